This is an optimization exercise on Yosys and OpenROAD, whose aim is small area, not a production implementation.
RTL that was checked went through simulation tests only; none was proved equivalent to the original.
The runs stand in the order in which they began. Some may have run side by side, so a run need not build on the results above it, and the first need not be the original design.
The series may have gaps, and a smaller design here may also do less where the tests do not look.
For runs 2, 11 to 13, 17 and 18, only the layout was checked, not whether the RTL still works.
The flow treats the clock pin as an ideal source, which a real chip does not have.
No activity file was given, so power comes from the tool's default toggle rates.

## run.sh

```bash
#!/bin/bash
# synth_recipe.tcl (not shown) runs the flow's synth.tcl, then flattens the netlist and writes it again
# the make line also repeats each setting of config.mk as NAME=value (left out here)
make -C /OpenROAD-flow-scripts/flow DESIGN_CONFIG=/design/flow/config.mk WORK_HOME=/design/flow/orfs CLKGATE_MAP_FILE= SYNTH_SCRIPT=/design/flow/synth_recipe.tcl finish
```

## config.mk

```make
export PLATFORM = sky130hd
export DESIGN_NAME = Pong
export DESIGN_NICKNAME = Pong
export VERILOG_FILES = /design/flow/design.v
export SDC_FILE = /design/flow/constraint.sdc
export NUM_CORES = 4
export LEC_CHECK = 0
export CAP_MARGIN = 20
export CORE_MARGIN = 2
export CORE_UTILIZATION = 40
export PLACE_DENSITY = 0.6
export SLEW_MARGIN = 20
```

## constraint.sdc

```tcl
create_clock -name core_clock -period 6.0 [get_ports {clock}]
set_input_delay 1.2000 -clock core_clock [delete_from_list [all_inputs] [get_ports {clock}]]
set_output_delay 1.2000 -clock core_clock [all_outputs]
set_load 0.01 [all_outputs]
```

## design.v

```verilog
module clock_divider #(
    parameter DIVISOR = 10000
    ) (
    input clock,
    input reset,
    output reg out_tick
    );
    integer counter;
    always @(posedge clock) begin
        if (reset) begin
            counter <= 0;
            out_tick <= 0;
        end else begin
            counter <= (counter >= DIVISOR-1) ? 0 : counter + 1;
            out_tick <= (counter >= DIVISOR-1) ? 1 : 0;
        end
    end
endmodule
module button_debouncer (
    input button,         
    input clock,            
    input reset,
    input enable,
    output reg debounced_button
    );
    parameter IDLE = 2'b00, PRESS_CHECK = 2'b01, PRESSED = 2'b10, RELEASE_CHECK = 2'b11;
    parameter DEBOUNCE_TIME = 10; 
    reg [1:0] state;
    reg [3:0] debounce_counter;
    always @(posedge clock) begin
        if (reset) begin
            debounced_button <= 0;
            debounce_counter <= 0;
            state <= IDLE;
        end else if (enable) begin
            case (state)
                IDLE: begin
                    debounced_button <= 0;
                    debounce_counter <= 0;
                    state <= (button) ? PRESS_CHECK : IDLE;
                end
                PRESS_CHECK: begin
                    if (!button) begin
                        state <= IDLE;
                    end else if (debounce_counter == DEBOUNCE_TIME) begin
                        state <= PRESSED;
                    end else begin
                        debounce_counter <= debounce_counter + 1;
                    end
                end
                PRESSED: begin
                    debounced_button <= 1;
                    debounce_counter <= 0;
                    state <= (!button) ? RELEASE_CHECK : PRESSED;
                end
                RELEASE_CHECK: begin
                    if (button) begin
                        state <= PRESSED;
                    end else if (debounce_counter == DEBOUNCE_TIME) begin
                        state <= IDLE;
                    end else begin 
                        debounce_counter <= debounce_counter + 1;
                    end
                end
            endcase
        end
    end
endmodule
module VGA_Sync_Pulse_Generator #(
    parameter   
    TOTAL_COLS = 800, 
    TOTAL_ROWS = 525,
    ACTIVE_COLS = 640,
    ACTIVE_ROWS = 480
    ) (
    input clock,  
    input reset,
    output out_Hsync,
    output out_Vsync,
    output reg [9:0] column_count,
    output reg [9:0] row_count
    );
    always @(posedge clock) begin
        if (reset) begin
            column_count <= 0;
            row_count <= 0;
        end else if (column_count == TOTAL_COLS-1) begin
            column_count <= 0;
            row_count <= (row_count == TOTAL_ROWS-1) ? 0 : row_count + 1;
        end else begin
            column_count <= column_count + 1;
        end
    end
    assign out_Hsync = (column_count < ACTIVE_COLS-1) ? 1 : 0;
    assign out_Vsync = (row_count < ACTIVE_ROWS-1) ? 1 : 0;
endmodule 
module VGA_Sync_to_Count #(
    parameter
    TOTAL_COLS = 800,
    TOTAL_ROWS = 525
    ) (
    input clock,
    input reset,
    input in_Hsync,
    input in_Vsync,
    output reg out_Hsync,
    output reg out_Vsync,
    output reg [9:0] column_count,
    output reg [9:0] row_count
    );
    wire start;
    assign start = (~in_Vsync & in_Vsync); 
    always @(posedge clock) begin
        if (reset) begin
            out_Hsync <= 0;
            out_Vsync <= 0;
        end else begin
            out_Hsync <= in_Hsync;
            out_Vsync <= in_Vsync;
        end
    end
    always @(posedge clock) begin
        if (reset || start) begin
            row_count <= 0;
            column_count <= 0;
        end else begin
            if (column_count == TOTAL_COLS-1) begin
                row_count <= (row_count == TOTAL_ROWS-1) ? 0 : row_count + 1;
                column_count <= 0;
            end else begin
                column_count <= column_count + 1;
            end
        end
    end
endmodule
module VGA_Sync_Porch #(
    parameter   
    TOTAL_COLS = 800, 
    TOTAL_ROWS = 525,
    ACTIVE_COLS = 640,
    ACTIVE_ROWS = 480,
    H_FRONT_PORCH = 16,
    H_BACK_PORCH = 48,
    V_FRONT_PORCH = 10,
    V_BACK_PORCH = 33
    ) (
    input clock,
    input reset,
    input in_Hsync,
    input in_Vsync,
    input [3:0] in_Red,
    input [3:0] in_Green,
    input [3:0] in_Blue,
    output reg out_Hsync,
    output reg out_Vsync,
    output reg [3:0] out_Red,
    output reg [3:0] out_Green,
    output reg [3:0] out_Blue
    );
    wire temp_Hsync, temp_Vsync;
    wire [9:0] column_count, row_count;
    reg [3:0] temp_Red, temp_Green, temp_Blue;
    VGA_Sync_to_Count #(
        .TOTAL_COLS(TOTAL_COLS),
        .TOTAL_ROWS(TOTAL_ROWS)
        ) Sync_to_Count_wrap (
        .clock(clock),
        .reset(reset),
        .in_Hsync(in_Hsync),
        .in_Vsync(in_Vsync),
        .out_Hsync(temp_Hsync),
        .out_Vsync(temp_Vsync),
        .column_count(column_count),
        .row_count(row_count)
        );
    always @(posedge clock) begin
        if (reset) begin
            out_Hsync <= 0;
            out_Vsync <= 0;
        end else begin
            out_Hsync <=  ((column_count < H_FRONT_PORCH + ACTIVE_COLS-1) 
            || (column_count > TOTAL_COLS - H_BACK_PORCH-1)) ? 1 : temp_Hsync;
            out_Vsync <= ((row_count < V_FRONT_PORCH + ACTIVE_ROWS-1)
            || (row_count > TOTAL_ROWS - V_BACK_PORCH-1)) ? 1 : temp_Vsync;
        end
    end
    always @(posedge clock) begin
        if (reset) begin
            temp_Red <= 0;
            temp_Green <= 0;
            temp_Blue <= 0;
            out_Red <= 0;
            out_Green <= 0;
            out_Blue <= 0;
        end else begin
            temp_Red <= in_Red;
            temp_Green <= in_Green;
            temp_Blue <= in_Blue;
            out_Red <= temp_Red;
            out_Green <= temp_Green;
            out_Blue <= temp_Blue;
        end
    end
endmodule
module Pong_Paddle_Control #(
    parameter
    PADDLE_HEIGHT = 6,
    GAME_HEIGHT = 30
    ) (
    input clock,
    input reset,
    input [5:0] column_count,
    input [5:0] row_count,
    input up, down,
    output reg [5:0] paddle_y
    );
    parameter PADDLE_SPEED = 125000;
    integer paddle_count;
    wire paddle_enable;
    assign paddle_enable = up ^ down;
    always @(posedge clock) begin
        if (reset) begin
            paddle_count <= 0;
            paddle_y <= 0;
        end else begin
            if (paddle_enable) begin
                paddle_count <= (paddle_count == PADDLE_SPEED) ? 0 : paddle_count + 1;
            end
            if (up && (paddle_count == PADDLE_SPEED) && paddle_y != 0) begin
                paddle_y <= paddle_y - 1;
            end else if (down && (paddle_count == PADDLE_SPEED) && paddle_y != GAME_HEIGHT-PADDLE_HEIGHT-1) begin
                paddle_y <= paddle_y + 1;
            end
        end
    end
endmodule
module Pong_Ball_Control #(
    parameter
    GAME_WIDTH = 40,
    GAME_HEIGHT = 30
    ) (
    input clock,
    input reset,
    input reset_n,
    input [5:0] column_count,
    input [5:0] row_count,
    output reg [5:0] ball_x,
    output reg [5:0] ball_y
    );
    parameter BALL_SPEED = 125000;
    reg [5:0] previous_ball_x, previous_ball_y;
    integer ball_count;
    always @(posedge clock) begin
        if (reset) begin
            ball_x <= GAME_WIDTH/2;
            ball_y <= GAME_HEIGHT/2;
            previous_ball_x <= GAME_WIDTH/2 + 1;
            previous_ball_y <= GAME_HEIGHT/2 + 1;
            ball_count <= 0;
        end else if (~reset_n) begin
            ball_x <= GAME_WIDTH/2;
            ball_y <= GAME_HEIGHT/2;
            previous_ball_x <= GAME_WIDTH/2 + 1;
            previous_ball_y <= GAME_HEIGHT/2 + 1;
        end else begin
            if (ball_count < BALL_SPEED) begin
                ball_count <= ball_count + 1;
            end else begin
                ball_count <= 0;
                previous_ball_x <= ball_x;
                previous_ball_y <= ball_y;
                ball_x <= ((previous_ball_x < ball_x && ball_x == GAME_WIDTH-1) 
                || (previous_ball_x > ball_x && ball_x != 0)) ? ball_x - 1 : ball_x + 1;
                ball_y <= ((previous_ball_y < ball_y && ball_y == GAME_HEIGHT-1) 
                || (previous_ball_y > ball_y && ball_y != 0)) ? ball_y - 1 : ball_y + 1;
            end
        end
    end
endmodule
module Draw #(
    parameter
    P1_PADDLE_X = 0,
    P2_PADDLE_X = 39,
    PADDLE_HEIGHT = 6
    ) (
    input clock,
    input reset,
    input [5:0] p1_paddle_y,
    input [5:0] p2_paddle_y,
    input [5:0] ball_x,
    input [5:0] ball_y,
    input [5:0] column_count,
    input [5:0] row_count,
    output [3:0] out_Red,
    output [3:0] out_Green,
    output [3:0] out_Blue
    );
    reg draw_ball, draw_paddle_p1, draw_paddle_p2;
    wire draw; 
    assign draw = draw_ball | draw_paddle_p1 | draw_paddle_p2;
    always @(posedge clock) begin
        if (reset) begin
            draw_paddle_p1 <= 0;
            draw_paddle_p2 <= 0;
            draw_ball <= 0;
        end else begin
            draw_paddle_p1 <= ((column_count == P1_PADDLE_X) && (row_count >= p1_paddle_y)
            && (row_count <= p1_paddle_y + PADDLE_HEIGHT)) ? 1 : 0;
            draw_paddle_p2 <= ((column_count == P2_PADDLE_X) && (row_count >= p2_paddle_y)
            && (row_count <= p2_paddle_y + PADDLE_HEIGHT)) ? 1 : 0;
            draw_ball <= (column_count == ball_x && row_count == ball_y) ? 1 : 0;
        end
    end
    assign out_Red = draw ? 4'b1111 : 4'b0000;
    assign out_Green = draw ? 4'b1111 : 4'b0000;
    assign out_Blue = draw ? 4'b1111 : 4'b0000;
endmodule
module Pong_FSM #(
    parameter
    TOTAL_COLS = 800,
    TOTAL_ROWS = 525,
    ACTIVE_COLS = 640,
    ACTIVE_ROWS = 480
    ) (
    input clock,
    input reset,
    input in_Hsync,
    input in_Vsync,
    input start,
    input p1_up,
    input p1_down,
    input p2_up,
    input p2_down,
    output reg out_Hsync,
    output reg out_Vsync,
    output reg [3:0] p1_score,
    output reg [3:0] p2_score,
    output [3:0] out_Red,
    output [3:0] out_Green,
    output [3:0] out_Blue
    );
    parameter GAME_WIDTH = 40, GAME_HEIGHT = 30;
    parameter SCORE_LIMIT = 9;
    parameter PADDLE_HEIGHT = 6;
    parameter P1_PADDLE_COLUMN = 0, P2_PADDLE_COLUMN = GAME_WIDTH-1;
    parameter IDLE = 3'd0, RUNNING = 3'd1, P1_SCORE = 3'd2, P2_SCORE = 3'd3, RESTART = 3'd4;
    reg [3:0] state;
    wire temp_Hsync, temp_Vsync, p1_draw_paddle, p2_draw_paddle, draw, reset_n;
    wire [9:0] column_count, row_count;
    wire [5:0] p1_paddle_y, p2_paddle_y, ball_x, ball_y;
    wire [5:0] small_column_count, small_row_count;
    assign small_column_count = column_count[9:4];
    assign small_row_count = row_count[9:4];
    assign reset_n = (state == RUNNING) ? 1 : 0;
    VGA_Sync_to_Count #(
        .TOTAL_COLS(TOTAL_COLS),
        .TOTAL_ROWS(TOTAL_ROWS)
        ) VGA_Sync_to_Count_wrap (
        .clock(clock),
        .reset(reset),
        .in_Hsync(in_Hsync),
        .in_Vsync(in_Vsync),
        .out_Hsync(temp_Hsync),
        .out_Vsync(temp_Vsync),
        .column_count(column_count),
        .row_count(row_count)
        );
    always @(posedge clock) begin
        if (reset) begin
            out_Hsync <= 0;
            out_Vsync <= 0;
        end else begin
            out_Hsync <= temp_Hsync;
            out_Vsync <= temp_Vsync;
        end
    end
    Pong_Paddle_Control #(
        .PADDLE_HEIGHT(PADDLE_HEIGHT),
        .GAME_HEIGHT(GAME_HEIGHT)
        ) p1_paddle (
        .clock(clock),
        .reset(reset),
        .column_count(small_column_count),
        .row_count(small_row_count),
        .up(p1_up),
        .down(p1_down),
        .paddle_y(p1_paddle_y)
        );
    Pong_Paddle_Control #(
        .PADDLE_HEIGHT(PADDLE_HEIGHT),
        .GAME_HEIGHT(GAME_HEIGHT)
        ) p2_paddle (
        .clock(clock),
        .reset(reset),
        .column_count(small_column_count),
        .row_count(small_row_count),
        .up(p2_up),
        .down(p2_down),
        .paddle_y(p2_paddle_y)
        );
    Pong_Ball_Control #(
        .GAME_HEIGHT(GAME_HEIGHT),
        .GAME_WIDTH(GAME_WIDTH)
        ) ball_wrap (
        .clock(clock),
        .reset(reset),
        .reset_n(reset_n),
        .column_count(small_column_count),
        .row_count(small_row_count),
        .ball_x(ball_x),
        .ball_y(ball_y)
        );
    Draw #(
        .P1_PADDLE_X(P1_PADDLE_COLUMN),
        .P2_PADDLE_X(P2_PADDLE_COLUMN),
        .PADDLE_HEIGHT(PADDLE_HEIGHT)
        ) draw_wrap (
        .clock(clock),
        .reset(reset),
        .p1_paddle_y(p1_paddle_y),
        .p2_paddle_y(p2_paddle_y),
        .ball_x(ball_x),
        .ball_y(ball_y),
        .column_count(small_column_count),
        .row_count(small_row_count),
        .out_Red(out_Red),
        .out_Green(out_Green),
        .out_Blue(out_Blue)
        );
    always @(posedge clock) begin
        if (reset) begin
            state <= IDLE;
            p1_score <= 0;
            p2_score <= 0;
        end else begin
            case (state)
            IDLE: state <= (start) ? RUNNING : IDLE;
            RUNNING: begin
                if ((ball_x == GAME_WIDTH-1) && ((ball_y < p2_paddle_y)
                    || (ball_y > (p2_paddle_y + PADDLE_HEIGHT)))) begin
                    state <= P1_SCORE;
                end else if ((ball_x == 0) && ((ball_y < p1_paddle_y) 
                    || (ball_y > (p1_paddle_y + PADDLE_HEIGHT)))) begin
                    state <= P2_SCORE;
                end
            end
            P1_SCORE: begin
                if (p1_score == SCORE_LIMIT-1) begin
                    p1_score <= 0;
                    p2_score <= 0;
                end else begin
                    p1_score <= p1_score + 1;
                end
                state <= RESTART;
            end
            P2_SCORE: begin
                if (p2_score == SCORE_LIMIT-1) begin
                    p1_score <= 0;
                    p2_score <= 0;
                end else begin
                    p2_score <= p2_score + 1;
                end
                state <= RESTART;
            end
            RESTART: state <= IDLE;
            default: state <= IDLE;
            endcase
        end
    end
endmodule
module Pong (
    input clock,
    input reset,
    input p1_up,
    input p1_down,
    input p2_up,
    input p2_down,
    input start,
    output out_Hsync,
    output out_Vsync,
    output [3:0] out_Red,
    output [3:0] out_Green,
    output [3:0] out_Blue,
    output [3:0] p1_score,
    output [3:0] p2_score
    );
    parameter TOTAL_COLS = 800, TOTAL_ROWS = 525;
    parameter ACTIVE_COLS = 640, ACTIVE_ROWS = 480;
    wire debounce_tick;
    wire temp1_Hsync, temp1_Vsync, temp2_Hsync, temp2_Vsync;
    wire [3:0] temp_Red, temp_Green, temp_Blue;
    wire p1_up_debounced, p1_down_debounced;
    wire p2_up_debounced, p2_down_debounced;
    clock_divider #(
        .DIVISOR(1250) 
        ) clock_debounce (
        .clock(clock),
        .reset(reset),
        .out_tick(debounce_tick)
        );
    button_debouncer debounce_p1_up(
        .clock(clock),
        .reset(reset),
        .enable(debounce_tick),
        .button(p1_up),
        .debounced_button(p1_up_debounced)
        );
    button_debouncer debounce_p1_down(
        .clock(clock),
        .reset(reset),
        .enable(debounce_tick),
        .button(p1_down),
        .debounced_button(p1_down_debounced)
        );
    button_debouncer debounce_p2_up(
        .clock(clock),
        .reset(reset),
        .enable(debounce_tick),
        .button(p2_up),
        .debounced_button(p2_up_debounced)
        );
    button_debouncer debounce_p2_down(
        .clock(clock),
        .reset(reset),
        .enable(debounce_tick),
        .button(p2_down),
        .debounced_button(p2_down_debounced)
        );
    VGA_Sync_Pulse_Generator #(
        .TOTAL_COLS(TOTAL_COLS),
        .TOTAL_ROWS(TOTAL_ROWS),
        .ACTIVE_COLS(ACTIVE_COLS),
        .ACTIVE_ROWS(ACTIVE_ROWS)
        ) sync_pulse_gen (
        .clock(clock),
        .reset(reset),
        .out_Hsync(temp1_Hsync),
        .out_Vsync(temp1_Vsync),
        .column_count(),
        .row_count()
        );
    Pong_FSM #(
        .TOTAL_COLS(TOTAL_COLS),
        .TOTAL_ROWS(TOTAL_ROWS),
        .ACTIVE_COLS(ACTIVE_COLS),
        .ACTIVE_ROWS(ACTIVE_ROWS)
        ) pong_fsm_wrap (
        .clock(clock),
        .reset(reset),
        .in_Hsync(temp1_Hsync),
        .in_Vsync(temp1_Vsync),
        .start(start),
        .p1_up(p1_up_debounced),
        .p1_down(p1_down_debounced),
        .p2_up(p2_up_debounced),
        .p2_down(p2_down_debounced),
        .out_Hsync(temp2_Hsync),
        .out_Vsync(temp2_Vsync),
        .p1_score(p1_score),
        .p2_score(p2_score),
        .out_Red(temp_Red),
        .out_Green(temp_Green),
        .out_Blue(temp_Blue)
        );
    VGA_Sync_Porch #(
        .TOTAL_COLS(TOTAL_COLS),
        .TOTAL_ROWS(TOTAL_ROWS),
        .ACTIVE_COLS(ACTIVE_COLS),
        .ACTIVE_ROWS(ACTIVE_ROWS)
        ) sync_porch (
        .clock(clock),
        .reset(reset),
        .in_Hsync(temp2_Hsync),
        .in_Vsync(temp2_Vsync),
        .in_Red(temp_Red),
        .in_Green(temp_Green),
        .in_Blue(temp_Blue),
        .out_Hsync(out_Hsync),
        .out_Vsync(out_Vsync),
        .out_Red(out_Red),
        .out_Green(out_Green),
        .out_Blue(out_Blue)
        );
endmodule
```

==> impl_metrics.py, run 1 <==
metrics = {
    "clock_tree": {
        "htree_levels": 2,
        "clk_latency_ns": 0.53,
        "ctsHoldBuffers": 0,
        "cts_max_path_buffers": 3,
        "cts_tree": "yes",
        "post_cts_buffers": 0,
        "clock-sinks": 277,
        "cts_resized": 0,
        "clk_pin_slew_ns": 0.06,
        "root_buffer": "clkbuf_16",
        "cts_made_buffers": 34,
    },
    "run": {
        "cap_violations": 0,
    },
    "timing": {
        "worst_slew_pin_slew_ns": 0.989,
        "relSlewSlack_pct": 34.1,
        "skew_ns": 0.0191,
        "finalSetupViolCount": 0,
        "final.min_clock_period_ns": 3.72,
        "rsz0062_at_grt": "false",
        "hold_viol": 0,
        "final_max_slew_viol_count": 0,
        "holdWs_ns": 0.445,
        "timing.fmax_mhz": 269,
        "fin_crit_sh_pct": 62.0,
        "fin_setup_tns_ns": 0,
    },
    "setup_path": {
        "cp-end-kind": "flip-flop",
        "path_class": "flip-flop to flip-flop",
        "cpMaxStageDelayCell": "mux2i_1",
        "path_cells": "inv_1 > ha_1 > a21o_1 > a21o_1 > a221oi_1 > mux2i_1 > ha_1 > a21oi_1 > o21ai_0 > a21o_1 > a21oi_1 > xor2_1 > or3_1 > a21oi_1",
        "r2r-start": "pong_fsm_wrap.ball_wrap.ball_x[3]$_SDFFE_PP0N_",
        "startpoint_type": "flip-flop",
        "reg2reg_slack_ns": 2.28,
        "required_ns": 6.45,
        "worstPathMaxFanout": 6,
        "r2r_end": "pong_fsm_wrap.ball_wrap.ball_x[5]$_SDFFE_PP0N_",
        "crit_arrival_ns": 4.17,
        "cpPeakStageDelay_ns": 0.58,
        "reg2reg_depth": 14,
    },
    "route": {
        "dr.first_iter.drc_count": 459,
        "drtAntennaViolNets": 0,
        "drc": 0,
        "vias_per_cell": 5.11,
        "maxUsedRoutingLayer": "met4",
        "wl_met3_um": 747,
        "wl_met1_um": 14200,
        "wire_per_inst_um": 12.7,
        "dr_wl_met2_um": 12500,
        "vias": 11300,
        "drt_pre_antenna_iters": 5,
        "wl_um": 28000,
    },
    "min_path": {
        "worstHoldPathType": "flip-flop to flip-flop",
        "holdPathStages": 1,
    },
    "floorplan": {
        "die_h_um": 194,
        "io_pins": 29,
        "start_util_pct": 40.5,
        "core_um2": 35500,
        "dieArea_um2": 37500,
        "die_w_um": 194,
        "row_count": 69,
    },
    "grt": {
        "gr-total-overflow": 0,
        "track_usage_pct": 15.0,
        "antenna_found_initial": 0,
        "grt_max_degree": 71,
        "grt_first_pass_wirelength_um": 49700,
        "grt_pass1_vias": 10900,
    },
    "synthesis": {
        "synth_edf_count": 0,
        "ys_seq_area_share_pct": 38.6,
        "syn_inst": 1705,
        "synth_top_flop_cell": "dfxtp_1",
        "synth_seq_cells": 277,
        "async_flop_share_pct": 0,
        "syn-num-nets": 1818,
        "yosys_warnings": 9,
        "postSynthAreaPerCell_um2": 8.43,
        "syn-cell-area_um2": 14400,
        "synth_cell_types": 68,
    },
    "placed_design": {
        "globalplace.congestion": 0.801,
        "post-dp-hpwl_um": 19000,
        "portBuffers": 28,
    },
    "pwr": {
        "vdd_drop_max_mv": 0.222,
        "power_leakage_uw": 0.00619,
        "power_density_nw_per_um2": 244,
    },
    "final_layout": {
        "diodes": 0,
        "area_growth_pct": 12.3,
        "drive_gt1_share_pct": 4.88,
        "fin_nets": 1830,
    },
    "outcome": {
        "outcome": "no timing/DRC/antenna violations",
    },
}
[cell families (layout without fill, tap and decap cells)]
| group | count (synthesis) | count (layout) | synth area share [%] |
|---|---|---|---|
| buffers and inverters | 124 | 161 | 3.55 |
| XOR/XNOR | 200 | 200 | 12.2 |
| flip-flops | 277 | 277 | 38.6 |
| AO/OA/AOI/OAI | 230 | 230 | 9.91 |
| multiplexers | 14 | 14 | 0.983 |
| AND/OR/NAND/NOR | 754 | 754 | 25.4 |
| adder cells (fa/ha/maj) | 106 | 106 | 9.43 |
[final cells by class]
| class | instances | area (um^2) |
|---|---|---|
| tap | 461 | 577 |
| sequential | 277 | 5550 |
| timing repair buffer | 33 | 315 |
| multi-input combinational | 1304 | 8330 |
| fill | 3534 | 19300 |
| clock inverter | 12 | 86.3 |
| inverter | 67 | 251 |
| clock buffer | 49 | 1040 |
[Yosys cell counts (33+ instances only)]
master / count / area share (%)
a21oi_1: 83 / 2.9
nand4_1: 65 / 2.8
and3_1: 35 / 1.5
ha_1: 102 / 8.9
xor2_1: 132 / 8.0
xnor2_1: 68 / 4.1
nor2_1: 283 / 7.4
dfxtp_1: 277 / 39
nand3_1: 76 / 2.6
clkbuf_1: 38 / 0.99
o21ai_0: 56 / 1.9
nand2_1: 135 / 3.5
inv_1: 66 / 1.7
nor3_1: 33 / 1.1
[report_power, final]
group	total (uW)	switching [uW]	leakage (uW)	internal, uW
combinational	77.4	50.8	0.00338	26.7
sequential	1860	11.0	0.00224	1850
clock	2000	793	0.000567	1210
total	3940	854	0.00619	3090
[layer usage]
layer,up-vias,global-route usage (%)
li1,5907,-
met1,5232,20.1
met2,87,24.7
met3,42,2.53
met4,0,4.58
met5,-,0
[cells in the final DEF (no fill, tap or decap), types with 27 or more instances in the layout]
cell	n
a21oi_1	83
ha_1	102
inv_1	66
nor2_1	283
and3_1	35
xnor2_1	68
nand4_1	65
clkbuf_16	35
nand2_1	135
nor3_1	33
dfxtp_1	277
o21ai_0	56
clkdlybuf4s50_1	27
xor2_1	132
nand3_1	76
[critical path, delay by kind of cell (launching register included)]
family                     cells  cell delay, ns
and+or+nand+nor                1            0.33
xor gates and xnor gates       1            0.10
adders and majority gates      2            0.67
DFF                            1            0.43
muxes                          1            0.58
AOI/OAI and AO/OA              8            1.45
buffers and inverters          1            0.11
[through the flow]
step | instance area (um^2) | util [%] | total power (uW) | setup WS, ns | std cells
2_1_floorplan | 14400 | - | 1960 | 2.65 | 1705
3_3_place_gp | 15000 | 42.3 | 1980 | 2.35 | 2142
3_5_place_dp | 15000 | 42.3 | 1980 | 2.28 | 2142
4_1_cts | 16100 | 45.5 | 4020 | 2.28 | 2203
5_1_grt | 16100 | 45.5 | 4110 | 2.05 | 2203
6_report | 16100 | 45.5 | 3940 | 2.28 | 2203
[worst max-delay path by stage]
stage                                                   start  cells after the start                                        endpoint  slack, ns
3_3_place_gp   pong_fsm_wrap.ball_wrap.ball_x[3]$_SDFFE_PP0N_                     14  pong_fsm_wrap.ball_wrap.ball_x[5]$_SDFFE_PP0N_       2.35
2_1_floorplan  pong_fsm_wrap.ball_wrap.ball_x[3]$_SDFFE_PP0N_                     14  pong_fsm_wrap.ball_wrap.ball_x[5]$_SDFFE_PP0N_       2.65
3_5_place_dp   pong_fsm_wrap.ball_wrap.ball_x[3]$_SDFFE_PP0N_                     14  pong_fsm_wrap.ball_wrap.ball_x[5]$_SDFFE_PP0N_       2.28
5_1_grt        pong_fsm_wrap.ball_wrap.ball_x[3]$_SDFFE_PP0N_                     14  pong_fsm_wrap.ball_wrap.ball_x[5]$_SDFFE_PP0N_       2.05
4_1_cts        pong_fsm_wrap.ball_wrap.ball_x[3]$_SDFFE_PP0N_                     14  pong_fsm_wrap.ball_wrap.ball_x[5]$_SDFFE_PP0N_       2.28
6_report       pong_fsm_wrap.ball_wrap.ball_x[3]$_SDFFE_PP0N_                     14  pong_fsm_wrap.ball_wrap.ball_x[5]$_SDFFE_PP0N_       2.28
[state kept, by name (all words and copies together), names as in the netlist, 6 cells and up, named ones only]
signal                                             flops
clock_debounce.counter                                32
pong_fsm_wrap.VGA_Sync_to_Count_wrap.column_count     10
pong_fsm_wrap.VGA_Sync_to_Count_wrap.row_count        10
pong_fsm_wrap.ball_wrap.ball_count                    32
pong_fsm_wrap.ball_wrap.ball_x                         6
pong_fsm_wrap.ball_wrap.ball_y                         6
pong_fsm_wrap.ball_wrap.previous_ball_x                6
pong_fsm_wrap.ball_wrap.previous_ball_y                6
pong_fsm_wrap.p1_paddle.paddle_count                  32
pong_fsm_wrap.p1_paddle.paddle_y                       6
pong_fsm_wrap.p2_paddle.paddle_count                  32
pong_fsm_wrap.p2_paddle.paddle_y                       6
sync_porch.Sync_to_Count_wrap.column_count            10
sync_porch.Sync_to_Count_wrap.row_count               10
sync_pulse_gen.column_count                           10
sync_pulse_gen.row_count                              10
==> run 2, diff against run 1 <==
==> design.v (replaced) <==
module Pong (
    input clock,
    input reset,
    input p1_up,
    input p1_down,
    input p2_up,
    input p2_down,
    input start,
    output reg out_Hsync,
    output reg out_Vsync,
    output [3:0] out_Red,
    output [3:0] out_Green,
    output [3:0] out_Blue,
    output reg [3:0] p1_score,
    output reg [3:0] p2_score
    );
    reg [9:0] col, row;
    wire col_end = (col[9:8] == 2'b11) && (col[4:0] == 5'h1f);    
    wire row_end = row[9] && row[3] && row[2];                     
    always @(posedge clock) begin
        if (reset) begin
            col <= 0;
            row <= 0;
        end else if (col_end) begin
            col <= 0;
            row <= row_end ? 10'd0 : row + 1'b1;
        end else begin
            col <= col + 1'b1;
        end
    end
    always @(posedge clock) begin
        if (reset) begin
            out_Hsync <= 0;
            out_Vsync <= 0;
        end else begin
            out_Hsync <= !((col >= 655) && (col <= 751));
            out_Vsync <= !((row >= 489) && (row <= 491));
        end
    end
    reg [10:0] tcnt;
    reg tick;
    wire tcnt_end = tcnt[10] && tcnt[7] && tcnt[6] && tcnt[5] && tcnt[0];  
    always @(posedge clock) begin
        if (reset) begin
            tcnt <= 0;
            tick <= 0;
        end else begin
            tcnt <= tcnt_end ? 11'd0 : tcnt + 1'b1;
            tick <= tcnt_end;
        end
    end
    wire [3:0] btn = {p2_down, p2_up, p1_down, p1_up};
    reg  [3:0] deb;
    reg  [1:0] dst [0:3];
    reg  [3:0] dcnt [0:3];
    integer i;
    always @(posedge clock) begin
        for (i = 0; i < 4; i = i + 1) begin
            if (reset) begin
                deb[i] <= 0;
                dst[i] <= 2'b00;
            end else if (tick) begin
                case (dst[i])
                2'b00: begin
                    deb[i] <= 0;
                    dcnt[i] <= 0;
                    dst[i] <= btn[i] ? 2'b01 : 2'b00;
                end
                2'b01: begin
                    if (!btn[i]) dst[i] <= 2'b00;
                    else if (dcnt[i][3] && dcnt[i][1]) dst[i] <= 2'b10;
                    else dcnt[i] <= dcnt[i] + 1'b1;
                end
                2'b10: begin
                    deb[i] <= 1;
                    dcnt[i] <= 0;
                    dst[i] <= btn[i] ? 2'b10 : 2'b11;
                end
                2'b11: begin
                    if (btn[i]) dst[i] <= 2'b10;
                    else if (dcnt[i][3] && dcnt[i][1]) dst[i] <= 2'b00;
                    else dcnt[i] <= dcnt[i] + 1'b1;
                end
                endcase
            end
        end
    end
    reg [16:0] pc1, pc2;
    reg [4:0] py1, py2;
    wire pl1 = pc1[16] & pc1[15] & pc1[14] & pc1[13] & pc1[11] & pc1[6] & pc1[3];
    wire pl2 = pc2[16] & pc2[15] & pc2[14] & pc2[13] & pc2[11] & pc2[6] & pc2[3];
    always @(posedge clock) begin
        if (reset) begin
            pc1 <= 0;
            py1 <= 0;
        end else begin
            if (deb[0] ^ deb[1]) pc1 <= pl1 ? 17'd0 : pc1 + 1'b1;
            if (deb[0] && pl1 && py1 != 0) py1 <= py1 - 1'b1;
            else if (deb[1] && pl1 && py1 != 23) py1 <= py1 + 1'b1;
        end
    end
    always @(posedge clock) begin
        if (reset) begin
            pc2 <= 0;
            py2 <= 0;
        end else begin
            if (deb[2] ^ deb[3]) pc2 <= pl2 ? 17'd0 : pc2 + 1'b1;
            if (deb[2] && pl2 && py2 != 0) py2 <= py2 - 1'b1;
            else if (deb[3] && pl2 && py2 != 23) py2 <= py2 + 1'b1;
        end
    end
    localparam IDLE = 2'd0, RUNNING = 2'd1, SCORE = 2'd2, RESTART = 2'd3;
    reg [1:0] state;
    wire running = (state == RUNNING);
    reg [16:0] bc;
    reg [5:0] bx;
    reg [4:0] by;
    reg bxl, byu;    
    wire bl = bc[16] & bc[15] & bc[14] & bc[13] & bc[11] & bc[6] & bc[3];
    wire decx = bxl ? (bx != 0) : (bx == 39);
    wire decy = byu ? (by != 0) : (by == 29);
    always @(posedge clock) begin
        if (reset) begin
            bc <= 0;
        end else if (running) begin
            bc <= bl ? 17'd0 : bc + 1'b1;
        end
    end
    always @(posedge clock) begin
        if (reset || !running) begin
            bx <= 20;
            by <= 15;
            bxl <= 1;
            byu <= 1;
        end else if (bl) begin
            bx <= decx ? bx - 1'b1 : bx + 1'b1;
            by <= decy ? by - 1'b1 : by + 1'b1;
            bxl <= decx;
            byu <= decy;
        end
    end
    wire [4:0] pys = bx[5] ? py2 : py1;
    wire [5:0] pys_end = pys + 6;
    wire miss = (by < pys) || (by > pys_end);
    wire at_edge = (bx == 39) || (bx == 0);
    always @(posedge clock) begin
        if (reset) begin
            state <= IDLE;
            p1_score <= 0;
            p2_score <= 0;
        end else begin
            case (state)
            IDLE: state <= start ? RUNNING : IDLE;
            RUNNING: if (at_edge && miss) state <= SCORE;
            SCORE: begin
                if (bx[5]) begin
                    if (p1_score[3]) begin
                        p1_score <= 0;
                        p2_score <= 0;
                    end else begin
                        p1_score <= p1_score + 1'b1;
                    end
                end else begin
                    if (p2_score[3]) begin
                        p1_score <= 0;
                        p2_score <= 0;
                    end else begin
                        p2_score <= p2_score + 1'b1;
                    end
                end
                state <= RESTART;
            end
            RESTART: state <= IDLE;
            endcase
        end
    end
    wire [5:0] cc = col[9:4];
    wire [5:0] rc = row[9:4];
    wire [4:0] pyd = cc[5] ? py2 : py1;    
    wire [5:0] pyd_end = pyd + 6;
    wire on_paddle_col = (cc == 0) || (cc == 39);
    wire draw_now = (on_paddle_col && (rc >= pyd) && (rc <= pyd_end))
                  || (cc == bx && rc == {1'b0, by});
    reg d1, d2, d3;
    always @(posedge clock) begin
        if (reset) begin
            d1 <= 0;
            d2 <= 0;
            d3 <= 0;
        end else begin
            d1 <= draw_now;
            d2 <= d1;
            d3 <= d2;
        end
    end
    assign out_Red = {4{d3}};
    assign out_Green = {4{d3}};
    assign out_Blue = {4{d3}};
endmodule
==> run 2 against run 1 <==
  * Still clean
  * Power shrank 41%
  * Synthesized cell count shrank 47%
  * Sequential power shrank 44%
  * Clock power shrank 44%
  * Die area shrank 44%
  * Combinational power grew 120%
  * Hold slack lost 0.0038 ns
  * Setup slack gained 0.55 ns
  * Flip-flop and latch count shrank 128
  * Critical path type unchanged
  * Largest cell class unchanged
==> impl_metrics.py, run 2 <==
metrics = {
    "timing": {
        "final.min_clock_period_ns": 3.17,
        "timing.fmax_mhz": 315,
        "worst_slack_ns": 2.83,
        "fin_crit_sh_pct": 52.9,
        "rsz0062_at_grt": "false",
        "skew_ns": 0.00776,
        "relSlewSlack_pct": 30.7,
        "final_max_slew_viol_count": 0,
        "worst_slew_pin_slew_ns": 1.04,
        "finalSetupViolCount": 0,
        "hold_viol": 0,
        "fin_setup_tns_ns": 0,
    },
    "route": {
        "vias": 6063,
        "drt_pre_antenna_iters": 5,
        "drtAntennaViolNets": 0,
        "wire_per_inst_um": 12.8,
        "vias_per_cell": 5.11,
        "wl_um": 15200,
        "dr.first_iter.drc_count": 262,
        "drc": 0,
    },
    "floorplan": {
        "row_count": 51,
        "die_w_um": 145,
        "io_pins": 29,
        "core_um2": 19500,
        "die_h_um": 145,
        "start_util_pct": 40.8,
        "dieArea_um2": 21100,
    },
    "setup_path": {
        "cp-startpoint": "bx[5]$_SDFFE_PP0P_",
        "r2r_end": "bx[5]$_SDFFE_PP0P_",
        "startpoint_type": "flip-flop",
        "crit_path_end": "bx[5]$_SDFFE_PP0P_",
        "reg2reg_depth": 7,
        "path_class": "flip-flop to flip-flop",
        "crit_arrival_ns": 3.52,
        "r2r-start": "bx[5]$_SDFFE_PP0P_",
        "reg2reg_slack_ns": 2.83,
        "worstPathMaxFanout": 26,
        "cp-end-kind": "flip-flop",
        "required_ns": 6.35,
    },
    "grt": {
        "grt_max_degree": 47,
        "grt_first_pass_wirelength_um": 26600,
        "antenna_found_initial": 0,
        "gr-total-overflow": 0,
        "grt_pass1_vias": 5573,
        "track_usage_pct": 14.9,
    },
    "synthesis": {
        "syn_inst": 897,
        "yosysTopAreaCell": "dfxtp_1",
        "synth_cell_types": 48,
        "syn-cell-area_um2": 7970,
        "synth_top_flop_cell": "dfxtp_1",
        "yosys_warnings": 3,
        "postSynthAreaPerCell_um2": 8.89,
        "ys_seq_area_share_pct": 39.4,
        "synth.area.top_cells": "dfxtp_1, ha_1, xnor2_1, edfxtp_1, nor2_1",
        "synth_edf_count": 16,
        "synthTopCellsByCount": "dfxtp_1, nor2_1, nand2_1, xnor2_1, ha_1",
        "syn-num-nets": 961,
        "async_flop_share_pct": 0,
        "netlist.area_leader.share_pct": 33.4,
        "synth_most_common_cell": "dfxtp_1",
        "synth_seq_cells": 149,
    },
    "clock_tree": {
        "cts_tree": "yes",
        "ctsHoldBuffers": 0,
        "cts_made_buffers": 17,
        "clk_pin_slew_ns": 0.06,
        "root_buffer": "clkbuf_16",
        "clk_latency_ns": 0.43,
        "post_cts_buffers": 0,
        "cts_max_path_buffers": 2,
        "clock-sinks": 149,
        "htree_levels": 4,
        "cts_resized": 0,
    },
    "pwr": {
        "p_comb_share_pct": 7.2,
        "power_leakage_uw": 0.00337,
        "p_sw_share_pct": 23.8,
        "power_density_nw_per_um2": 257,
        "seq_power_share_pct": 44.8,
        "p_switching_uw": 552,
        "clkPwrFrac_pct": 48.0,
        "finalPower_uw": 2320,
        "vdd_drop_max_mv": 0.155,
        "internal-power_uw": 1770,
    },
    "placed_design": {
        "post-dp-hpwl_um": 10300,
        "pre_cts_ws_ns": 2.48,
        "dp.cells": 1155,
        "portBuffers": 28,
        "globalplace.congestion": 0.772,
    },
    "run": {
        "cap_violations": 0,
    },
    "final_layout": {
        "diodes": 0,
        "seqCellArea_um2": 3140,
        "layout_commonest_cell": "dfxtp_1",
        "fin_nets": 973,
        "multi_input_comb_area_um2": 4550,
        "area_growth_pct": 13.2,
        "num-fill-cells": 1954,
        "drive_gt1_share_pct": 4.01,
        "reg_top3": "bc (17), pc1 (17), pc2 (17)",
        "final_cell_mix": "dfxtp_1, nor2_1, nand2_1, xnor2_1, ha_1",
        "fin_cells": 1187,
        "final_util_pct": 46.2,
    },
    "outcome": {
        "outcome": "no timing/DRC/antenna violations",
    },
    "min_path": {
        "worstHoldPathType": "flip-flop to flip-flop",
    },
}
==> run 2: cell count changes in the layout (fill, tap and decap cells not counted), sizes merged, moves of 38 or more <==
cell	delta
xor2	-90
dfxtp	-144
a21oi	-41
inv	-38
nand2	-70
nand4	-40
nor2	-156
ha	-49
==> run 2: kinds of logic (layout without fill, tap and decap cells) <==
group | count (synthesis) | in the layout | share of synthesized area [%]
compound gates | 125 | 125 | 9.82
xor+xnor | 103 | 103 | 11.3
fa+ha+maj | 57 | 57 | 9.32
flops | 149 | 149 | 39.4
mux | 35 | 35 | 4.57
buf+inv | 65 | 90 | 3.62
simple gates | 363 | 363 | 21.9
==> run 2: area by class of cell <==
class | count | area share (%)
Clock buffer | 21 | 5.10
Clock inverter | 11 | 1.68
Inverter | 29 | 1.21
Multi-Input combinational cell | 683 | 50.4
Sequential cell | 149 | 34.8
Tap cell | 265 | 3.67
Timing Repair Buffer | 29 | 3.13
==> run 2: power groups by stage <==
stage | registers, uW | clock network (uW) | logic [uW]
6_report | 1040 | 1110 | 168
5_1_grt | 1040 | 1180 | 191
4_1_cts | 1040 | 1140 | 168
3_5_place_dp | 1060 | 0 | 167
3_3_place_gp | 1060 | 0 | 167
2_1_floorplan | 1060 | 0 | 125
==> run 2: worst min path at each step <==
stage                        from            end  slack (ns)  cells after the start
global route        d1$_SDFF_PP0_  d2$_SDFF_PP0_        0.45                      1
CTS                 d1$_SDFF_PP0_  d2$_SDFF_PP0_        0.44                      1
global placement    d1$_SDFF_PP0_  d2$_SDFF_PP0_        0.42                      1
finish              d1$_SDFF_PP0_  d2$_SDFF_PP0_        0.44                      1
floorplan           d1$_SDFF_PP0_  d2$_SDFF_PP0_        0.41                      1
detailed placement  d1$_SDFF_PP0_  d2$_SDFF_PP0_        0.43                      1
==> run 2: critical path, stage by stage, from the launching register on <==
cell	delay [ns]
dfxtp_1	1.00
a41oi_1	0.25
a211oi_2	0.60
ha_1	0.30
nand3_1	0.09
o211ai_1	0.23
mux4_2	0.53
o2111ai_1	0.09
==> run 2: layer usage <==
| layer | global-route usage (%) | vias up | routed length, um |
|---|---|---|---|
| met5 | 0 | - | 0 |
| met4 | 5.59 | 0 | 200 |
| met3 | 3.30 | 15 | 469 |
| met2 | 23.2 | 81 | 6750 |
| met1 | 20.3 | 2798 | 7750 |
| li1 | - | 3169 | - |
==> run 2: stage by stage <==
| stage | area (um^2) | hold WS (ns) |
|---|---|---|
| after floorplan | 7970 | 0.414 |
| after global placement | 8410 | 0.420 |
| after detailed placement | 8410 | 0.425 |
| after CTS | 9020 | 0.439 |
| after global routing | 9030 | 0.453 |
| final | 9030 | 0.441 |
==> run 3, diff against run 2 <==
==> design.v (replaced) <==
module Pong (
    input clock,
    input reset,
    input p1_up,
    input p1_down,
    input p2_up,
    input p2_down,
    input start,
    output reg out_Hsync,
    output reg out_Vsync,
    output [3:0] out_Red,
    output [3:0] out_Green,
    output [3:0] out_Blue,
    output reg [3:0] p1_score,
    output reg [3:0] p2_score
    );
    reg [9:0] col, row;
    wire col_end = col[9] & col[8] & col[4] & col[3] & col[2] & col[1] & col[0];  
    wire row_end = row[9] & row[3] & row[2];                                      
    wire [10:0] ccar;
    wire [10:0] rcar;
    assign ccar[0] = 1'b1;
    assign rcar[0] = col_end;
    genvar g;
    generate
        for (g = 0; g < 10; g = g + 1) begin : rast
            assign ccar[g+1] = ccar[g] & col[g];
            assign rcar[g+1] = rcar[g] & row[g];
        end
    endgenerate
    always @(posedge clock) begin
        if (reset || col_end) col <= 0;
        else col <= col ^ ccar[9:0];
        if (reset || (col_end && row_end)) row <= 0;
        else row <= row ^ rcar[9:0];
    end
    wire h_low = (col[9:7] == 3'b101) && (col[6:4] != 3'b111)
               && ((col[6:4] != 3'b000) || (col[3:0] == 4'b1111));
    wire v_low = (row[9:2] == 8'b0111_1010) && (row[1:0] != 2'b00);
    always @(posedge clock) begin
        if (reset) begin
            out_Hsync <= 0;
            out_Vsync <= 0;
        end else begin
            out_Hsync <= !h_low;
            out_Vsync <= !v_low;
        end
    end
    reg [10:0] tw;
    wire tick = (tw == 11'b00000111100);
    always @(posedge clock) begin
        if (reset) tw <= 11'b01111111111;
        else if (tick) tw <= 0;
        else tw <= {~tw[9:0], tw[10] ~^ tw[8]};
    end
    wire [3:0] btn = {p2_down, p2_up, p1_down, p1_up};
    reg  [3:0] L, C;
    reg  [3:0] dc [0:3];
    wire [3:0] x = btn ^ L;
    wire [3:0] t11;
    generate
        for (g = 0; g < 4; g = g + 1) begin : deb
            assign t11[g] = (dc[g] == 4'b0011);
            always @(posedge clock) begin
                if (reset) begin
                    L[g] <= 0;
                    C[g] <= 0;
                end else if (tick) begin
                    L[g] <= L[g] ^ (C[g] & t11[g]);
                    C[g] <= x[g] ^ (C[g] & t11[g]);
                end
                if (tick) begin
                    if (C[g] & x[g] & !t11[g]) dc[g] <= {~dc[g][2:0], dc[g][3] ~^ dc[g][2]};
                    else dc[g] <= 0;
                end
            end
        end
    endgenerate
    localparam [16:0] LIM = 17'b10000101100000111;
    reg [16:0] pc1, pc2;
    reg [4:0] py1, py2;
    wire pl1 = (pc1 == LIM);
    wire pl2 = (pc2 == LIM);
    wire pe1 = L[0] ^ L[1];
    wire pe2 = L[2] ^ L[3];
    always @(posedge clock) begin
        if (reset || (pe1 && pl1)) pc1 <= 0;
        else if (pe1) pc1 <= {~pc1[15:0], pc1[16] ~^ pc1[13]};
        if (reset || (pe2 && pl2)) pc2 <= 0;
        else if (pe2) pc2 <= {~pc2[15:0], pc2[16] ~^ pc2[13]};
    end
    wire m1 = pl1 & (L[0] ? (py1 != 0) : (L[1] & (py1 != 23)));
    wire m2 = pl2 & (L[2] ? (py2 != 0) : (L[3] & (py2 != 23)));
    wire [5:0] t1, t2;
    assign t1[0] = m1;
    assign t2[0] = m2;
    generate
        for (g = 0; g < 5; g = g + 1) begin : pad
            assign t1[g+1] = t1[g] & (py1[g] ^ L[0]);
            assign t2[g+1] = t2[g] & (py2[g] ^ L[2]);
        end
    endgenerate
    always @(posedge clock) begin
        if (reset) begin
            py1 <= 0;
            py2 <= 0;
        end else begin
            py1 <= py1 ^ t1[4:0];
            py2 <= py2 ^ t2[4:0];
        end
    end
    reg s0, s1;
    wire running = s0 & !s1;
    wire scoring = s0 & s1;
    reg [16:0] bc;
    reg [5:0] bx;
    reg [4:0] by;
    reg bxl, byu;    
    wire bl = (bc == LIM);
    always @(posedge clock) begin
        if (reset || (running && bl)) bc <= 0;
        else if (running) bc <= {~bc[15:0], bc[16] ~^ bc[13]};
    end
    wire decx = bxl ? (bx != 0) : (bx == 39);
    wire decy = byu ? (by != 0) : (by == 29);
    wire [6:0] tx;
    wire [5:0] ty;
    assign tx[0] = 1'b1;
    assign ty[0] = 1'b1;
    generate
        for (g = 0; g < 6; g = g + 1) begin : bxg
            assign tx[g+1] = tx[g] & (bx[g] ^ decx);
        end
        for (g = 0; g < 5; g = g + 1) begin : byg
            assign ty[g+1] = ty[g] & (by[g] ^ decy);
        end
    endgenerate
    always @(posedge clock) begin
        if (reset || !running) begin
            bx <= 20;
            by <= 15;
            bxl <= 1;
            byu <= 1;
        end else if (bl) begin
            bx <= bx ^ tx[5:0];
            by <= by ^ ty[4:0];
            bxl <= decx;
            byu <= decy;
        end
    end
    wire [4:0] pys = bx[5] ? py2 : py1;
    wire [6:0] sd = {2'b00, by} - {2'b00, pys};
    wire hit = (sd[6:3] == 0) && (sd[2:0] != 3'b111);
    wire at_edge = (bx == 39) || (bx == 0);
    wire [4:0] s1c, s2c;
    assign s1c[0] = 1'b1;
    assign s2c[0] = 1'b1;
    generate
        for (g = 0; g < 4; g = g + 1) begin : scg
            assign s1c[g+1] = s1c[g] & p1_score[g];
            assign s2c[g+1] = s2c[g] & p2_score[g];
        end
    endgenerate
    always @(posedge clock) begin
        if (reset) begin
            s0 <= 0;
            s1 <= 0;
            p1_score <= 0;
            p2_score <= 0;
        end else begin
            s0 <= !s1 & (s0 | start);
            s1 <= s0 & (s1 | (at_edge & !hit));
            if (scoring) begin
                if (bx[5] ? p1_score[3] : p2_score[3]) begin
                    p1_score <= 0;
                    p2_score <= 0;
                end else if (bx[5]) begin
                    p1_score <= p1_score ^ s1c[3:0];
                end else begin
                    p2_score <= p2_score ^ s2c[3:0];
                end
            end
        end
    end
    wire [5:0] cc = col[9:4];
    wire [5:0] rc = row[9:4];
    wire [4:0] pyd = cc[5] ? py2 : py1;    
    wire [6:0] dd = {1'b0, rc} - {2'b00, pyd};
    wire on_paddle_col = (cc == 0) || (cc == 39);
    wire draw_now = (on_paddle_col && (dd[6:3] == 0) && (dd[2:0] != 3'b111))
                  || (cc == bx && rc == {1'b0, by});
    reg d1, d2, d3;
    always @(posedge clock) begin
        if (reset) begin
            d1 <= 0;
            d2 <= 0;
            d3 <= 0;
        end else begin
            d1 <= draw_now;
            d2 <= d1;
            d3 <= d2;
        end
    end
    assign out_Red = {4{d3}};
    assign out_Green = {4{d3}};
    assign out_Blue = {4{d3}};
endmodule
==> run 3 against run 2 <==
  * Count of clock-buffer cells in the layout increased by 1
  * Hold slack got worse by 0.054 ns
  * Maximum frequency increased by 14%
  * First-iteration DRC count increased by 27%
  * Die area decreased by 13%
  * Highest routed layer unchanged
==> impl_metrics.py, run 3 <==
metrics = {
    "outcome": {
        "outcome": "no timing/DRC/antenna violations",
    },
    "grt": {
        "grt_pass1_vias": 4670,
        "antenna_found_initial": 0,
        "gr-total-overflow": 0,
        "grt_first_pass_wirelength_um": 22400,
        "track_usage_pct": 15.3,
        "grt_max_degree": 60,
    },
    "floorplan": {
        "row_count": 48,
        "start_util_pct": 40.4,
        "io_pins": 29,
        "die_w_um": 135,
        "die_h_um": 135,
        "dieArea_um2": 18300,
        "core_um2": 17100,
    },
    "final_layout": {
        "final_cell_mix": "nor2_1, dfxtp_1, a21oi_1, ha_1, a211oi_1",
        "diodes": 0,
        "reg_top3": "bc (17), pc1 (17), pc2 (17)",
        "layout_commonest_cell": "nor2_1",
        "fin_nets": 797,
        "drive_gt1_share_pct": 8.36,
        "fin_cells": 991,
        "area_growth_pct": 14.7,
    },
    "timing": {
        "fin_setup_tns_ns": 0,
        "final_max_slew_viol_count": 0,
        "hold_viol": 0,
        "skew_ns": 0.00696,
        "timing.fmax_mhz": 361,
        "worst_slew_pin_slew_ns": 0.936,
        "finalSetupViolCount": 0,
        "worst_slack_ns": 3.23,
        "final.min_clock_period_ns": 2.77,
        "fin_crit_sh_pct": 46.2,
        "rsz0062_at_grt": "false",
        "relSlewSlack_pct": 37.6,
    },
    "clock_tree": {
        "cts_resized": 0,
        "cts_tree": "yes",
        "clk_pin_slew_ns": 0.06,
        "cts_max_path_buffers": 2,
        "ctsHoldBuffers": 0,
        "clk_latency_ns": 0.42,
        "htree_levels": 4,
        "root_buffer": "clkbuf_16",
        "clock-sinks": 144,
        "post_cts_buffers": 0,
        "cts_made_buffers": 17,
    },
    "route": {
        "drt_pre_antenna_iters": 5,
        "dr.first_iter.drc_count": 334,
        "vias": 5106,
        "wl_um": 13400,
        "drtAntennaViolNets": 0,
        "drc": 0,
        "wire_per_inst_um": 13.5,
        "vias_per_cell": 5.15,
    },
    "synthesis": {
        "async_flop_share_pct": 0,
        "synth_cell_types": 66,
        "synth_top_flop_cell": "dfxtp_1",
        "yosysTopAreaCell": "dfxtp_1",
        "ys_seq_area_share_pct": 44.1,
        "syn-num-nets": 799,
        "synth_seq_cells": 144,
        "syn_inst": 755,
        "postSynthAreaPerCell_um2": 9.14,
        "syn-cell-area_um2": 6900,
        "synth_most_common_cell": "nor2_1",
        "synth_edf_count": 16,
        "synth.area.top_cells": "dfxtp_1, nor2_1, edfxtp_1, ha_1, a211oi_1",
        "yosys_warnings": 2,
        "netlist.area_leader.share_pct": 37.1,
        "synthTopCellsByCount": "nor2_1, dfxtp_1, a21oi_1, ha_1, a211oi_1",
    },
    "setup_path": {
        "startpoint_type": "flip-flop",
        "required_ns": 6.31,
        "reg2reg_depth": 13,
        "r2r_end": "row[9]$_SDFF_PP0_",
        "crit_arrival_ns": 3.08,
        "r2r-start": "col[9]$_SDFF_PP0_",
        "path_class": "flip-flop to flip-flop",
        "cp-end-kind": "flip-flop",
        "worstPathMaxFanout": 10,
        "crit_path_end": "row[9]$_SDFF_PP0_",
        "reg2reg_slack_ns": 3.23,
        "cp-startpoint": "col[9]$_SDFF_PP0_",
    },
    "pwr": {
        "p_switching_uw": 442,
        "seq_power_share_pct": 44.2,
        "power_leakage_uw": 0.00302,
        "internal-power_uw": 1830,
        "clkPwrFrac_pct": 53.0,
        "p_sw_share_pct": 19.4,
        "p_comb_share_pct": 2.9,
        "vdd_drop_max_mv": 0.194,
        "power_density_nw_per_um2": 287,
    },
    "placed_design": {
        "dp.cells": 959,
        "post-dp-hpwl_um": 9150,
        "pre_cts_ws_ns": 3.24,
        "globalplace.congestion": 0.777,
        "portBuffers": 28,
    },
    "min_path": {
        "worstHoldPathType": "flip-flop to flip-flop",
    },
    "run": {
        "cap_violations": 0,
    },
}
-- run 3: logic make-up after synthesis --
group                    synth area share (%)
AND/OR/NAND/NOR                          21.9
flip-flops                               44.1
AO/OA/AOI/OAI                            13.9
buffers and inverters                    5.06
adder cells (fa/ha/maj)                  6.93
XOR/XNOR                                 4.32
multiplexers                             3.75
-- run 3: area by class of cell --
type	count	area, um^2
fillers	1608	9150
multi-input cells	537	3520
flip-flops and latches	144	3040
clock buffers	22	474
repair buffers	32	305
well taps	225	282
clock inverters	10	206
inverters	21	78.8
-- run 3: critical path, stage by stage, from the launching register on --
cell and delay (ns):
dfxtp_1 0.47, nand4_1 0.18, nor2_1 0.09, ha_1 0.19
ha_1 0.18, ha_1 0.18, ha_1 0.18, ha_1 0.18
ha_1 0.18, ha_1 0.18, ha_1 0.18, ha_1 0.18
xor2_1 0.14, and2_1 0.16
-- run 3: worst min path at each step --
stage	from	end	slack, ns	cells after the start
after floorplan	tw[4]$_SDFF_PP1_	tw[5]$_SDFF_PP1_	0.37	1
after global placement	tw[2]$_SDFF_PP1_	tw[3]$_SDFF_PP1_	0.37	1
after detailed placement	tw[4]$_SDFF_PP1_	tw[5]$_SDFF_PP1_	0.38	1
after CTS	tw[4]$_SDFF_PP1_	tw[5]$_SDFF_PP1_	0.39	1
after global routing	tw[4]$_SDFF_PP1_	tw[5]$_SDFF_PP1_	0.41	1
final	tw[4]$_SDFF_PP1_	tw[5]$_SDFF_PP1_	0.39	1
-- run 3: metal layers --
metal	track usage (%)	part of all wire [%]	vias to the layer above	wire length, um
met1	20.3	49	2353	6510
met4	5.56	1.3	0	172
met3	3.89	3.7	18	497
li1	-	-	2652	-
met2	24.2	46	83	6230
met5	0	0	-	0
-- run 3: per-stage QoR --
| step | total power (uW) | util [%] | instance area [um^2] | hold WS, ns |
|---|---|---|---|---|
| 2_1_floorplan | 1070 | - | 6900 | 0.365 |
| 3_3_place_gp | 1090 | 42.4 | 7230 | 0.373 |
| 3_5_place_dp | 1090 | 42.4 | 7230 | 0.378 |
| 4_1_cts | 2300 | 46.4 | 7910 | 0.392 |
| 5_1_grt | 2350 | 46.4 | 7910 | 0.414 |
| 6_report | 2270 | 46.4 | 7910 | 0.387 |
-- run 3: power by group through the flow --
stage / registers [uW] / logic, uW / clock network, uW
after floorplan: 1020 / 52.0 / 0
after global placement: 1020 / 64.6 / 0
after detailed placement: 1020 / 66.4 / 0
after CTS: 1000 / 66.6 / 1230
after global routing: 1010 / 73.5 / 1270
final: 1000 / 65.6 / 1200
==> run 4, diff against run 3 <==
--- a/config.mk
+++ b/config.mk
@@ -10,2 +10,5 @@
 export CORE_UTILIZATION = 40
+export CTS_BUF_LIST = sky130_fd_sc_hd__clkbuf_2 sky130_fd_sc_hd__clkbuf_4 sky130_fd_sc_hd__clkbuf_8
+export CTS_CLUSTER_DIAMETER = 100
+export CTS_CLUSTER_SIZE = 30
 export PLACE_DENSITY = 0.6
==> run 4 against run 3 <==
  * Highest routed layer unchanged
  * Via count is essentially flat
  * Combinational power about the same
  * Design area is 2.3% lower
  * Power shrank 12%
  * Clock power shrank 22%
  * Clock skew is 0.0044 ns higher
  * Synthesized area is the same
  * Setup slack gained 0.0075 ns
  * Sequential power is essentially flat
  * Non-clock buffer count unchanged
  * Routed wire length shrank 0.39%
  * Critical path depth is the same
  * Critical endpoint unchanged
==> impl_metrics.py, run 4 <==
metrics = {
    "outcome": {
        "outcome": "no timing/DRC/antenna violations",
    },
    "route": {
        "drtAntennaViolNets": 0,
        "dr.first_iter.drc_count": 310,
        "drt_pre_antenna_iters": 5,
        "wl_um": 13400,
        "wire_per_inst_um": 13.5,
        "vias_per_cell": 5.15,
        "vias": 5105,
        "drc": 0,
    },
    "pwr": {
        "finalPower_uw": 2010,
        "p_comb_share_pct": 3.3,
        "seq_power_share_pct": 49.9,
        "power_density_nw_per_um2": 260,
        "clkPwrFrac_pct": 46.8,
        "p_switching_uw": 412,
        "p_sw_share_pct": 20.5,
        "vdd_drop_max_mv": 0.126,
        "power_leakage_uw": 0.00294,
        "internal-power_uw": 1600,
    },
    "synthesis": {
        "synth_edf_count": 16,
        "netlist.area_leader.share_pct": 37.1,
        "yosys_warnings": 2,
        "synth_cell_types": 66,
        "syn-cell-area_um2": 6900,
        "synth_most_common_cell": "nor2_1",
        "synth_top_flop_cell": "dfxtp_1",
        "async_flop_share_pct": 0,
        "syn-num-nets": 799,
        "synth.area.top_cells": "dfxtp_1, nor2_1, edfxtp_1, ha_1, a211oi_1",
        "syn_inst": 755,
        "yosysTopAreaCell": "dfxtp_1",
        "synthTopCellsByCount": "nor2_1, dfxtp_1, a21oi_1, ha_1, a211oi_1",
        "ys_seq_area_share_pct": 44.1,
        "postSynthAreaPerCell_um2": 9.14,
        "synth_seq_cells": 144,
    },
    "final_layout": {
        "drive_gt1_share_pct": 8.62,
        "num-fill-cells": 1640,
        "layout_commonest_cell": "nor2_1",
        "fin_nets": 797,
        "diodes": 0,
        "final_cell_mix": "nor2_1, dfxtp_1, a21oi_1, ha_1, a211oi_1",
        "reg_top3": "bc (17), pc1 (17), pc2 (17)",
        "area_growth_pct": 12.0,
    },
    "grt": {
        "grt_pass1_vias": 4730,
        "antenna_found_initial": 0,
        "track_usage_pct": 15.3,
        "grt_first_pass_wirelength_um": 22300,
        "grt_max_degree": 60,
        "gr-total-overflow": 0,
    },
    "floorplan": {
        "io_pins": 29,
        "core_um2": 17100,
        "start_util_pct": 40.4,
        "dieArea_um2": 18300,
        "die_h_um": 135,
        "row_count": 48,
        "die_w_um": 135,
    },
    "timing": {
        "final_max_slew_viol_count": 0,
        "skew_ns": 0.0114,
        "finalSetupViolCount": 0,
        "hold_viol": 0,
        "fin_crit_sh_pct": 46.1,
        "worst_slack_ns": 3.23,
        "timing.fmax_mhz": 362,
        "rsz0062_at_grt": "false",
        "worst_slew_pin_slew_ns": 0.936,
        "relSlewSlack_pct": 37.5,
        "final.min_clock_period_ns": 2.77,
        "fin_setup_tns_ns": 0,
    },
    "min_path": {
        "worstHoldPathType": "flip-flop to flip-flop",
    },
    "clock_tree": {
        "clock-sinks": 144,
        "cts_max_path_buffers": 2,
        "clk_pin_slew_ns": 0.07,
        "root_buffer": "clkbuf_8",
        "clk_latency_ns": 0.45,
        "post_cts_buffers": 0,
        "cts_resized": 0,
        "cts_tree": "yes",
        "cts_made_buffers": 17,
        "htree_levels": 4,
        "ctsHoldBuffers": 0,
    },
    "setup_path": {
        "cp_common_cell": "ha_1",
        "critPathTopFamily": "adder cells",
        "worstPathMaxFanout": 10,
        "path_class": "flip-flop to flip-flop",
        "cp-end-kind": "flip-flop",
        "path_cells": "nand4_1 > nor2_1 > ha_1 > ha_1 > ha_1 > ha_1 > ha_1 > ha_1 > ha_1 > ha_1 > ha_1 > xor2_1 > and2_1",
        "required_ns": 6.34,
        "crit_arrival_ns": 3.11,
        "cpPeakStageDelay_ns": 0.47,
        "cpMaxStageDelayCell": "dfxtp_1",
        "reg2reg_slack_ns": 3.23,
        "startpoint_type": "flip-flop",
        "path_buf_inv": 0,
    },
    "placed_design": {
        "globalplace.congestion": 0.777,
        "portBuffers": 28,
        "pre_cts_ws_ns": 3.24,
        "post-dp-hpwl_um": 9150,
    },
    "run": {
        "cap_violations": 0,
    },
}
[run 4: cell counts after synthesis]
No cell type changed its count.
[run 4: final timing paths]
path | end | cells past startpoint | from
max | row[9]$_SDFF_PP0_ | 13 | col[9]$_SDFF_PP0_
min | tw[5]$_SDFF_PP1_ | 1 | tw[4]$_SDFF_PP1_
max reg2reg | row[9]$_SDFF_PP0_ | 13 | col[9]$_SDFF_PP0_
min reg2reg | tw[5]$_SDFF_PP1_ | 1 | tw[4]$_SDFF_PP1_
[run 4: layer usage]
layer | share of wire (%) | track usage, % | vias to the layer above
met5 | 0 | 0 | -
met4 | 1.7 | 5.67 | 0
met3 | 4.0 | 4.41 | 23
met2 | 46 | 24.0 | 82
met1 | 49 | 20.2 | 2347
li1 | - | - | 2653
[run 4: kinds of logic after synthesis]
family | synth area share (%)
AND/OR/NAND/NOR | 21.9
AO/OA/AOI/OAI | 13.9
flip-flops | 44.1
XOR/XNOR | 4.32
adder cells (fa/ha/maj) | 6.93
multiplexers | 3.75
buffers and inverters | 5.06
[run 4: power by group through the flow]
stage                     clock network [uW]  logic [uW]  registers (uW)
after detailed placement                   0        66.4            1020
after global routing                    1000        73.4            1010
after CTS                                964        66.4            1000
final                                    941        65.6            1000
after global placement                     0        64.6            1020
after floorplan                            0        52.0            1020
[run 4: layout make-up]
type	count	area (um^2)	share of cell area [%]
well taps	225	282	3.64
repair buffers	32	305	3.95
flip-flops and latches	144	3040	39.4
clock inverters	10	206	2.67
clock buffers	22	290	3.76
multi-input cells	537	3520	45.6
inverters	21	78.8	1.02
[run 4: through the flow]
step / utilization (%) / cell area (um^2) / std cells / hold slack [ns]
6_report: 45.3 / 7730 / 991 / 0.392
5_1_grt: 45.3 / 7730 / 991 / 0.420
4_1_cts: 45.3 / 7730 / 991 / 0.396
3_5_place_dp: 42.4 / 7230 / 959 / 0.378
3_3_place_gp: 42.4 / 7230 / 959 / 0.373
2_1_floorplan: - / 6900 / 755 / 0.365
[run 4: worst reg2reg max path, stage by stage, from the launching register on]
cell	delay [ns]
dfxtp_1	0.47
nand4_1	0.18
nor2_1	0.09
ha_1	0.19
ha_1	0.18
ha_1	0.18
ha_1	0.18
ha_1	0.18
ha_1	0.18
ha_1	0.18
ha_1	0.18
ha_1	0.19
xor2_1	0.14
and2_1	0.16
==> run 5, diff against run 4 <==
==> flow/run.sh (new file) <==
#!/bin/bash
export CTS_ARGS="-sink_clustering_enable -repair_clock_nets -dont_use_dummy_load -buf_list {sky130_fd_sc_hd__clkbuf_8} -sink_clustering_size 40 -sink_clustering_max_diameter 150"
export BUFFER_PORTS_ARGS="-buffer_cell sky130_fd_sc_hd__buf_1"
bash standard.sh > standard.log 2>&1
==> standard.sh (new file) <==
#!/bin/bash
# synth_recipe.tcl (not shown) runs the flow's synth.tcl, then flattens the netlist and writes it again
# the make line also repeats each setting of config.mk as NAME=value (left out here)
make -C /OpenROAD-flow-scripts/flow DESIGN_CONFIG=/design/flow/config.mk WORK_HOME=/design/flow/orfs CLKGATE_MAP_FILE= SYNTH_SCRIPT=/design/flow/synth_recipe.tcl "${@:-finish}"
removed: run.sh
==> run 5 against run 4 <==
  * Still clean
  * Flip-flop and latch count is the same
  * Synthesized area stayed put
  * Combinational power decreased by 9.8%
  * Sequential share of layout area grew 2.3 points
  * Utilization shrank 2.5 points
  * Critical path depth did not move
  * Die area stayed put
  * Final cell count shrank 1.5%
  * Power down 20%
  * Highest routed layer unchanged
==> impl_metrics.py, run 5 <==
metrics = {
    "synthesis": {
        "synth_top_flop_cell": "dfxtp_1",
        "syn-cell-area_um2": 6900,
        "netlist.area_leader.share_pct": 37.1,
        "postSynthAreaPerCell_um2": 9.14,
        "synth_cell_types": 66,
        "yosysTopAreaCell": "dfxtp_1",
        "synth_seq_cells": 144,
        "async_flop_share_pct": 0,
        "yosys_warnings": 2,
        "ys_seq_area_share_pct": 44.1,
        "synth_most_common_cell": "nor2_1",
        "syn-num-nets": 799,
        "syn_inst": 755,
        "synth.area.top_cells": "dfxtp_1, nor2_1, edfxtp_1, ha_1, a211oi_1",
        "synth_edf_count": 16,
        "synthTopCellsByCount": "nor2_1, dfxtp_1, a21oi_1, ha_1, a211oi_1",
    },
    "clock_tree": {
        "post_cts_buffers": 0,
        "htree_levels": 4,
        "cts_tree": "yes",
        "clk_pin_slew_ns": 0.07,
        "cts_resized": 0,
        "clk_latency_ns": 0.44,
        "clock-sinks": 144,
        "cts_made_buffers": 17,
        "ctsHoldBuffers": 0,
        "root_buffer": "clkbuf_8",
        "cts_max_path_buffers": 2,
    },
    "floorplan": {
        "dieArea_um2": 18300,
        "die_h_um": 135,
        "start_util_pct": 40.4,
        "row_count": 48,
        "core_um2": 17100,
        "die_w_um": 135,
        "io_pins": 29,
    },
    "setup_path": {
        "startpoint_type": "flip-flop",
        "worstPathMaxFanout": 10,
        "path_class": "flip-flop to flip-flop",
        "reg2reg_slack_ns": 3.23,
        "cp-end-kind": "flip-flop",
        "crit_arrival_ns": 3.10,
        "required_ns": 6.33,
    },
    "pwr": {
        "power_leakage_uw": 0.00274,
        "finalPower_uw": 1610,
        "vdd_drop_max_mv": 0.120,
        "power_density_nw_per_um2": 221,
    },
    "grt": {
        "antenna_found_initial": 0,
        "gr-total-overflow": 0,
        "track_usage_pct": 15.5,
        "grt_pass1_vias": 4812,
        "grt_first_pass_wirelength_um": 22800,
        "grt_max_degree": 60,
    },
    "timing": {
        "relSlewSlack_pct": 39.4,
        "finalSetupViolCount": 0,
        "timing.fmax_mhz": 362,
        "fin_setup_tns_ns": 0,
        "final_max_slew_viol_count": 0,
        "hold_viol": 0,
        "rsz0062_at_grt": "false",
        "worst_slew_pin_slew_ns": 0.900,
        "skew_ns": 0.0177,
        "fin_crit_sh_pct": 46.1,
        "final.min_clock_period_ns": 2.77,
    },
    "route": {
        "vias": 5127,
        "drc": 0,
        "dr.first_iter.drc_count": 250,
        "wire_per_inst_um": 13.6,
        "wl_um": 13300,
        "drt_pre_antenna_iters": 4,
        "drtAntennaViolNets": 0,
        "vias_per_cell": 5.25,
    },
    "run": {
        "cap_violations": 0,
    },
    "final_layout": {
        "num-fill-cells": 1652,
        "final_cell_mix": "nor2_1, dfxtp_1, a21oi_1, ha_1, a211oi_1",
        "reg_top3": "bc (17), pc1 (17), pc2 (17)",
        "fin_nets": 797,
        "seqCellArea_um2": 3040,
        "area_growth_pct": 5.75,
        "layout_commonest_cell": "nor2_1",
        "drive_gt1_share_pct": 6.79,
        "diodes": 0,
        "design_area_um2": 7300,
        "multi_input_comb_area_um2": 3520,
    },
    "min_path": {
        "worstHoldPathType": "flip-flop to flip-flop",
    },
    "placed_design": {
        "post-dp-hpwl_um": 9470,
        "globalplace.congestion": 0.862,
        "dpl-instance-area_um2": 7060,
        "portBuffers": 28,
    },
    "outcome": {
        "outcome": "no timing/DRC/antenna violations",
    },
}
-- run 5: layout make-up --
| cell class | count | share of cell area, % |
|---|---|---|
| clock buffer | 17 | 3.21 |
| inverter | 21 | 1.08 |
| multi-input combinational | 537 | 48.3 |
| sequential | 144 | 41.7 |
| tap | 225 | 3.86 |
| timing repair buffer | 32 | 1.87 |
-- run 5: layer usage --
| metal | vias to the layer above | wire length, um | track usage, % |
|---|---|---|---|
| met1 | 2410 | 6480 | 20.0 |
| met5 | - | 0 | 0 |
| met3 | 7 | 479 | 4.45 |
| li1 | 2626 | - | - |
| met4 | 0 | 95 | 5.50 |
| met2 | 84 | 6260 | 25.0 |
-- run 5: worst max-delay path, stage by stage (launching register included) --
cell     delay (ns)
dfxtp_1        0.47
nand4_1        0.17
nor2_1         0.09
ha_1           0.19
ha_1           0.19
ha_1           0.18
ha_1           0.18
ha_1           0.18
ha_1           0.18
ha_1           0.18
ha_1           0.17
ha_1           0.18
xor2_1         0.14
and2_1         0.16
-- run 5: worst paths after layout --
check,start,end,cells past startpoint
hold / removal,tw[5]$_SDFF_PP1_,tw[6]$_SDFF_PP1_,1
setup reg to reg,col[9]$_SDFF_PP0_,row[9]$_SDFF_PP0_,13
hold reg to reg,tw[5]$_SDFF_PP1_,tw[6]$_SDFF_PP1_,1
setup / recovery,col[9]$_SDFF_PP0_,row[9]$_SDFF_PP0_,13
-- run 5: cell families after synthesis --
logic type                 Yosys count  synth area share [%]
buffers and inverters               74                  5.06
adders and majority gates           37                  6.93
xor gates and xnor gates            34                  4.32
muxes                               25                  3.75
DFF                                144                  44.1
AOI/OAI and AO/OA                  141                  13.9
and+or+nand+nor                    300                  21.9
-- run 5: where the power goes --
group	switching [uW]	leakage (uW)	total, uW	internal [uW]
Sequential	14.0	0.00118	1000	990
Combinational	36.2	0.00145	59.2	23.0
Clock	301	0.000122	550	249
Total	351	0.00274	1610	1260
-- run 5: stage by stage --
stage               hold WS, ns  util, %  instances  setup slack [ns]
floorplan                 0.365        -        755              3.42
global placement          0.369     41.4        959              3.31
detailed placement        0.376     41.4        959              3.25
CTS                       0.390     42.8        976              3.23
global route              0.400     42.8        976              2.99
finish                    0.390     42.8        976              3.23
==> run 6, diff against run 5 <==
==> flow/run.sh (replaced) <==
#!/bin/bash
export CTS_ARGS="-sink_clustering_enable -repair_clock_nets -dont_use_dummy_load -buf_list {sky130_fd_sc_hd__clkbuf_2 sky130_fd_sc_hd__clkbuf_4 sky130_fd_sc_hd__clkbuf_8} -sink_clustering_size 30 -sink_clustering_max_diameter 100"
export BUFFER_PORTS_ARGS="-buffer_cell sky130_fd_sc_hd__buf_1"
export RECOVER_POWER=100
bash standard.sh > standard.log 2>&1
==> run 6 against run 5 <==
  * Now fails the layout checks on capacitance limit, slew limit
  * Synthesized area is the same
  * Flip-flop and latch count is the same
  * Utilization shrank 0.088 points
  * Highest routed layer unchanged
  * Design area shrank 0.21%
  * First-iteration DRC count shrank 0.80%
==> impl_metrics.py, run 6 <==
metrics = {
    "pwr": {
        "vdd_drop_max_mv": 0.122,
        "power_leakage_uw": 0.00272,
        "power_density_nw_per_um2": 222,
    },
    "setup_path": {
        "startpoint_type": "input port",
        "cp-end-kind": "flip-flop",
        "required_ns": 6.33,
        "crit_arrival_ns": 4.22,
        "worstPathMaxFanout": 59,
        "path_class": "input port to flip-flop",
    },
    "floorplan": {
        "core_um2": 17100,
        "die_h_um": 135,
        "dieArea_um2": 18300,
        "row_count": 48,
        "start_util_pct": 40.4,
        "io_pins": 29,
        "die_w_um": 135,
    },
    "clock_tree": {
        "post_cts_buffers": 0,
        "ctsHoldBuffers": 0,
        "clock-sinks": 144,
        "cts_resized": 0,
        "htree_levels": 4,
        "root_buffer": "clkbuf_8",
        "cts_tree": "yes",
        "cts_made_buffers": 17,
        "clk_latency_ns": 0.44,
        "clk_pin_slew_ns": 0.06,
        "cts_max_path_buffers": 2,
    },
    "placed_design": {
        "post-dp-hpwl_um": 9470,
        "globalplace.congestion": 0.862,
        "dp.cells": 959,
        "portBuffers": 28,
    },
    "synthesis": {
        "synth_most_common_cell": "nor2_1",
        "synth_compound_area_share_pct": 13.9,
        "synth_mux_area_share_pct": 3.75,
        "synth-xor-area-share_pct": 4.32,
        "synth_top_flop_cell": "dfxtp_1",
        "synth_cell_types": 66,
        "synthTopCellsByCount": "nor2_1, dfxtp_1, a21oi_1, ha_1, a211oi_1",
        "synth_top_family_by_area": "simple AND/OR/NAND/NOR gates",
        "netlist.area_leader.share_pct": 37.1,
        "synthSimpleGateAreaFrac_pct": 21.9,
        "synth_edf_count": 16,
        "syn-cell-area_um2": 6900,
        "ys_seq_area_share_pct": 44.1,
        "postSynthAreaPerCell_um2": 9.14,
        "syn-num-nets": 799,
        "yosys_warnings": 2,
        "synth_fa_ha_area_share_pct": 6.93,
        "synth.area.top_cells": "dfxtp_1, nor2_1, edfxtp_1, ha_1, a211oi_1",
        "synth_seq_cells": 144,
        "syn_inst": 755,
        "async_flop_share_pct": 0,
        "yosysTopAreaCell": "dfxtp_1",
    },
    "timing": {
        "hold_viol": 0,
        "timing.fmax_mhz": 257,
        "relSlewSlack_pct": -73.0,
        "skew_ns": 0.0173,
        "final.min_clock_period_ns": 3.89,
        "holdWs_ns": 0.389,
        "rsz0062_at_grt": "false",
        "worst_slew_pin_slew_ns": 2.60,
        "final_max_slew_viol_count": 60,
        "fin_crit_sh_pct": 64.8,
        "finalSetupViolCount": 0,
        "fin_setup_tns_ns": 0,
    },
    "final_layout": {
        "reg_top3": "bc (17), pc1 (17), pc2 (17)",
        "drive_gt1_share_pct": 6.13,
        "final_cell_mix": "nor2_1, dfxtp_1, a21oi_1, ha_1, a211oi_1",
        "fin_nets": 797,
        "area_growth_pct": 5.53,
        "layout_commonest_cell": "nor2_1",
        "diodes": 0,
        "fin_cells": 976,
        "final_util_pct": 42.7,
    },
    "outcome": {
        "outcome": "failed layout checks",
        "check.faults": "capacitance limit, slew limit",
    },
    "route": {
        "wl_um": 13300,
        "vias": 5107,
        "dr.first_iter.drc_count": 248,
        "drtAntennaViolNets": 0,
        "drc": 0,
        "drt_pre_antenna_iters": 4,
        "wire_per_inst_um": 13.6,
        "vias_per_cell": 5.23,
    },
    "grt": {
        "grt_first_pass_wirelength_um": 22800,
        "grt_pass1_vias": 4812,
        "gr-total-overflow": 0,
        "track_usage_pct": 15.5,
        "grt_max_degree": 60,
        "antenna_found_initial": 0,
    },
    "run": {
        "cap_violations": 1,
    },
    "min_path": {
        "worstHoldPathType": "flip-flop to flip-flop",
    },
}
[run 6: cell counts after synthesis]
No cell type changed its count.
[run 6: critical path: stages]
cell and delay (ns):
clkbuf_2 0.07, clkbuf_1 1.82, nor2_1 0.61, nand2_1 0.22, a21oi_1 0.06, a31o_2 0.21
[run 6: stage by stage]
| step | worst slack, ns | area, um^2 | power (uW) |
|---|---|---|---|
| floorplan | 3.42 | 6900 | 1070 |
| global placement | 3.31 | 7060 | 1080 |
| detailed placement | 3.25 | 7060 | 1090 |
| CTS | 3.23 | 7300 | 1640 |
| global route | 1.80 | 7280 | 1690 |
| finish | 2.11 | 7280 | 1620 |
[run 6: cell type report]
class                      instances  area (um^2)
timing repair buffer              32          133
multi-input combinational        537         3510
inverter                          21         78.8
fill                            1654         9780
tap                              225          282
clock buffer                      17          234
sequential                       144         3040
[run 6: per-layer routing]
| metal | vias to the layer above | part of all wire [%] | GRT usage (%) | wire [um] |
|---|---|---|---|---|
| met1 | 2385 | 49 | 20.0 | 6470 |
| met4 | 0 | 1.3 | 5.50 | 177 |
| met2 | 83 | 46 | 25.0 | 6180 |
| met3 | 14 | 3.6 | 4.45 | 479 |
| met5 | - | 0 | 0 | 0 |
| li1 | 2625 | - | - | - |
[run 6: final timing paths]
path / startpoint / to / slack (ns) / cells after the start
worst max-delay path: reset / bx[5]$_SDFFE_PP0P_ / 2.11 / 6
worst min-delay path: tw[5]$_SDFF_PP1_ / tw[6]$_SDFF_PP1_ / 0.39 / 1
worst max register to register: col[9]$_SDFF_PP0_ / row[9]$_SDFF_PP0_ / 3.24 / 13
worst min register to register: tw[5]$_SDFF_PP1_ / tw[6]$_SDFF_PP1_ / 0.39 / 1
[run 6: where the power goes]
part / leakage (uW) / switching, uW / internal, uW / total [uW]
clock: 0.000122 / 304 / 249 / 553
combinational: 0.00142 / 36.1 / 22.6 / 58.6
sequential: 0.00118 / 13.9 / 990 / 1000
total: 0.00272 / 354 / 1260 / 1620
[run 6: logic make-up after synthesis]
| logic type | after synthesis |
|---|---|
| buffers and inverters | 74 |
| AOI/OAI and AO/OA | 141 |
| and+or+nand+nor | 300 |
| DFF | 144 |
| xor gates and xnor gates | 34 |
| adders and majority gates | 37 |
| muxes | 25 |
==> run 7, diff against run 6 <==
--- a/flow/run.sh
+++ b/flow/run.sh
@@ -3,3 +3,2 @@
 export BUFFER_PORTS_ARGS="-buffer_cell sky130_fd_sc_hd__buf_1"
-export RECOVER_POWER=100
 bash standard.sh > standard.log 2>&1
==> run 7 against run 6 <==
  * Non-clock buffer count unchanged
  * Sequential share of layout area down 0.086 points
  * Largest power group unchanged
  * Via count up 0.39%
  * Synthesized area unchanged
  * Now clean on timing, DRC and antenna
  * Clock power about the same
  * Design area up 0.21%
  * Highest routed layer unchanged
  * Maximum frequency up 41%
  * Final cell count unchanged
  * Clock skew about the same
  * Global-route usage unchanged
  * First-iteration DRC count up 0.81%
==> impl_metrics.py, run 7 <==
metrics = {
    "floorplan": {
        "start_util_pct": 40.4,
        "die_h_um": 135,
        "core_um2": 17100,
        "row_count": 48,
        "dieArea_um2": 18300,
        "die_w_um": 135,
        "io_pins": 29,
    },
    "timing": {
        "worst_slew_pin_slew_ns": 0.900,
        "finalSetupViolCount": 0,
        "hold_viol": 0,
        "skew_ns": 0.0177,
        "rsz0062_at_grt": "false",
        "relSlewSlack_pct": 39.4,
        "timing.fmax_mhz": 362,
        "final_max_slew_viol_count": 0,
        "final.min_clock_period_ns": 2.77,
        "fin_crit_sh_pct": 46.1,
        "fin_setup_tns_ns": 0,
        "holdWs_ns": 0.390,
    },
    "synthesis": {
        "synth_seq_cells": 144,
        "synthSimpleGateAreaFrac_pct": 21.9,
        "async_flop_share_pct": 0,
        "synthTopCellsByCount": "nor2_1, dfxtp_1, a21oi_1, ha_1, a211oi_1",
        "synth-xor-area-share_pct": 4.32,
        "synth_fa_ha_area_share_pct": 6.93,
        "syn-cell-area_um2": 6900,
        "netlist.area_leader.share_pct": 37.1,
        "synth_top_family_by_area": "simple AND/OR/NAND/NOR gates",
        "synth_cell_types": 66,
        "synth.area.top_cells": "dfxtp_1, nor2_1, edfxtp_1, ha_1, a211oi_1",
        "synth_compound_area_share_pct": 13.9,
        "syn-num-nets": 799,
        "yosys_warnings": 2,
        "synth_most_common_cell": "nor2_1",
        "postSynthAreaPerCell_um2": 9.14,
        "synth_mux_area_share_pct": 3.75,
        "syn_inst": 755,
        "synth_edf_count": 16,
        "synth_top_flop_cell": "dfxtp_1",
        "ys_seq_area_share_pct": 44.1,
        "yosysTopAreaCell": "dfxtp_1",
    },
    "final_layout": {
        "reg_top3": "bc (17), pc1 (17), pc2 (17)",
        "diodes": 0,
        "area_growth_pct": 5.75,
        "design_area_um2": 7300,
        "layout_commonest_cell": "nor2_1",
        "final_cell_mix": "nor2_1, dfxtp_1, a21oi_1, ha_1, a211oi_1",
        "fin_nets": 797,
        "drive_gt1_share_pct": 6.79,
    },
    "pwr": {
        "p_switching_uw": 351,
        "seq_power_share_pct": 62.2,
        "clkPwrFrac_pct": 34.1,
        "vdd_drop_max_mv": 0.120,
        "internal-power_uw": 1260,
        "power_density_nw_per_um2": 221,
        "p_comb_share_pct": 3.7,
        "p_sw_share_pct": 21.8,
        "power_leakage_uw": 0.00274,
    },
    "clock_tree": {
        "clock-sinks": 144,
        "root_buffer": "clkbuf_8",
        "post_cts_buffers": 0,
        "htree_levels": 4,
        "cts_made_buffers": 17,
        "clk_pin_slew_ns": 0.07,
        "cts_resized": 0,
        "cts_tree": "yes",
        "clk_latency_ns": 0.44,
        "cts_max_path_buffers": 2,
        "ctsHoldBuffers": 0,
    },
    "grt": {
        "gr-total-overflow": 0,
        "grt_pass1_vias": 4812,
        "grt_first_pass_wirelength_um": 22800,
        "grt_max_degree": 60,
        "antenna_found_initial": 0,
        "track_usage_pct": 15.5,
    },
    "min_path": {
        "worstHoldPathType": "flip-flop to flip-flop",
    },
    "route": {
        "dr.first_iter.drc_count": 250,
        "drtAntennaViolNets": 0,
        "vias": 5127,
        "wire_per_inst_um": 13.6,
        "wl_um": 13300,
        "vias_per_cell": 5.25,
        "drt_pre_antenna_iters": 4,
        "drc": 0,
    },
    "placed_design": {
        "dpl-instance-area_um2": 7060,
        "portBuffers": 28,
        "globalplace.congestion": 0.862,
        "post-dp-hpwl_um": 9470,
    },
    "setup_path": {
        "cpMaxStageDelayCell": "dfxtp_1",
        "path_buf_inv": 0,
        "startpoint_type": "flip-flop",
        "cpPeakStageDelay_ns": 0.47,
        "path_class": "flip-flop to flip-flop",
        "required_ns": 6.33,
        "crit_arrival_ns": 3.10,
        "cp_common_cell": "ha_1",
        "worstPathMaxFanout": 10,
        "critPathTopFamily": "adder cells",
        "path_cells": "nand4_1 > nor2_1 > ha_1 > ha_1 > ha_1 > ha_1 > ha_1 > ha_1 > ha_1 > ha_1 > ha_1 > xor2_1 > and2_1",
        "cp-end-kind": "flip-flop",
    },
    "run": {
        "cap_violations": 0,
    },
    "outcome": {
        "outcome": "no timing/DRC/antenna violations",
    },
}
==> run 7: metrics by stage <==
step / power [uW] / util (%) / worst slack (ns) / std cells
2_1_floorplan: 1070 / - / 3.42 / 755
3_3_place_gp: 1080 / 41.4 / 3.31 / 959
3_5_place_dp: 1090 / 41.4 / 3.25 / 959
4_1_cts: 1640 / 42.8 / 3.23 / 976
5_1_grt: 1690 / 42.8 / 2.99 / 976
6_report: 1610 / 42.8 / 3.23 / 976
==> run 7: cell type report <==
type	count	area, um^2
Fill cell	1652	9760
Multi-Input combinational cell	537	3520
Sequential cell	144	3040
Tap cell	225	282
Clock buffer	17	234
Timing Repair Buffer	32	136
Inverter	21	78.8
==> run 7: worst reg2reg max path: cells and delay by family, from the launching register on <==
family,cells,cell delay [ns]
adder cells (fa/ha/maj),9,1.63
XOR/XNOR,1,0.14
AND/OR/NAND/NOR,3,0.43
flip-flops,1,0.47
==> run 7: final timing paths <==
path	end	cells after the start	slack [ns]	from
max reg2reg	row[9]$_SDFF_PP0_	13	3.23	col[9]$_SDFF_PP0_
max	row[9]$_SDFF_PP0_	13	3.23	col[9]$_SDFF_PP0_
min reg2reg	tw[6]$_SDFF_PP1_	1	0.39	tw[5]$_SDFF_PP1_
min	tw[6]$_SDFF_PP1_	1	0.39	tw[5]$_SDFF_PP1_
==> run 7: layer usage <==
layer / track usage, % / vias up / wire length (um)
met5: 0 / - / 0
met4: 5.50 / 0 / 95
met3: 4.45 / 7 / 479
met2: 25.0 / 84 / 6260
met1: 20.0 / 2410 / 6480
li1: - / 2626 / -
==> run 7: power groups by stage <==
stage	registers (uW)	logic [uW]	clock network (uW)
after CTS	1000	60.2	575
after global routing	1010	67.9	615
after global placement	1020	57.6	0
after floorplan	1020	52.0	0
after detailed placement	1030	60.0	0
final	1000	59.2	550
==> run 7: cell families after synthesis <==
kind of cell	count (synthesis)
mux	25
compound gates	141
fa+ha+maj	37
xor+xnor	34
flops	144
simple gates	300
buf+inv	74
==> run 8, diff against run 7 <==
==> flow/run.sh (replaced) <==
#!/bin/bash
export CTS_ARGS="-sink_clustering_enable -repair_clock_nets -dont_use_dummy_load -buf_list {sky130_fd_sc_hd__clkbuf_8} -sink_clustering_size 40 -sink_clustering_max_diameter 150"
export BUFFER_PORTS_ARGS="-buffer_cell sky130_fd_sc_hd__buf_1"
bash standard.sh > standard.log 2>&1
==> config.mk (replaced) <==
export PLATFORM = sky130hd
export DESIGN_NAME = Pong
export DESIGN_NICKNAME = Pong
export VERILOG_FILES = /design/flow/design.v
export SDC_FILE = /design/flow/constraint.sdc
export NUM_CORES = 4
export LEC_CHECK = 0
export CAP_MARGIN = 20
export CORE_MARGIN = 2
export CORE_UTILIZATION = 65
export PLACE_DENSITY = 0.75
export SLEW_MARGIN = 20
==> run 8 against run 7 <==
  * Synthesized cell count is the same
  * Register-to-register slack gained 0.04 ns
  * Critical endpoint unchanged
  * Critical path type unchanged
  * Synthesized area is the same
  * Non-clock buffer count is the same
  * Setup slack gained 0.043 ns
  * Sequential power is essentially flat
  * Still clean on timing, DRC and antenna
  * Count of clock-buffer cells in the layout is the same
  * Clock skew grew 0.0053 ns
==> impl_metrics.py, run 8 <==
metrics = {
    "synthesis": {
        "syn-num-nets": 799,
        "yosys_warnings": 2,
        "synthSimpleGateAreaFrac_pct": 21.9,
        "synth.area.top_cells": "dfxtp_1, nor2_1, edfxtp_1, ha_1, a211oi_1",
        "yosysTopAreaCell": "dfxtp_1",
        "synth_most_common_cell": "nor2_1",
        "synth_fa_ha_area_share_pct": 6.93,
        "synth-xor-area-share_pct": 4.32,
        "synth_top_family_by_area": "simple AND/OR/NAND/NOR gates",
        "synth_cell_types": 66,
        "synthTopCellsByCount": "nor2_1, dfxtp_1, a21oi_1, ha_1, a211oi_1",
        "synth_top_flop_cell": "dfxtp_1",
        "syn_inst": 755,
        "netlist.area_leader.share_pct": 37.1,
        "syn-cell-area_um2": 6900,
        "async_flop_share_pct": 0,
        "synth_compound_area_share_pct": 13.9,
        "ys_seq_area_share_pct": 44.1,
        "synth_mux_area_share_pct": 3.75,
        "postSynthAreaPerCell_um2": 9.14,
        "synth_edf_count": 16,
        "synth_seq_cells": 144,
    },
    "setup_path": {
        "crit_arrival_ns": 3.04,
        "required_ns": 6.31,
        "r2r_end": "row[9]$_SDFF_PP0_",
        "startpoint_type": "flip-flop",
        "reg2reg_depth": 13,
        "reg2reg_slack_ns": 3.28,
        "r2r-start": "col[9]$_SDFF_PP0_",
        "worstPathMaxFanout": 10,
        "path_class": "flip-flop to flip-flop",
        "cp-end-kind": "flip-flop",
    },
    "clock_tree": {
        "clock-sinks": 144,
        "cts_tree": "yes",
        "ctsHoldBuffers": 0,
        "root_buffer": "clkbuf_8",
        "clk_pin_slew_ns": 0.07,
        "cts_resized": 0,
        "cts_made_buffers": 17,
        "clk_latency_ns": 0.43,
        "post_cts_buffers": 0,
        "htree_levels": 4,
        "cts_max_path_buffers": 2,
    },
    "final_layout": {
        "num-fill-cells": 830,
        "diodes": 0,
        "final_cell_mix": "nor2_1, dfxtp_1, a21oi_1, ha_1, a211oi_1",
        "fin_nets": 797,
        "layout_commonest_cell": "nor2_1",
        "drive_gt1_share_pct": 6.79,
        "design_area_um2": 7180,
        "reg_top3": "bc (17), pc1 (17), pc2 (17)",
        "multi_input_comb_area_um2": 3520,
        "area_growth_pct": 4.13,
        "seqCellArea_um2": 3040,
    },
    "floorplan": {
        "die_h_um": 107,
        "io_pins": 29,
        "die_w_um": 107,
        "row_count": 37,
        "dieArea_um2": 11500,
        "core_um2": 10300,
        "start_util_pct": 66.8,
    },
    "route": {
        "drtAntennaViolNets": 0,
        "drc": 0,
        "vias_per_cell": 5.84,
        "vias": 5181,
        "drt_pre_antenna_iters": 5,
        "wire_per_inst_um": 14.0,
        "dr.first_iter.drc_count": 260,
        "wl_um": 12400,
    },
    "timing": {
        "final.min_clock_period_ns": 2.72,
        "skew_ns": 0.0230,
        "rsz0062_at_grt": "false",
        "finalSetupViolCount": 0,
        "timing.fmax_mhz": 367,
        "fin_crit_sh_pct": 45.4,
        "relSlewSlack_pct": 36.1,
        "fin_setup_tns_ns": 0,
        "final_max_slew_viol_count": 0,
        "hold_viol": 0,
        "worst_slew_pin_slew_ns": 0.949,
    },
    "run": {
        "cap_violations": 0,
    },
    "placed_design": {
        "dpl-instance-area_um2": 6950,
        "globalplace.congestion": 0.785,
        "portBuffers": 28,
        "post-dp-hpwl_um": 8830,
    },
    "grt": {
        "track_usage_pct": 22.8,
        "gr-total-overflow": 0,
        "antenna_found_initial": 0,
        "grt_pass1_vias": 4731,
        "grt_max_degree": 60,
        "grt_first_pass_wirelength_um": 21200,
    },
    "min_path": {
        "min_to": "tw[5]$_SDFF_PP1_",
        "min-delay-start": "tw[4]$_SDFF_PP1_",
        "holdPathStages": 1,
        "worstHoldPathType": "flip-flop to flip-flop",
    },
    "pwr": {
        "finalPower_uw": 1600,
        "power_leakage_uw": 0.00274,
        "vdd_drop_max_mv": 0.161,
        "power_density_nw_per_um2": 223,
    },
    "outcome": {
        "outcome": "no timing/DRC/antenna violations",
    },
}
[run 8: final cells by class]
| class | count | share of cell area (%) |
|---|---|---|
| clock buffers | 17 | 3.26 |
| repair buffers | 32 | 1.90 |
| well taps | 136 | 2.37 |
| inverters | 21 | 1.10 |
| flip-flops and latches | 144 | 42.4 |
| multi-input cells | 537 | 49.0 |
[run 8: metal layers]
| layer | GRT usage, % | part of all wire, % |
|---|---|---|
| met3 | 4.01 | 3.0 |
| met1 | 29.4 | 48 |
| met2 | 37.6 | 47 |
| met5 | 0 | 0 |
| met4 | 9.93 | 1.7 |
[run 8: cell families after synthesis]
family          Yosys count
compound gates          141
fa+ha+maj                37
flops                   144
simple gates            300
buf+inv                  74
xor+xnor                 34
mux                      25
[run 8: worst max path at each step]
stage	startpoint	endpoint	slack (ns)
floorplan	col[9]$_SDFF_PP0_	row[9]$_SDFF_PP0_	3.42
global placement	col[9]$_SDFF_PP0_	row[9]$_SDFF_PP0_	3.33
detailed placement	col[9]$_SDFF_PP0_	row[9]$_SDFF_PP0_	3.25
CTS	col[9]$_SDFF_PP0_	row[9]$_SDFF_PP0_	3.26
global route	col[9]$_SDFF_PP0_	row[9]$_SDFF_PP0_	3.11
finish	col[9]$_SDFF_PP0_	row[9]$_SDFF_PP0_	3.28
[run 8: power by group]
group          switching [uW]  total, uW  internal (uW)  leakage, uW
combinational            36.2       59.1           23.0      0.00145
sequential               14.2       1000            990      0.00118
clock                     290        539            249     0.000122
[run 8: metrics by stage]
stage / cells / hold slack (ns) / worst slack (ns) / utilization, %
floorplan: 755 / 0.365 / 3.42 / -
global placement: 870 / 0.370 / 3.33 / 67.3
detailed placement: 870 / 0.381 / 3.25 / 67.3
CTS: 887 / 0.382 / 3.26 / 69.6
global route: 887 / 0.404 / 3.11 / 69.6
finish: 887 / 0.384 / 3.28 / 69.6
[run 8: critical path, cell delays in order, from the launching register on]
cell     delay (ns)
dfxtp_1        0.45
nand4_1        0.16
nor2_1         0.09
ha_1           0.19
ha_1           0.18
ha_1           0.18
ha_1           0.18
ha_1           0.18
ha_1           0.18
ha_1           0.18
ha_1           0.18
ha_1           0.18
xor2_1         0.13
and2_1         0.16
==> run 9, diff against run 8 <==
--- a/config.mk
+++ b/config.mk
@@ -9,4 +9,4 @@
 export CORE_MARGIN = 2
-export CORE_UTILIZATION = 65
-export PLACE_DENSITY = 0.75
+export CORE_UTILIZATION = 80
+export PLACE_DENSITY = 0.88
 export SLEW_MARGIN = 20
==> run 9 against run 8 <==
  * Still clean on timing, DRC and antenna
  * Critical endpoint unchanged
  * First-iteration DRC count up 30%
  * Utilization up 17 points
  * Critical path depth unchanged
  * Final cell count down 3.5%
  * Register-to-register slack worse by 0.11 ns
  * Critical path type unchanged
  * Design area down 0.54%
  * Clock power up 1%
  * Power up 0.69%
  * Hold slack better by 0.031 ns
==> impl_metrics.py, run 9 <==
metrics = {
    "placed_design": {
        "post-dp-hpwl_um": 9510,
        "globalplace.congestion": 0.828,
        "dp.cells": 839,
        "pre_cts_ws_ns": 3.25,
        "portBuffers": 28,
    },
    "setup_path": {
        "startpoint_type": "flip-flop",
        "critPathTopFamily": "adder cells",
        "cpMaxStageDelayCell": "dfxtp_1",
        "cpPeakStageDelay_ns": 0.63,
        "path_class": "flip-flop to flip-flop",
        "path_cells": "nand4_1 > nor2_1 > ha_1 > ha_1 > ha_1 > ha_1 > ha_1 > ha_1 > ha_1 > ha_1 > ha_1 > xor2_1 > and2_1",
        "cp-end-kind": "flip-flop",
        "crit_arrival_ns": 3.22,
        "required_ns": 6.39,
        "cp_common_cell": "ha_1",
        "worstPathMaxFanout": 10,
        "path_buf_inv": 0,
    },
    "clock_tree": {
        "clk_latency_ns": 0.45,
        "cts_max_path_buffers": 2,
        "post_cts_buffers": 0,
        "ctsHoldBuffers": 0,
        "clock-sinks": 144,
        "cts_tree": "yes",
        "htree_levels": 4,
        "cts_resized": 0,
        "root_buffer": "clkbuf_8",
        "clk_pin_slew_ns": 0.08,
        "cts_made_buffers": 17,
    },
    "final_layout": {
        "area_growth_pct": 3.57,
        "num-fill-cells": 464,
        "reg_top3": "bc (17), pc1 (17), pc2 (17)",
        "drive_gt1_share_pct": 6.79,
        "fin_cells": 856,
        "layout_commonest_cell": "nor2_1",
        "diodes": 0,
        "final_cell_mix": "nor2_1, dfxtp_1, a21oi_1, ha_1, a211oi_1",
        "fin_nets": 797,
    },
    "timing": {
        "worst_slew_pin_slew_ns": 0.905,
        "holdWs_ns": 0.414,
        "skew_ns": 0.0301,
        "fin_crit_sh_pct": 47.2,
        "rsz0062_at_grt": "false",
        "timing.fmax_mhz": 353,
        "worst_slack_ns": 3.17,
        "finalSetupViolCount": 0,
        "final_max_slew_viol_count": 0,
        "relSlewSlack_pct": 39.1,
        "hold_viol": 0,
        "fin_setup_tns_ns": 0,
        "final.min_clock_period_ns": 2.83,
    },
    "pwr": {
        "finalPower_uw": 1610,
        "vdd_drop_max_mv": 0.185,
        "power_leakage_uw": 0.00274,
        "power_density_nw_per_um2": 226,
    },
    "synthesis": {
        "netlist.area_leader.share_pct": 37.1,
        "synthSimpleGateAreaFrac_pct": 21.9,
        "synth-xor-area-share_pct": 4.32,
        "yosysTopAreaCell": "dfxtp_1",
        "yosys_warnings": 2,
        "synth_edf_count": 16,
        "synth_seq_cells": 144,
        "synth_most_common_cell": "nor2_1",
        "synth_cell_types": 66,
        "ys_seq_area_share_pct": 44.1,
        "synth.area.top_cells": "dfxtp_1, nor2_1, edfxtp_1, ha_1, a211oi_1",
        "synthTopCellsByCount": "nor2_1, dfxtp_1, a21oi_1, ha_1, a211oi_1",
        "synth_compound_area_share_pct": 13.9,
        "syn_inst": 755,
        "synth_fa_ha_area_share_pct": 6.93,
        "async_flop_share_pct": 0,
        "syn-num-nets": 799,
        "postSynthAreaPerCell_um2": 9.14,
        "synth_mux_area_share_pct": 3.75,
        "syn-cell-area_um2": 6900,
        "synth_top_flop_cell": "dfxtp_1",
        "synth_top_family_by_area": "simple AND/OR/NAND/NOR gates",
    },
    "route": {
        "vias_per_cell": 6.26,
        "drc": 0,
        "wire_per_inst_um": 16.2,
        "drtAntennaViolNets": 0,
        "dr.first_iter.drc_count": 337,
        "wl_um": 13900,
        "vias": 5359,
        "drt_pre_antenna_iters": 5,
    },
    "floorplan": {
        "core_um2": 8300,
        "row_count": 33,
        "die_h_um": 96.9,
        "dieArea_um2": 9380,
        "io_pins": 29,
        "start_util_pct": 83.1,
        "die_w_um": 96.9,
    },
    "grt": {
        "gr-total-overflow": 0,
        "busiest_layer": "met2",
        "use_met3_pct": 7.37,
        "track_usage_pct": 30.6,
        "grt_first_pass_wirelength_um": 23700,
        "met2_usage_pct": 51.5,
        "grt.met1_usage_pct": 38.2,
        "grt_pass1_vias": 5154,
        "antenna_found_initial": 0,
        "grt_max_degree": 48,
    },
    "run": {
        "cap_violations": 0,
    },
    "min_path": {
        "worstHoldPathType": "flip-flop to flip-flop",
    },
    "outcome": {
        "outcome": "no timing/DRC/antenna violations",
    },
}
## run 9: kinds of logic after synthesis
logic type | count (synthesis)
simple gates | 300
flops | 144
buf+inv | 74
mux | 25
fa+ha+maj | 37
xor+xnor | 34
compound gates | 141
## run 9: cell type report
cell class | instances | area [um^2] | area share (%)
Tap cell | 105 | 131 | 1.84
Inverter | 21 | 78.8 | 1.10
Sequential cell | 144 | 3040 | 42.6
Multi-Input combinational cell | 537 | 3520 | 49.3
Clock buffer | 17 | 234 | 3.27
Timing Repair Buffer | 32 | 136 | 1.91
## run 9: metrics by stage
step                util (%)  area, um^2
floorplan                  -        6900
global placement        83.3        6910
detailed placement      83.3        6910
CTS                     86.1        7150
global route            86.1        7150
finish                  86.1        7150
## run 9: routing by layer
| layer | vias to the layer above | part of all wire [%] | wire length [um] |
|---|---|---|---|
| met5 | - | 0 | 0 |
| met4 | 0 | 2.3 | 316 |
| met3 | 39 | 4.9 | 678 |
| met2 | 173 | 49 | 6810 |
| met1 | 2521 | 44 | 6100 |
| li1 | 2626 | - | - |
## run 9: power breakdown
group	switching [uW]	internal, uW	total [uW]
sequential	15.3	990	1000
combinational	37.6	23.0	60.5
clock	299	249	547
## run 9: path summary, 6_finish.rpt
path | startpoint | endpoint | slack (ns) | cells past startpoint
worst max-delay path | col[9]$_SDFF_PP0_ | row[9]$_SDFF_PP0_ | 3.17 | 13
worst min-delay path | tw[5]$_SDFF_PP1_ | tw[6]$_SDFF_PP1_ | 0.41 | 1
worst max register to register | col[9]$_SDFF_PP0_ | row[9]$_SDFF_PP0_ | 3.17 | 13
worst min register to register | tw[5]$_SDFF_PP1_ | tw[6]$_SDFF_PP1_ | 0.41 | 1
==> run 10, diff against run 9 <==
--- a/design.v
+++ b/design.v
@@ -8,4 +8,4 @@
     input start,
-    output reg out_Hsync,
-    output reg out_Vsync,
+    output out_Hsync,
+    output out_Vsync,
     output [3:0] out_Red,
@@ -13,6 +13,28 @@
     output [3:0] out_Blue,
-    output reg [3:0] p1_score,
-    output reg [3:0] p2_score
+    output [3:0] p1_score,
+    output [3:0] p2_score
     );
-    reg [9:0] col, row;
+    wire [9:0] col, row;
+    wire tick, d3, running;
+    wire [3:0] L;
+    wire [4:0] py1, py2, by;
+    wire [5:0] bx;
+    raster u_r(.clock(clock), .reset(reset), .col(col), .row(row), .out_Hsync(out_Hsync), .out_Vsync(out_Vsync));
+    ticker u_t(.clock(clock), .reset(reset), .tick(tick));
+    debounce u_d0(.clock(clock), .reset(reset), .tick(tick), .b(p1_up), .L(L[0]));
+    debounce u_d1(.clock(clock), .reset(reset), .tick(tick), .b(p1_down), .L(L[1]));
+    debounce u_d2(.clock(clock), .reset(reset), .tick(tick), .b(p2_up), .L(L[2]));
+    debounce u_d3(.clock(clock), .reset(reset), .tick(tick), .b(p2_down), .L(L[3]));
+    paddle u_p1(.clock(clock), .reset(reset), .up(L[0]), .down(L[1]), .py(py1));
+    paddle u_p2(.clock(clock), .reset(reset), .up(L[2]), .down(L[3]), .py(py2));
+    ball u_b(.clock(clock), .reset(reset), .running(running), .bx(bx), .by(by));
+    game u_g(.clock(clock), .reset(reset), .start(start), .bx(bx), .by(by), .py1(py1), .py2(py2),
+             .running(running), .p1_score(p1_score), .p2_score(p2_score));
+    draw u_dr(.clock(clock), .reset(reset), .col(col), .row(row), .bx(bx), .by(by), .py1(py1), .py2(py2), .d3(d3));
+    assign out_Red = {4{d3}};
+    assign out_Green = {4{d3}};
+    assign out_Blue = {4{d3}};
+endmodule
+module raster(input clock, input reset, output reg [9:0] col, output reg [9:0] row,
+              output reg out_Hsync, output reg out_Vsync);
     wire col_end = col[9] & col[8] & col[4] & col[3] & col[2] & col[1] & col[0];  
@@ -48,4 +70,6 @@
     end
+endmodule
+module ticker(input clock, input reset, output tick);
     reg [10:0] tw;
-    wire tick = (tw == 11'b00000111100);
+    assign tick = (tw == 11'b00000111100);
     always @(posedge clock) begin
@@ -55,65 +79,49 @@
     end
-    wire [3:0] btn = {p2_down, p2_up, p1_down, p1_up};
-    reg  [3:0] L, C;
-    reg  [3:0] dc [0:3];
-    wire [3:0] x = btn ^ L;
-    wire [3:0] t11;
-    generate
-        for (g = 0; g < 4; g = g + 1) begin : deb
-            assign t11[g] = (dc[g] == 4'b0011);
-            always @(posedge clock) begin
-                if (reset) begin
-                    L[g] <= 0;
-                    C[g] <= 0;
-                end else if (tick) begin
-                    L[g] <= L[g] ^ (C[g] & t11[g]);
-                    C[g] <= x[g] ^ (C[g] & t11[g]);
-                end
-                if (tick) begin
-                    if (C[g] & x[g] & !t11[g]) dc[g] <= {~dc[g][2:0], dc[g][3] ~^ dc[g][2]};
-                    else dc[g] <= 0;
-                end
-            end
-        end
-    endgenerate
+endmodule
+module debounce(input clock, input reset, input tick, input b, output reg L);
+    reg C;
+    reg [3:0] dc;
+    wire x = b ^ L;
+    wire t11 = (dc == 4'b0011);
+    always @(posedge clock) begin
+        if (reset) begin
+            L <= 0;
+            C <= 0;
+        end else if (tick) begin
+            L <= L ^ (C & t11);
+            C <= x ^ (C & t11);
+        end
+        if (tick) begin
+            if (C & x & !t11) dc <= {~dc[2:0], dc[3] ~^ dc[2]};
+            else dc <= 0;
+        end
+    end
+endmodule
+module paddle(input clock, input reset, input up, input down, output reg [4:0] py);
     localparam [16:0] LIM = 17'b10000101100000111;
-    reg [16:0] pc1, pc2;
-    reg [4:0] py1, py2;
-    wire pl1 = (pc1 == LIM);
-    wire pl2 = (pc2 == LIM);
-    wire pe1 = L[0] ^ L[1];
-    wire pe2 = L[2] ^ L[3];
-    always @(posedge clock) begin
-        if (reset || (pe1 && pl1)) pc1 <= 0;
-        else if (pe1) pc1 <= {~pc1[15:0], pc1[16] ~^ pc1[13]};
-        if (reset || (pe2 && pl2)) pc2 <= 0;
-        else if (pe2) pc2 <= {~pc2[15:0], pc2[16] ~^ pc2[13]};
-    end
-    wire m1 = pl1 & (L[0] ? (py1 != 0) : (L[1] & (py1 != 23)));
-    wire m2 = pl2 & (L[2] ? (py2 != 0) : (L[3] & (py2 != 23)));
-    wire [5:0] t1, t2;
-    assign t1[0] = m1;
-    assign t2[0] = m2;
+    reg [16:0] pc;
+    wire pl = (pc == LIM);
+    wire pe = up ^ down;
+    always @(posedge clock) begin
+        if (reset || (pe && pl)) pc <= 0;
+        else if (pe) pc <= {~pc[15:0], pc[16] ~^ pc[13]};
+    end
+    wire m = pl & (up ? (py != 0) : (down & (py != 23)));
+    wire [5:0] t;
+    assign t[0] = m;
+    genvar g;
     generate
         for (g = 0; g < 5; g = g + 1) begin : pad
-            assign t1[g+1] = t1[g] & (py1[g] ^ L[0]);
-            assign t2[g+1] = t2[g] & (py2[g] ^ L[2]);
-        end
-    endgenerate
-    always @(posedge clock) begin
-        if (reset) begin
-            py1 <= 0;
-            py2 <= 0;
-        end else begin
-            py1 <= py1 ^ t1[4:0];
-            py2 <= py2 ^ t2[4:0];
-        end
-    end
-    reg s0, s1;
-    wire running = s0 & !s1;
-    wire scoring = s0 & s1;
+            assign t[g+1] = t[g] & (py[g] ^ up);
+        end
+    endgenerate
+    always @(posedge clock) begin
+        if (reset) py <= 0;
+        else py <= py ^ t[4:0];
+    end
+endmodule
+module ball(input clock, input reset, input running, output reg [5:0] bx, output reg [4:0] by);
+    localparam [16:0] LIM = 17'b10000101100000111;
     reg [16:0] bc;
-    reg [5:0] bx;
-    reg [4:0] by;
-    reg bxl, byu;    
+    reg bxl, byu;
     wire bl = (bc == LIM);
@@ -129,2 +137,3 @@
     assign ty[0] = 1'b1;
+    genvar g;
     generate
@@ -150,5 +159,13 @@
     end
+endmodule
+module game(input clock, input reset, input start, input [5:0] bx, input [4:0] by,
+            input [4:0] py1, input [4:0] py2, output running,
+            output reg [3:0] p1_score, output reg [3:0] p2_score);
+    reg s0, s1;
+    assign running = s0 & !s1;
+    wire scoring = s0 & s1;
     wire [4:0] pys = bx[5] ? py2 : py1;
-    wire [6:0] sd = {2'b00, by} - {2'b00, pys};
-    wire hit = (sd[6:3] == 0) && (sd[2:0] != 3'b111);
+    wire [4:0] sd;
+    sub5 u_s(.a(by), .b(pys), .d(sd));
+    wire hit = (sd[4:3] == 2'b00) && (sd[2:0] != 3'b111);
     wire at_edge = (bx == 39) || (bx == 0);
@@ -157,2 +174,3 @@
     assign s2c[0] = 1'b1;
+    genvar g;
     generate
@@ -184,10 +202,14 @@
     end
+endmodule
+module draw(input clock, input reset, input [9:0] col, input [9:0] row, input [5:0] bx, input [4:0] by,
+            input [4:0] py1, input [4:0] py2, output reg d3);
     wire [5:0] cc = col[9:4];
     wire [5:0] rc = row[9:4];
-    wire [4:0] pyd = cc[5] ? py2 : py1;    
-    wire [6:0] dd = {1'b0, rc} - {2'b00, pyd};
+    wire [4:0] pyd = cc[5] ? py2 : py1;
+    wire [4:0] dd;
+    sub5 u_s(.a(rc[4:0]), .b(pyd), .d(dd));
     wire on_paddle_col = (cc == 0) || (cc == 39);
-    wire draw_now = (on_paddle_col && (dd[6:3] == 0) && (dd[2:0] != 3'b111))
+    wire draw_now = (on_paddle_col && !rc[5] && (dd[4:3] == 2'b00) && (dd[2:0] != 3'b111))
                   || (cc == bx && rc == {1'b0, by});
-    reg d1, d2, d3;
+    reg d1, d2;
     always @(posedge clock) begin
@@ -203,5 +225,13 @@
     end
-    assign out_Red = {4{d3}};
-    assign out_Green = {4{d3}};
-    assign out_Blue = {4{d3}};
-endmodule
+endmodule
+module sub5(input [4:0] a, input [4:0] b, output [4:0] d);
+    wire [5:0] c;
+    assign c[0] = 1'b1;
+    genvar g;
+    generate
+        for (g = 0; g < 5; g = g + 1) begin : fa
+            assign d[g] = a[g] ^ ~b[g] ^ c[g];
+            assign c[g+1] = (a[g] & ~b[g]) | (a[g] & c[g]) | (~b[g] & c[g]);
+        end
+    endgenerate
+endmodule
==> flow/run.sh (replaced) <==
#!/bin/bash
# Layout flow: the standard ORFS flow (standard.sh) with three changes:
#  - synthesis is the standard flow's script with an area-oriented ABC script (area.abc);
#    everything before ABC, and so every register, is the standard one;
#  - the clock tree is built by pre_cts.tcl / mtree.tcl instead of TritonCTS;
#  - ports are buffered with sky130_fd_sc_hd__buf_1.
# Each tool's output goes to the ORFS logs under orfs/logs and to flow_make.log.
set -euo pipefail
HERE=$(pwd)
F=$HERE/flow
sed "s#^source \$::env(SCRIPTS_DIR)/synth_preamble.tcl#&\nset abc_args [lreplace \$abc_args 1 1 $F/area.abc]#" \
    "$FLOW_HOME/scripts/synth.tcl" > "$HERE/synth_body.tcl"
grep -q "area.abc" "$HERE/synth_body.tcl"
sed "s#\$::env(SCRIPTS_DIR)/synth.tcl#$HERE/synth_body.tcl#" synth_recipe.tcl > "$HERE/my_synth.tcl"
grep -q "synth_body.tcl" "$HERE/my_synth.tcl"
sed "s#SYNTH_SCRIPT=[^ ]*#SYNTH_SCRIPT=$HERE/my_synth.tcl#" standard.sh > "$HERE/my_standard.sh"
grep -q "my_synth.tcl" "$HERE/my_standard.sh"
export PRE_CTS_TCL=$F/pre_cts.tcl
export BUFFER_PORTS_ARGS="-buffer_cell sky130_fd_sc_hd__buf_1"
bash "$HERE/my_standard.sh" > "$HERE/flow_make.log" 2>&1
==> flow/area.abc (new file) <==
strash
balance -l
resub -K 6 -l
rewrite -l
resub -K 6 -N 2 -l
refactor -l
resub -K 8 -l
balance -l
resub -K 8 -N 2 -l
rewrite -l
resub -K 10 -l
rewrite -z -l
resub -K 10 -N 2 -l
balance -l
resub -K 12 -l
refactor -z -l
resub -K 12 -N 2 -l
rewrite -z -l
balance -l
dch -f
amap
topo
==> flow/mtree.tcl (new file) <==
# Manual clock tree for a small design: the flip-flops are split into
# 2^L groups by recursive median bisection of their placed locations, each
# group is driven by one clock buffer at its centre, and the clock port
# drives those buffers (through one root buffer when there are more than 4).

proc mt_split { sinks levels } {
  if { $levels == 0 } { return [list $sinks] }
  set xs [lsort -integer [lmap s $sinks { lindex $s 1 }]]
  set ys [lsort -integer [lmap s $sinks { lindex $s 2 }]]
  set w [expr { [lindex $xs end] - [lindex $xs 0] }]
  set h [expr { [lindex $ys end] - [lindex $ys 0] }]
  set idx [expr { $w >= $h ? 1 : 2 }]
  set sorted [lsort -integer -index $idx $sinks]
  set half [expr { [llength $sorted] / 2 }]
  return [concat [mt_split [lrange $sorted 0 [expr { $half - 1 }]] [expr { $levels - 1 }]] \
                 [mt_split [lrange $sorted $half end] [expr { $levels - 1 }]]]
}

proc mt_buffer { block master name innet outnet x y } {
  set b [odb::dbInst_create $block $master $name]
  [$b findITerm A] connect $innet
  [$b findITerm X] connect $outnet
  $b setLocation [expr { $x - [$master getWidth] / 2 }] [expr { $y - [$master getHeight] / 2 }]
  $b setPlacementStatus PLACED
  return $b
}

proc manual_clock_tree { levels leaf_master root_master } {
  set db [ord::get_db]
  set block [ord::get_db_block]
  set clknet [$block findNet clock]
  set lm [$db findMaster $leaf_master]
  set sinks {}
  foreach it [$clknet getITerms] {
    set bb [[$it getInst] getBBox]
    lappend sinks [list $it [expr { ([$bb xMin] + [$bb xMax]) / 2 }] [expr { ([$bb yMin] + [$bb yMax]) / 2 }]]
  }
  set groups [mt_split $sinks $levels]
  set K [llength $groups]
  set srcnet $clknet
  if { $K > 4 } {
    set srcnet [odb::dbNet_create $block "clknet_root"]
    $srcnet setSigType CLOCK
  }
  set k 0
  set ax 0; set ay 0
  foreach g $groups {
    set net [odb::dbNet_create $block "clknet_leaf_$k"]
    $net setSigType CLOCK
    set sx 0; set sy 0
    foreach s $g { incr sx [lindex $s 1]; incr sy [lindex $s 2] }
    set cx [expr { $sx / [llength $g] }]
    set cy [expr { $sy / [llength $g] }]
    incr ax $cx; incr ay $cy
    foreach s $g {
      set it [lindex $s 0]
      $it disconnect
      $it connect $net
    }
    mt_buffer $block $lm "clkbuf_leaf_$k" $srcnet $net $cx $cy
    puts "clock leaf $k: [llength $g] sinks at ($cx, $cy)"
    incr k
  }
  if { $K > 4 } {
    mt_buffer $block [$db findMaster $root_master] "clkbuf_root" $clknet $srcnet \
      [expr { $ax / $K }] [expr { $ay / $K }]
  }
}
==> flow/pre_cts.tcl (new file) <==
# Hook run by ORFS's cts.tcl before clock_tree_synthesis: build the clock
# tree by hand (see mtree.tcl) and leave TritonCTS nothing to do.
source [file join [file dirname [info script]] mtree.tcl]
manual_clock_tree 3 sky130_fd_sc_hd__clkbuf_8 sky130_fd_sc_hd__clkbuf_8
set skip {clock clknet_root}
for {set k 0} {$k < 8} {incr k} { lappend skip "clknet_leaf_$k" }
set_cts_config -skip_nets $skip
set_propagated_clock [all_clocks]
--- a/config.mk
+++ b/config.mk
@@ -9,4 +9,4 @@
 export CORE_MARGIN = 2
-export CORE_UTILIZATION = 80
-export PLACE_DENSITY = 0.88
+export CORE_UTILIZATION = 65
+export PLACE_DENSITY = 0.75
 export SLEW_MARGIN = 20
==> run 10 against run 9 <==
  * Design area fell by 10%
  * Register-to-register slack worse by 0.49 ns
  * First-iteration DRC count decreased by 23%
  * Sequential share of layout area rose by 4.7 points
  * Power decreased by 9.5%
  * Final cell count shrank 6.8%
  * Utilization shrank 16 points
  * Still clean on timing, DRC and antenna
  * Highest routed layer unchanged
  * Synthesized area down 12%
  * Critical path depth decreased by 1
  * Synthesized cell count is 13% lower
  * Sequential power about the same
  * Combinational power shrank about 10%
==> impl_metrics.py, run 10 <==
metrics = {
    "pwr": {
        "power_leakage_uw": 0.00227,
        "vdd_drop_max_mv": 0.198,
        "power_density_nw_per_um2": 227,
    },
    "final_layout": {
        "reg_top3": "u_b.bc (17), u_p1.pc (17), u_p2.pc (17)",
        "seqCellArea_um2": 3040,
        "diodes": 0,
        "area_growth_pct": 5.63,
        "layout_commonest_cell": "dfxtp_1",
        "drive_gt1_share_pct": 2.62,
        "final_util_pct": 70.2,
        "final_cell_mix": "dfxtp_1, nor2_1, clkinv_1, o22ai_1, a221oi_1",
        "multi_input_comb_area_um2": 2620,
        "fin_nets": 729,
        "num-fill-cells": 746,
    },
    "route": {
        "drt_pre_antenna_iters": 5,
        "vias_per_cell": 5.99,
        "drc": 0,
        "wire_per_inst_um": 13.9,
        "dr.first_iter.drc_count": 260,
        "vias": 4784,
        "wl_um": 11100,
        "drtAntennaViolNets": 0,
    },
    "setup_path": {
        "cp-end-kind": "flip-flop",
        "cp_common_cell": "fa_1",
        "path_class": "flip-flop to flip-flop",
        "reg2reg_depth": 12,
        "cpPeakStageDelay_ns": 0.53,
        "required_ns": 6.34,
        "cpMaxStageDelayCell": "dfxtp_1",
        "crit_arrival_ns": 3.66,
        "worstPathMaxFanout": 10,
        "path_cells": "clkinv_1 > o22ai_1 > ha_1 > clkinv_1 > fa_1 > fa_1 > fa_1 > nor4_1 > o221ai_1 > nor2_1 > a41oi_1 > nor2_1",
        "startpoint_type": "flip-flop",
    },
    "synthesis": {
        "synth_seq_cells": 144,
        "yosys_warnings": 7,
        "syn_inst": 654,
        "postSynthAreaPerCell_um2": 9.31,
        "syn-num-nets": 694,
        "async_flop_share_pct": 0,
        "syn-cell-area_um2": 6090,
        "netlist.area_leader.share_pct": 42.1,
        "ys_seq_area_share_pct": 50.0,
        "synth_top_flop_cell": "dfxtp_1",
        "synthTopCellsByCount": "dfxtp_1, nor2_1, clkinv_1, a221oi_1, o22ai_1",
        "synth_edf_count": 16,
        "synth_most_common_cell": "dfxtp_1",
        "synth_cell_types": 35,
        "yosysTopAreaCell": "dfxtp_1",
        "synth.area.top_cells": "dfxtp_1, edfxtp_1, nor2_1, ha_1, clkinv_1",
    },
    "grt": {
        "antenna_found_initial": 0,
        "grt_first_pass_wirelength_um": 19200,
        "gr-total-overflow": 0,
        "track_usage_pct": 22.0,
        "grt_pass1_vias": 4308,
        "grt_max_degree": 33,
    },
    "clock_tree": {
        "post_cts_buffers": 0,
        "ctsHoldBuffers": 0,
        "clk_pin_slew_ns": 0.11,
        "cts_resized": 0,
        "clk_latency_ns": 0.40,
    },
    "floorplan": {
        "die_h_um": 101,
        "row_count": 35,
        "die_w_um": 101,
        "start_util_pct": 66.5,
        "io_pins": 29,
        "core_um2": 9150,
        "dieArea_um2": 10200,
    },
    "timing": {
        "final_max_slew_viol_count": 0,
        "rsz0062_at_grt": "false",
        "timing.fmax_mhz": 301,
        "worst_slew_pin_slew_ns": 0.679,
        "relSlewSlack_pct": 54.2,
        "final.min_clock_period_ns": 3.32,
        "finalSetupViolCount": 0,
        "hold_viol": 0,
        "fin_crit_sh_pct": 55.3,
        "worst_slack_ns": 2.68,
        "fin_setup_tns_ns": 0,
        "skew_ns": 0.0174,
    },
    "outcome": {
        "outcome": "no timing/DRC/antenna violations",
    },
    "placed_design": {
        "portBuffers": 28,
        "post-dp-hpwl_um": 8090,
        "pre_cts_ws_ns": 2.75,
        "globalplace.congestion": 0.920,
    },
    "min_path": {
        "worstHoldPathType": "flip-flop to flip-flop",
        "holdPathStages": 1,
    },
    "run": {
        "cap_violations": 0,
    },
}
-- run 10: changes by cell type after synthesis, moves of 25 or more --
cell      delta
a21oi_1     -27
a221oi_1    +33
clkbuf_1    -25
clkinv_1    +89
nor2_1      -39
o22ai_1     +32
-- run 10: layout make-up --
| class | count | area share [%] |
|---|---|---|
| repair buffers | 36 | 2.57 |
| flip-flops and latches | 144 | 47.3 |
| multi-input cells | 409 | 40.8 |
| well taps | 111 | 2.16 |
| plain buffers | 9 | 1.93 |
| inverters | 89 | 5.20 |
-- run 10: critical path, delay by kind of cell, from the launching register on --
family	cells	cell delay (ns)
AND/OR/NAND/NOR	3	0.50
adder cells (fa/ha/maj)	4	1.40
buffers and inverters	2	0.38
AO/OA/AOI/OAI	3	0.46
flip-flops	1	0.53
-- run 10: routing by layer --
| metal | wire length [um] | GRT usage (%) |
|---|---|---|
| met1 | 5350 | 31.4 |
| met2 | 5040 | 37.3 |
| met3 | 462 | 1.80 |
| met4 | 208 | 3.69 |
| met5 | 0 | 0 |
-- run 10: path summary, 6_finish.rpt --
check | startpoint | endpoint | slack, ns
max | u_r.col[9]$_SDFF_PP0_ | u_dr.d1$_SDFF_PP0_ | 2.68
min | u_t.tw[4]$_SDFF_PP1_ | u_t.tw[5]$_SDFF_PP1_ | 0.40
max reg2reg | u_r.col[9]$_SDFF_PP0_ | u_dr.d1$_SDFF_PP0_ | 2.68
min reg2reg | u_t.tw[4]$_SDFF_PP1_ | u_t.tw[5]$_SDFF_PP1_ | 0.40
-- run 10: per-stage QoR --
| step | cell area [um^2] | power, uW | std cells | hold slack (ns) |
|---|---|---|---|---|
| detailed placement | 6300 | 1080 | 789 | 0.372 |
| global placement | 6300 | 1080 | 789 | 0.364 |
| finish | 6430 | 1460 | 798 | 0.395 |
| floorplan | 6090 | 1060 | 654 | 0.358 |
| global route | 6430 | 1510 | 798 | 0.417 |
| CTS | 6430 | 1470 | 798 | 0.396 |
-- run 10: logic make-up after synthesis --
| family | count (synthesis) | share of synthesized area [%] |
|---|---|---|
| adders and majority gates | 33 | 7.52 |
| DFF | 144 | 50.0 |
| AOI/OAI and AO/OA | 176 | 20.4 |
| buffers and inverters | 101 | 6.97 |
| xor gates and xnor gates | 1 | 0.144 |
| and+or+nand+nor | 199 | 15.0 |
-- run 10: power by group --
part	internal, uW	switching [uW]	total, uW
combinational	19.1	35.3	54.4
sequential	989	11.6	1000
clock	136	268	404
total	1140	315	1460
==> run 11, diff against run 10 <==
--- a/design.v
+++ b/design.v
@@ -81,6 +81,6 @@
 module debounce(input clock, input reset, input tick, input b, output reg L);
-    reg C;
-    reg [3:0] dc;
+    reg [3:0] q;
     wire x = b ^ L;
-    wire t11 = (dc == 4'b0011);
+    wire last = (q == 4'b1001);
+    wire [3:0] nq = {~q[2:0], q[3] ~^ q[2]};
     always @(posedge clock) begin
@@ -88,10 +88,6 @@
             L <= 0;
-            C <= 0;
+            q <= 0;
         end else if (tick) begin
-            L <= L ^ (C & t11);
-            C <= x ^ (C & t11);
-        end
-        if (tick) begin
-            if (C & x & !t11) dc <= {~dc[2:0], dc[3] ~^ dc[2]};
-            else dc <= 0;
+            L <= L ^ last;
+            q <= x ? (last ? 4'b0000 : nq) : {4{last}};
         end
@@ -100,3 +96,3 @@
 module paddle(input clock, input reset, input up, input down, output reg [4:0] py);
-    localparam [16:0] LIM = 17'b10000101100000111;
+    localparam [16:0] LIM = 17'b10001110100001000;
     reg [16:0] pc;
@@ -106,3 +102,3 @@
         if (reset || (pe && pl)) pc <= 0;
-        else if (pe) pc <= {~pc[15:0], pc[16] ~^ pc[13]};
+        else if (pe) pc <= {pc[15:0], pc[16] ~^ pc[13]};
     end
@@ -123,3 +119,3 @@
 module ball(input clock, input reset, input running, output reg [5:0] bx, output reg [4:0] by);
-    localparam [16:0] LIM = 17'b10000101100000111;
+    localparam [16:0] LIM = 17'b10001110100001000;
     reg [16:0] bc;
@@ -129,3 +125,3 @@
         if (reset || (running && bl)) bc <= 0;
-        else if (running) bc <= {~bc[15:0], bc[16] ~^ bc[13]};
+        else if (running) bc <= {bc[15:0], bc[16] ~^ bc[13]};
     end
--- a/flow/area.abc
+++ b/flow/area.abc
@@ -1,2 +1,20 @@
 strash
+balance -l
+resub -K 6 -l
+rewrite -l
+resub -K 6 -N 2 -l
+refactor -l
+resub -K 8 -l
+balance -l
+resub -K 8 -N 2 -l
+rewrite -l
+resub -K 10 -l
+rewrite -z -l
+resub -K 10 -N 2 -l
+balance -l
+resub -K 12 -l
+refactor -z -l
+resub -K 12 -N 2 -l
+rewrite -z -l
+balance -l
 balance -l
--- a/flow/pre_cts.tcl
+++ b/flow/pre_cts.tcl
@@ -3,3 +3,3 @@
 source [file join [file dirname [info script]] mtree.tcl]
-manual_clock_tree 3 sky130_fd_sc_hd__clkbuf_8 sky130_fd_sc_hd__clkbuf_8
+manual_clock_tree 3 sky130_fd_sc_hd__clkbuf_8 sky130_fd_sc_hd__clkbuf_4
 set skip {clock clknet_root}
--- a/config.mk
+++ b/config.mk
@@ -7,3 +7,3 @@
 export LEC_CHECK = 0
-export CAP_MARGIN = 20
+export CAP_MARGIN = 0
 export CORE_MARGIN = 2
@@ -11,2 +11,2 @@
 export PLACE_DENSITY = 0.75
-export SLEW_MARGIN = 20
+export SLEW_MARGIN = 0
==> run 11 against run 10 <==
  * Register-to-register slack got worse by 0.08 ns
  * Final cell count down 4.9%
  * Via count is 0.42% higher
  * Critical path depth unchanged
  * Routed wire length rose by 5.6%
  * Hold slack worse by 0.0034 ns
  * Power is 3.4% lower
  * Sequential power fell by 4%
  * Synthesized area fell by 1.4%
  * Setup slack worse by 0.075 ns
  * Clock skew fell by 0.0027 ns
==> impl_metrics.py, run 11 <==
metrics = {
    "outcome": {
        "outcome": "no timing/DRC/antenna violations",
    },
    "final_layout": {
        "reg_top3": "u_b.bc (17), u_p1.pc (17), u_p2.pc (17)",
        "layout_commonest_cell": "dfxtp_1",
        "final_cell_mix": "dfxtp_1, nor2_1, clkinv_1, o221a_1, o21ai_0",
        "drive_gt1_share_pct": 2.31,
        "fin_nets": 690,
        "diodes": 0,
        "area_growth_pct": 5.26,
        "final_util_pct": 69.3,
    },
    "synthesis": {
        "synth_cell_types": 38,
        "yosys_warnings": 7,
        "syn_inst": 618,
        "synth_seq_cells": 140,
        "yosysTopAreaCell": "dfxtp_1",
        "synth_top_flop_cell": "dfxtp_1",
        "ys_seq_area_share_pct": 46.7,
        "synthTopCellsByCount": "dfxtp_1, nor2_1, clkinv_1, o221a_1, o21ai_0",
        "synth.area.top_cells": "dfxtp_1, o221a_1, ha_1, nor2_1, clkinv_1",
        "syn-cell-area_um2": 6000,
        "synth_edf_count": 0,
        "syn-num-nets": 658,
        "netlist.area_leader.share_pct": 46.7,
        "postSynthAreaPerCell_um2": 9.71,
        "synth_most_common_cell": "dfxtp_1",
        "async_flop_share_pct": 0,
    },
    "grt": {
        "use_met3_pct": 1.67,
        "grt_max_degree": 46,
        "met2_usage_pct": 38.6,
        "track_usage_pct": 23.0,
        "busiest_layer": "met2",
        "antenna_found_initial": 0,
        "gr-total-overflow": 0,
        "grt_first_pass_wirelength_um": 20000,
        "grt_pass1_vias": 4426,
        "grt.met1_usage_pct": 33.5,
    },
    "timing": {
        "fin_setup_tns_ns": 0,
        "skew_ns": 0.0147,
        "final_max_slew_viol_count": 0,
        "worst_slew_pin_slew_ns": 1.17,
        "final.min_clock_period_ns": 3.39,
        "finalSetupViolCount": 0,
        "timing.fmax_mhz": 295,
        "fin_crit_sh_pct": 56.5,
        "hold_viol": 0,
        "rsz0062_at_grt": "false",
        "relSlewSlack_pct": 21.7,
    },
    "pwr": {
        "vdd_drop_max_mv": 0.208,
        "finalPower_uw": 1410,
        "power_leakage_uw": 0.00227,
        "power_density_nw_per_um2": 223,
    },
    "route": {
        "drt_pre_antenna_iters": 5,
        "drtAntennaViolNets": 0,
        "wl_um": 11700,
        "vias": 4804,
        "vias_per_cell": 6.33,
        "drc": 0,
        "wire_per_inst_um": 15.4,
        "dr.first_iter.drc_count": 165,
    },
    "floorplan": {
        "start_util_pct": 65.9,
        "die_w_um": 100,
        "core_um2": 9110,
        "die_h_um": 100,
        "row_count": 35,
        "dieArea_um2": 10000,
        "io_pins": 29,
    },
    "placed_design": {
        "post-dp-hpwl_um": 8140,
        "portBuffers": 28,
        "globalplace.congestion": 0.815,
    },
    "clock_tree": {
        "post_cts_buffers": 0,
        "clk_latency_ns": 0.50,
        "ctsHoldBuffers": 0,
        "cts_resized": 0,
        "clk_pin_slew_ns": 0.11,
    },
    "setup_path": {
        "required_ns": 6.45,
        "worstPathMaxFanout": 13,
        "cp-end-kind": "flip-flop",
        "path_class": "flip-flop to flip-flop",
        "startpoint_type": "flip-flop",
        "crit_arrival_ns": 3.84,
    },
    "run": {
        "cap_violations": 0,
    },
    "min_path": {
        "worstHoldPathType": "flip-flop to flip-flop",
    },
}
run 11: cell count changes after synthesis, sizes merged, moves of 12 or more:
| cell | change |
|---|---|
| a221oi | -27 |
| clkinv | -19 |
| dfxtp | +12 |
| edfxtp | -16 |
| nor2 | -24 |
| o221a | +62 |
run 11: final cells by class:
class	instances	area (um^2)
buffer	9	118
tap	111	139
fill	758	2790
multi-input combinational	396	2850
inverter	70	263
timing repair buffer	33	143
sequential	140	2800
run 11: path summary, 6_finish.rpt:
| path | startpoint | endpoint | slack [ns] | cells past startpoint |
|---|---|---|---|---|
| setup reg to reg | u_r.col[9]$_SDFF_PP0_ | u_dr.d1$_SDFF_PP0_ | 2.61 | 12 |
| hold / removal | u_t.tw[5]$_SDFF_PP1_ | u_t.tw[6]$_SDFF_PP1_ | 0.39 | 1 |
| hold reg to reg | u_t.tw[5]$_SDFF_PP1_ | u_t.tw[6]$_SDFF_PP1_ | 0.39 | 1 |
| setup / recovery | u_r.col[9]$_SDFF_PP0_ | u_dr.d1$_SDFF_PP0_ | 2.61 | 12 |
run 11: per-stage QoR:
step | setup WS (ns) | hold WS [ns] | area, um^2 | cells
after floorplan | 2.57 | 0.353 | 6000 | 618
after global placement | 2.72 | 0.368 | 6200 | 750
after detailed placement | 2.65 | 0.371 | 6200 | 750
after CTS | 2.62 | 0.394 | 6310 | 759
after global routing | 2.19 | 0.410 | 6310 | 759
final | 2.61 | 0.392 | 6310 | 759
run 11: cell families (layout without fill, tap and decap cells):
logic type | after synthesis | in the layout | synth area share [%]
buffers and inverters | 82 | 112 | 5.88
adder cells (fa/ha/maj) | 33 | 33 | 7.63
AO/OA/AOI/OAI | 194 | 194 | 25.9
XOR/XNOR | 1 | 1 | 0.146
flip-flops | 140 | 140 | 46.7
AND/OR/NAND/NOR | 168 | 168 | 13.8
run 11: layer usage:
metal  wire length (um)  share of wire [%]
met2               5390                 46
met4                191                1.6
met5                  0                  0
met1               5660                 48
met3                439                3.8
run 11: critical path: stages, from the launching register on:
cell       delay (ns)
dfxtp_1          0.61
clkinv_1         0.30
o22ai_1          0.21
ha_1             0.18
clkinv_1         0.07
fa_1             0.38
fa_1             0.39
fa_1             0.39
o21ai_0          0.25
o2111ai_1        0.16
a211oi_1         0.27
a31oi_1          0.07
nor2_1           0.08
run 11: where the power goes:
| part | switching (uW) | internal [uW] |
|---|---|---|
| clock | 268 | 127 |
| combinational | 34.4 | 20.7 |
| sequential | 12.2 | 947 |
==> run 12, diff against run 11 <==
--- a/config.mk
+++ b/config.mk
@@ -10,2 +10,3 @@
 export CORE_UTILIZATION = 65
+export GPL_TIMING_DRIVEN = 0
 export PLACE_DENSITY = 0.75
==> run 12 against run 11 <==
  * Design area rose by 1.2%
  * Die area did not move
  * Register-to-register slack got worse by 0.06 ns
  * Critical endpoint is now u_g.p1_score[3]$_SDFFE_PP0P_
  * Largest power group unchanged
  * Highest routed layer unchanged
==> impl_metrics.py, run 12 <==
metrics = {
    "timing": {
        "final.min_clock_period_ns": 3.78,
        "worst_slack_ns": 2.22,
        "finalSetupViolCount": 0,
        "holdWs_ns": 0.392,
        "relSlewSlack_pct": 17.1,
        "skew_ns": 0.0117,
        "rsz0062_at_grt": "false",
        "fin_crit_sh_pct": 63.0,
        "fin_setup_tns_ns": 0,
        "timing.fmax_mhz": 265,
        "final_max_slew_viol_count": 0,
        "worst_slew_pin_slew_ns": 1.24,
        "hold_viol": 0,
    },
    "setup_path": {
        "reg2reg_slack_ns": 2.55,
        "crit_arrival_ns": 4.14,
        "critPathTopFamily": "buffers and inverters",
        "reg2reg_depth": 6,
        "cp-end-kind": "flip-flop",
        "worstPathMaxFanout": 45,
        "cpPeakStageDelay_ns": 1.31,
        "cp-startpoint": "reset",
        "r2r-start": "u_g.s0$_SDFF_PP0_",
        "path_cells": "buf_1 > clkinv_1 > o21ai_0 > nor2_1",
        "required_ns": 6.36,
        "path_class": "input port to flip-flop",
        "startpoint_type": "input port",
        "path_buf_inv": 2,
        "r2r_end": "u_b.bx[3]$_SDFFE_PP0P_",
        "cpMaxStageDelayCell": "clkinv_1",
    },
    "clock_tree": {
        "clk_pin_slew_ns": 0.10,
        "ctsHoldBuffers": 0,
        "post_cts_buffers": 0,
        "cts_resized": 0,
        "clk_latency_ns": 0.49,
    },
    "pwr": {
        "power_density_nw_per_um2": 221,
        "vdd_drop_max_mv": 0.194,
        "power_leakage_uw": 0.00232,
    },
    "synthesis": {
        "synth_top_flop_cell": "dfxtp_1",
        "synth_compound_area_share_pct": 25.9,
        "syn-cell-area_um2": 6000,
        "netlist.area_leader.share_pct": 46.7,
        "synth_cell_types": 38,
        "synth_fa_ha_area_share_pct": 7.63,
        "postSynthAreaPerCell_um2": 9.71,
        "synth_seq_cells": 140,
        "synthSimpleGateAreaFrac_pct": 13.8,
        "yosysTopAreaCell": "dfxtp_1",
        "yosys_warnings": 7,
        "ys_seq_area_share_pct": 46.7,
        "synth_edf_count": 0,
        "synth_top_family_by_area": "compound AO/OA/AOI/OAI gates",
        "synth.area.top_cells": "dfxtp_1, o221a_1, ha_1, nor2_1, clkinv_1",
        "synthTopCellsByCount": "dfxtp_1, nor2_1, clkinv_1, o221a_1, o21ai_0",
        "async_flop_share_pct": 0,
        "synth-xor-area-share_pct": 0.146,
        "syn-num-nets": 658,
        "synth_most_common_cell": "dfxtp_1",
        "syn_inst": 618,
        "synth_mux_area_share_pct": 0,
    },
    "grt": {
        "track_usage_pct": 22.4,
        "grt_pass1_vias": 4251,
        "grt_first_pass_wirelength_um": 19400,
        "grt_max_degree": 46,
        "gr-total-overflow": 0,
        "antenna_found_initial": 0,
    },
    "min_path": {
        "min-delay-start": "u_t.tw[2]$_SDFF_PP1_",
        "worstHoldPathType": "flip-flop to flip-flop",
        "min_to": "u_t.tw[3]$_SDFF_PP1_",
        "holdPathStages": 1,
    },
    "placed_design": {
        "globalplace.congestion": 0.797,
        "post-dp-hpwl_um": 7910,
        "portBuffers": 28,
        "dp.cells": 758,
        "dpl-instance-area_um2": 6260,
        "pre_cts_ws_ns": 1.67,
    },
    "route": {
        "drt_pre_antenna_iters": 4,
        "vias_per_cell": 6.15,
        "vias": 4723,
        "wl_um": 11300,
        "dr.first_iter.drc_count": 188,
        "drc": 0,
        "drtAntennaViolNets": 0,
        "wire_per_inst_um": 14.8,
    },
    "run": {
        "cap_violations": 0,
    },
    "floorplan": {
        "row_count": 35,
        "dieArea_um2": 10000,
        "die_w_um": 100,
        "start_util_pct": 65.9,
        "die_h_um": 100,
        "io_pins": 29,
        "core_um2": 9110,
    },
    "final_layout": {
        "fin_nets": 699,
        "diodes": 0,
        "multi_input_comb_area_um2": 2860,
        "area_growth_pct": 6.49,
        "num-fill-cells": 720,
        "layout_commonest_cell": "dfxtp_1",
        "final_cell_mix": "dfxtp_1, nor2_1, clkinv_1, o221a_1, o21ai_0",
        "reg_top3": "u_b.bc (17), u_p1.pc (17), u_p2.pc (17)",
        "fin_cells": 768,
        "design_area_um2": 6390,
        "drive_gt1_share_pct": 3.81,
        "seqCellArea_um2": 2800,
    },
    "outcome": {
        "outcome": "no timing/DRC/antenna violations",
    },
}
## run 12: cell counts after synthesis
No cell type changed its count.
## run 12: cells by family after synthesis
group,count (synthesis)
compound gates,194
simple gates,168
flops,140
buf+inv,82
fa+ha+maj,33
xor+xnor,1
## run 12: final cells by class
type,count,share of cell area (%)
Buffer,21,3.25
Inverter,70,4.11
Multi-Input combinational cell,396,44.7
Sequential cell,140,43.9
Tap cell,111,2.17
Timing Repair Buffer,30,1.88
## run 12: per-layer routing
| layer | GRT usage (%) | part of all wire, % | up-vias |
|---|---|---|---|
| li1 | - | - | 2418 |
| met1 | 33.5 | 50 | 2224 |
| met2 | 36.7 | 45 | 67 |
| met3 | 1.60 | 2.8 | 14 |
| met4 | 2.85 | 1.5 | 0 |
| met5 | 0 | 0 | - |
## run 12: worst reg2reg max path, cell delays in order (launching register included)
cell and delay (ns):
dfxtp_1 0.36, clkinv_1 0.09, nor2_1 0.85, clkinv_1 0.76, nor2_1 0.69, clkinv_1 0.33
a221oi_1 0.28
## run 12: report_power, final
group	total [uW]	switching [uW]	internal, uW
logic	57.8	34.5	23.3
registers	960	12.6	947
clock network	395	268	127
## run 12: per-stage QoR
stage / utilization, % / total power (uW)
6_report: 70.1 / 1410
5_1_grt: 70.1 / 1470
4_1_cts: 70.0 / 1420
3_5_place_dp: 68.7 / 1040
3_3_place_gp: 68.5 / 1040
2_1_floorplan: - / 1020
## run 12: how the worst max path moves through the flow
| stage | cells past startpoint | endpoint |
|---|---|---|
| final | 4 | u_g.p1_score[3]$_SDFFE_PP0P_ |
| after global routing | 4 | u_g.p1_score[3]$_SDFFE_PP0P_ |
| after CTS | 5 | u_p2.pc[2]$_SDFFE_PP0N_ |
| after detailed placement | 4 | u_g.p1_score[2]$_SDFFE_PP0P_ |
| after global placement | 7 | u_d0.L$_SDFFE_PP0P_ |
| after floorplan | 7 | u_d0.L$_SDFFE_PP0P_ |
==> run 13, diff against run 12 <==
==> flow/area.abc (replaced) <==
strash
&get -n
&deepsyn -J 100 -T 240
&put
balance -l
resub -K 6 -l
rewrite -l
resub -K 6 -N 2 -l
refactor -l
resub -K 8 -l
balance -l
resub -K 8 -N 2 -l
rewrite -l
resub -K 10 -l
rewrite -z -l
resub -K 10 -N 2 -l
balance -l
resub -K 12 -l
refactor -z -l
resub -K 12 -N 2 -l
rewrite -z -l
balance -l
dch -f
amap -m -F 4 -A 8 -C 1000
topo
--- a/config.mk
+++ b/config.mk
@@ -10,3 +10,2 @@
 export CORE_UTILIZATION = 65
-export GPL_TIMING_DRIVEN = 0
 export PLACE_DENSITY = 0.75
==> run 13 against run 12 <==
  * Sequential power decreased by 1%
  * Synthesized cell count increased by 7.8%
  * First-iteration DRC count increased by 23%
  * Critical path depth increased by 8
  * Highest routed layer unchanged
  * Synthesized area decreased by 1.6%
  * Combinational power decreased by 23%
  * Setup slack improved by 0.28 ns
  * Hold slack got worse by 0.0012 ns
  * Global-route usage increased by 0.37 points
  * Via count increased by 1.1%
  * Maximum frequency increased by 8.1%
  * Sequential share of layout area increased by 1.4 points
  * Still clean
  * Critical endpoint is now u_dr.d1$_SDFF_PP0_
==> impl_metrics.py, run 13 <==
metrics = {
    "grt": {
        "antenna_found_initial": 0,
        "track_usage_pct": 22.7,
        "grt_pass1_vias": 4380,
        "gr-total-overflow": 0,
        "grt_max_degree": 34,
        "grt_first_pass_wirelength_um": 19400,
    },
    "synthesis": {
        "synth_seq_cells": 140,
        "ys_seq_area_share_pct": 47.5,
        "synth_most_common_cell": "dfxtp_1",
        "netlist.area_leader.share_pct": 47.5,
        "syn_inst": 666,
        "yosys_warnings": 7,
        "syn-cell-area_um2": 5900,
        "synth_edf_count": 0,
        "synth_cell_types": 39,
        "yosysTopAreaCell": "dfxtp_1",
        "synth.area.top_cells": "dfxtp_1, o22ai_1, clkinv_1, ha_1, o221ai_1",
        "async_flop_share_pct": 0,
        "synth_top_flop_cell": "dfxtp_1",
        "postSynthAreaPerCell_um2": 8.86,
        "syn-num-nets": 706,
        "synthTopCellsByCount": "dfxtp_1, clkinv_1, o22ai_1, nor2_1, ha_1",
    },
    "setup_path": {
        "r2r_end": "u_dr.d1$_SDFF_PP0_",
        "reg2reg_depth": 12,
        "r2r-start": "u_r.col[9]$_SDFF_PP0_",
        "cpPeakStageDelay_ns": 0.57,
        "reg2reg_slack_ns": 2.50,
        "path_class": "flip-flop to flip-flop",
        "cp-end-kind": "flip-flop",
        "crit_arrival_ns": 3.90,
        "startpoint_type": "flip-flop",
        "cpMaxStageDelayCell": "dfxtp_1",
        "required_ns": 6.41,
        "path_cells": "clkinv_1 > o22ai_1 > ha_1 > clkinv_1 > fa_1 > fa_1 > fa_1 > a21oi_1 > nor2_1 > a2111oi_0 > a41oi_1 > nor3_1",
        "worstPathMaxFanout": 11,
        "critPathTopFamily": "adder cells",
        "cp_common_cell": "fa_1",
        "path_buf_inv": 2,
    },
    "timing": {
        "skew_ns": 0.0126,
        "hold_viol": 0,
        "final_max_slew_viol_count": 0,
        "worst_slew_pin_slew_ns": 0.847,
        "finalSetupViolCount": 0,
        "worst_slack_ns": 2.50,
        "timing.fmax_mhz": 286,
        "rsz0062_at_grt": "false",
        "fin_crit_sh_pct": 58.3,
        "relSlewSlack_pct": 43.2,
        "fin_setup_tns_ns": 0,
        "final.min_clock_period_ns": 3.50,
    },
    "final_layout": {
        "num-fill-cells": 703,
        "reg_top3": "u_b.bc (17), u_p1.pc (17), u_p2.pc (17)",
        "final_cell_mix": "dfxtp_1, clkinv_1, o22ai_1, nor2_1, buf_1",
        "area_growth_pct": 4.87,
        "seqCellArea_um2": 2800,
        "drive_gt1_share_pct": 1.73,
        "fin_nets": 735,
        "layout_commonest_cell": "dfxtp_1",
        "multi_input_comb_area_um2": 2520,
        "diodes": 0,
    },
    "floorplan": {
        "core_um2": 8760,
        "die_h_um": 99.3,
        "row_count": 34,
        "io_pins": 29,
        "die_w_um": 99.3,
        "start_util_pct": 67.4,
        "dieArea_um2": 9860,
    },
    "pwr": {
        "power_density_nw_per_um2": 224,
        "finalPower_uw": 1390,
        "power_leakage_uw": 0.00221,
        "vdd_drop_max_mv": 0.216,
    },
    "clock_tree": {
        "cts_resized": 0,
        "post_cts_buffers": 0,
        "ctsHoldBuffers": 0,
        "clk_pin_slew_ns": 0.10,
        "clk_latency_ns": 0.49,
    },
    "min_path": {
        "worstHoldPathType": "flip-flop to flip-flop",
        "min_to": "u_t.tw[6]$_SDFF_PP1_",
        "holdPathStages": 1,
        "min-delay-start": "u_t.tw[5]$_SDFF_PP1_",
    },
    "outcome": {
        "outcome": "no timing/DRC/antenna violations",
    },
    "placed_design": {
        "portBuffers": 28,
        "globalplace.congestion": 0.865,
        "pre_cts_ws_ns": 2.42,
        "post-dp-hpwl_um": 8200,
    },
    "route": {
        "wl_um": 11200,
        "drt_pre_antenna_iters": 5,
        "drc": 0,
        "dr.first_iter.drc_count": 231,
        "vias_per_cell": 5.96,
        "wire_per_inst_um": 14.0,
        "vias": 4777,
        "drtAntennaViolNets": 0,
    },
    "run": {
        "cap_violations": 0,
    },
}
-- run 13: final cells by class --
type / count / area share, %
Buffer: 9 / 1.90
Timing Repair Buffer: 30 / 1.94
Multi-Input combinational cell: 382 / 40.7
Inverter: 132 / 8.00
Sequential cell: 140 / 45.3
Tap cell: 108 / 2.18
-- run 13: metrics by stage --
| step | cell area [um^2] | hold WS [ns] | instances | utilization, % |
|---|---|---|---|---|
| final | 6190 | 0.391 | 801 | 70.6 |
| after global routing | 6190 | 0.414 | 801 | 70.6 |
| after CTS | 6190 | 0.394 | 801 | 70.6 |
| after detailed placement | 6070 | 0.371 | 792 | 69.3 |
| after global placement | 6070 | 0.367 | 792 | 69.3 |
| after floorplan | 5900 | 0.358 | 666 | - |
-- run 13: report_power, final --
part	total, uW	internal [uW]	switching (uW)	leakage, uW
Combinational	44.4	12.5	31.9	0.00102
Sequential	948	940	7.48	0.00113
Clock	394	127	267	0.0000621
Total	1390	1080	306	0.00221
-- run 13: logic make-up (layout without fill, tap and decap cells) --
kind of cell,count (synthesis),after routing,synth area share (%)
buffers and inverters,144,171,9.92
multiplexers,2,2,0.339
adder cells (fa/ha/maj),33,33,7.76
flip-flops,140,140,47.5
AO/OA/AOI/OAI,183,183,20.7
AND/OR/NAND/NOR,164,164,13.8
-- run 13: worst max-delay path by stage --
stage	startpoint	to	slack (ns)	cells past startpoint
2_1_floorplan	u_r.col[9]$_SDFF_PP0_	u_dr.d1$_SDFF_PP0_	2.97	12
3_3_place_gp	reset	u_d2.q[3]$_SDFFE_PP0P_	2.58	7
3_5_place_dp	reset	u_d0.q[2]$_SDFFE_PP0P_	2.42	7
4_1_cts	u_r.col[9]$_SDFF_PP0_	u_dr.d1$_SDFF_PP0_	2.54	12
5_1_grt	u_r.col[9]$_SDFF_PP0_	u_dr.d1$_SDFF_PP0_	2.25	12
6_report	u_r.col[9]$_SDFF_PP0_	u_dr.d1$_SDFF_PP0_	2.50	12
-- run 13: layer usage --
metal	GRT usage, %	vias up	wire length, um
met5	0	-	0
met4	4.00	0	192
met3	1.48	17	435
met2	39.2	106	5150
met1	32.1	2191	5450
li1	-	2463	-
==> run 14, diff against run 13 <==
--- a/design.v
+++ b/design.v
@@ -104,3 +104,4 @@
     end
-    wire m = pl & (up ? (py != 0) : (down & (py != 23)));
+    wire mu = up & (py != 0);
+    wire m = pl & (mu | (down & (py != 23)));
     wire [5:0] t;
@@ -110,3 +111,3 @@
         for (g = 0; g < 5; g = g + 1) begin : pad
-            assign t[g+1] = t[g] & (py[g] ^ up);
+            assign t[g+1] = t[g] & (py[g] ^ mu);
         end
==> run 14 against run 13 <==
  * Still clean
  * Sequential power about the same
  * Combinational power is 5.0% lower
  * Clock power fell by 1%
  * Final cell count up 0.50%
  * Utilization rose by 0.071 points
  * Hold slack gained 0.00083 ns
  * Maximum frequency rose by 2.3%
  * Die area about the same
  * First-iteration DRC count down 6.5%
==> impl_metrics.py, run 14 <==
metrics = {
    "synthesis": {
        "synth_cell_types": 32,
        "synth_seq_cells": 140,
        "ys_seq_area_share_pct": 47.4,
        "synth_edf_count": 0,
        "async_flop_share_pct": 0,
        "yosysTopAreaCell": "dfxtp_1",
        "postSynthAreaPerCell_um2": 8.83,
        "synth.area.top_cells": "dfxtp_1, o22ai_1, clkinv_1, ha_1, o221ai_1",
        "synth_top_flop_cell": "dfxtp_1",
        "syn-num-nets": 709,
        "synth_most_common_cell": "dfxtp_1",
        "syn_inst": 669,
        "synthTopCellsByCount": "dfxtp_1, clkinv_1, o22ai_1, nor2_1, o21ai_0",
        "netlist.area_leader.share_pct": 47.4,
        "syn-cell-area_um2": 5910,
        "yosys_warnings": 7,
    },
    "placed_design": {
        "portBuffers": 28,
        "post-dp-hpwl_um": 8270,
        "globalplace.congestion": 0.840,
    },
    "floorplan": {
        "die_h_um": 99.3,
        "start_util_pct": 67.4,
        "core_um2": 8760,
        "dieArea_um2": 9870,
        "row_count": 34,
        "die_w_um": 99.3,
        "io_pins": 29,
    },
    "setup_path": {
        "required_ns": 6.40,
        "critPathTopFamily": "adder cells",
        "path_cells": "clkinv_1 > o22ai_1 > ha_1 > clkinv_1 > fa_1 > fa_1 > fa_1 > o21ai_0 > o221ai_1 > a211oi_1 > a41oi_1 > nor3_1",
        "reg2reg_slack_ns": 2.58,
        "cpPeakStageDelay_ns": 0.58,
        "path_class": "flip-flop to flip-flop",
        "startpoint_type": "flip-flop",
        "path_buf_inv": 2,
        "crit_arrival_ns": 3.82,
        "worstPathMaxFanout": 12,
        "cpMaxStageDelayCell": "dfxtp_1",
        "cp-end-kind": "flip-flop",
        "cp_common_cell": "fa_1",
    },
    "final_layout": {
        "layout_commonest_cell": "dfxtp_1",
        "fin_nets": 739,
        "diodes": 0,
        "final_cell_mix": "dfxtp_1, clkinv_1, o22ai_1, nor2_1",
        "final_util_pct": 70.7,
        "reg_top3": "u_b.bc (17), u_p1.pc (17), u_p2.pc (17)",
        "drive_gt1_share_pct": 1.72,
        "area_growth_pct": 4.91,
    },
    "route": {
        "drc": 0,
        "wire_per_inst_um": 13.8,
        "vias": 4799,
        "vias_per_cell": 5.96,
        "wl_um": 11100,
        "dr.first_iter.drc_count": 216,
        "drtAntennaViolNets": 0,
        "drt_pre_antenna_iters": 6,
    },
    "timing": {
        "skew_ns": 0.00903,
        "timing.fmax_mhz": 293,
        "final_max_slew_viol_count": 0,
        "worst_slew_pin_slew_ns": 0.977,
        "hold_viol": 0,
        "relSlewSlack_pct": 34.2,
        "final.min_clock_period_ns": 3.42,
        "rsz0062_at_grt": "false",
        "fin_crit_sh_pct": 56.9,
        "finalSetupViolCount": 0,
        "fin_setup_tns_ns": 0,
    },
    "clock_tree": {
        "ctsHoldBuffers": 0,
        "post_cts_buffers": 0,
        "clk_pin_slew_ns": 0.10,
        "clk_latency_ns": 0.49,
        "cts_resized": 0,
    },
    "grt": {
        "grt_first_pass_wirelength_um": 19900,
        "track_usage_pct": 23.2,
        "antenna_found_initial": 0,
        "gr-total-overflow": 0,
        "grt_max_degree": 28,
        "grt_pass1_vias": 4601,
    },
    "pwr": {
        "vdd_drop_max_mv": 0.177,
        "power_density_nw_per_um2": 222,
        "power_leakage_uw": 0.00219,
    },
    "min_path": {
        "worstHoldPathType": "flip-flop to flip-flop",
    },
    "run": {
        "cap_violations": 0,
    },
    "outcome": {
        "outcome": "no timing/DRC/antenna violations",
    },
}
==> run 14: cell types whose count changed in the layout (fill, tap and decap cells not counted), sizes merged, moves of 4 or more <==
| cell | previous run | this run |
|---|---|---|
| o21ai | 21 | 28 |
| nand2 | 19 | 26 |
| o22ai | 82 | 78 |
| o211ai | 1 | 6 |
| nor4 | 8 | 4 |
| or4 | 1 | 5 |
| o31ai | 1 | 5 |
| nand3 | 16 | 12 |
==> run 14: worst reg2reg max path: stages (launching register included) <==
cell,delay (ns)
dfxtp_1,0.58
clkinv_1,0.26
o22ai_1,0.22
ha_1,0.17
clkinv_1,0.07
fa_1,0.37
fa_1,0.38
fa_1,0.38
o21ai_0,0.25
o221ai_1,0.14
a211oi_1,0.20
a41oi_1,0.07
nor3_1,0.23
==> run 14: layer usage <==
metal / vias to the layer above / GRT usage [%] / share of wire [%]
met4: 0 / 4.11 / 1.4
met3: 14 / 1.83 / 4.2
met1: 2226 / 31.6 / 47
li1: 2460 / - / -
met5: - / 0 / 0
met2: 99 / 41.1 / 47
==> run 14: cells by family after synthesis <==
logic type | count (synthesis) | synth area share (%)
and+or+nand+nor | 163 | 13.6
DFF | 140 | 47.4
AOI/OAI and AO/OA | 190 | 21.2
adders and majority gates | 33 | 7.75
muxes | 2 | 0.339
buffers and inverters | 141 | 9.72
==> run 14: final timing paths <==
path	to	cells after the start	start
worst max-delay path	u_dr.d1$_SDFF_PP0_	12	u_r.col[9]$_SDFF_PP0_
worst min-delay path	u_t.tw[3]$_SDFF_PP1_	1	u_t.tw[2]$_SDFF_PP1_
worst max register to register	u_dr.d1$_SDFF_PP0_	12	u_r.col[9]$_SDFF_PP0_
worst min register to register	u_t.tw[3]$_SDFF_PP1_	1	u_t.tw[2]$_SDFF_PP1_
==> run 14: cell type report <==
| class | count | area (um^2) |
|---|---|---|
| Inverter | 129 | 484 |
| Timing Repair Buffer | 31 | 128 |
| Sequential cell | 140 | 2800 |
| Buffer | 9 | 118 |
| Fill cell | 718 | 2570 |
| Tap cell | 108 | 135 |
| Multi-Input combinational cell | 388 | 2530 |
==> run 14: stage by stage <==
step	std cells	area, um^2	setup WS, ns	total power, uW	hold WS, ns
after detailed placement	796	6080	2.24	1010	0.367
after CTS	805	6200	2.57	1390	0.391
after floorplan	669	5910	2.97	997	0.358
final	805	6200	2.58	1380	0.391
after global routing	805	6200	2.26	1430	0.409
after global placement	796	6080	2.36	1010	0.362
==> run 14: power breakdown <==
group | total [uW] | internal (uW) | switching (uW)
logic | 42.2 | 11.6 | 30.6
registers | 946 | 940 | 6.36
clock network | 389 | 127 | 263
==> run 15, diff against run 14 <==
==> flow/run.sh (replaced) <==
#!/bin/bash
# Layout flow: the standard ORFS flow (standard.sh) with these changes:
#  - synthesis is the standard flow's script (synth_recipe.tcl) running ORFS's synth.tcl
#    with an area-oriented ABC script (area.abc) and without Yosys's
#    extract_fa pass, so ABC maps the adder logic too.  Everything up to and
#    including the flip-flop mapping is unchanged, so the registers are the
#    standard synthesis's;
#  - the clock tree is built by pre_cts.tcl / mtree.tcl instead of TritonCTS;
#  - ports are buffered with sky130_fd_sc_hd__buf_1.
# Tool output: ORFS logs under orfs/logs, the make output in flow_make.log.
set -euo pipefail
HERE=$(pwd)
F=$HERE/flow
sed -e "s#^source \$::env(SCRIPTS_DIR)/synth_preamble.tcl#&\nset abc_args [lreplace \$abc_args 1 1 $F/area.abc]#" \
    -e "s#^  extract_fa {\*}\[dont_use_extract_fa_args\]#  \# extract_fa skipped#" \
    "$FLOW_HOME/scripts/synth.tcl" > "$HERE/synth_body.tcl"
grep -q "area.abc" "$HERE/synth_body.tcl"
grep -q "extract_fa skipped" "$HERE/synth_body.tcl"
sed "s#\$::env(SCRIPTS_DIR)/synth.tcl#$HERE/synth_body.tcl#" synth_recipe.tcl > "$HERE/my_synth.tcl"
grep -q "synth_body.tcl" "$HERE/my_synth.tcl"
sed "s#SYNTH_SCRIPT=[^ ]*#SYNTH_SCRIPT=$HERE/my_synth.tcl#" standard.sh > "$HERE/my_standard.sh"
grep -q "my_synth.tcl" "$HERE/my_standard.sh"
export PRE_CTS_TCL=$F/pre_cts.tcl
export BUFFER_PORTS_ARGS="-buffer_cell sky130_fd_sc_hd__buf_1"
bash "$HERE/my_standard.sh" > "$HERE/flow_make.log" 2>&1
--- a/flow/area.abc
+++ b/flow/area.abc
@@ -2,3 +2,3 @@
 &get -n
-&deepsyn -J 100 -T 240
+&deepsyn -J 500 -T 240
 &put
==> run 15 against run 14 <==
  * Design area is 4.8% lower
  * Combinational power decreased by 8.3%
  * Setup slack gained 0.14 ns
  * Critical path depth shrank 3
  * Global-route usage up 0.27 points
  * Routed wire length rose by 1.6%
  * First-iteration DRC count up 8.3%
  * Synthesized cell count up 1.6%
  * Largest cell class unchanged
  * Highest routed layer unchanged
==> impl_metrics.py, run 15 <==
metrics = {
    "final_layout": {
        "num-fill-cells": 663,
        "reg_top3": "u_b.bc (17), u_p1.pc (17), u_p2.pc (17)",
        "diodes": 0,
        "layout_commonest_cell": "dfxtp_1",
        "design_area_um2": 5900,
        "final_cell_mix": "dfxtp_1, clkinv_1, o22ai_1, nor2_1, o21ai_0",
        "fin_nets": 715,
        "area_growth_pct": 4.83,
        "drive_gt1_share_pct": 1.42,
    },
    "pwr": {
        "vdd_drop_max_mv": 0.186,
        "p_switching_uw": 301,
        "clkPwrFrac_pct": 28.6,
        "power_leakage_uw": 0.00193,
        "p_sw_share_pct": 21.9,
        "power_density_nw_per_um2": 234,
        "p_comb_share_pct": 2.8,
        "seq_power_share_pct": 68.6,
        "internal-power_uw": 1080,
    },
    "setup_path": {
        "crit_arrival_ns": 3.64,
        "cp-end-kind": "flip-flop",
        "worstPathMaxFanout": 7,
        "required_ns": 6.37,
        "path_class": "flip-flop to flip-flop",
        "startpoint_type": "flip-flop",
    },
    "route": {
        "drt_pre_antenna_iters": 5,
        "vias_per_cell": 6.04,
        "vias": 4902,
        "dr.first_iter.drc_count": 234,
        "drtAntennaViolNets": 0,
        "wl_um": 11300,
        "drc": 0,
        "wire_per_inst_um": 14.0,
    },
    "synthesis": {
        "syn-cell-area_um2": 5630,
        "synth_top_flop_cell": "dfxtp_1",
        "ys_seq_area_share_pct": 49.8,
        "syn_inst": 680,
        "syn-num-nets": 687,
        "netlist.area_leader.share_pct": 49.8,
        "synth_seq_cells": 140,
        "postSynthAreaPerCell_um2": 8.27,
        "synth.area.top_cells": "dfxtp_1, o22ai_1, clkinv_1, o21ai_0, nor2_1",
        "synth_edf_count": 0,
        "async_flop_share_pct": 0,
        "yosys_warnings": 7,
        "synthTopCellsByCount": "dfxtp_1, clkinv_1, o22ai_1, nor2_1, o21ai_0",
        "synth_most_common_cell": "dfxtp_1",
        "synth_cell_types": 34,
        "yosysTopAreaCell": "dfxtp_1",
    },
    "floorplan": {
        "start_util_pct": 67.8,
        "io_pins": 29,
        "die_w_um": 97.0,
        "die_h_um": 97.0,
        "core_um2": 8300,
        "dieArea_um2": 9420,
        "row_count": 33,
    },
    "timing": {
        "relSlewSlack_pct": 47.3,
        "rsz0062_at_grt": "false",
        "fin_crit_sh_pct": 54.5,
        "final.min_clock_period_ns": 3.27,
        "worst_slew_pin_slew_ns": 0.790,
        "timing.fmax_mhz": 306,
        "skew_ns": 0.0127,
        "holdWs_ns": 0.394,
        "worst_slack_ns": 2.73,
        "final_max_slew_viol_count": 0,
        "hold_viol": 0,
        "fin_setup_tns_ns": 0,
        "finalSetupViolCount": 0,
    },
    "placed_design": {
        "pre_cts_ws_ns": 2.49,
        "dpl-instance-area_um2": 5780,
        "globalplace.congestion": 0.934,
        "portBuffers": 28,
        "post-dp-hpwl_um": 8210,
    },
    "grt": {
        "gr-total-overflow": 0,
        "antenna_found_initial": 0,
        "track_usage_pct": 23.4,
        "grt_first_pass_wirelength_um": 19500,
        "grt_max_degree": 27,
        "grt_pass1_vias": 4364,
    },
    "clock_tree": {
        "post_cts_buffers": 0,
        "cts_resized": 0,
        "clk_pin_slew_ns": 0.11,
        "ctsHoldBuffers": 0,
        "clk_latency_ns": 0.50,
    },
    "min_path": {
        "worstHoldPathType": "flip-flop to flip-flop",
    },
    "outcome": {
        "outcome": "no timing/DRC/antenna violations",
    },
    "run": {
        "cap_violations": 0,
    },
}
run 15: worst paths after layout:
check / cells past startpoint / slack (ns) / start / end
hold reg to reg: 1 / 0.39 / u_t.tw[3]$_SDFF_PP1_ / u_t.tw[4]$_SDFF_PP1_
setup reg to reg: 9 / 2.73 / u_t.tw[8]$_SDFF_PP1_ / u_d1.q[0]$_SDFFE_PP0P_
setup / recovery: 9 / 2.73 / u_t.tw[8]$_SDFF_PP1_ / u_d1.q[0]$_SDFFE_PP0P_
hold / removal: 1 / 0.39 / u_t.tw[3]$_SDFF_PP1_ / u_t.tw[4]$_SDFF_PP1_
run 15: kinds of logic (layout without fill, tap and decap cells):
| logic type | after synthesis | in the layout | share of synthesized area [%] |
|---|---|---|---|
| buffers and inverters | 139 | 165 | 10.1 |
| AOI/OAI and AO/OA | 232 | 232 | 25.8 |
| DFF | 140 | 140 | 49.8 |
| and+or+nand+nor | 169 | 169 | 14.3 |
run 15: layer usage:
| metal | GRT usage (%) | routed length [um] | vias to the layer above |
|---|---|---|---|
| li1 | - | - | 2491 |
| met1 | 31.9 | 5200 | 2246 |
| met2 | 41.2 | 5260 | 146 |
| met3 | 2.38 | 675 | 19 |
| met4 | 3.90 | 192 | 0 |
| met5 | 0 | 0 | - |
run 15: per-stage QoR:
| stage | total power, uW | util (%) | instances |
|---|---|---|---|
| after CTS | 1390 | 71.1 | 811 |
| final | 1380 | 71.1 | 811 |
| after global placement | 1000 | 69.7 | 802 |
| after floorplan | 994 | - | 680 |
| after detailed placement | 1010 | 69.7 | 802 |
| after global routing | 1430 | 71.1 | 811 |
run 15: layout make-up:
class,count,area (um^2),area share [%]
repair buffers,29,113,1.91
plain buffers,9,118,1.99
inverters,127,477,8.08
well taps,105,131,2.23
multi-input cells,401,2260,38.3
flip-flops and latches,140,2800,47.5
run 15: worst max-delay path, stage by stage, from the launching register on:
cell and delay [ns]:
dfxtp_1 0.34, or4_1 0.52, nor3_1 0.48, clkinv_1 0.37
nor4_1 0.53, a21oi_1 0.20, o21ai_0 0.37, clkinv_1 0.15
o21ai_0 0.09, o21ai_0 0.10
run 15: power groups by stage:
stage | logic (uW) | clock network, uW | registers [uW]
after floorplan | 28.2 | 0 | 966
after global placement | 37.1 | 0 | 966
after detailed placement | 38.5 | 0 | 967
after CTS | 38.6 | 404 | 945
after global routing | 43.6 | 435 | 947
final | 38.7 | 394 | 945
==> run 16, diff against run 15 <==
--- a/config.mk
+++ b/config.mk
@@ -9,4 +9,4 @@
 export CORE_MARGIN = 2
-export CORE_UTILIZATION = 65
-export PLACE_DENSITY = 0.75
+export CORE_UTILIZATION = 80
+export PLACE_DENSITY = 0.86
 export SLEW_MARGIN = 0
==> run 16 against run 15 <==
  * Maximum frequency increased by 4.1%
  * Clock skew grew 0.0023 ns
  * Synthesized area is the same
  * Synthesized cell count did not move
  * Final cell count is 1.1% lower
  * Clock power shrank 1%
  * Flip-flop and latch count is the same
  * Critical endpoint is now u_d1.q[1]$_SDFFE_PP0P_
  * Critical path type unchanged
  * Setup slack gained 0.13 ns
  * Combinational power about the same
  * Sequential share of layout area increased by 0.091 points
==> impl_metrics.py, run 16 <==
metrics = {
    "route": {
        "drt_pre_antenna_iters": 5,
        "vias_per_cell": 6.32,
        "dr.first_iter.drc_count": 351,
        "drtAntennaViolNets": 0,
        "wire_per_inst_um": 15.3,
        "wl_um": 12300,
        "vias": 5070,
        "drc": 0,
    },
    "floorplan": {
        "io_pins": 29,
        "start_util_pct": 82.8,
        "die_w_um": 87.9,
        "core_um2": 6790,
        "die_h_um": 87.9,
        "row_count": 30,
        "dieArea_um2": 7720,
    },
    "synthesis": {
        "yosys_warnings": 7,
        "synth_cell_types": 34,
        "syn_inst": 680,
        "async_flop_share_pct": 0,
        "syn-num-nets": 687,
        "synth.area.top_cells": "dfxtp_1, o22ai_1, clkinv_1, o21ai_0, nor2_1",
        "postSynthAreaPerCell_um2": 8.27,
        "synth_most_common_cell": "dfxtp_1",
        "synth_top_flop_cell": "dfxtp_1",
        "synth_edf_count": 0,
        "synth_seq_cells": 140,
        "yosysTopAreaCell": "dfxtp_1",
        "syn-cell-area_um2": 5630,
        "netlist.area_leader.share_pct": 49.8,
        "ys_seq_area_share_pct": 49.8,
        "synthTopCellsByCount": "dfxtp_1, clkinv_1, o22ai_1, nor2_1, o21ai_0",
    },
    "pwr": {
        "power_density_nw_per_um2": 233,
        "vdd_drop_max_mv": 0.266,
        "power_leakage_uw": 0.00193,
        "finalPower_uw": 1370,
    },
    "timing": {
        "timing.fmax_mhz": 318,
        "final_max_slew_viol_count": 0,
        "worst_slew_pin_slew_ns": 0.847,
        "fin_setup_tns_ns": 0,
        "fin_crit_sh_pct": 52.4,
        "relSlewSlack_pct": 43.5,
        "final.min_clock_period_ns": 3.14,
        "finalSetupViolCount": 0,
        "skew_ns": 0.0150,
        "worst_slack_ns": 2.86,
        "hold_viol": 0,
        "rsz0062_at_grt": "false",
    },
    "final_layout": {
        "fin_nets": 715,
        "multi_input_comb_area_um2": 2260,
        "design_area_um2": 5890,
        "seqCellArea_um2": 2800,
        "final_cell_mix": "dfxtp_1, clkinv_1, o22ai_1, nor2_1, o21ai_0",
        "reg_top3": "u_b.bc (17), u_p1.pc (17), u_p2.pc (17)",
        "num-fill-cells": 392,
        "drive_gt1_share_pct": 1.42,
        "fin_cells": 802,
        "diodes": 0,
        "area_growth_pct": 4.63,
        "layout_commonest_cell": "dfxtp_1",
    },
    "clock_tree": {
        "clk_latency_ns": 0.48,
        "cts_resized": 0,
        "clk_pin_slew_ns": 0.11,
        "ctsHoldBuffers": 0,
        "post_cts_buffers": 0,
    },
    "grt": {
        "grt_first_pass_wirelength_um": 20200,
        "gr-total-overflow": 0,
        "grt_pass1_vias": 4663,
        "grt_max_degree": 27,
        "busiest_layer": "met2",
        "met2_usage_pct": 59.1,
        "grt.met1_usage_pct": 38.9,
        "track_usage_pct": 31.5,
        "antenna_found_initial": 0,
        "use_met3_pct": 2.92,
    },
    "setup_path": {
        "required_ns": 6.35,
        "r2r_end": "u_d1.q[1]$_SDFFE_PP0P_",
        "reg2reg_depth": 11,
        "path_class": "flip-flop to flip-flop",
        "crit_path_end": "u_d1.q[1]$_SDFFE_PP0P_",
        "crit_arrival_ns": 3.49,
        "reg2reg_slack_ns": 2.86,
        "cp-end-kind": "flip-flop",
        "cp-startpoint": "u_t.tw[8]$_SDFF_PP1_",
        "startpoint_type": "flip-flop",
        "worstPathMaxFanout": 7,
        "r2r-start": "u_t.tw[8]$_SDFF_PP1_",
    },
    "outcome": {
        "outcome": "no timing/DRC/antenna violations",
    },
    "placed_design": {
        "pre_cts_ws_ns": 2.45,
        "dp.cells": 793,
        "portBuffers": 28,
        "dpl-instance-area_um2": 5770,
        "globalplace.congestion": 0.929,
        "post-dp-hpwl_um": 8990,
    },
    "min_path": {
        "min-delay-start": "u_t.tw[5]$_SDFF_PP1_",
        "worstHoldPathType": "flip-flop to flip-flop",
    },
    "run": {
        "cap_violations": 0,
    },
}
[run 16: cell counts in the layout (fill, tap and decap cells not counted)]
Identical to the previous run, type by type.
[run 16: area by class of cell]
class                   instances  area share, %
repair buffers                 29           1.91
well taps                      96           2.04
multi-input cells             401           38.3
flip-flops and latches        140           47.6
plain buffers                   9           2.00
inverters                     127           8.10
[run 16: where the power goes]
group          internal (uW)  switching [uW]  leakage [uW]
clock                    127             262     0.0000621
sequential               939            6.30       0.00113
combinational           10.3            28.6      0.000732
[run 16: kinds of logic after synthesis]
group | Yosys count | synth area share [%]
AO/OA/AOI/OAI | 232 | 25.8
buffers and inverters | 139 | 10.1
flip-flops | 140 | 49.8
AND/OR/NAND/NOR | 169 | 14.3
[run 16: per-layer routing]
layer / wire length [um] / up-vias
met5: 0 / -
met4: 213 / 0
met3: 648 / 25
met2: 6310 / 180
met1: 5100 / 2382
li1: - / 2483
[run 16: worst max-delay path: stages (launching register included)]
cell and delay [ns]:
dfxtp_1 0.35, or4_1 0.52, nor3_1 0.45, clkinv_1 0.36
nor4_1 0.50, nor2_1 0.08, a21oi_1 0.21, a21oi_1 0.09
o21ai_0 0.15, clkinv_1 0.13, o21ai_0 0.09, o21ai_0 0.10
[run 16: stage by stage]
| step | utilization, % | hold WS, ns |
|---|---|---|
| 6_report | 86.6 | 0.388 |
| 5_1_grt | 86.6 | 0.405 |
| 4_1_cts | 86.6 | 0.389 |
| 3_5_place_dp | 84.9 | 0.369 |
| 3_3_place_gp | 84.9 | 0.366 |
| 2_1_floorplan | - | 0.358 |
[run 16: worst min-delay path by stage]
stage	slack, ns	cells after the start	end
3_5_place_dp	0.37	1	u_t.tw[6]$_SDFF_PP1_
3_3_place_gp	0.37	1	u_t.tw[3]$_SDFF_PP1_
5_1_grt	0.41	1	u_t.tw[6]$_SDFF_PP1_
2_1_floorplan	0.36	1	u_t.tw[6]$_SDFF_PP1_
6_report	0.39	1	u_t.tw[6]$_SDFF_PP1_
4_1_cts	0.39	1	u_t.tw[6]$_SDFF_PP1_
==> run 17, diff against run 16 <==
--- a/design.v
+++ b/design.v
@@ -83,4 +83,4 @@
     wire x = b ^ L;
-    wire last = (q == 4'b1001);
-    wire [3:0] nq = {~q[2:0], q[3] ~^ q[2]};
+    wire last = q[3] & q[2];             
+    wire [3:0] qc = {q[2] & q[1] & q[0], q[1] & q[0], q[0], 1'b1};
     always @(posedge clock) begin
@@ -91,3 +91,3 @@
             L <= L ^ last;
-            q <= x ? (last ? 4'b0000 : nq) : {4{last}};
+            q <= x ? (last ? 4'd0 : q ^ qc) : {3'b000, last};
         end
--- a/config.mk
+++ b/config.mk
@@ -9,4 +9,4 @@
 export CORE_MARGIN = 2
-export CORE_UTILIZATION = 80
-export PLACE_DENSITY = 0.86
+export CORE_UTILIZATION = 65
+export PLACE_DENSITY = 0.75
 export SLEW_MARGIN = 0
==> run 17 against run 16 <==
  * Critical path type unchanged
  * Utilization down 15 points
  * Still clean
  * Sequential power about the same
  * Flip-flop and latch count unchanged
  * Die area up 22%
  * Hold slack better by 0.0063 ns
==> impl_metrics.py, run 17 <==
metrics = {
    "setup_path": {
        "startpoint_type": "flip-flop",
        "required_ns": 6.44,
        "path_cells": "and3_1 > nand2_1 > nor2_1 > clkinv_1 > nor3_1 > and2_0 > nand4_1 > or3_1 > nor3_1 > clkinv_1 > nor2_1 > o21a_1",
        "worstPathMaxFanout": 6,
        "cp-end-kind": "flip-flop",
        "cpPeakStageDelay_ns": 0.43,
        "reg2reg_slack_ns": 2.98,
        "critPathTopFamily": "simple AND/OR/NAND/NOR gates",
        "crit_arrival_ns": 3.46,
        "path_buf_inv": 2,
        "cpMaxStageDelayCell": "or3_1",
        "path_class": "flip-flop to flip-flop",
    },
    "floorplan": {
        "io_pins": 29,
        "core_um2": 8300,
        "dieArea_um2": 9420,
        "start_util_pct": 67.8,
        "die_h_um": 97.1,
        "die_w_um": 97.1,
        "row_count": 33,
    },
    "pwr": {
        "power_density_nw_per_um2": 233,
        "p_comb_share_pct": 3.1,
        "clkPwrFrac_pct": 28.3,
        "seq_power_share_pct": 68.7,
        "p_switching_uw": 300,
        "vdd_drop_max_mv": 0.177,
        "p_sw_share_pct": 21.8,
        "internal-power_uw": 1080,
        "power_leakage_uw": 0.00196,
        "finalPower_uw": 1380,
    },
    "synthesis": {
        "synthTopCellsByCount": "dfxtp_1, clkinv_1, nor2_1, o22ai_1, o21ai_0",
        "yosys_warnings": 7,
        "syn-cell-area_um2": 5630,
        "syn-num-nets": 689,
        "synth_edf_count": 0,
        "async_flop_share_pct": 0,
        "postSynthAreaPerCell_um2": 8.25,
        "netlist.area_leader.share_pct": 49.8,
        "synth_most_common_cell": "dfxtp_1",
        "synth.area.top_cells": "dfxtp_1, o22ai_1, clkinv_1, nor2_1, o21ai_0",
        "synth_top_flop_cell": "dfxtp_1",
        "syn_inst": 682,
        "yosysTopAreaCell": "dfxtp_1",
        "ys_seq_area_share_pct": 49.8,
        "synth_seq_cells": 140,
        "synth_cell_types": 32,
    },
    "placed_design": {
        "dpl-instance-area_um2": 5800,
        "globalplace.congestion": 0.863,
        "pre_cts_ws_ns": 2.54,
        "post-dp-hpwl_um": 8350,
        "portBuffers": 28,
    },
    "grt": {
        "grt_max_degree": 31,
        "antenna_found_initial": 0,
        "gr-total-overflow": 0,
        "grt_pass1_vias": 4592,
        "grt_first_pass_wirelength_um": 19800,
        "track_usage_pct": 23.7,
    },
    "route": {
        "vias": 4838,
        "drc": 0,
        "dr.first_iter.drc_count": 182,
        "vias_per_cell": 5.94,
        "wire_per_inst_um": 14.1,
        "drtAntennaViolNets": 0,
        "drt_pre_antenna_iters": 4,
        "wl_um": 11500,
    },
    "clock_tree": {
        "post_cts_buffers": 0,
        "clk_latency_ns": 0.49,
        "cts_resized": 0,
        "ctsHoldBuffers": 0,
        "clk_pin_slew_ns": 0.11,
    },
    "timing": {
        "timing.fmax_mhz": 331,
        "rsz0062_at_grt": "false",
        "worst_slew_pin_slew_ns": 0.806,
        "hold_viol": 0,
        "relSlewSlack_pct": 46.2,
        "fin_crit_sh_pct": 50.4,
        "final.min_clock_period_ns": 3.02,
        "worst_slack_ns": 2.98,
        "finalSetupViolCount": 0,
        "fin_setup_tns_ns": 0,
        "skew_ns": 0.0101,
        "final_max_slew_viol_count": 0,
    },
    "final_layout": {
        "drive_gt1_share_pct": 1.69,
        "layout_commonest_cell": "dfxtp_1",
        "final_cell_mix": "dfxtp_1, clkinv_1, nor2_1, o22ai_1, o21ai_0",
        "reg_top3": "u_b.bc (17), u_p1.pc (17), u_p2.pc (17)",
        "design_area_um2": 5910,
        "area_growth_pct": 5.07,
        "fin_nets": 718,
        "diodes": 0,
    },
    "run": {
        "cap_violations": 0,
    },
    "outcome": {
        "outcome": "no timing/DRC/antenna violations",
    },
    "min_path": {
        "worstHoldPathType": "flip-flop to flip-flop",
    },
}
## run 17: cell types whose count changed after synthesis, moves of 4 or more
cell,change
nor2_1,+26
a221oi_1,+4
clkinv_1,-8
o211a_1,+4
o21ai_0,-18
a22oi_1,-6
## run 17: through the flow
stage,std cells,util (%),hold WS [ns]
global route,814,71.3,0.408
finish,814,71.3,0.394
detailed placement,805,69.8,0.370
global placement,805,69.8,0.362
CTS,814,71.3,0.396
floorplan,682,-,0.358
## run 17: power groups by stage
| stage | registers, uW | logic [uW] | clock network (uW) |
|---|---|---|---|
| after floorplan | 966 | 31.0 | 0 |
| after global placement | 967 | 40.5 | 0 |
| after detailed placement | 968 | 42.1 | 0 |
| after CTS | 947 | 42.3 | 399 |
| after global routing | 948 | 47.8 | 431 |
| final | 947 | 42.3 | 390 |
## run 17: worst paths after layout
kind	cells after the start	start	endpoint
worst max-delay path	12	u_r.col[0]$_SDFF_PP0_	u_r.row[9]$_SDFF_PP0_
worst min register to register	1	u_t.tw[2]$_SDFF_PP1_	u_t.tw[3]$_SDFF_PP1_
worst max register to register	12	u_r.col[0]$_SDFF_PP0_	u_r.row[9]$_SDFF_PP0_
worst min-delay path	1	u_t.tw[2]$_SDFF_PP1_	u_t.tw[3]$_SDFF_PP1_
## run 17: worst reg2reg max path, delay by kind of cell, from the launching register on
kind	cells	cell delay, ns
and+or+nand+nor	9	2.21
DFF	1	0.40
buffers and inverters	2	0.25
AOI/OAI and AO/OA	1	0.12
## run 17: routing by layer
metal	share of wire, %	GRT usage, %	routed length, um	up-vias
met4	1.7	4.98	193	0
met1	47	31.3	5380	2226
met3	3.9	2.59	447	19
met5	0	0	0	-
met2	47	42.0	5440	85
li1	-	-	-	2508
## run 17: cell families (layout without fill, tap and decap cells)
family | after synthesis | after routing | synth area share [%]
AND/OR/NAND/NOR | 196 | 196 | 16.1
AO/OA/AOI/OAI | 215 | 215 | 24.6
buffers and inverters | 131 | 158 | 9.54
flip-flops | 140 | 140 | 49.8
## run 17: cell type report
type | instances | area, um^2
multi-input cells | 411 | 2300
well taps | 105 | 131
repair buffers | 30 | 120
inverters | 119 | 447
flip-flops and latches | 140 | 2800
fillers | 673 | 2380
plain buffers | 9 | 118
==> run 18, diff against run 17 <==
--- a/flow/area.abc
+++ b/flow/area.abc
@@ -2,3 +2,3 @@
 &get -n
-&deepsyn -J 500 -T 240
+&deepsyn -J 100 -T 240
 &put
==> run 18 against run 17 <==
  * Still clean on timing, DRC and antenna
  * Clock power about the same
  * Final cell count unchanged
  * Synthesized area unchanged
  * First-iteration DRC count unchanged
  * Combinational power about the same
  * Hold slack unchanged
  * Critical path depth unchanged
  * Register-to-register slack about the same
  * Critical path type unchanged
==> impl_metrics.py, run 18 <==
metrics = {
    "grt": {
        "track_usage_pct": 23.7,
        "grt_pass1_vias": 4592,
        "grt_first_pass_wirelength_um": 19800,
        "grt_max_degree": 31,
        "gr-total-overflow": 0,
        "antenna_found_initial": 0,
    },
    "clock_tree": {
        "cts_resized": 0,
        "post_cts_buffers": 0,
        "ctsHoldBuffers": 0,
        "clk_latency_ns": 0.49,
        "clk_pin_slew_ns": 0.11,
    },
    "synthesis": {
        "ys_seq_area_share_pct": 49.8,
        "synth_most_common_cell": "dfxtp_1",
        "synth.area.top_cells": "dfxtp_1, o22ai_1, clkinv_1, nor2_1, o21ai_0",
        "netlist.area_leader.share_pct": 49.8,
        "synthTopCellsByCount": "dfxtp_1, clkinv_1, nor2_1, o22ai_1, o21ai_0",
        "synth_cell_types": 32,
        "synth_top_flop_cell": "dfxtp_1",
        "synth_seq_cells": 140,
        "yosysTopAreaCell": "dfxtp_1",
        "syn-cell-area_um2": 5630,
        "synth_edf_count": 0,
        "yosys_warnings": 7,
        "syn-num-nets": 689,
        "async_flop_share_pct": 0,
        "syn_inst": 682,
        "postSynthAreaPerCell_um2": 8.25,
    },
    "setup_path": {
        "cpPeakStageDelay_ns": 0.43,
        "cp-end-kind": "flip-flop",
        "required_ns": 6.44,
        "worstPathMaxFanout": 6,
        "crit_arrival_ns": 3.46,
        "path_class": "flip-flop to flip-flop",
        "path_buf_inv": 2,
        "path_cells": "and3_1 > nand2_1 > nor2_1 > clkinv_1 > nor3_1 > and2_0 > nand4_1 > or3_1 > nor3_1 > clkinv_1 > nor2_1 > o21a_1",
        "critPathTopFamily": "simple AND/OR/NAND/NOR gates",
        "startpoint_type": "flip-flop",
        "cpMaxStageDelayCell": "or3_1",
    },
    "timing": {
        "timing.fmax_mhz": 331,
        "fin_setup_tns_ns": 0,
        "skew_ns": 0.0101,
        "rsz0062_at_grt": "false",
        "final.min_clock_period_ns": 3.02,
        "finalSetupViolCount": 0,
        "worst_slack_ns": 2.98,
        "hold_viol": 0,
        "worst_slew_pin_slew_ns": 0.806,
        "relSlewSlack_pct": 46.2,
        "final_max_slew_viol_count": 0,
        "fin_crit_sh_pct": 50.4,
    },
    "floorplan": {
        "start_util_pct": 67.8,
        "dieArea_um2": 9420,
        "die_h_um": 97.1,
        "die_w_um": 97.1,
        "row_count": 33,
        "core_um2": 8300,
        "io_pins": 29,
    },
    "final_layout": {
        "fin_cells": 814,
        "num-fill-cells": 673,
        "diodes": 0,
        "layout_commonest_cell": "dfxtp_1",
        "reg_top3": "u_b.bc (17), u_p1.pc (17), u_p2.pc (17)",
        "final_util_pct": 71.3,
        "drive_gt1_share_pct": 1.69,
        "area_growth_pct": 5.07,
        "fin_nets": 718,
        "final_cell_mix": "dfxtp_1, clkinv_1, nor2_1, o22ai_1, o21ai_0",
    },
    "route": {
        "wire_per_inst_um": 14.1,
        "drc": 0,
        "drt_pre_antenna_iters": 4,
        "wl_um": 11500,
        "drtAntennaViolNets": 0,
        "vias": 4838,
        "vias_per_cell": 5.94,
        "dr.first_iter.drc_count": 182,
    },
    "pwr": {
        "power_density_nw_per_um2": 233,
        "finalPower_uw": 1380,
        "power_leakage_uw": 0.00196,
        "vdd_drop_max_mv": 0.177,
    },
    "placed_design": {
        "globalplace.congestion": 0.863,
        "dp.cells": 805,
        "post-dp-hpwl_um": 8350,
        "pre_cts_ws_ns": 2.54,
        "portBuffers": 28,
    },
    "min_path": {
        "worstHoldPathType": "flip-flop to flip-flop",
    },
    "outcome": {
        "outcome": "no timing/DRC/antenna violations",
    },
    "run": {
        "cap_violations": 0,
    },
}
[run 18: worst paths after layout]
check	from	to	slack [ns]	depth (start not counted)
max reg2reg	u_r.col[0]$_SDFF_PP0_	u_r.row[9]$_SDFF_PP0_	2.98	12
min	u_t.tw[2]$_SDFF_PP1_	u_t.tw[3]$_SDFF_PP1_	0.39	1
max	u_r.col[0]$_SDFF_PP0_	u_r.row[9]$_SDFF_PP0_	2.98	12
min reg2reg	u_t.tw[2]$_SDFF_PP1_	u_t.tw[3]$_SDFF_PP1_	0.39	1
[run 18: kinds of logic after synthesis]
family,count (synthesis),share of synthesized area (%)
and+or+nand+nor,196,16.1
DFF,140,49.8
buffers and inverters,131,9.54
AOI/OAI and AO/OA,215,24.6
[run 18: cell type report]
class / instances / area [um^2] / share of cell area (%)
buffer: 9 / 118 / 1.99
sequential: 140 / 2800 / 47.4
multi-input combinational: 411 / 2300 / 38.8
timing repair buffer: 30 / 120 / 2.03
inverter: 119 / 447 / 7.55
tap: 105 / 131 / 2.22
[run 18: power breakdown]
| part | total [uW] | switching [uW] | internal (uW) | leakage [uW] |
|---|---|---|---|---|
| registers | 947 | 7.24 | 939 | 0.00113 |
| clock network | 390 | 263 | 127 | 0.0000621 |
| logic | 42.3 | 30.2 | 12.1 | 0.000759 |
| total | 1380 | 300 | 1080 | 0.00196 |
[run 18: routing by layer]
metal | vias to the layer above | GRT usage [%] | routed length (um)
met5 | - | 0 | 0
met4 | 0 | 4.98 | 193
met3 | 19 | 2.59 | 447
met2 | 85 | 42.0 | 5440
met1 | 2226 | 31.3 | 5380
li1 | 2508 | - | -
[run 18: metrics by stage]
step / hold WS, ns / area, um^2
2_1_floorplan: 0.358 / 5630
3_5_place_dp: 0.370 / 5800
3_3_place_gp: 0.362 / 5800
6_report: 0.394 / 5910
5_1_grt: 0.408 / 5910
4_1_cts: 0.396 / 5910

## re-timing with driven ports
The flow's constraints put no driver on any port. The routed layouts listed below were extracted and timed again, unchanged, in two steps.
Step 1 sets driving cells, clkbuf_16 on the clock port and buf_2 on the other inputs (assumed; they add their load-dependent delay and slew).
Step 2, shift: input delay + t, output delay - t, t = (earliest + latest rising clock arrival at the registers) / 2. This alone moves slack from input paths to output paths.
a / b / c = ideal ports / drivers / drivers and shift; a / b = the first two.
run	shift t [ns]	setup WS [ns]	slew at the worst register clock pin (ns)
run 1	0.563	2.278 / 2.278 / 2.278	0.06 / 0.06
run 2	0.467	2.828 / 2.828 / 2.494	0.07 / 0.07
run 3	0.455	3.227 / 3.227 / 3.227	0.06 / 0.06
run 4	0.481	3.235 / 3.219 / 3.235	0.08 / 0.08
run 5	0.471	3.234 / 3.234 / 3.234	0.07 / 0.07
run 6	0.476	2.111 / 2.128 / 1.652	0.07 / 0.07
run 7	0.471	3.234 / 3.234 / 3.234	0.07 / 0.07
run 8	0.453	3.277 / 3.277 / 3.277	0.08 / 0.08
run 9	0.465	3.170 / 3.170 / 3.170	0.09 / 0.09
run 10	0.420	2.683 / 2.683 / 2.683	0.11 / 0.11
run 11	0.518	2.607 / 2.607 / 2.607	0.11 / 0.11
run 12	0.514	2.221 / 2.216 / 1.702	0.11 / 0.11
run 13	0.508	2.505 / 2.505 / 2.457	0.11 / 0.11
run 14	0.515	2.584 / 2.584 / 2.252	0.11 / 0.11
run 15	0.522	2.728 / 2.728 / 2.397	0.11 / 0.11
run 16	0.500	2.857 / 2.857 / 2.405	0.11 / 0.11
run 17	0.511	2.975 / 2.975 / 2.496	0.11 / 0.11
run 18	0.511	2.975 / 2.975 / 2.496	0.11 / 0.11
For run 12, which loses most, drivers alone change the setup slack by -0.005 ns; drivers and shift together by -0.519 ns.
